From an optimization exercise on the open Yosys and OpenROAD flow, aimed at small area and a short achievable clock period; shortcuts taken in it are not production practice. At most, simulation tests tie the RTL to the original design; equivalence was not proved. Runs are listed by start time; runs that overlapped did not see each other's results, and the first one shown may already differ from the original design. Some runs may be left out. An edit can pass the tests and still lose a function that they never use. Only the layout flow was run in runs 3 to 12, 18 and 25 to 28; the RTL was not checked for function there. Power figures rest on the tool's default switching activity, not on a simulated workload.

### flow/run.sh
#!/bin/bash
# synth_recipe.tcl (not shown) runs the flow's synth.tcl, then flattens the netlist and writes it again
# the make line also repeats each setting of config.mk as NAME=value (left out here)
make -C /OpenROAD-flow-scripts/flow DESIGN_CONFIG=/design/flow/config.mk WORK_HOME=/design/flow/orfs CLKGATE_MAP_FILE= SYNTH_SCRIPT=/design/flow/synth_recipe.tcl finish
### flow/constraint.sdc
create_clock -name core_clock -period 12.0 [get_ports {clk}]
set_input_delay 2.4000 -clock core_clock [delete_from_list [all_inputs] [get_ports {clk}]]
set_output_delay 2.4000 -clock core_clock [all_outputs]
set_load 0.01 [all_outputs]
### flow/config.mk
export PLATFORM = sky130hd
export DESIGN_NAME = max_pool_3x3
export DESIGN_NICKNAME = max_pool_3x3
export VERILOG_FILES = /design/flow/design.v
export SDC_FILE = /design/flow/constraint.sdc
export NUM_CORES = 4
export LEC_CHECK = 0
export CAP_MARGIN = 20
export CORE_MARGIN = 2
export CORE_UTILIZATION = 40
export SLEW_MARGIN = 20
### flow/design.v
module max_c(input [31:0] i1, 
            input [31:0] i2,
            output [31:0] max); 
    assign max = (i1 > i2) ? i1 : i2;
endmodule
module max_relu( input [31:0] i1, 
            input [31:0] i2,
            output [31:0] max); 
    assign max = (~i1[31]) ? 
                        ((~i2[31]) ? 
                                ((i1[30:0] > i2[30:0]) ? 
                                        i1 
                                        : i2) 
                                : i1) 
                        : ((~i2[31]) ? 
                                i2 
                                : 0);
endmodule
module max_pool_3x3 (
    input [31:0] v1,
    input [31:0] v2,
    input [31:0] v3,
    input [31:0] v4,
    input [31:0] v5,
    input [31:0] v6,
    input [31:0] v7,
    input [31:0] v8,
    input [31:0] v9,
    input en, 
    input clk,
    output reg [31:0]selected );  
    wire [31:0] max12;
    wire [31:0] max34;
    wire [31:0] max56;
    wire [31:0] max78;
    wire [31:0] max14;
    wire [31:0] max58;
    wire [31:0] max18;
    wire [31:0] max19;
    max_relu m12 (v1, v2, max12);
    max_relu m34 (v3, v4, max34);
    max_relu m56 (v5, v6, max56);
    max_relu m78 (v7, v8, max78);
    max_c m14 (max12, max34, max14);
    max_c m58 (max56, max78, max58);
    max_c m18 (max14, max58, max18);
    max_relu m19(max18, v9, max19);
    always @ (posedge clk)
    begin
        if (en) begin
            selected <= max19;
        end
    end
endmodule
==> results of run 1 <==
-- repair_timing --
item | in CTS | in global routing
setup buffers | 0 | 2
resized for setup | 0 | 34
hold endpoints to repair | 0 | 0
endpoints found under the setup margin | 0 | 31
-- through the flow --
stage,TNS [ns],hold slack (ns)
final,0,2.85
after global routing,-0.00207,2.87
after CTS,0,2.85
after detailed placement,-0.0307,3.13
after global placement,0,3.12
after floorplan,0,2.51
-- cells in the final DEF, fill, tap and decap left out, drive strengths merged, types with 7 or more instances in the layout --
cell | Yosys | routed
a211oi | 13 | 13
a21o | 50 | 50
a21oi | 73 | 73
a22o | 33 | 33
a22oi | 91 | 91
buf | 11 | 40
clkbuf | 36 | 7
clkdlybuf4s50 | 0 | 320
edfxtp | 31 | 31
ha | 247 | 247
inv | 231 | 231
mux2i | 62 | 62
nand2 | 91 | 91
nand2b | 8 | 8
nand3 | 23 | 23
nand4 | 43 | 43
nor2 | 33 | 33
nor2b | 14 | 14
nor3 | 17 | 17
o211ai | 7 | 7
o21a | 12 | 12
o21ai | 127 | 127
-- final cells by class --
cell class	instances	area, µm²	share of cell area
Sequential cell	31	931	0.0662
Tap cell	324	405	0.0288
Clock inverter	1	5.00	0.000356
Timing Repair Buffer	360	3610	0.257
Clock buffer	7	133	0.00943
Antenna cell	1	2.50	0.000178
Inverter	231	867	0.0617
Multi-Input combinational cell	1008	8110	0.577
-- worst max-delay path: cells and delay by family --
kind	cells	cell delay (ns)
AOI/OAI and AO/OA	23	4.23
adders and majority gates	4	1.21
buffers and inverters	6	1.30
muxes	1	0.37
and+or+nand+nor	9	1.96
-- power groups by stage --
stage,Clock [µW],Sequential [µW],Combinational [µW]
floorplan,0,226,701
global placement,0,216,1180
detailed placement,0,212,1200
CTS,126,213,1210
global route,132,216,1370
finish,124,213,1230
-- routing by layer --
layer | up-vias | global-route usage | wire, µm
met2 | 337 | 0.443 | 17000
met1 | 5004 | 0.362 | 16700
met3 | 30 | 0.0326 | 1860
li1 | 5475 | - | -
met5 | - | 0 | 0
met4 | 0 | 0.0475 | 569
-- how the worst min path moves through the flow --
stage	depth (start not counted)	endpoint	start
floorplan	0	selected[0]	en
global placement	2	selected[2]	v9[2]
detailed placement	2	selected[2]	v9[2]
CTS	2	selected[2]	v9[2]
global route	2	selected[2]	v9[2]
finish	2	selected[2]	v9[2]
-- cell families after synthesis --
logic type | share of synthesized area
compound gates | 0.289
fa+ha+maj | 0.311
buf+inv | 0.108
flops | 0.0938
mux | 0.0637
other cells | 0.000378
simple gates | 0.134
==> notes.md, run 1 <==
Vias 10800; slowest cell on the critical path or4_1; CP arrival about 12 ns; Final Max Slew Viols 0; top achievable clock speed 86.9 MHz; status no timing/DRC/antenna violations; I/O pin cnt between 300 and 400; Worst EP required about 12 ns; CTS tree yes; final cell count without fillers slightly below 2000; worst-path maximum fanout 31; fill cell count 2315; Die Area ~26000 µm²; Top FF cell, synth edfxtp_1; DRT iter0 DRCs about 740; first-pass GRT wire length roughly 55 mm; leading area contributor after synthesis ha_1; Vias/cell about 5.5; crit path time final 11.50 ns; Tcrit/Tclk final 0.959; Worst Setup SP v4[12]; Post-synth EDFFs 31; input/output buffers 320; HP Class in2reg; Clk pwr share 0.079; total gr overflow 0; Die Ht about 160 µm; peak supply drop ~97 µV; total power between 1500 and 2000 µW; Worst Setup Start Kind input pin; Longest Clk Path Bufs 2; clk slew on worst S/H paths roughly 0.050 ns; max reg flops 31; Synth cell types 63; first drt pass iteration count 5; PwrDens between 100 and 150 nW/µm²; Routed WL around 36 mm; critical path class in2reg; final setup vio count 0; Post-synth ARST share 0; DRC Markers 0; Placed Area between 10000 and 15000 µm²; Routed Antenna Nets 0; synth cell count leaders ha_1, inv_1, o21ai_0; final instance area approximately 14000 µm²; Post-Place Cells between 1500 and 2000; Core ar. about 24000 µm²; syn avg cell area around 7.5 µm²; synth warn 1; Initial Util 0.408; layout cells sized above 1 0.0513; clock sinks 31; Area Growth Syn to Fin 41.7%; combinational power share 0.785; final worst slack about 0.5 ns; hpwl dp 31.1 mm; Worst Max-Slew Pin Slew 0.538 ns; initial antenna violation count 1; number of H-tree levels 2; Row Count 57; GR Util All Layers 0.263; worst setup path end selected[30]; max_slew headroom 0.638; largest net degree at the start of global routing 33; maximum capacitance violations 0; sw frac 0.461; Yosys top cell area share 0.311; delay of the slowest critical-path stage roughly 0.5 ns; Layout Utilization 0.578; CP endpoint kind register; Routed WL per cell about 18 µm; FF+latch count, synth 31; CTS Buf Count 5; Final Hold Viols 0; Post-Syn Area approximately 10000 µm²; vias in the first global route between 10000 and 15000; internal power about 840 µW; Biggest register selected; Setup WS pre-CTS -0.0122 ns; Die X between 150 and 200 µm; sequential share of the synthesized area 0.0938; ranking of synthesized cells by area ha_1, edfxtp_1, inv_1; share of power burned in registers 0.136; gpl congestion approximately 0.96; CTS root buf clkbuf_16; largest registers selected: 31 flops; Sw Pwr 724 µW; most frequent cell after synthesis ha_1; # hold bufs at CTS 0; Static Leak ~0.0070 µW; Cells after Synth 1317; fin nets 2174
==> inputs of run 2 (changes only) <==
==> flow/flow/run.sh (new file) <==
#!/bin/bash
# Standard ORFS layout, with the smallest buffer cell on every port.
set -euo pipefail
export BUFFER_PORTS_ARGS="-buffer_cell sky130_fd_sc_hd__buf_1"
bash standard.sh > standard_flow.log 2>&1
==> flow/standard.sh (new file) <==
#!/bin/bash
# synth_recipe.tcl (not shown) runs the flow's synth.tcl, then flattens the netlist and writes it again
# the make line also repeats each setting of config.mk as NAME=value (left out here)
make -C /OpenROAD-flow-scripts/flow DESIGN_CONFIG=/design/flow/config.mk WORK_HOME=/design/flow/orfs CLKGATE_MAP_FILE= SYNTH_SCRIPT=/design/flow/synth_recipe.tcl "${@:-finish}"
removed: flow/run.sh
==> run 2 against run 1 <==
Area after synthesis stayed put; core utilization is 8.8 points lower; still clean on timing, DRC and antenna; sequential share of layout area is 1.2 points higher; clock power hardly changed; critical endpoint is now selected[13]; first-iteration DRC count is 3.2% lower; critical path type unchanged; cell count is 0.10% higher.
==> notes.md, run 2 <==
status no timing/DRC/antenna violations (unchanged); ranking of synthesized cells by area ha_1, edfxtp_1, inv_1 (unchanged); commonest cells after routing, fill and taps aside buf_1, ha_1, inv_1 (was clkdlybuf4s50_1, ha_1, inv_1); first-pass GRT wire length 51.9 mm (was 54.5 mm); input/output buffers 320 (unchanged); min-delay src v9[2] (unchanged); CTS root buf clkbuf_16 (unchanged); Die Ht 161 µm (unchanged); initial antenna violation count 2 (was 1); fin nets 2175 (was 2174); Top FF cell, synth edfxtp_1 (unchanged); DRC Markers 0 (unchanged); Vias/cell 5.51 (was 5.53); slowest cell on the critical path mux2i_1 (was or4_1); maximum capacitance violations 0 (unchanged); final setup vio count 0 (unchanged); Area Growth Syn to Fin 20.2% (was 41.7%); FF+latch count, synth 31 (unchanged); gpl congestion 0.923 (was 0.962); I/O pin cnt 322 (unchanged); Routed Antenna Nets 0 (unchanged); # hold bufs at CTS 0 (unchanged); most frequent cell after synthesis ha_1 (unchanged); critical path class in2reg (unchanged); Biggest register selected (unchanged); layout cells sized above 1 0.0445 (was 0.0513); Tcrit/Tclk final 0.946 (was 0.959); Worst Setup SP v6[8] (was v4[12]); Cells after Synth 1317 (unchanged); Post-synth ARST share 0 (unchanged); clock sinks 31 (unchanged); max_slew headroom 0.413 (was 0.638); PwrDens 121 nW/µm² (was 112 nW/µm²); Die Area 26100 µm² (unchanged); vias in the first global route 10100 (was 10500); Final Max Slew Viols 0 (unchanged); CP arrival 11.36 ns (was 11.51 ns); Vias 10800 (about the same); syn avg cell area 7.53 µm² (unchanged); largest net degree at the start of global routing 41 (was 33); Post-Syn Area 9920 µm² (unchanged); Worst Max-Slew Pin Slew 0.880 ns (was 0.538 ns); leading area contributor after synthesis ha_1 (unchanged); worst-path maximum fanout 19 (was 31); CP bufs+invs 5 (was 6); largest registers selected: 31 flops (unchanged); max reg flops 31 (unchanged); hpwl dp 29.3 mm (was 31.1 mm); HP Class in2reg (unchanged); Worst EP required 12.01 ns (about the same); most common cell after layout, fill and taps aside buf_1 (was clkdlybuf4s50_1); most used cell along the critical path o21ai_0; peak supply drop 85.2 µV (was 96.5 µV); Longest Clk Path Bufs 2 (unchanged); setup TNS 0 ns (unchanged); Yosys top cell area share 0.311 (unchanged); Core ar. 24300 µm² (unchanged); CTS Buf Count 5 (unchanged); Static Leak 0.00608 µW (was 0.00697 µW); total gr overflow 0 (unchanged); Routed WL 33.7 mm (was 36.1 mm); critical path's top delay family compound AO/OA/AOI/OAI gates (unchanged); synth warn 1 (unchanged); clk slew on worst S/H paths 0.06 ns (was 0.05 ns); fill cell count 2499 (was 2315); delay of the slowest critical-path stage 0.40 ns (was 0.49 ns); top achievable clock speed 88.1 MHz (was 86.9 MHz); Synth cell types 63 (unchanged); Row Count 57 (unchanged); GR Util All Layers 0.247 (was 0.263); CP endpoint kind register (unchanged); number of H-tree levels 2 (unchanged); register area 931 µm² (unchanged); Worst Setup Start Kind input pin (unchanged); sequential share of the synthesized area 0.0938 (unchanged); Routed WL per cell 17.1 µm (was 18.4 µm); CTS tree yes (unchanged); synth cell count leaders ha_1, inv_1, o21ai_0 (unchanged); crit path time final 11.35 ns (was 11.50 ns); Die X 161 µm (unchanged); Fin Hold WS 2.46 ns (was 2.85 ns); area of the multi-input gates 8030 µm² (was 8110 µm²); Final Hold Viols 0 (unchanged); DRT iter0 DRCs 720 (was 744); RSZ-0062 raised after global routing false; Post-synth EDFFs 31 (unchanged); Initial Util 0.408 (unchanged); first drt pass iteration count 5 (unchanged)
## run 2: cell counts after synthesis
Identical to the previous run, type by type.
## run 2: kinds of logic after synthesis
kind of cell,after synthesis,synth area share
AO/OA/AOI/OAI,439,0.289
buffers and inverters,278,0.108
AND/OR/NAND/NOR,258,0.134
adder cells (fa/ha/maj),247,0.311
multiplexers,63,0.0637
flip-flops,31,0.0938
other,1,0.000378
## run 2: repair_timing
action,CTS,global route
endpoints found under the hold margin,0,0
resized for setup,0,13
setup endpoints to repair,0,31
setup buffers,0,6
## run 2: routing by layer
metal	part of all wire	track usage	wire (µm)	up-vias
met5	0	0	0	-
met4	0.018	0.0491	619	0
met3	0.063	0.0293	2120	41
met2	0.46	0.412	15500	384
met1	0.46	0.344	15500	4906
li1	-	-	-	5487
## run 2: path summary, 6_finish.rpt
path,end,slack [ns],cells after the start
worst max-delay path,selected[13],0.65,44
worst min-delay path,selected[2],2.46,2
## run 2: layout make-up
cell class	count	area share
multi-input cells	1008	0.673
well taps	324	0.0340
flip-flops and latches	31	0.0780
clock inverters	2	0.000629
diodes	2	0.000420
inverters	231	0.0727
repair buffers	361	0.131
clock buffers	6	0.0108
## run 2: per-stage QoR
stage | cell area (µm²) | util | power (µW) | instances | setup WS [ns]
4_1_cts | 11800 | 0.486 | 1420 | 1957 | 0.432
6_report | 11900 | 0.491 | 1440 | 1965 | 0.648
5_1_grt | 11900 | 0.491 | 1580 | 1965 | 0.0172
3_3_place_gp | 11700 | 0.481 | 1280 | 1949 | 0.401
2_1_floorplan | 9920 | - | 928 | 1317 | 1.07
3_5_place_dp | 11700 | 0.481 | 1290 | 1949 | 0.177
## run 2: report_power, final
| part | switching, µW | total (µW) | internal (µW) | leakage [µW] |
|---|---|---|---|---|
| logic | 655 | 1110 | 455 | 0.00572 |
| registers | 14.9 | 203 | 188 | 0.000301 |
| clock network | 50.8 | 126 | 75.6 | 0.0000659 |
==> inputs of run 3 (changes only) <==
==> flow/design.v (replaced) <==
module max_c #(parameter W = 32) (
    input  [W-1:0] a,
    input  [W-1:0] b,
    output         gt);
    localparam L = $clog2(W);
    wire [2*W-2:0] g;
    wire [2*W-2:0] p;
    assign g[W-1:0] = a & ~b;
    assign p[W-1:0] = a | ~b;
    genvar l, i;
    generate
        for (l = 0; l < L; l = l + 1) begin : lvl
            localparam N   = W >> l;               
            localparam IN  = 2*W - 2*N;            
            localparam OUT = 2*W - N;              
            for (i = 0; i < N/2; i = i + 1) begin : node
                assign g[OUT+i] = g[IN+2*i+1] | (p[IN+2*i+1] & g[IN+2*i]);
                assign p[OUT+i] = p[IN+2*i+1] & p[IN+2*i];
            end
        end
    endgenerate
    assign gt = g[2*W-2];
endmodule
module max_relu (
    input  [31:0] a,
    input  [31:0] b,
    input  [31:0] c,
    output        sa,
    output        sb,
    output        sc);
    wire ab, ac, bc;
    max_c #(32) cab ({~a[31], a[30:0]}, {~b[31], b[30:0]}, ab);
    max_c #(32) cac ({~a[31], a[30:0]}, {~c[31], c[30:0]}, ac);
    max_c #(32) cbc ({~b[31], b[30:0]}, {~c[31], c[30:0]}, bc);
    assign sa = ab & ac;
    assign sb = ~ab & bc;
    assign sc = ~ac & ~bc;
endmodule
module max_pool_3x3 (
    input [31:0] v1,
    input [31:0] v2,
    input [31:0] v3,
    input [31:0] v4,
    input [31:0] v5,
    input [31:0] v6,
    input [31:0] v7,
    input [31:0] v8,
    input [31:0] v9,
    input en,
    input clk,
    output [31:0] selected);
    wire s1, s2, s3, s4, s5, s6, s7, s8, s9;
    max_relu g0 (v1, v2, v3, s1, s2, s3);
    max_relu g1 (v4, v5, v6, s4, s5, s6);
    max_relu g2 (v7, v8, v9, s7, s8, s9);
    wire [31:0] m0 = ({32{s1}} & v1) | ({32{s2}} & v2) | ({32{s3}} & v3);
    wire [31:0] m1 = ({32{s4}} & v4) | ({32{s5}} & v5) | ({32{s6}} & v6);
    wire [31:0] m2 = ({32{s7}} & v7) | ({32{s8}} & v8) | ({32{s9}} & v9);
    wire t0, t1, t2;
    max_relu gf (m0, m1, m2, t0, t1, t2);
    wire u0 = t0 & ~m0[31];
    wire u1 = t1 & ~m1[31];
    wire u2 = t2 & ~m2[31];
    wire [30:0] mx = ({31{u0}} & m0[30:0]) | ({31{u1}} & m1[30:0]) | ({31{u2}} & m2[30:0]);
    reg [30:0] q;
    always @(posedge clk)
        if (en) q <= mx;
    assign selected = {1'b0, q};
endmodule
==> run 3 against run 2 <==
Cell count increased by 0.15%; hold slack better by 0.20 ns; sequential share of layout area is 0.66 points higher; maximum frequency increased by 34%; clock power about the same; largest power group unchanged; global-route usage grew 6.9 points; area after synthesis is 5.4% lower; first-iteration DRC count grew to 3.0 times the previous value; die area down 5.3%; core utilization shrank 1.8 points; critical path type unchanged; via count grew 21%; wire length grew 25%.
==> notes.md, run 3 <==
peak supply drop 66.5 µV (was 85.2 µV); Setup WS pre-CTS 3.32 ns (was 0.177 ns); vias in the first global route 11400 (was 10100); max_slew headroom 0.171 (was 0.413); Static Leak 0.00406 µW (was 0.00608 µW); I/O pin cnt 322 (unchanged); most common cell after layout, fill and taps aside buf_1 (unchanged); Worst EP required 12.11 ns (was 12.01 ns); Core ar. 23300 µm² (was 24300 µm²); first drt pass iteration count 8 (was 5); initial antenna violation count 0 (was 2); leading area contributor after synthesis a222oi_1 (was ha_1); clk slew on worst S/H paths 0.05 ns (was 0.06 ns); fill cell count 2523 (was 2499); Clk pwr share 0.106 (was 0.088); total power 1150 µW (was 1440 µW); Cells after Synth 1343 (was 1317); gpl congestion 0.993 (was 0.923); status no timing/DRC/antenna violations (unchanged); DRC Markers 0 (unchanged); crit path time final 8.48 ns (was 11.35 ns); max reg flops 31 (unchanged); hpwl dp 34.6 mm (was 29.3 mm); Die Area 24700 µm² (was 26100 µm²); Biggest register q (was selected); Final Hold Viols 0 (unchanged); syn avg cell area 6.99 µm² (was 7.53 µm²); input/output buffers 320 (unchanged); Worst Setup Start Kind input pin (unchanged); combinational power share 0.735 (was 0.771); Die X 157 µm (was 161 µm); fin nets 1938 (was 2175); FF+latch count, synth 31 (unchanged); CP endpoint kind register (unchanged); HP Class in2reg (unchanged); Die Ht 157 µm (was 161 µm); Post-synth ARST share 0 (unchanged); DRT iter0 DRCs 2171 (was 720); share of power burned in registers 0.159 (was 0.141); Fin Hold WS 2.66 ns (was 2.46 ns); total gr overflow 0 (unchanged); Routed WL 42.1 mm (was 33.7 mm); synth cell count leaders inv_1, a222oi_1, nand2_1 (was ha_1, inv_1, o21ai_0); Vias/cell 6.64 (was 5.51); post-CTS setup buffer count 0 (unchanged); CTS tree yes (unchanged); sw frac 0.530 (was 0.501); PwrDens 105 nW/µm² (was 121 nW/µm²); Worst Max-Slew Pin Slew 1.24 ns (was 0.880 ns); Sw Pwr 611 µW (was 721 µW); CTS root buf clkbuf_16 (unchanged); CP arrival 8.58 ns (was 11.36 ns); first-pass GRT wire length 62.7 mm (was 51.9 mm); final worst slack 3.52 ns (was 0.648 ns); ant diodes 0 (was 2); clock sinks 31 (unchanged); synth warn 1 (unchanged); Routed WL per cell 21.4 µm (was 17.1 µm); Routed Antenna Nets 0 (unchanged); Final Max Slew Viols 0 (unchanged); Row Count 56 (was 57); Layout Utilization 0.473 (was 0.491); Vias 13100 (was 10800); final setup vio count 0 (unchanged); sequential share of the synthesized area 0.0992 (was 0.0938); commonest cells after routing, fill and taps aside buf_1, inv_1, a222oi_1 (was buf_1, ha_1, inv_1); worst-path maximum fanout 31 (was 19); largest net degree at the start of global routing 43 (was 41); GR Util All Layers 0.316 (was 0.247); Tcrit/Tclk final 0.706 (was 0.946); maximum capacitance violations 0 (unchanged); ranking of synthesized cells by area a222oi_1, edfxtp_1, inv_1 (was ha_1, edfxtp_1, inv_1); largest registers q: 31 flops (was selected: 31 flops); internal power 541 µW (was 719 µW); most frequent cell after synthesis inv_1 (was ha_1); setup TNS 0 ns (unchanged); Area Growth Syn to Fin 17.2% (was 20.2%); Post-Syn Area 9390 µm² (was 9920 µm²); Longest Clk Path Bufs 2 (unchanged); Synth cell types 77 (was 63); # hold bufs at CTS 0 (unchanged); critical path class in2reg (unchanged); Initial Util 0.404 (was 0.408); number of H-tree levels 2 (unchanged); RSZ-0062 raised after global routing false (unchanged); top achievable clock speed 118 MHz (was 88.1 MHz); layout cells sized above 1 0.0315 (was 0.0445); CTS Buf Count 5 (unchanged); Post-synth EDFFs 31 (unchanged); Top FF cell, synth edfxtp_1 (unchanged); Yosys top cell area share 0.104 (was 0.311); CTS resizes 0 (unchanged)
## run 3: path summary, 6_finish.rpt
check,from,endpoint,slack (ns),cells past startpoint
worst max-delay path,v2[26],q[7],3.52,18
worst min-delay path,v5[25],q[25],2.66,3
## run 3: area by class of cell
| type | instances | area [µm²] | area share |
|---|---|---|---|
| flip-flops and latches | 31 | 931 | 0.0846 |
| clock inverters | 2 | 7.51 | 0.000682 |
| inverters | 217 | 815 | 0.0740 |
| clock buffers | 6 | 129 | 0.0117 |
| repair buffers | 342 | 1360 | 0.123 |
| multi-input cells | 1051 | 7360 | 0.669 |
| well taps | 319 | 399 | 0.0363 |
## run 3: power by group through the flow
stage	registers, µW	logic (µW)	clock network, µW
global route	186	909	127
CTS	184	822	122
finish	183	846	123
global placement	185	813	0
detailed placement	186	818	0
floorplan	197	533	0
## run 3: logic make-up (layout without fill, tap and decap cells)
| logic type | count (synthesis) | in the layout | synth area share |
|---|---|---|---|
| other cells | 1 | 1 | 0.000399 |
| compound gates | 573 | 573 | 0.483 |
| buf+inv | 261 | 567 | 0.118 |
| fa+ha+maj | 71 | 71 | 0.0761 |
| flops | 31 | 31 | 0.0992 |
| simple gates | 406 | 406 | 0.224 |
## run 3: critical path: stages
cell,delay [ns]
buf_1,0.18
inv_1,0.10
a222oi_1,0.49
nor4b_1,0.53
nand3_1,0.19
a311oi_1,0.37
or3_1,0.45
nor2_1,0.18
buf_4,0.27
a222oi_1,0.92
nor2b_1,0.12
maj3_1,0.39
o221a_2,0.24
a2111o_1,0.32
a21oi_1,0.24
nand2_1,0.08
or3_2,0.77
o221ai_1,0.32
## run 3: layer usage
layer | vias to the layer above | global-route usage | share of wire
met5 | - | 0 | 0
met4 | 0 | 0.0740 | 0.021
met3 | 59 | 0.0465 | 0.11
met2 | 869 | 0.518 | 0.45
met1 | 6132 | 0.437 | 0.42
li1 | 6017 | - | -
## run 3: stage by stage
stage	instances	instance area, µm²
4_1_cts	1967	11000
5_1_grt	1968	11000
2_1_floorplan	1343	9390
6_report	1968	11000
3_5_place_dp	1959	10900
3_3_place_gp	1955	10800
==> inputs of run 4 (changes only) <==
--- a/flow/config.mk
+++ b/flow/config.mk
@@ -9,3 +9,4 @@
 export CORE_MARGIN = 2
 export CORE_UTILIZATION = 40
+export SETUP_SLACK_MARGIN = 5
 export SLEW_MARGIN = 20
==> run 4 against run 3 <==
Sequential share of layout area fell by 1.3 points; critical path depth grew 2; sequential power hardly changed; count of clock-buffer cells in the layout stayed put; largest power group unchanged; power increased by 26%; wire length increased by 12%; synthesized cell count unchanged; area after synthesis unchanged; die area stayed put; non-clock buffer count grew 140; via count rose by 8.7%; maximum frequency grew 19%.
==> notes.md, run 4 <==
status no timing/DRC/antenna violations (unchanged); first drt pass iteration count 13 (was 8); min-delay src v5[25] (unchanged); CTS tree yes (unchanged); final worst slack 4.90 ns (was 3.52 ns); most frequent cell after synthesis inv_1 (unchanged); crit path time final 7.10 ns (was 8.48 ns); setup TNS 0 ns (unchanged); worst-path maximum fanout 6 (was 31); Vias/cell 6.72 (was 6.64); gpl congestion 0.993 (unchanged); Worst EP required 12.11 ns (about the same); CTS root buf clkbuf_16 (unchanged); synth cell count leaders inv_1, a222oi_1, nand2_1 (unchanged); Cells after Synth 1343 (unchanged); ranking of synthesized cells by area a222oi_1, edfxtp_1, inv_1 (unchanged); Die Area 24700 µm² (unchanged); clock sinks 31 (unchanged); Final Max Slew Viols 0 (unchanged); fill cell count 2323 (was 2523); share of power burned in registers 0.126 (was 0.159); combinational power share 0.789 (was 0.735); Biggest register q (unchanged); CTS Buf Count 5 (unchanged); largest registers q: 31 flops (unchanged); max_slew headroom 0.386 (was 0.171); vias in the first global route 11800 (was 11400); internal power 720 µW (was 541 µW); Setup WS pre-CTS 3.32 ns (unchanged); RSZ-0062 raised after global routing false (unchanged); commonest cells after routing, fill and taps aside buf_1, inv_1, buf_4 (was buf_1, inv_1, a222oi_1); Worst Max-Slew Pin Slew 0.921 ns (was 1.24 ns); GR Util All Layers 0.327 (was 0.316); top achievable clock speed 141 MHz (was 118 MHz); synth warn 1 (unchanged); final setup vio count 0 (unchanged); Routed WL per cell 22.2 µm (was 21.4 µm); fin nets 2085 (was 1938); HP Class in2reg (unchanged); Worst Setup Start Kind input pin (unchanged); Final Hold Viols 0 (unchanged); number of H-tree levels 2 (unchanged); # hold bufs at CTS 0 (unchanged); largest net degree at the start of global routing 32 (was 43); most common cell after layout, fill and taps aside buf_1 (unchanged); layout cells sized above 1 0.185 (was 0.0315); Longest Clk Path Bufs 2 (unchanged); Static Leak 0.00507 µW (was 0.00406 µW); Post-synth ARST share 0 (unchanged); Post-Syn Area 9390 µm² (unchanged); Die X 157 µm (unchanged); sequential share of the synthesized area 0.0992 (unchanged); Worst Setup SP v3[20] (was v2[26]); clk slew on worst S/H paths 0.06 ns (was 0.05 ns); DRT iter0 DRCs 2300 (was 2171); leading area contributor after synthesis a222oi_1 (unchanged); critical path class in2reg (unchanged); I/O pin cnt 322 (unchanged); input/output buffers 320 (unchanged); FF+latch count, synth 31 (unchanged); first-pass GRT wire length 64.8 mm (was 62.7 mm); max reg flops 31 (unchanged); Core ar. 23300 µm² (unchanged); hpwl dp 34.6 mm (unchanged); ant diodes 0 (unchanged); maximum capacitance violations 0 (unchanged); CP endpoint kind register (unchanged); Sw Pwr 736 µW (was 611 µW); syn avg cell area 6.99 µm² (unchanged); Post-synth EDFFs 31 (unchanged); CP arrival 7.22 ns (was 8.58 ns); Area Growth Syn to Fin 38.1% (was 17.2%); initial antenna violation count 0 (unchanged); Fin Hold WS 2.68 ns (was 2.66 ns); Initial Util 0.404 (unchanged); Routed WL 46.9 mm (was 42.1 mm); DRC Markers 0 (unchanged); total gr overflow 0 (unchanged); Clk pwr share 0.085 (was 0.106); Yosys top cell area share 0.104 (unchanged); PwrDens 112 nW/µm² (was 105 nW/µm²); sw frac 0.505 (was 0.530); peak supply drop 79.8 µV (was 66.5 µV); Synth cell types 77 (unchanged); Routed Antenna Nets 0 (unchanged); Die Ht 157 µm (unchanged); Row Count 56 (unchanged); Vias 14200 (was 13100); Tcrit/Tclk final 0.592 (was 0.706); Top FF cell, synth edfxtp_1 (unchanged)
[run 4: cell counts after synthesis]
Identical to the previous run, type by type.
[run 4: cell families (layout without fill, tap and decap cells)]
kind of cell    after synthesis  after routing  share of synthesized area
flops                        31             31                     0.0992
buf+inv                     261            707                      0.118
compound gates              573            573                      0.483
simple gates                406            413                      0.224
other cells                   1              1                   0.000399
fa+ha+maj                    71             71                     0.0761
[run 4: worst paths after layout]
path  endpoint  slack (ns)  cells after the start
max       q[1]        4.90                     20
min      q[25]        2.68                      3
[run 4: timing repair]
action,CTS,global route
buffers inserted,58,75
gates resized for setup,59,146
endpoints found under the setup margin,31,31
pin swaps,37,100
gates cloned,3,12
[run 4: critical path, stage by stage]
cell	delay (ns)
buf_1	0.30
o22ai_1	0.15
a221o_1	0.39
a21oi_1	0.25
o21ai_2	0.16
or3_4	0.45
nor2_4	0.23
buf_12	0.15
a222oi_1	0.09
buf_4	0.17
buf_6	0.12
a222oi_1	0.44
o2111ai_1	0.21
or3_4	0.44
a2111oi_4	0.29
a211oi_2	0.13
a211oi_2	0.33
buf_6	0.19
or2b_1	0.23
o221ai_1	0.08
[run 4: per-stage QoR]
step | instance area, µm² | util | power, µW | cells
floorplan | 9390 | - | 730 | 1343
global placement | 10800 | 0.466 | 998 | 1955
detailed placement | 10900 | 0.467 | 1000 | 1959
CTS | 11700 | 0.503 | 1230 | 2028
global route | 13000 | 0.557 | 1510 | 2115
finish | 13000 | 0.557 | 1460 | 2115
[run 4: power by group through the flow]
stage | registers [µW] | logic (µW) | clock network [µW]
after floorplan | 197 | 533 | 0
after global placement | 185 | 813 | 0
after detailed placement | 186 | 818 | 0
after CTS | 184 | 926 | 122
after global routing | 185 | 1200 | 127
final | 183 | 1150 | 124
[run 4: metal layers]
metal  global-route usage  share of wire  up-vias
met4               0.0879          0.034        0
met3               0.0504           0.12      134
met1                0.444           0.39     6663
met2                0.540           0.45     1085
li1                     -              -     6332
met5                    0              0        -
[run 4: area by class of cell]
cell class | count | area (µm²) | area share
clock buffer | 6 | 129 | 0.00994
clock inverter | 2 | 7.51 | 0.000579
inverter | 217 | 815 | 0.0628
multi-input combinational | 1058 | 8010 | 0.617
sequential | 31 | 931 | 0.0718
tap | 319 | 399 | 0.0308
timing repair buffer | 482 | 2680 | 0.207
==> inputs of run 5 (changes only) <==
--- a/flow/config.mk
+++ b/flow/config.mk
@@ -9,4 +9,4 @@
 export CORE_MARGIN = 2
 export CORE_UTILIZATION = 40
-export SETUP_SLACK_MARGIN = 5
+export SETUP_SLACK_MARGIN = 3
 export SLEW_MARGIN = 20
==> run 5 against run 4 <==
Still clean on timing, DRC and antenna; wire length fell by 10%; via count fell by 8.0%; cell count fell by 7.0%; setup slack got worse by 1.4 ns; die area did not move; sequential share of layout area rose by 1.3 points; synthesized cell count did not move; hold slack got worse by 0.016 ns; global-route usage fell by 1.1 points.
==> notes.md, run 5 <==
gpl congestion 0.993 (unchanged); CP bufs+invs 3 (was 5); largest net degree at the start of global routing 43 (was 32); Top FF cell, synth edfxtp_1 (unchanged); uppermost layer routed met4 (unchanged); maximum capacitance violations 0 (unchanged); slowest cell on the critical path a222oi_1 (was or3_4); Final Hold Viols 0 (unchanged); Worst path depth 18 (was 20); total gr overflow 0 (unchanged); most common cell after layout, fill and taps aside buf_1 (unchanged); commonest cells after routing, fill and taps aside buf_1, inv_1, a222oi_1 (was buf_1, inv_1, buf_4); leading area contributor after synthesis a222oi_1 (unchanged); ranking of synthesized cells by area a222oi_1, edfxtp_1, inv_1 (unchanged); Worst Setup SP v2[26] (was v3[20]); CTS root buf clkbuf_16 (unchanged); Post-synth EDFFs 31 (unchanged); WL met2 18.8 mm (was 21.2 mm); Worst EP required 12.11 ns (about the same); synth warn 1 (unchanged); Biggest register q (unchanged); Vias/cell 6.64 (was 6.72); met3 WL 4.53 mm (was 5.81 mm); Final Max Slew Viols 0 (unchanged); setup TNS 0 ns (unchanged); delay of the slowest critical-path stage 0.92 ns (was 0.45 ns); Routed WL 42.1 mm (was 46.9 mm); Worst Setup Start Kind input pin (unchanged); hpwl dp 34.6 mm (unchanged); critical path class in2reg (unchanged); Cells after Synth 1343 (unchanged); total power 1150 µW (was 1460 µW); initial antenna violation count 0 (unchanged); most used cell along the critical path a222oi_1; hold path depth 3 (unchanged); FF+latch count, synth 31 (unchanged); worst-path maximum fanout 31 (was 6); Yosys top cell area share 0.104 (unchanged); number of H-tree levels 2 (unchanged); Die Area 24700 µm² (unchanged); post-CTS setup buffer count 0 (was 58); Tcrit/Tclk final 0.706 (was 0.592); synth cell count leaders inv_1, a222oi_1, nand2_1 (unchanged); max reg flops 31 (unchanged); critical path's top delay family compound AO/OA/AOI/OAI gates (unchanged); Post-Place Cells 1959 (unchanged); Setup WS pre-CTS 3.32 ns (unchanged); # hold bufs at CTS 0 (unchanged); ant diodes 0 (unchanged); status no timing/DRC/antenna violations (unchanged); input/output buffers 320 (unchanged); CP endpoint kind register (unchanged); first-pass GRT wire length 62.7 mm (was 64.8 mm); min-delay src v5[25] (unchanged); PwrDens 105 nW/µm² (was 112 nW/µm²); CTS tree yes (unchanged); Core ar. 23300 µm² (unchanged); Die X 157 µm (unchanged); syn avg cell area 6.99 µm² (unchanged); DRT iter0 DRCs 2171 (was 2300); RSZ-0062 raised after global routing false (unchanged); fin nets 1938 (was 2085); Post-synth ARST share 0 (unchanged); max_slew headroom 0.171 (was 0.386); CP arrival 8.58 ns (was 7.22 ns); clk slew on worst S/H paths 0.05 ns (was 0.06 ns); Worst Max-Slew Pin Slew 1.24 ns (was 0.921 ns); DRC Markers 0 (unchanged); Routed WL per cell 21.4 µm (was 22.2 µm); Area Growth Syn to Fin 17.2% (was 38.1%); most frequent cell after synthesis inv_1 (unchanged); Longest Clk Path Bufs 2 (unchanged); Vias 13100 (was 14200); first drt pass iteration count 8 (was 13); fill cell count 2523 (was 2323); top achievable clock speed 118 MHz (was 141 MHz); final setup vio count 0 (unchanged); crit path time final 8.48 ns (was 7.10 ns); final cell count without fillers 1968 (was 2115); Hold Path End q[25] (unchanged); I/O pin cnt 322 (unchanged); vias in the first global route 11400 (was 11800); GR Util All Layers 0.316 (was 0.327); CTS resizes 0 (was 59); layout cells sized above 1 0.0315 (was 0.185); Post-Route M1 WL 17.9 mm (was 18.3 mm); Routed Antenna Nets 0 (unchanged); CTS Buf Count 5 (unchanged); HP Class in2reg (unchanged); largest registers q: 31 flops (unchanged); worst-path cell chain buf_1 > inv_1 > a222oi_1 > nor4b_1 > nand3_1 > a311oi_1 > or3_1 > nor2_1 > buf_4 > a222oi_1 > nor2b_1 > maj3_1 > o221a_2 > a2111o_1 > a21oi_1 > nand2_1 > or3_2 > o221ai_1 (was buf_1 > o22ai_1 > a221o_1 > a21oi_1 > o21ai_2 > or3_4 > nor2_4 > buf_12 > a222oi_1 > buf_4 > buf_6 > a222oi_1 > o2111ai_1 > or3_4 > a2111oi_4 > a211oi_2 > a211oi_2 > buf_6 > or2b_1 > o221ai_1); Layout Utilization 0.473 (was 0.557); sequential share of the synthesized area 0.0992 (unchanged); final worst slack 3.52 ns (was 4.90 ns); Initial Util 0.404 (unchanged); Die Ht 157 µm (unchanged); Row Count 56 (unchanged); clock sinks 31 (unchanged); Synth cell types 77 (unchanged); Post-Syn Area 9390 µm² (unchanged); Static Leak 0.00406 µW (was 0.00507 µW); peak supply drop 66.5 µV (was 79.8 µV)
[run 5: cell counts after synthesis]
Identical to the previous run, type by type.
[run 5: cells by family after synthesis]
family | synth area share
DFF | 0.0992
buffers and inverters | 0.118
other | 0.000399
AOI/OAI and AO/OA | 0.483
and+or+nand+nor | 0.224
adders and majority gates | 0.0761
[run 5: per-layer routing]
layer,up-vias,global-route usage
li1,6017,-
met1,6132,0.437
met5,-,0
met4,0,0.0740
met2,869,0.518
met3,59,0.0465
[run 5: how the worst max path moves through the flow]
stage,end
2_1_floorplan,q[18]
6_report,q[7]
4_1_cts,q[7]
3_3_place_gp,q[22]
5_1_grt,q[22]
3_5_place_dp,q[7]
[run 5: area by class of cell]
type	count	area, µm²	share of cell area
inverters	217	815	0.0740
multi-input cells	1051	7360	0.669
clock buffers	6	129	0.0117
repair buffers	342	1360	0.123
well taps	319	399	0.0363
flip-flops and latches	31	931	0.0846
clock inverters	2	7.51	0.000682
[run 5: power breakdown]
| part | leakage, µW | internal, µW | switching (µW) | total [µW] |
|---|---|---|---|---|
| logic | 0.00369 | 297 | 549 | 846 |
| clock network | 0.0000659 | 75.4 | 47.2 | 123 |
| registers | 0.000297 | 169 | 13.9 | 183 |
| total | 0.00406 | 541 | 611 | 1150 |
[run 5: through the flow]
stage / hold WS, ns / area (µm²)
after floorplan: 2.51 / 9390
final: 2.66 / 11000
after CTS: 2.67 / 11000
after global routing: 2.69 / 11000
after global placement: 2.86 / 10800
after detailed placement: 2.86 / 10900
==> inputs of run 6 (changes only) <==
==> flow/flow/run.sh (replaced) <==
#!/bin/bash
# The standard layout, with two changes: ABC maps the logic with flow/map.abc
# (delay-targeted mapping) and every port gets the smallest buffer cell.
set -euo pipefail
here=$(pwd)
export BUFFER_PORTS_ARGS="-buffer_cell sky130_fd_sc_hd__buf_1"
export FLOW_ABC_SCRIPT=$here/flow/map.abc
sed "s|SYNTH_SCRIPT=[^ ]*|SYNTH_SCRIPT=$here/flow/synth.tcl|" standard.sh > flow_standard.sh
bash flow_standard.sh > standard_flow.log 2>&1
==> flow/flow/map.abc (new file) <==
strash
dch
map -D 2500
buffer
upsize -D 2500
dnsize -D 2500
==> flow/flow/synth.tcl (new file) <==
# The standard synthesis script, with ABC's mapping script replaced by flow/map.abc
proc synth {args} { yosys synth -nofsm -noshare {*}$args }
proc abc {args} {
  set i [lsearch -exact $args -script]
  if { $i >= 0 } { lset args [expr {$i + 1}] $::env(FLOW_ABC_SCRIPT) }
  yosys abc {*}$args
}
source $::env(SCRIPTS_DIR)/synth.tcl
# left out here: clear keep_hierarchy, flatten, clean up, hide names made inside functions, write 1_2_yosys.v
--- a/flow/config.mk
+++ b/flow/config.mk
@@ -9,4 +9,3 @@
 export CORE_MARGIN = 2
 export CORE_UTILIZATION = 40
-export SETUP_SLACK_MARGIN = 3
 export SLEW_MARGIN = 20
==> run 6 against run 5 <==
Sequential cell count did not move; wire length rose by 3.6%; still clean; critical path type unchanged; highest routed layer unchanged; hold slack gained 0.086 ns; sequential share of layout area increased by 0.054 points; first-iteration DRC count decreased by 20%; non-clock buffer count fell by 12; critical path depth rose by 3; synthesized cell count grew 23%; cell count up 15%; global-route usage rose by 2.2 points; count of clock-buffer cells in the layout decreased by 1.
==> notes.md, run 6 <==
status no timing/DRC/antenna violations (unchanged); Worst EP required 12.11 ns (about the same); Longest Clk Path Bufs 2 (unchanged); synth cell count leaders inv_1, nand2_1, nor2_1 (was inv_1, a222oi_1, nand2_1); largest registers q: 31 flops (unchanged); Core ar. 22800 µm² (was 23300 µm²); Die Area 24500 µm² (was 24700 µm²); commonest cells after routing, fill and taps aside buf_1, inv_1, nand2_1 (was buf_1, inv_1, a222oi_1); CTS resizes 0 (unchanged); crit path time final 8.08 ns (was 8.48 ns); Die Ht 157 µm (about the same); post-CTS setup buffer count 0 (unchanged); fill cell count 2509 (was 2523); Vias/cell 6.23 (was 6.64); layout cells sized above 1 0.0319 (was 0.0315); Synth cell types 62 (was 77); Initial Util 0.409 (was 0.404); DRT iter0 DRCs 1743 (was 2171); vias in the first global route 12400 (was 11400); slowest cell on the critical path a21o_1 (was a222oi_1); peak supply drop 66.8 µV (was 66.5 µV); setup TNS 0 ns (unchanged); CP endpoint kind register (unchanged); gpl congestion 1.01 (was 0.993); first drt pass iteration count 8 (unchanged); RSZ-0062 raised after global routing false (unchanged); Post-Syn Area 9310 µm² (was 9390 µm²); # hold bufs at CTS 0 (unchanged); GR Util All Layers 0.338 (was 0.316); Hold Path End q[11] (was q[25]); CTS Buf Count 5 (unchanged); Top FF cell, synth edfxtp_1 (unchanged); leading area contributor after synthesis inv_1 (was a222oi_1); Static Leak 0.00474 µW (was 0.00406 µW); max reg flops 31 (unchanged); total gr overflow 0 (unchanged); worst-path cell chain buf_1 > inv_1 > o221ai_1 > o221ai_1 > a221oi_1 > o2111ai_1 > a21oi_1 > nand2_1 > inv_1 > a22oi_1 > o21ai_0 > inv_1 > nand2_1 > o21ai_0 > a21oi_1 > nand2_1 > nor4_1 > and3_1 > a21o_1 > nand4_1 > o211ai_1 (was buf_1 > inv_1 > a222oi_1 > nor4b_1 > nand3_1 > a311oi_1 > or3_1 > nor2_1 > buf_4 > a222oi_1 > nor2b_1 > maj3_1 > o221a_2 > a2111o_1 > a21oi_1 > nand2_1 > or3_2 > o221ai_1); Final Max Slew Viols 0 (unchanged); first-pass GRT wire length 66.2 mm (was 62.7 mm); CP arrival 8.18 ns (was 8.58 ns); min-delay src v3[11] (was v5[25]); Area Growth Syn to Fin 17.4% (was 17.2%); Row Count 55 (was 56); worst-path maximum fanout 33 (was 31); Routed WL per cell 19.3 µm (was 21.4 µm); Setup WS pre-CTS 3.84 ns (was 3.32 ns); sequential share of the synthesized area 0.100 (was 0.0992); most frequent cell after synthesis inv_1 (unchanged); final worst slack 3.92 ns (was 3.52 ns); ranking of synthesized cells by area inv_1, edfxtp_1, nand2_1 (was a222oi_1, edfxtp_1, inv_1); Post-synth EDFFs 31 (unchanged); clk slew on worst S/H paths 0.05 ns (about the same); largest net degree at the start of global routing 34 (was 43); PwrDens 120 nW/µm² (was 105 nW/µm²); Final Hold Viols 0 (unchanged); Routed Antenna Nets 0 (unchanged); hold path depth 5 (was 3); HP Class in2reg (unchanged); DRC Markers 0 (unchanged); Yosys top cell area share 0.119 (was 0.104); input/output buffers 320 (unchanged); total power 1310 µW (was 1150 µW); Worst Max-Slew Pin Slew 1.22 ns (was 1.24 ns); hpwl dp 36.4 mm (was 34.6 mm); most common cell after layout, fill and taps aside buf_1 (unchanged); maximum capacitance violations 0 (unchanged); syn avg cell area 5.64 µm² (was 6.99 µm²); I/O pin cnt 322 (unchanged); number of H-tree levels 2 (unchanged); Tcrit/Tclk final 0.673 (was 0.706); CTS root buf clkbuf_16 (unchanged); delay of the slowest critical-path stage 0.84 ns (was 0.92 ns); Die X 157 µm (about the same); Biggest register q (unchanged); CTS tree yes (unchanged); synth warn 1 (unchanged); FF+latch count, synth 31 (unchanged); initial antenna violation count 0 (unchanged); Post-synth ARST share 0 (unchanged); Routed WL 43.6 mm (was 42.1 mm); clock sinks 31 (unchanged); Cells after Synth 1652 (was 1343); critical path class in2reg (unchanged); Worst Setup Start Kind input pin (unchanged); final setup vio count 0 (unchanged); Vias 14100 (was 13100); max_slew headroom 0.189 (was 0.171); top achievable clock speed 124 MHz (was 118 MHz); fin nets 2233 (was 1938)
==> run 6: cell types whose count changed in the layout (fill, tap and decap cells not counted), moves of 74 or more <==
cell | previous run | this run
nand2_1 | 90 | 231
a21oi_1 | 50 | 130
nor2_1 | 65 | 189
nand4_1 | 4 | 82
nand2b_1 | 74 | 0
inv_1 | 216 | 295
a222oi_1 | 98 | 0
==> run 6: final cells by class <==
cell class,instances,area (µm²),area share
clock buffer,5,125,0.0114
antenna,1,2.50,0.000229
inverter,314,1180,0.108
timing repair buffer,330,1280,0.118
clock inverter,3,38.8,0.00355
tap,313,392,0.0358
sequential,31,931,0.0852
multi-input combinational,1261,6980,0.638
==> run 6: per-layer routing <==
metal / track usage / wire, µm / vias to the layer above
li1: - / - / 6625
met1: 0.463 / 18000 / 6379
met2: 0.538 / 19100 / 986
met3: 0.0568 / 5140 / 78
met4: 0.111 / 1310 / 0
met5: 0 / 0 / -
==> run 6: how the worst max path moves through the flow <==
stage / slack, ns / end / startpoint / cells after the start
2_1_floorplan: 6.40 / q[24] / v5[18] / 19
3_3_place_gp: 4.05 / q[27] / v5[16] / 21
3_5_place_dp: 3.84 / q[24] / v5[17] / 21
4_1_cts: 4.12 / q[24] / v5[17] / 21
5_1_grt: 3.35 / q[11] / v5[16] / 21
6_report: 3.92 / q[24] / v5[17] / 21
==> run 6: critical path, delay by kind of cell <==
family | cells | cell delay [ns]
buffers and inverters | 4 | 1.51
AO/OA/AOI/OAI | 11 | 2.67
AND/OR/NAND/NOR | 6 | 1.57
==> run 6: stage by stage <==
step,util,std cells,hold WS (ns),area [µm²]
after floorplan,-,1652,2.51,9310
after global placement,0.472,2248,2.87,10700
after detailed placement,0.472,2248,2.85,10700
after CTS,0.479,2256,2.73,10900
after global routing,0.480,2257,2.81,10900
final,0.480,2258,2.75,10900
==> run 6: kinds of logic after synthesis <==
kind of cell    Yosys count  share of synthesized area
other cells               1                   0.000403
simple gates            645                      0.307
compound gates          615                      0.441
flops                    31                      0.100
buf+inv                 360                      0.152
==> run 6: power breakdown <==
part | switching (µW) | total [µW] | internal [µW]
logic | 685 | 978 | 293
clock network | 47.1 | 144 | 96.7
registers | 15.3 | 188 | 173
==> inputs of run 7 (changes only) <==
--- a/flow/config.mk
+++ b/flow/config.mk
@@ -9,3 +9,4 @@
 export CORE_MARGIN = 2
 export CORE_UTILIZATION = 40
+export GPL_TIMING_DRIVEN = 0
 export SLEW_MARGIN = 20
==> run 7 against run 6 <==
Still clean on timing, DRC and antenna; area after synthesis is the same; cell area grew 1.3%; global-route usage increased by 0.46 points; combinational power about the same; setup slack gained 0.80 ns; hold slack lost 0.043 ns; die area unchanged; power up 1.2%; clock power decreased by 12%; first-iteration DRC count increased by 0.17%; cell count up 1.8%; sequential share of layout area decreased by 0.11 points; critical path type unchanged; highest routed layer unchanged.
==> notes.md, run 7 <==
status no timing/DRC/antenna violations (unchanged); CTS tree yes (unchanged); register area 931 µm² (unchanged); Area Growth Syn to Fin 18.9% (was 17.4%); Vias/cell 6.08 (was 6.23); Yosys top cell area share 0.119 (unchanged); # hold bufs at CTS 0 (unchanged); initial antenna violation count 3 (was 0); Vias 14000 (was 14100); CTS Buf Count 5 (unchanged); leading area contributor after synthesis inv_1 (unchanged); I/O pin cnt 322 (unchanged); HP Class in2reg (unchanged); clock sinks 31 (unchanged); Setup WS pre-CTS 4.65 ns (was 3.84 ns); Placed Area 10900 µm² (was 10700 µm²); DRT iter0 DRCs 1746 (was 1743); most frequent cell after synthesis inv_1 (unchanged); Die Area 24500 µm² (unchanged); Post-synth EDFFs 31 (unchanged); area of the multi-input gates 6970 µm² (was 6980 µm²); Cells after Synth 1652 (unchanged); syn avg cell area 5.64 µm² (unchanged); gpl congestion 0.991 (was 1.01); clk slew on worst S/H paths 0.06 ns (was 0.05 ns); final instance area 11100 µm² (was 10900 µm²); final worst slack 4.72 ns (was 3.92 ns); Die X 157 µm (unchanged); Top FF cell, synth edfxtp_1 (unchanged); final setup vio count 0 (unchanged); delay of the slowest critical-path stage 0.88 ns (was 0.84 ns); Final Hold Viols 0 (unchanged); critical path's top delay family compound AO/OA/AOI/OAI gates (unchanged); CP bufs+invs 5 (was 4); Routed Antenna Nets 0 (unchanged); layout cells sized above 1 0.0449 (was 0.0319); Final Max Slew Viols 0 (unchanged); synth cell count leaders inv_1, nand2_1, nor2_1 (unchanged); critical path class in2reg (unchanged); Biggest register q (unchanged); synth warn 1 (unchanged); input/output buffers 320 (unchanged); Die Ht 157 µm (unchanged); worst-path cell chain buf_1 > inv_1 > a21oi_1 > nand2_1 > o311ai_1 > nand3_1 > o2111ai_1 > a21oi_1 > nand2_2 > buf_2 > nor2_1 > nor3_1 > inv_1 > a221oi_1 > nand2_1 > o31ai_1 > a31oi_2 > nand3_4 > buf_6 > o211ai_1 (was buf_1 > inv_1 > o221ai_1 > o221ai_1 > a221oi_1 > o2111ai_1 > a21oi_1 > nand2_1 > inv_1 > a22oi_1 > o21ai_0 > inv_1 > nand2_1 > o21ai_0 > a21oi_1 > nand2_1 > nor4_1 > and3_1 > a21o_1 > nand4_1 > o211ai_1); Row Count 55 (unchanged); most common cell after layout, fill and taps aside buf_1 (unchanged); largest family of logic cells by synthesized area compound AO/OA/AOI/OAI gates (unchanged); Longest Clk Path Bufs 2 (unchanged); max_slew headroom 0.130 (was 0.189); Routed WL 44.4 mm (was 43.6 mm); Post-Syn Area 9310 µm² (unchanged); simple-gate share of the synthesized area 0.307 (unchanged); crit path time final 7.28 ns (was 8.08 ns); number of H-tree levels 2 (unchanged); Synth Area in Compound Gates 0.441 (unchanged); post-synthesis xor/xnor area fraction 0 (unchanged); post-synthesis mux area share 0 (unchanged); largest net degree at the start of global routing 32 (was 34); Tcrit/Tclk final 0.607 (was 0.673); PwrDens 120 nW/µm² (about the same); largest registers q: 31 flops (unchanged); RSZ-0062 raised after global routing false (unchanged); ranking of synthesized cells by area inv_1, edfxtp_1, nand2_1 (unchanged); CP endpoint kind register (unchanged); total power 1320 µW (was 1310 µW); Worst Setup Start Kind input pin (unchanged); hpwl dp 38.2 mm (was 36.4 mm); first-pass GRT wire length 66.1 mm (was 66.2 mm); sequential share of the synthesized area 0.100 (unchanged); maximum capacitance violations 0 (unchanged); slowest cell on the critical path nor3_1 (was a21o_1); peak supply drop 78.2 µV (was 66.8 µV); CTS resizes 0 (unchanged); post-CTS setup buffer count 0 (unchanged); fin nets 2271 (was 2233); setup TNS 0 ns (unchanged); Layout Utilization 0.486 (was 0.480); CTS root buf clkbuf_16 (unchanged); CP arrival 7.26 ns (was 8.18 ns); Static Leak 0.00483 µW (was 0.00474 µW); vias in the first global route 12400 (about the same); GR Util All Layers 0.342 (was 0.338); Routed WL per cell 19.3 µm (about the same); Post-Synth Adder-Cell Area 0 (unchanged); top achievable clock speed 137 MHz (was 124 MHz); FF+latch count, synth 31 (unchanged); Worst EP required 11.98 ns (was 12.11 ns); DRC Markers 0 (unchanged); commonest cells after routing, fill and taps aside buf_1, inv_1, nand2_1 (unchanged); worst-path maximum fanout 10 (was 33); fill cell count 2567 (was 2509); Synth cell types 62 (unchanged); total gr overflow 0 (unchanged); first drt pass iteration count 6 (was 8); max reg flops 31 (unchanged); Post-synth ARST share 0 (unchanged); Worst Max-Slew Pin Slew 1.31 ns (was 1.22 ns); Core ar. 22800 µm² (unchanged); Initial Util 0.409 (unchanged)
## run 7: cell counts after synthesis
No cell type changed its count.
## run 7: routing by layer
layer	up-vias	part of all wire	track usage
li1	6713	-	-
met1	6298	0.41	0.448
met2	874	0.44	0.554
met3	90	0.11	0.0645
met4	0	0.036	0.138
met5	-	0	0
## run 7: cell type report
type,count,share of cell area
antenna,3,0.000678
buffer,46,0.0212
clock buffer,5,0.0113
clock inverter,3,0.00215
inverter,314,0.106
multi-input combinational,1261,0.629
sequential,31,0.0840
tap,313,0.0354
timing repair buffer,322,0.110
## run 7: power by group
part,internal (µW),switching [µW]
combinational,312,700
clock,77.4,49.7
sequential,172,13.1
total,562,763
## run 7: final timing paths
path	startpoint	end	slack, ns	cells past startpoint
worst max-delay path	v7[6]	q[22]	4.72	20
worst min-delay path	en	q[28]	2.70	1
## run 7: logic make-up (layout without fill, tap and decap cells)
family                 Yosys count  in the layout
other                            1              4
buffers and inverters          360            690
flip-flops                      31             31
AO/OA/AOI/OAI                  615            615
AND/OR/NAND/NOR                645            645
## run 7: metrics by stage
stage / hold slack (ns) / std cells
floorplan: 2.51 / 1652
global placement: 2.84 / 2285
detailed placement: 2.85 / 2286
CTS: 2.72 / 2294
global route: 2.74 / 2296
finish: 2.70 / 2298
==> inputs of run 8 (changes only) <==
--- a/flow/config.mk
+++ b/flow/config.mk
@@ -9,4 +9,4 @@
 export CORE_MARGIN = 2
 export CORE_UTILIZATION = 40
-export GPL_TIMING_DRIVEN = 0
+export SETUP_SLACK_MARGIN = 5
 export SLEW_MARGIN = 20
==> run 8 against run 7 <==
Hold slack improved by 0.0012 ns; sequential share of layout area is 0.14 points lower; count of clock-buffer cells in the layout did not move; cell count fell by 1.1%; still clean on timing, DRC and antenna.
==> notes.md, run 8 <==
HP Class in2reg (unchanged); most used cell along the critical path o211ai_1; Area Growth Syn to Fin 20.9% (was 18.9%); worst setup path end q[24] (was q[22]); max reg flops 31 (unchanged); total gr overflow 0 (unchanged); Routed Antenna Nets 0 (unchanged); CP endpoint kind register (unchanged); max_slew headroom 0.361 (was 0.130); Top FF cell, synth edfxtp_1 (unchanged); # hold bufs at CTS 0 (unchanged); syn avg cell area 5.64 µm² (unchanged); first drt pass iteration count 7 (was 6); leading area contributor after synthesis inv_1 (unchanged); initial antenna violation count 0 (was 3); synth warn 1 (unchanged); sequential share of the synthesized area 0.100 (unchanged); I/O pin cnt 322 (unchanged); delay of the slowest critical-path stage 0.40 ns (was 0.88 ns); number of H-tree levels 2 (unchanged); Biggest register q (unchanged); Initial Util 0.409 (unchanged); Post-synth ARST share 0 (unchanged); PwrDens 124 nW/µm² (was 120 nW/µm²); Post-synth EDFFs 31 (unchanged); Die Area 24500 µm² (unchanged); hpwl dp 36.4 mm (was 38.2 mm); Core ar. 22800 µm² (unchanged); DRT iter0 DRCs 1918 (was 1746); peak supply drop 59.6 µV (was 78.2 µV); critical path's top delay family compound AO/OA/AOI/OAI gates (unchanged); largest registers q: 31 flops (unchanged); status no timing/DRC/antenna violations (unchanged); top achievable clock speed 148 MHz (was 137 MHz); most frequent cell after synthesis inv_1 (unchanged); Worst Setup SP v9[1] (was v7[6]); Worst Max-Slew Pin Slew 0.958 ns (was 1.31 ns); synth cell count leaders inv_1, nand2_1, nor2_1 (unchanged); fill cell count 2485 (was 2567); min-delay src v7[22] (was en); gpl congestion 1.01 (was 0.991); Routed WL per cell 19.6 µm (was 19.3 µm); Yosys top cell area share 0.119 (unchanged); fin nets 2248 (was 2271); most common cell after layout, fill and taps aside buf_1 (unchanged); Worst path depth 23 (was 20); clk slew on worst S/H paths 0.05 ns (was 0.06 ns); met3 WL 5.28 mm (was 4.92 mm); Post-Route M1 WL 18.3 mm (was 18.2 mm); commonest cells after routing, fill and taps aside buf_1, inv_1, nand2_1 (unchanged); RSZ-0062 raised after global routing true (was false); Fin Hold WS 2.70 ns (about the same); Synth cell types 62 (unchanged); Vias/cell 6.33 (was 6.08); vias in the first global route 12500 (was 12400); DRC Markers 0 (unchanged); Cells after Synth 1652 (unchanged); hold path depth 3 (was 1); Longest Clk Path Bufs 2 (unchanged); Die Ht 157 µm (unchanged); Row Count 55 (unchanged); Tcrit/Tclk final 0.563 (was 0.607); final setup vio count 0 (unchanged); slowest cell on the critical path a41oi_4 (was nor3_1); Static Leak 0.00484 µW (was 0.00483 µW); layout cells sized above 1 0.0495 (was 0.0449); worst-path cell chain buf_1 > inv_1 > o211ai_1 > o21ai_0 > a21oi_1 > o311ai_2 > a31oi_1 > nor2_1 > nor2_2 > nand3_4 > inv_6 > nand2_1 > nand3_1 > inv_1 > o21ai_0 > o21ai_0 > o211ai_1 > nor2_1 > nand3_1 > o211ai_1 > a41oi_4 > nand3_4 > o211ai_1 (was buf_1 > inv_1 > a21oi_1 > nand2_1 > o311ai_1 > nand3_1 > o2111ai_1 > a21oi_1 > nand2_2 > buf_2 > nor2_1 > nor3_1 > inv_1 > a221oi_1 > nand2_1 > o31ai_1 > a31oi_2 > nand3_4 > buf_6 > o211ai_1); first-pass GRT wire length 66.6 mm (was 66.1 mm); CP arrival 6.86 ns (was 7.26 ns); Final Max Slew Viols 0 (unchanged); WL met2 19.5 mm (was 19.7 mm); CTS Buf Count 5 (unchanged); ranking of synthesized cells by area inv_1, edfxtp_1, nand2_1 (unchanged); largest net degree at the start of global routing 33 (was 32); CTS tree yes (unchanged); crit path time final 6.75 ns (was 7.28 ns); uppermost layer routed met4 (unchanged); maximum capacitance violations 0 (unchanged); Vias 14400 (was 14000); input/output buffers 320 (unchanged); FF+latch count, synth 31 (unchanged); CP bufs+invs 4 (was 5); Die X 157 µm (unchanged); Routed WL 44.6 mm (was 44.4 mm); clock sinks 31 (unchanged); Worst Setup Start Kind input pin (unchanged); setup TNS 0 ns (unchanged); worst-path maximum fanout 19 (was 10); final worst slack 5.25 ns (was 4.72 ns); CTS root buf clkbuf_16 (unchanged); critical path class in2reg (unchanged); Post-Syn Area 9310 µm² (unchanged); GR Util All Layers 0.340 (was 0.342); Worst EP required 12.11 ns (was 11.98 ns); Final Hold Viols 0 (unchanged); Setup WS pre-CTS 3.84 ns (was 4.65 ns)
-- run 8: cell types whose count changed in the layout (fill, tap and decap cells not counted), moves of 3 or more --
cell / delta
a221oi_1: -4
buf_4: +15
a21oi_1: -3
buf_2: -31
clkbuf_1: -10
nand2_4: +3
-- run 8: routing by layer --
layer,global-route usage,vias up
met4,0.117,0
met2,0.539,1045
met1,0.466,6551
met5,0,-
met3,0.0559,108
li1,-,6673
-- run 8: final cells by class --
type	count	area [µm²]	area share
flip-flops and latches	31	931	0.0827
clock inverters	3	38.8	0.00345
repair inverters	1	5.00	0.000445
inverters	314	1190	0.106
well taps	313	392	0.0348
diodes	1	2.50	0.000222
repair buffers	342	1380	0.122
multi-input cells	1263	7200	0.639
clock buffers	5	125	0.0111
-- run 8: cell families (layout without fill, tap and decap cells) --
kind of cell,Yosys count,in the layout,synth area share
buffers and inverters,360,665,0.152
AND/OR/NAND/NOR,645,645,0.307
AO/OA/AOI/OAI,615,617,0.441
flip-flops,31,31,0.100
other,1,2,0.000403
-- run 8: metrics by stage --
step / utilization / cell area, µm² / cells / power (µW)
2_1_floorplan: - / 9310 / 1652 / 830
5_1_grt: 0.494 / 11300 / 2272 / 1480
6_report: 0.494 / 11300 / 2273 / 1400
4_1_cts: 0.483 / 11000 / 2258 / 1290
3_5_place_dp: 0.472 / 10700 / 2248 / 1130
3_3_place_gp: 0.472 / 10700 / 2248 / 1120
-- run 8: tightest hold or removal path: cells and delay by family --
kind	cells	cell delay [ns]
compound gates	2	0.32
buf+inv	1	0.15
-- run 8: worst min-delay path by stage --
| stage | end | slack (ns) |
|---|---|---|
| floorplan | q[0] | 2.51 |
| detailed placement | selected[7] | 2.85 |
| finish | q[22] | 2.70 |
| CTS | q[30] | 2.70 |
| global route | q[22] | 2.75 |
| global placement | selected[7] | 2.87 |
-- run 8: power breakdown --
group | leakage, µW | switching (µW) | internal (µW)
logic | 0.00446 | 732 | 332
clock network | 0.0000812 | 47.4 | 96.7
registers | 0.000297 | 15.4 | 173
-- run 8: timing repair --
| item | CTS | global route |
|---|---|---|
| gates resized for setup | 16 | 26 |
| hold endpoints to repair | 0 | 0 |
| cloned | 1 | 2 |
| pin swaps | 0 | 3 |
| endpoints found under the setup margin | 31 | 31 |
| buffers inserted | 1 | 12 |
==> inputs of run 9 (changes only) <==
--- a/flow/flow/run.sh
+++ b/flow/flow/run.sh
@@ -5,4 +5,5 @@
 here=$(pwd)
 export BUFFER_PORTS_ARGS="-buffer_cell sky130_fd_sc_hd__buf_1"
+export SETUP_SLACK_MARGIN=6.5
 export FLOW_ABC_SCRIPT=$here/flow/map.abc
 sed "s|SYNTH_SCRIPT=[^ ]*|SYNTH_SCRIPT=$here/flow/synth.tcl|" standard.sh > flow_standard.sh
--- a/flow/config.mk
+++ b/flow/config.mk
@@ -9,4 +9,3 @@
 export CORE_MARGIN = 2
 export CORE_UTILIZATION = 40
-export SETUP_SLACK_MARGIN = 5
 export SLEW_MARGIN = 20
==> run 9 against run 8 <==
Still clean; cell count rose by 6.3%; clock power is 4% higher; setup slack improved by 0.59 ns; die area unchanged; wire length grew 14%; first-iteration DRC count rose by 9.9%; count of clock-buffer cells in the layout did not move; maximum frequency increased by 9.5%; sequential share of layout area fell by 1.7 points.
==> notes.md, run 9 <==
Cells after Synth 1652 (unchanged); CTS Buf Count 5 (unchanged); slowest cell on the critical path a211oi_2 (was a41oi_4); RSZ-0062 raised after global routing true (unchanged); Core ar. 22800 µm² (unchanged); Post-Place Cells 2247 (was 2248); sequential share of the synthesized area 0.100 (unchanged); combinational power share 0.819 (was 0.762); M2 GR Usage 0.630 (was 0.539); Setup WS pre-CTS 3.70 ns (was 3.84 ns); hpwl dp 36.1 mm (was 36.4 mm); crit path time final 6.17 ns (was 6.75 ns); Longest Clk Path Bufs 2 (unchanged); Hold Path End q[30] (was q[22]); CP endpoint kind register (unchanged); most used cell along the critical path buf_4 (was o211ai_1); Die Ht 157 µm (unchanged); clk slew on worst S/H paths 0.06 ns (was 0.05 ns); commonest cells after routing, fill and taps aside buf_1, inv_1, nand2_1 (unchanged); fill cell count 2229 (was 2485); Fin Hold WS 2.68 ns (was 2.70 ns); top achievable clock speed 162 MHz (was 148 MHz); I/O pin cnt 322 (unchanged); Die X 157 µm (unchanged); min-delay src v7[30] (was v7[22]); max_slew headroom 0.432 (was 0.361); Post-synth EDFFs 31 (unchanged); CP arrival 6.18 ns (was 6.86 ns); Row Count 55 (unchanged); Routed WL 50.8 mm (was 44.6 mm); share of power burned in registers 0.100 (was 0.135); Worst Max-Slew Pin Slew 0.851 ns (was 0.958 ns); synth cell count leaders inv_1, nand2_1, nor2_1 (unchanged); delay of the slowest critical-path stage 0.32 ns (was 0.40 ns); Routed WL per cell 21.0 µm (was 19.6 µm); initial antenna violation count 0 (unchanged); Synth cell types 62 (unchanged); ant diodes 0 (was 1); final cell count without fillers 2416 (was 2273); hold path depth 3 (unchanged); worst-path cell chain buf_2 > a22oi_2 > o211ai_1 > a211oi_2 > o21ai_2 > a211oi_2 > buf_4 > o21ai_4 > buf_4 > buf_4 > buf_4 > o221ai_4 > nor2_1 > a21oi_1 > a31oi_1 > o211ai_1 > nand2_2 > o2111ai_4 > a21oi_4 > buf_12 > buf_16 > nand4_1 > nand3_1 (was buf_1 > inv_1 > o211ai_1 > o21ai_0 > a21oi_1 > o311ai_2 > a31oi_1 > nor2_1 > nor2_2 > nand3_4 > inv_6 > nand2_1 > nand3_1 > inv_1 > o21ai_0 > o21ai_0 > o211ai_1 > nor2_1 > nand3_1 > o211ai_1 > a41oi_4 > nand3_4 > o211ai_1); internal power 856 µW (was 601 µW); CTS tree yes (unchanged); GR Util All Layers 0.387 (was 0.340); vias in the first global route 14000 (was 12500); number of H-tree levels 2 (unchanged); Routed Antenna Nets 0 (unchanged); clock sinks 31 (unchanged); Vias/cell 6.39 (was 6.33); Final Max Slew Viols 0 (unchanged); max reg flops 31 (unchanged); status no timing/DRC/antenna violations (unchanged); GRT busiest layer met2 (unchanged); largest registers q: 31 flops (unchanged); total gr overflow 0 (unchanged); CTS root buf clkbuf_16 (unchanged); Yosys top cell area share 0.119 (unchanged); Area Growth Syn to Fin 52.1% (was 20.9%); Final Hold Viols 0 (unchanged); total power 1870 µW (was 1400 µW); FF+latch count, synth 31 (unchanged); Worst Setup Start Kind input pin (unchanged); DRC Markers 0 (unchanged); first drt pass iteration count 19 (was 7); largest net degree at the start of global routing 32 (was 33); Initial Util 0.409 (unchanged); leading area contributor after synthesis inv_1 (unchanged); most common cell after layout, fill and taps aside buf_1 (unchanged); most frequent cell after synthesis inv_1 (unchanged); Post-Syn Area 9310 µm² (unchanged); Static Leak 0.00604 µW (was 0.00484 µW); Sw Pwr 1010 µW (was 794 µW); final setup vio count 0 (unchanged); sw frac 0.542 (was 0.569); ranking of synthesized cells by area inv_1, edfxtp_1, nand2_1 (unchanged); syn avg cell area 5.64 µm² (unchanged); final worst slack 5.83 ns (was 5.25 ns); Post-synth ARST share 0 (unchanged); Worst EP required 12.02 ns (was 12.11 ns); input/output buffers 320 (unchanged); setup TNS 0 ns (unchanged); Tcrit/Tclk final 0.514 (was 0.563); worst-path maximum fanout 15 (was 19); fin nets 2392 (was 2248); layout cells sized above 1 0.252 (was 0.0495); Worst Setup SP v3[15] (was v9[1]); Clk pwr share 0.080 (was 0.103); gpl congestion 0.988 (was 1.01); HP Class in2reg (unchanged); Vias 15400 (was 14400); maximum capacitance violations 0 (unchanged); peak supply drop 95.8 µV (was 59.6 µV); PwrDens 132 nW/µm² (was 124 nW/µm²); synth warn 1 (unchanged); DRT iter0 DRCs 2108 (was 1918); first-pass GRT wire length 74.7 mm (was 66.6 mm); critical path class in2reg (unchanged); Biggest register q (unchanged); Top FF cell, synth edfxtp_1 (unchanged); met3 Track Usage GR 0.0731 (was 0.0559); M1 GR Usage 0.488 (was 0.466); Die Area 24500 µm² (unchanged)
-- run 9: cell counts after synthesis --
No cell type changed its count.
-- run 9: routing by layer --
| metal | share of wire | up-vias |
|---|---|---|
| met1 | 0.38 | 6980 |
| met4 | 0.063 | 0 |
| met5 | 0 | - |
| li1 | - | 6999 |
| met3 | 0.12 | 245 |
| met2 | 0.44 | 1215 |
-- run 9: per-stage QoR --
step	util	cell area [µm²]
floorplan	-	9390
global placement	0.475	10800
detailed placement	0.475	10800
CTS	0.587	13400
global route	0.622	14200
finish	0.622	14200
-- run 9: power groups by stage --
stage | Clock (µW) | Sequential, µW | Combinational, µW
6_report | 150 | 187 | 1530
5_1_grt | 152 | 190 | 1600
4_1_cts | 148 | 188 | 1330
3_5_place_dp | 0 | 191 | 951
3_3_place_gp | 0 | 190 | 944
2_1_floorplan | 0 | 202 | 635
-- run 9: timing repair --
action / 4_1_cts / 5_1_grt
pin swaps: 84 / 91
hold endpoints to repair: 0 / 0
gates cloned: 20 / 1
buffers inserted: 98 / 42
gates resized for setup: 330 / 134
hold buffers: 0 / 0
setup endpoints to repair: 31 / 31
-- run 9: worst max-delay path by stage --
stage | slack, ns | to | cells after the start
2_1_floorplan | 6.47 | q[24] | 21
3_3_place_gp | 4.00 | q[26] | 20
3_5_place_dp | 3.70 | q[1] | 21
4_1_cts | 5.99 | q[26] | 20
5_1_grt | 5.69 | q[20] | 27
6_report | 5.83 | q[0] | 23
-- run 9: cell families after synthesis --
family,count (synthesis),share of synthesized area
buf+inv,360,0.152
compound gates,615,0.441
other cells,1,0.000403
simple gates,645,0.307
flops,31,0.100
-- run 9: area by class of cell --
class,instances,area (µm²),share of cell area
Timing Repair Buffer,472,2750,0.194
Clock inverter,3,43.8,0.00309
Timing Repair inverter,2,13.8,0.000971
Inverter,314,1250,0.0886
Multi-Input combinational cell,1276,8660,0.611
Tap cell,313,392,0.0276
Clock buffer,5,125,0.00883
Sequential cell,31,931,0.0657
-- run 9: worst max-delay path, delay by kind of cell --
kind	cells	cell delay [ns]
simple gates	4	0.45
compound gates	12	2.21
buf+inv	7	1.08
==> inputs of run 10 (changes only) <==
--- a/flow/flow/run.sh
+++ b/flow/flow/run.sh
@@ -5,5 +5,4 @@
 here=$(pwd)
 export BUFFER_PORTS_ARGS="-buffer_cell sky130_fd_sc_hd__buf_1"
-export SETUP_SLACK_MARGIN=6.5
 export FLOW_ABC_SCRIPT=$here/flow/map.abc
 sed "s|SYNTH_SCRIPT=[^ ]*|SYNTH_SCRIPT=$here/flow/synth.tcl|" standard.sh > flow_standard.sh
--- a/flow/config.mk
+++ b/flow/config.mk
@@ -9,3 +9,5 @@
 export CORE_MARGIN = 2
 export CORE_UTILIZATION = 40
+export GPL_TIMING_DRIVEN = 0
+export SETUP_SLACK_MARGIN = 5
 export SLEW_MARGIN = 20
==> run 10 against run 9 <==
Hold slack better by 0.028 ns; clock power is 15% lower; count of clock-buffer cells in the layout stayed put; combinational power is 33% lower; cell area is 21% lower; wire length is 12% lower; critical endpoint is now q[22]; largest power group unchanged.
==> notes.md, run 10 <==
max reg flops 31 (unchanged); DRC Markers 0 (unchanged); leading area contributor after synthesis inv_1 (unchanged); vias in the first global route 12400 (was 14000); sequential share of the synthesized area 0.100 (unchanged); Top FF cell, synth edfxtp_1 (unchanged); Vias 14100 (was 15400); Tcrit/Tclk final 0.569 (was 0.514); Die Area 24500 µm² (unchanged); layout cells sized above 1 0.0575 (was 0.252); fin nets 2273 (was 2392); Worst Max-Slew Pin Slew 0.885 ns (was 0.851 ns); Area Growth Syn to Fin 20.9% (was 52.1%); most frequent cell after synthesis inv_1 (unchanged); worst-path cell chain buf_1 > inv_1 > a21oi_1 > nand2_1 > o311ai_1 > nand3_1 > o2111ai_1 > a21oi_1 > nand2_2 > buf_2 > o221ai_1 > a21boi_0 > o211a_1 > nand2_1 > o31ai_1 > a31o_2 > buf_2 > nand4_1 > o211ai_1 (was buf_2 > a22oi_2 > o211ai_1 > a211oi_2 > o21ai_2 > a211oi_2 > buf_4 > o21ai_4 > buf_4 > buf_4 > buf_4 > o221ai_4 > nor2_1 > a21oi_1 > a31oi_1 > o211ai_1 > nand2_2 > o2111ai_4 > a21oi_4 > buf_12 > buf_16 > nand4_1 > nand3_1); maximum capacitance violations 0 (unchanged); CTS Buf Count 5 (unchanged); min-delay src en (was v7[30]); Die Ht 157 µm (unchanged); fill cell count 2556 (was 2229); Worst EP required 12.08 ns (was 12.02 ns); most common cell after layout, fill and taps aside buf_1 (unchanged); Core ar. 22800 µm² (unchanged); clock sinks 31 (unchanged); Post-Syn Area 9310 µm² (unchanged); total gr overflow 0 (unchanged); critical path's top delay family compound AO/OA/AOI/OAI gates (unchanged); total power 1340 µW (was 1870 µW); Cells after Synth 1652 (unchanged); RSZ-0062 raised after global routing false (was true); CTS root buf clkbuf_16 (unchanged); hold path depth 1 (was 3); Routed WL per cell 19.4 µm (was 21.0 µm); final setup vio count 0 (unchanged); Post-synth ARST share 0 (unchanged); top achievable clock speed 146 MHz (was 162 MHz); crit path time final 6.83 ns (was 6.17 ns); Initial Util 0.409 (unchanged); Worst Setup Start Kind input pin (unchanged); initial antenna violation count 3 (was 0); ranking of synthesized cells by area inv_1, edfxtp_1, nand2_1 (unchanged); Longest Clk Path Bufs 2 (unchanged); HP Class in2reg (unchanged); Die X 157 µm (unchanged); gpl congestion 0.991 (was 0.988); GR Util All Layers 0.343 (was 0.387); slowest cell on the critical path o311ai_1 (was a211oi_2); critical path class in2reg (unchanged); CP endpoint kind register (unchanged); DRT iter0 DRCs 1785 (was 2108); Worst Setup SP v7[6] (was v3[15]); Static Leak 0.00490 µW (was 0.00604 µW); largest registers q: 31 flops (unchanged); commonest cells after routing, fill and taps aside buf_1, inv_1, nand2_1 (unchanged); Hold Path End q[28] (was q[30]); clk slew on worst S/H paths 0.06 ns (about the same); Final Max Slew Viols 0 (unchanged); synth warn 1 (unchanged); setup TNS 0 ns (unchanged); Synth cell types 62 (unchanged); first-pass GRT wire length 66.2 mm (was 74.7 mm); Vias/cell 6.11 (was 6.39); CP bufs+invs 4 (was 7); Yosys top cell area share 0.119 (unchanged); Post-synth EDFFs 31 (unchanged); FF+latch count, synth 31 (unchanged); syn avg cell area 5.64 µm² (unchanged); PwrDens 119 nW/µm² (was 132 nW/µm²); synth cell count leaders inv_1, nand2_1, nor2_1 (unchanged); input/output buffers 320 (unchanged); number of H-tree levels 2 (unchanged); CP arrival 6.91 ns (was 6.18 ns); delay of the slowest critical-path stage 0.48 ns (was 0.32 ns); Routed Antenna Nets 0 (unchanged); Biggest register q (unchanged); I/O pin cnt 322 (unchanged); max_slew headroom 0.410 (was 0.432); peak supply drop 78.3 µV (was 95.8 µV); Row Count 55 (unchanged); first drt pass iteration count 6 (was 19); Routed WL 44.6 mm (was 50.8 mm); status no timing/DRC/antenna violations (unchanged); CTS tree yes (unchanged); largest net degree at the start of global routing 32 (unchanged); worst-path maximum fanout 10 (was 15); hpwl dp 38.2 mm (was 36.1 mm); Final Hold Viols 0 (unchanged)
[run 10: cell count changes in the layout (fill, tap and decap cells not counted), moves of 18 or more]
| cell | previous run | this run |
|---|---|---|
| o21ai_0 | 57 | 80 |
| nor2_1 | 170 | 189 |
| buf_4 | 136 | 8 |
| buf_1 | 263 | 319 |
| a22oi_1 | 71 | 89 |
| a21oi_2 | 32 | 2 |
| a21oi_1 | 96 | 130 |
| inv_2 | 39 | 17 |
| inv_1 | 259 | 295 |
| a22oi_2 | 19 | 1 |
[run 10: final cells by class]
cell class / instances / area, µm² / share of cell area
clock buffer: 5 / 125 / 0.0111
multi-input combinational: 1261 / 7120 / 0.633
tap: 313 / 392 / 0.0348
inverter: 314 / 1180 / 0.105
antenna: 4 / 10.0 / 0.000889
sequential: 31 / 931 / 0.0827
clock inverter: 3 / 23.8 / 0.00211
buffer: 46 / 243 / 0.0216
timing repair buffer: 324 / 1230 / 0.109
[run 10: repair_timing]
item / 4_1_cts / 5_1_grt
pin swaps: 0 / 4
resized for setup: 2 / 35
setup buffers: 0 / 2
hold buffers: 0 / 0
endpoints found under the setup margin: 13 / 31
[run 10: kinds of logic (layout without fill, tap and decap cells)]
group,Yosys count,in the layout,synth area share
simple gates,645,645,0.307
compound gates,615,615,0.441
buf+inv,360,692,0.152
flops,31,31,0.100
other cells,1,5,0.000403
[run 10: per-stage QoR]
stage	utilization	hold slack, ns	setup slack (ns)	std cells	cell area (µm²)
6_report	0.494	2.70	5.17	2301	11300
5_1_grt	0.494	2.74	5.00	2298	11300
3_3_place_gp	0.479	2.84	4.68	2285	10900
3_5_place_dp	0.479	2.85	4.65	2286	10900
2_1_floorplan	-	2.51	6.40	1652	9310
4_1_cts	0.486	2.71	5.00	2294	11100
[run 10: how the worst max path moves through the flow]
stage | to | slack, ns | depth (start not counted)
2_1_floorplan | q[24] | 6.40 | 19
3_3_place_gp | q[22] | 4.68 | 20
3_5_place_dp | q[22] | 4.65 | 20
4_1_cts | q[22] | 5.00 | 22
5_1_grt | q[22] | 5.00 | 22
6_report | q[22] | 5.17 | 19
[run 10: metal layers]
metal / track usage / part of all wire
met3: 0.0654 / 0.11
met1: 0.448 / 0.41
met4: 0.129 / 0.036
met5: 0 / 0
met2: 0.558 / 0.44
[run 10: where the power goes]
| group | total [µW] | switching (µW) | internal (µW) |
|---|---|---|---|
| clock network | 127 | 49.8 | 77.4 |
| logic | 1030 | 710 | 323 |
| registers | 185 | 12.8 | 172 |
| total | 1340 | 772 | 572 |
==> inputs of run 11 (changes only) <==
--- a/flow/design.v
+++ b/flow/design.v
@@ -29,11 +29,14 @@
     output        sb,
     output        sc);
-    wire ab, ac, bc;
-    max_c #(32) cab ({~a[31], a[30:0]}, {~b[31], b[30:0]}, ab);
-    max_c #(32) cac ({~a[31], a[30:0]}, {~c[31], c[30:0]}, ac);
-    max_c #(32) cbc ({~b[31], b[30:0]}, {~c[31], c[30:0]}, bc);
+    wire lab, lac, lbc;
+    max_c #(32) cab ({1'b0, a[30:0]}, {1'b0, b[30:0]}, lab);
+    max_c #(32) cac ({1'b0, a[30:0]}, {1'b0, c[30:0]}, lac);
+    max_c #(32) cbc ({1'b0, b[30:0]}, {1'b0, c[30:0]}, lbc);
+    wire ab = ~a[31] & (b[31] | lab);
+    wire ac = ~a[31] & (c[31] | lac);
+    wire bc = ~b[31] & (c[31] | lbc);
     assign sa = ab & ac;
-    assign sb = ~ab & bc;
-    assign sc = ~ac & ~bc;
+    assign sb = ~ab & bc & ~b[31];
+    assign sc = ~ac & ~bc & ~c[31];
 endmodule
 module max_pool_3x3 (
@@ -54,16 +57,14 @@
     max_relu g1 (v4, v5, v6, s4, s5, s6);
     max_relu g2 (v7, v8, v9, s7, s8, s9);
-    wire [31:0] m0 = ({32{s1}} & v1) | ({32{s2}} & v2) | ({32{s3}} & v3);
-    wire [31:0] m1 = ({32{s4}} & v4) | ({32{s5}} & v5) | ({32{s6}} & v6);
-    wire [31:0] m2 = ({32{s7}} & v7) | ({32{s8}} & v8) | ({32{s9}} & v9);
+    wire [30:0] m0 = ({31{s1}} & v1[30:0]) | ({31{s2}} & v2[30:0]) | ({31{s3}} & v3[30:0]);
+    wire [30:0] m1 = ({31{s4}} & v4[30:0]) | ({31{s5}} & v5[30:0]) | ({31{s6}} & v6[30:0]);
+    wire [30:0] m2 = ({31{s7}} & v7[30:0]) | ({31{s8}} & v8[30:0]) | ({31{s9}} & v9[30:0]);
     wire t0, t1, t2;
-    max_relu gf (m0, m1, m2, t0, t1, t2);
-    wire u0 = t0 & ~m0[31];
-    wire u1 = t1 & ~m1[31];
-    wire u2 = t2 & ~m2[31];
-    wire [30:0] mx = ({31{u0}} & m0[30:0]) | ({31{u1}} & m1[30:0]) | ({31{u2}} & m2[30:0]);
+    max_relu gf ({1'b0, m0}, {1'b0, m1}, {1'b0, m2}, t0, t1, t2);
     reg [30:0] q;
+    wire [30:0] d = ({31{t0 & en}} & m0) | ({31{t1 & en}} & m1) | ({31{t2 & en}} & m2)
+                  | ({31{~en}} & q);
     always @(posedge clk)
-        if (en) q <= mx;
+        q <= d;
     assign selected = {1'b0, q};
 endmodule
--- a/flow/config.mk
+++ b/flow/config.mk
@@ -9,5 +9,4 @@
 export CORE_MARGIN = 2
 export CORE_UTILIZATION = 40
-export GPL_TIMING_DRIVEN = 0
 export SETUP_SLACK_MARGIN = 5
 export SLEW_MARGIN = 20
==> run 11 against run 10 <==
Cell count is 1.4% lower; core utilization is 0.81 points lower; via count is 2.2% lower; non-clock buffer count is 29 lower; first-iteration DRC count is 4.4% lower; critical path depth is 3 higher; clock power is 4% higher; sequential share of layout area is 2.7 points lower; critical path type unchanged; sequential power is 9.7% lower; count of clock-buffer cells in the layout is 1 higher.
==> notes.md, run 11 <==
status no timing/DRC/antenna violations (unchanged); synth cell count leaders inv_1, nand2_1, nor2_1 (unchanged); FF+latch count, synth 31 (unchanged); Synth cell types 70 (was 62); Worst-Skew Late Latency approximately 0.28 ns; total gr overflow 0 (unchanged); largest net degree at the start of global routing 94 (was 32); final setup vio count 0 (unchanged); Die Area 24600 µm² (was 24500 µm²); syn avg cell area 5.64 µm² (about the same); worst-path maximum fanout 25 (was 10); crit path time final 6.69 ns (was 6.83 ns); Row Count 55 (unchanged); worst-path cell chain buf_1 > nor2_1 > a21oi_1 > o211ai_1 > nor3_1 > o21ai_0 > o2111ai_1 > a31oi_1 > nor2_1 > o21ai_2 > a21oi_4 > inv_4 > o21ai_2 > inv_1 > o221ai_2 > o21ai_1 > a21oi_1 > o2111a_1 > o21a_2 > buf_4 > nand4_1 > nand4_1 (was buf_1 > inv_1 > a21oi_1 > nand2_1 > o311ai_1 > nand3_1 > o2111ai_1 > a21oi_1 > nand2_2 > buf_2 > o221ai_1 > a21boi_0 > o211a_1 > nand2_1 > o31ai_1 > a31o_2 > buf_2 > nand4_1 > o211ai_1); Initial Util 0.410 (was 0.409); Post-synth EDFFs 0 (was 31); DRC Markers 0 (unchanged); CTS root buf clkbuf_16 (unchanged); Die Ht 157 µm (about the same); Tcrit/Tclk final 0.558 (was 0.569); leading area contributor after synthesis inv_1 (unchanged); critical path class in2reg (unchanged); critical path's top delay family compound AO/OA/AOI/OAI gates (unchanged); Final Hold Viols 0 (unchanged); Yosys top cell area share 0.117 (was 0.119); Die X 157 µm (about the same); first-pass GRT wire length 62.9 mm (was 66.2 mm); Final Max Slew Viols 0 (unchanged); input/output buffers 320 (unchanged); number of H-tree levels 2 (unchanged); most common cell after layout, fill and taps aside buf_1 (unchanged); I/O pin cnt 322 (unchanged); clk_skew 0 ns; Placed Area 10700 µm² (was 10900 µm²); Routed WL 41.9 mm (was 44.6 mm); RSZ-0062 raised after global routing false (unchanged); slowest cell on the critical path a21oi_4 (was o311ai_1); Longest Clk Path Bufs 2 (unchanged); sequential share of the synthesized area 0.0664 (was 0.100); CP arrival 6.90 ns (was 6.91 ns); gpl congestion 1.02 (was 0.991); initial antenna violation count 0 (was 3); ant diodes 0 (was 4); CP endpoint kind register (unchanged); Worst EP required 12.21 ns (was 12.08 ns); Post-synth ARST share 0 (unchanged); commonest cells after routing, fill and taps aside buf_1, inv_1, nand2_1 (unchanged); max_slew headroom 0.317 (was 0.410); most frequent cell after synthesis inv_1 (unchanged); Routed Antenna Nets 0 (unchanged); first drt pass iteration count 8 (was 6); final cell count without fillers 2269 (was 2301); GR Util All Layers 0.314 (was 0.343); top achievable clock speed 149 MHz (was 146 MHz); DRT iter0 DRCs 1707 (was 1785); max reg flops 31 (unchanged); clk slew on worst S/H paths 0.06 ns (about the same); maximum capacitance violations 0 (unchanged); delay of the slowest critical-path stage 0.34 ns (was 0.48 ns); final instance area 11100 µm² (was 11300 µm²); Biggest register q (unchanged); Core ar. 22800 µm² (unchanged); ranking of synthesized cells by area inv_1, nand4_1, nand2_1 (was inv_1, edfxtp_1, nand2_1); Area Growth Syn to Fin 18.5% (was 20.9%); Static Leak 0.00464 µW (was 0.00490 µW); layout cells sized above 1 0.0598 (was 0.0575); Worst Max-Slew Pin Slew 1.01 ns (was 0.885 ns); Worst Setup Start Kind input pin (unchanged); PwrDens 97.4 nW/µm² (was 119 nW/µm²); largest registers q: 31 flops (unchanged); Post-Place Cells 2245 (was 2286); Cells after Synth 1658 (was 1652); CTS Buf Count 5 (unchanged); synth warn 1 (unchanged); vias in the first global route 12100 (was 12400); HP Class reg2reg (was in2reg); CTS tree yes (unchanged); Routed WL per cell 18.5 µm (was 19.4 µm); Top FF cell, synth dfxtp_1 (was edfxtp_1); Vias/cell 6.06 (was 6.11); hpwl dp 33.2 mm (was 38.2 mm); Vias 13800 (was 14100); peak supply drop 79.1 µV (was 78.3 µV); clock sinks 31 (unchanged); Post-Syn Area 9350 µm² (was 9310 µm²); # hold bufs at CTS 0 (unchanged); setup TNS 0 ns (unchanged); total power 1080 µW (was 1340 µW); Layout Utilization 0.486 (was 0.494); fin nets 2246 (was 2273); CP bufs+invs 4 (unchanged)
-- run 11: changes by cell type in the layout (fill, tap and decap cells not counted), sizes merged, moves of 18 or more --
cell    change
a21oi      +20
o21ai      +18
nand4      +55
o22ai      -32
edfxtp     -31
dfxtp      +31
nand3      -19
-- run 11: worst paths after layout --
path / start / to / slack [ns] / depth (start not counted)
worst min-delay path: q[6] / q[6] / 0.49 / 2
worst max register to register: q[20] / q[20] / 11.34 / 2
worst min register to register: q[6] / q[6] / 0.49 / 2
worst max-delay path: v5[15] / q[22] / 5.31 / 22
-- run 11: power breakdown --
group	total (µW)	internal [µW]	switching [µW]	leakage (µW)
Sequential	167	143	24.0	0.000256
Combinational	779	242	537	0.00431
Clock	132	81.1	51.2	0.0000727
-- run 11: final cells by class --
class                           instances  area, µm²
Sequential cell                        31        621
Multi-Input combinational cell       1266       7370
Fill cell                            2503      11700
Timing Repair Buffer                  341       1380
Clock buffer                            6        139
Clock inverter                          1       5.00
Inverter                              311       1170
Tap cell                              313        392
-- run 11: kinds of logic after synthesis --
| kind of cell | after synthesis | share of synthesized area |
|---|---|---|
| other | 1 | 0.000401 |
| and+or+nand+nor | 647 | 0.317 |
| AOI/OAI and AO/OA | 613 | 0.452 |
| DFF | 31 | 0.0664 |
| buffers and inverters | 366 | 0.165 |
-- run 11: worst register-to-register path, stage by stage (launching register included) --
cell and delay (ns):
dfxtp_1 0.44, nand2_1 0.08, nand4_1 0.08
-- run 11: layer usage --
layer / GRT usage / vias up / part of all wire
met2: 0.507 / 853 / 0.44
met4: 0.133 / 0 / 0.047
met5: 0 / - / 0
met1: 0.418 / 6135 / 0.41
met3: 0.0419 / 100 / 0.10
li1: - / 6673 / -
-- run 11: metrics by stage --
step,hold WS (ns),setup slack (ns)
after floorplan,0.517,6.66
after global placement,0.468,4.57
after detailed placement,0.470,4.57
after CTS,0.483,5.01
after global routing,0.495,5.02
final,0.486,5.31
-- run 11: repair_timing --
action | CTS | global route
setup endpoints to repair | 31 | 31
resized for setup | 2 | 19
gates cloned | 0 | 5
pin swaps | 0 | 5
buffers inserted | 0 | 11
==> inputs of run 12 (changes only) <==
--- a/flow/config.mk
+++ b/flow/config.mk
@@ -8,5 +8,5 @@
 export CAP_MARGIN = 20
 export CORE_MARGIN = 2
-export CORE_UTILIZATION = 40
+export CORE_UTILIZATION = 60
 export SETUP_SLACK_MARGIN = 5
 export SLEW_MARGIN = 20
==> run 12 against run 11 <==
Global-route usage up 10 points; clock power down 4%; maximum frequency fell by 2.1%; largest power group unchanged; still clean; core utilization up 22 points; die area decreased by 33%; combinational power is 7.4% lower; hold slack got worse by 0.0070 ns; cell count shrank 6.1%; register-to-register slack lost 0.02 ns; via count grew 2.2%; sequential cell count unchanged; setup slack worse by 0.14 ns.
==> notes.md, run 12 <==
layout cells sized above 1 0.0494 (was 0.0598); max_slew headroom 0.240 (was 0.317); DRC Markers 0 (unchanged); most frequent cell after synthesis inv_1 (unchanged); synth warn 1 (unchanged); share of power burned in registers 0.165 (was 0.155); Post-synth ARST share 0 (unchanged); Placed Area 10500 µm² (was 10700 µm²); synth cell count leaders inv_1, nand2_1, nor2_1 (unchanged); worst-path maximum fanout 31 (was 25); PwrDens 94.7 nW/µm² (was 97.4 nW/µm²); initial antenna violation count 0 (unchanged); Post-synth EDFFs 0 (unchanged); fin nets 2231 (was 2246); Cells after Synth 1658 (unchanged); peak supply drop 79.6 µV (was 79.1 µV); Routed Antenna Nets 0 (unchanged); Final Hold Viols 0 (unchanged); sequential share of the synthesized area 0.0664 (unchanged); final worst slack 5.17 ns (was 5.31 ns); FF+latch count, synth 31 (unchanged); commonest cells after routing, fill and taps aside buf_1, inv_1, nand2_1 (unchanged); Worst Max-Slew Pin Slew 1.14 ns (was 1.01 ns); vias in the first global route 12200 (was 12100); hpwl dp 29.1 mm (was 33.2 mm); Vias 14100 (was 13800); Yosys top cell area share 0.117 (unchanged); RSZ-0062 raised after global routing false (unchanged); largest net degree at the start of global routing 95 (was 94); fill cell count 1490 (was 2503); Final Max Slew Viols 0 (unchanged); first-pass GRT wire length 57.0 mm (was 62.9 mm); CTS Buf Count 5 (unchanged); ant diodes 0 (unchanged); Layout Utilization 0.705 (was 0.486); clock sinks 31 (unchanged); largest registers q: 31 flops (unchanged); # hold bufs at CTS 0 (unchanged); syn avg cell area 5.64 µm² (unchanged); Area Growth Syn to Fin 14.6% (was 18.5%); internal power 442 µW (was 466 µW); Core ar. 15200 µm² (was 22800 µm²); critical path class in2reg (unchanged); input/output buffers 320 (unchanged); number of H-tree levels 2 (unchanged); total gr overflow 0 (unchanged); top achievable clock speed 146 MHz (was 149 MHz); Worst-Skew Late Latency 0.28 ns (about the same); I/O pin cnt 322 (unchanged); ranking of synthesized cells by area inv_1, nand4_1, nand2_1 (unchanged); sw frac 0.565 (was 0.568); Post-Syn Area 9350 µm² (unchanged); first drt pass iteration count 9 (was 8); Row Count 45 (was 55); HP Class reg2reg (unchanged); Die Ht 129 µm (was 157 µm); Initial Util 0.615 (was 0.410); Setup WS pre-CTS 4.65 ns (was 4.57 ns); CP arrival 7.05 ns (was 6.90 ns); final cell count without fillers 2130 (was 2269); Biggest register q (unchanged); Routed WL per cell 17.3 µm (was 18.5 µm); CTS tree yes (unchanged); Tcrit/Tclk final 0.570 (was 0.558); Routed WL 36.9 mm (was 41.9 mm); combinational power share 0.710 (was 0.722); DRT iter0 DRCs 1572 (was 1707); Synth cell types 70 (unchanged); setup TNS 0 ns (unchanged); final instance area 10700 µm² (was 11100 µm²); Clk pwr share 0.125 (was 0.123); most common cell after layout, fill and taps aside buf_1 (unchanged); Top FF cell, synth dfxtp_1 (unchanged); Worst EP required 12.21 ns (about the same); max reg flops 31 (unchanged); gpl congestion 1.04 (was 1.02); CP endpoint kind register (unchanged); clk slew on worst S/H paths 0.06 ns (about the same); leading area contributor after synthesis inv_1 (unchanged); Post-Place Cells 2120 (was 2245); GR Util All Layers 0.414 (was 0.314); Die X 129 µm (was 157 µm); Vias/cell 6.60 (was 6.06); Die Area 16600 µm² (was 24600 µm²); maximum capacitance violations 0 (unchanged); crit path time final 6.83 ns (was 6.69 ns); final setup vio count 0 (unchanged); Worst Setup Start Kind input pin (unchanged); clk_skew 0 ns (unchanged); status no timing/DRC/antenna violations (unchanged); Longest Clk Path Bufs 2 (unchanged); Static Leak 0.00455 µW (was 0.00464 µW); Sw Pwr 573 µW (was 612 µW); CTS root buf clkbuf_16 (unchanged)
[run 12: cell types whose count changed in the layout (fill, tap and decap cells not counted), moves of 2 or more]
cell / previous run / this run
a21o_4: 4 / 2
a21oi_4: 6 / 3
o21ai_0: 80 / 78
o21bai_1: 2 / 4
clkbuf_1: 0 / 2
o21bai_2: 2 / 0
o21ai_1: 33 / 37
o21ai_2: 11 / 9
buf_4: 19 / 11
[run 12: final timing paths]
check,startpoint,endpoint,slack [ns],cells after the start
worst min-delay path,q[25],q[25],0.48,2
worst min register to register,q[25],q[25],0.48,2
worst max register to register,q[16],q[16],11.32,2
worst max-delay path,v9[3],q[1],5.17,20
[run 12: what timing repair did]
item,CTS,global route
endpoints found under the setup margin,11,31
resized for setup,3,13
pin swaps,0,1
buffers inserted,0,2
hold endpoints to repair,0,0
[run 12: power groups by stage]
stage          Sequential [µW]  Clock [µW]  Combinational [µW]
2_1_floorplan              182           0                 441
3_5_place_dp               167           0                 669
4_1_cts                    165         124                 673
5_1_grt                    171         130                 771
6_report                   168         127                 721
3_3_place_gp               165           0                 660
[run 12: cells by family (layout without fill, tap and decap cells)]
| kind of cell | after synthesis | after routing | synth area share |
|---|---|---|---|
| other | 1 | 1 | 0.000401 |
| AO/OA/AOI/OAI | 613 | 613 | 0.452 |
| buffers and inverters | 366 | 650 | 0.165 |
| AND/OR/NAND/NOR | 647 | 647 | 0.317 |
| flip-flops | 31 | 31 | 0.0664 |
[run 12: final cells by class]
type                            count  area, µm²  area share
Inverter                          311       1170       0.109
Clock inverter                      1       5.00    0.000467
Timing Repair Buffer              331       1280       0.120
Sequential cell                    31        621      0.0579
Clock buffer                        7        133      0.0124
Tap cell                          188        235      0.0219
Multi-Input combinational cell   1261       7270       0.678
[run 12: through the flow]
stage / power, µW / hold slack (ns)
CTS: 963 / 0.482
floorplan: 623 / 0.517
finish: 1010 / 0.479
detailed placement: 835 / 0.469
global placement: 825 / 0.464
global route: 1070 / 0.508
[run 12: critical path: stages]
cell and delay, ns:
buf_1 0.07, inv_1 0.10, nor2_1 0.14, a21oi_1 0.06, a221oi_1 0.33, o2111ai_1 0.17, a31oi_1 0.38, nor3_2 0.12
o211ai_4 0.58, inv_2 0.32, a221oi_2 0.56, inv_1 0.11, nor3_1 0.24, a21oi_1 0.06, o21ai_0 0.10, a21oi_1 0.08
o21bai_1 0.40, a21o_4 0.43, o2111ai_1 0.21, nand4_1 0.16
[run 12: layer usage]
layer	vias to the layer above	part of all wire	track usage
met3	157	0.12	0.0649
li1	6637	-	-
met5	-	0	0
met1	6244	0.38	0.522
met2	1028	0.44	0.674
met4	0	0.058	0.234
==> inputs of run 13 (changes only) <==
--- a/flow/design.v
+++ b/flow/design.v
@@ -1,7 +1,6 @@
-module max_c #(parameter W = 32) (
+module max_c #(parameter L = 5, parameter W = 1 << L) (
     input  [W-1:0] a,
     input  [W-1:0] b,
     output         gt);
-    localparam L = $clog2(W);
     wire [2*W-2:0] g;
     wire [2*W-2:0] p;
@@ -30,7 +29,7 @@
     output        sc);
     wire lab, lac, lbc;
-    max_c #(32) cab ({1'b0, a[30:0]}, {1'b0, b[30:0]}, lab);
-    max_c #(32) cac ({1'b0, a[30:0]}, {1'b0, c[30:0]}, lac);
-    max_c #(32) cbc ({1'b0, b[30:0]}, {1'b0, c[30:0]}, lbc);
+    max_c #(5) cab ({1'b0, a[30:0]}, {1'b0, b[30:0]}, lab);
+    max_c #(5) cac ({1'b0, a[30:0]}, {1'b0, c[30:0]}, lac);
+    max_c #(5) cbc ({1'b0, b[30:0]}, {1'b0, c[30:0]}, lbc);
     wire ab = ~a[31] & (b[31] | lab);
     wire ac = ~a[31] & (c[31] | lac);
--- a/flow/config.mk
+++ b/flow/config.mk
@@ -8,5 +8,5 @@
 export CAP_MARGIN = 20
 export CORE_MARGIN = 2
-export CORE_UTILIZATION = 60
+export CORE_UTILIZATION = 40
 export SETUP_SLACK_MARGIN = 5
 export SLEW_MARGIN = 20
==> run 13 against run 12 <==
Still clean; clock skew is the same; non-clock buffer count grew 10; maximum frequency grew 2.1%; cell area grew 3.4%; power grew 6.3%; area after synthesis is the same; first-iteration DRC count grew 8.6%; global-route usage shrank 10 points; register-to-register slack gained 0.02 ns; clock power grew 4%; synthesized cell count is the same; critical endpoint is now q[22]; largest cell class unchanged; largest power group unchanged; highest routed layer unchanged.
==> notes.md, run 13 <==
total gr overflow 0 (unchanged); CP endpoint kind register (unchanged); most common cell after layout, fill and taps aside buf_1 (unchanged); Post-synth EDFFs 0 (unchanged); first-pass GRT wire length 62.9 mm (was 57.0 mm); peak supply drop 79.1 µV (was 79.6 µV); Sw Pwr 612 µW (was 573 µW); leading area contributor after synthesis inv_1 (unchanged); clk_skew 0 ns (unchanged); sequential share of the synthesized area 0.0664 (unchanged); most frequent cell after synthesis inv_1 (unchanged); Row Count 55 (was 45); Tcrit/Tclk final 0.558 (was 0.570); Routed Antenna Nets 0 (unchanged); syn avg cell area 5.64 µm² (unchanged); slowest cell on the critical path a21oi_4 (was o211ai_4); Yosys top cell area share 0.117 (unchanged); Die Ht 157 µm (was 129 µm); Synth cell types 70 (unchanged); Die X 157 µm (was 129 µm); setup TNS 0 ns (unchanged); Worst Max-Slew Pin Slew 1.01 ns (was 1.14 ns); area of the multi-input gates 7370 µm² (was 7270 µm²); number of H-tree levels 2 (unchanged); ant diodes 0 (unchanged); total power 1080 µW (was 1010 µW); fin nets 2246 (was 2231); layout cells sized above 1 0.0598 (was 0.0494); Routed WL per cell 18.5 µm (was 17.3 µm); critical path class in2reg (unchanged); GR Util All Layers 0.314 (was 0.414); CTS Buf Count 5 (unchanged); Routed WL 41.9 mm (was 36.9 mm); delay of the slowest critical-path stage 0.34 ns (was 0.58 ns); max reg flops 31 (unchanged); CP arrival 6.90 ns (was 7.05 ns); max_slew headroom 0.317 (was 0.240); hpwl dp 33.2 mm (was 29.1 mm); PwrDens 97.4 nW/µm² (was 94.7 nW/µm²); sw frac 0.568 (was 0.565); status no timing/DRC/antenna violations (unchanged); internal power 466 µW (was 442 µW); Die Area 24600 µm² (was 16600 µm²); Worst EP required 12.21 ns (about the same); Post-Syn Area 9350 µm² (unchanged); Cells after Synth 1658 (unchanged); Vias 13800 (was 14100); Worst Setup Start Kind input pin (unchanged); vias in the first global route 12100 (was 12200); share of power burned in registers 0.155 (was 0.165); Area Growth Syn to Fin 18.5% (was 14.6%); Clk pwr share 0.123 (was 0.125); I/O pin cnt 322 (unchanged); clk slew on worst S/H paths 0.06 ns (about the same); CTS root buf clkbuf_16 (unchanged); first drt pass iteration count 8 (was 9); Vias/cell 6.06 (was 6.60); Post-synth ARST share 0 (unchanged); crit path time final 6.69 ns (was 6.83 ns); RSZ-0062 raised after global routing false (unchanged); Longest Clk Path Bufs 2 (unchanged); combinational power share 0.722 (was 0.710); fill cell count 2503 (was 1490); final worst slack 5.31 ns (was 5.17 ns); synth cell count leaders inv_1, nand2_1, nor2_1 (unchanged); maximum capacitance violations 0 (unchanged); ranking of synthesized cells by area inv_1, nand4_1, nand2_1 (unchanged); Core ar. 22800 µm² (was 15200 µm²); largest registers q: 31 flops (unchanged); Top FF cell, synth dfxtp_1 (unchanged); FF+latch count, synth 31 (unchanged); Setup WS pre-CTS 4.57 ns (was 4.65 ns); clock sinks 31 (unchanged); worst-path cell chain buf_1 > nor2_1 > a21oi_1 > o211ai_1 > nor3_1 > o21ai_0 > o2111ai_1 > a31oi_1 > nor2_1 > o21ai_2 > a21oi_4 > inv_4 > o21ai_2 > inv_1 > o221ai_2 > o21ai_1 > a21oi_1 > o2111a_1 > o21a_2 > buf_4 > nand4_1 > nand4_1 (was buf_1 > inv_1 > nor2_1 > a21oi_1 > a221oi_1 > o2111ai_1 > a31oi_1 > nor3_2 > o211ai_4 > inv_2 > a221oi_2 > inv_1 > nor3_1 > a21oi_1 > o21ai_0 > a21oi_1 > o21bai_1 > a21o_4 > o2111ai_1 > nand4_1); Initial Util 0.410 (was 0.615); final setup vio count 0 (unchanged); commonest cells after routing, fill and taps aside buf_1, inv_1, nand2_1 (unchanged); # hold bufs at CTS 0 (unchanged); Static Leak 0.00464 µW (was 0.00455 µW); Post-Place Cells 2245 (was 2120); HP Class reg2reg (unchanged); Final Max Slew Viols 0 (unchanged); synth warn 1 (unchanged); CTS tree yes (unchanged); initial antenna violation count 0 (unchanged); register area 621 µm² (unchanged); DRT iter0 DRCs 1707 (was 1572); gpl congestion 1.02 (was 1.04); DRC Markers 0 (unchanged); final cell count without fillers 2269 (was 2130); input/output buffers 320 (unchanged); largest net degree at the start of global routing 94 (was 95); top achievable clock speed 149 MHz (was 146 MHz); Biggest register q (unchanged); Final Hold Viols 0 (unchanged); worst-path maximum fanout 25 (was 31); Worst-Skew Late Latency 0.28 ns (about the same)
## run 13: cell counts after synthesis
Identical to the previous run, type by type.
## run 13: stage by stage
stage / utilization / hold slack (ns) / instance area (µm²)
2_1_floorplan: - / 0.517 / 9350
3_3_place_gp: 0.468 / 0.468 / 10700
3_5_place_dp: 0.468 / 0.470 / 10700
4_1_cts: 0.475 / 0.483 / 10800
5_1_grt: 0.486 / 0.495 / 11100
6_report: 0.486 / 0.486 / 11100
## run 13: worst max-delay path: cells and delay by family
| kind | cells | cell delay, ns |
|---|---|---|
| simple gates | 5 | 0.80 |
| compound gates | 13 | 2.77 |
| buf+inv | 4 | 0.91 |
## run 13: logic make-up (layout without fill, tap and decap cells)
| group | count (synthesis) | after routing | synth area share |
|---|---|---|---|
| and+or+nand+nor | 647 | 647 | 0.317 |
| AOI/OAI and AO/OA | 613 | 618 | 0.452 |
| buffers and inverters | 366 | 659 | 0.165 |
| DFF | 31 | 31 | 0.0664 |
| other | 1 | 1 | 0.000401 |
## run 13: power by group through the flow
stage / Combinational (µW) / Clock, µW / Sequential (µW)
after floorplan: 441 / 0 / 182
after global placement: 686 / 0 / 168
after global routing: 836 / 137 / 172
final: 779 / 132 / 167
after CTS: 690 / 132 / 167
after detailed placement: 687 / 0 / 168
## run 13: cell type report
cell class / count / share of cell area
multi-input cells: 1266 / 0.665
repair buffers: 341 / 0.125
inverters: 311 / 0.106
flip-flops and latches: 31 / 0.0560
well taps: 313 / 0.0354
clock buffers: 6 / 0.0125
clock inverters: 1 / 0.000452
## run 13: path summary, 6_finish.rpt
check,from,to,slack [ns],cells after the start
worst min-delay path,q[6],q[6],0.49,2
worst max register to register,q[20],q[20],11.34,2
worst min register to register,q[6],q[6],0.49,2
worst max-delay path,v5[15],q[22],5.31,22
## run 13: routing by layer
metal	routed length, µm	global-route usage	up-vias
li1	-	-	6673
met1	17300	0.418	6135
met2	18300	0.507	853
met3	4320	0.0419	100
met4	1950	0.133	0
met5	0	0	-
## run 13: repair_timing
action                     in CTS  in global routing
cloned                          0                  5
buffers inserted                0                 11
setup endpoints to repair      31                 31
resized for setup               2                 19
pin swaps                       0                  5
==> inputs of run 14 (changes only) <==
--- a/flow/config.mk
+++ b/flow/config.mk
@@ -9,4 +9,4 @@
 export CORE_MARGIN = 2
 export CORE_UTILIZATION = 40
-export SETUP_SLACK_MARGIN = 5
+export SETUP_SLACK_MARGIN = 4
 export SLEW_MARGIN = 20
==> run 14 against run 13 <==
Still clean on timing, DRC and antenna; combinational power decreased by 9.1%; first-iteration DRC count decreased by 3.7%; cell area decreased by 2.3%; count of clock-buffer cells in the layout unchanged; maximum frequency decreased by 9.4%; critical path type unchanged; highest routed layer unchanged.
==> notes.md, run 14 <==
Worst Setup SP v9[0] (was v5[15]); largest family of logic cells by synthesized area compound AO/OA/AOI/OAI gates (unchanged); leading area contributor after synthesis inv_1 (unchanged); Post-Route M1 WL 17.2 mm (was 17.3 mm); # hold bufs at CTS 0 (unchanged); number of H-tree levels 2 (unchanged); Yosys top cell area share 0.117 (unchanged); clock sinks 31 (unchanged); final setup vio count 0 (unchanged); post-synthesis mux area share 0 (unchanged); hold path depth 2 (unchanged); post-CTS setup buffer count 0 (unchanged); Top FF cell, synth dfxtp_1 (unchanged); WL met2 17.8 mm (was 18.3 mm); Post-Place Cells 2245 (unchanged); sequential share of the synthesized area 0.0664 (unchanged); uppermost layer routed met4 (unchanged); layout cells sized above 1 0.0469 (was 0.0598); ranking of synthesized cells by area inv_1, nand4_1, nand2_1 (unchanged); Routed WL 40.6 mm (was 41.9 mm); R2R cell count 2 (unchanged); CTS Buf Count 5 (unchanged); commonest cells after routing, fill and taps aside buf_1, inv_1, nand2_1 (unchanged); peak supply drop 103 µV (was 79.1 µV); Static Leak 0.00455 µW (was 0.00464 µW); R2R Path Start q[20] (unchanged); min-delay src q[0] (was q[6]); CP arrival 7.60 ns (was 6.90 ns); Cells after Synth 1658 (unchanged); Worst EP required 12.21 ns (about the same); Synth cell types 70 (unchanged); FF+latch count, synth 31 (unchanged); gpl congestion 1.02 (unchanged); CP endpoint kind register (unchanged); total gr overflow 0 (unchanged); Worst-Skew Late Latency 0.28 ns (about the same); maximum capacitance violations 0 (unchanged); Fin Hold WS 0.482 ns (was 0.486 ns); synth cell count leaders inv_1, nand2_1, nor2_1 (unchanged); vias in the first global route 12100 (about the same); Vias 13600 (was 13800); input/output buffers 320 (unchanged); DRT iter0 DRCs 1644 (was 1707); largest registers q: 31 flops (unchanged); Post-synth ARST share 0 (unchanged); Vias/cell 6.02 (was 6.06); CTS tree yes (unchanged); clk slew on worst S/H paths 0.05 ns (was 0.06 ns); HP Class reg2reg (unchanged); setup TNS 0 ns (unchanged); most frequent cell after synthesis inv_1 (unchanged); clk_skew 0 ns (unchanged); ant diodes 0 (unchanged); met3 WL 3.87 mm (was 4.32 mm); register area 621 µm² (unchanged); Die Area 24600 µm² (unchanged); Core ar. 22800 µm² (unchanged); synth warn 1 (unchanged); Die Ht 157 µm (unchanged); simple-gate share of the synthesized area 0.317 (unchanged); Synth Area in Compound Gates 0.452 (unchanged); DRC Markers 0 (unchanged); max reg flops 31 (unchanged); post-synthesis xor/xnor area fraction 0 (unchanged); Biggest register q (unchanged); syn avg cell area 5.64 µm² (unchanged); CTS resizes 0 (was 2); final cell count without fillers 2253 (was 2269); Routed WL per cell 18.0 µm (was 18.5 µm); Initial Util 0.410 (unchanged); Area Growth Syn to Fin 15.7% (was 18.5%); Post-Synth Adder-Cell Area 0 (unchanged); Tcrit/Tclk final 0.616 (was 0.558); fin nets 2230 (was 2246); top achievable clock speed 135 MHz (was 149 MHz); PwrDens 93.0 nW/µm² (was 97.4 nW/µm²); largest net degree at the start of global routing 94 (unchanged); Worst Max-Slew Pin Slew 1.20 ns (was 1.01 ns); Worst Setup Start Kind input pin (unchanged); Final Max Slew Viols 0 (unchanged); crit path time final 7.39 ns (was 6.69 ns); most common cell after layout, fill and taps aside buf_1 (unchanged); Post-synth EDFFs 0 (unchanged); Die X 157 µm (unchanged); Routed Antenna Nets 0 (unchanged); initial antenna violation count 0 (unchanged); Final Hold Viols 0 (unchanged); worst-path maximum fanout 31 (was 25); CTS root buf clkbuf_16 (unchanged); first drt pass iteration count 6 (was 8); critical path class in2reg (unchanged); I/O pin cnt 322 (unchanged); Row Count 55 (unchanged); Post-Syn Area 9350 µm² (unchanged); hpwl dp 33.2 mm (unchanged); status no timing/DRC/antenna violations (unchanged); total power 1010 µW (was 1080 µW); Longest Clk Path Bufs 2 (unchanged); first-pass GRT wire length 62.9 mm (about the same); fill cell count 2529 (was 2503); max_slew headroom 0.202 (was 0.317); GR Util All Layers 0.314 (about the same); RSZ-0062 raised after global routing false (unchanged); area of the multi-input gates 7210 µm² (was 7370 µm²)
-- run 14: cell counts after synthesis --
Identical to the previous run, type by type.
-- run 14: worst paths after layout --
kind,endpoint,slack (ns)
worst max-delay path,q[22],4.61
worst min-delay path,q[0],0.48
worst max register to register,q[20],11.33
worst min register to register,q[0],0.48
-- run 14: logic make-up after synthesis --
group / count (synthesis)
DFF: 31
and+or+nand+nor: 647
buffers and inverters: 366
AOI/OAI and AO/OA: 613
other: 1
-- run 14: power by group --
group          switching [µW]  internal (µW)
clock network            50.7           81.1
registers                24.2            143
logic                     495            213
total                     569            437
-- run 14: layer usage --
metal	GRT usage	vias up
met5	0	-
met1	0.418	6052
li1	-	6623
met3	0.0419	93
met4	0.133	0
met2	0.507	797
-- run 14: per-stage QoR --
stage          instance area (µm²)  utilization  setup WS, ns
6_report                     10800        0.475          4.61
2_1_floorplan                 9350            -          6.66
4_1_cts                      10800        0.474          4.83
5_1_grt                      10800        0.475          4.20
3_3_place_gp                 10700        0.468          4.57
3_5_place_dp                 10700        0.468          4.57
-- run 14: critical path: stages --
cell	delay, ns
buf_1	0.07
inv_1	0.15
nand2_1	0.07
o21ai_0	0.24
a221oi_1	0.13
o2111ai_1	0.24
a31oi_1	0.20
nor3_2	0.27
o21ai_1	0.09
nand3b_1	0.34
buf_4	0.33
inv_2	0.19
a22oi_1	0.17
o21ai_1	0.22
a22oi_1	0.29
o21a_1	0.17
o21ai_0	0.08
nor2_1	0.25
nand3_1	0.14
a21oi_2	0.20
a21o_1	0.95
nand4_1	0.22
nand4_1	0.18
-- run 14: final cells by class --
type,count,area share
Sequential cell,31,0.0574
Tap cell,313,0.0362
Clock inverter,1,0.000463
Clock buffer,6,0.0128
Inverter,311,0.108
Timing Repair Buffer,330,0.119
Multi-Input combinational cell,1261,0.666
==> inputs of run 15 (changes only) <==
--- a/flow/flow/run.sh
+++ b/flow/flow/run.sh
@@ -5,4 +5,5 @@
 here=$(pwd)
 export BUFFER_PORTS_ARGS="-buffer_cell sky130_fd_sc_hd__buf_1"
+export SETUP_SLACK_MARGIN=6
 export FLOW_ABC_SCRIPT=$here/flow/map.abc
 sed "s|SYNTH_SCRIPT=[^ ]*|SYNTH_SCRIPT=$here/flow/synth.tcl|" standard.sh > flow_standard.sh
--- a/flow/config.mk
+++ b/flow/config.mk
@@ -9,4 +9,3 @@
 export CORE_MARGIN = 2
 export CORE_UTILIZATION = 40
-export SETUP_SLACK_MARGIN = 4
 export SLEW_MARGIN = 20
==> run 15 against run 14 <==
Combinational power is 51% higher; first-iteration DRC count rose by 32%; hold slack got worse by 0.0052 ns; maximum frequency grew 21%; core utilization grew 12 points; setup slack improved by 1.3 ns; count of clock-buffer cells in the layout stayed put; cell count is 5.7% higher; area after synthesis stayed put; global-route usage rose by 2.5 points; critical endpoint is now q[19]; largest power group unchanged.
==> notes.md, run 15 <==
status no timing/DRC/antenna violations (unchanged); initial antenna violation count 0 (unchanged); sw frac 0.544 (was 0.566); Die X 157 µm (unchanged); simple-gate share of the synthesized area 0.317 (unchanged); largest family of logic cells by synthesized area compound AO/OA/AOI/OAI gates (unchanged); gpl congestion 1.02 (unchanged); post-synthesis xor/xnor area fraction 0 (unchanged); Final Hold Viols 0 (unchanged); Cells after Synth 1658 (unchanged); Synth cell types 70 (unchanged); RSZ-0062 raised after global routing true (was false); max_slew headroom 0.367 (was 0.202); critical path class in2reg (unchanged); most frequent cell after synthesis inv_1 (unchanged); top achievable clock speed 163 MHz (was 135 MHz); Post-synth ARST share 0 (unchanged); Routed WL per cell 20.7 µm (was 18.0 µm); Yosys top cell area share 0.117 (unchanged); Final Max Slew Viols 0 (unchanged); Core ar. 22800 µm² (unchanged); total power 1380 µW (was 1010 µW); GR Util All Layers 0.339 (was 0.314); ranking of synthesized cells by area inv_1, nand4_1, nand2_1 (unchanged); total gr overflow 0 (unchanged); CP arrival 6.28 ns (was 7.60 ns); Routed WL 49.3 mm (was 40.6 mm); Area Growth Syn to Fin 45.1% (was 15.7%); crit path time final 6.12 ns (was 7.39 ns); worst-path maximum fanout 8 (was 31); synth warn 1 (unchanged); Worst Max-Slew Pin Slew 0.949 ns (was 1.20 ns); DRT iter0 DRCs 2172 (was 1644); combinational power share 0.780 (was 0.703); Clk pwr share 0.098 (was 0.131); Post-Synth Adder-Cell Area 0 (unchanged); Static Leak 0.00565 µW (was 0.00455 µW); Post-Syn Area 9350 µm² (unchanged); internal power 628 µW (was 437 µW); sequential share of the synthesized area 0.0664 (unchanged); final instance area 13600 µm² (was 10800 µm²); Biggest register q (unchanged); Worst-Skew Late Latency 0.29 ns (was 0.28 ns); clk_skew 0 ns (unchanged); clk slew on worst S/H paths 0.06 ns (was 0.05 ns); Routed Antenna Nets 0 (unchanged); Vias 15300 (was 13600); Worst EP required 12.17 ns (was 12.21 ns); input/output buffers 320 (unchanged); CTS Buf Count 5 (unchanged); post-synthesis mux area share 0 (unchanged); DRC Markers 0 (unchanged); syn avg cell area 5.64 µm² (unchanged); R2R Setup Slk 11.36 ns (was 11.33 ns); Post-synth EDFFs 0 (unchanged); fin nets 2359 (was 2230); CTS tree yes (unchanged); CTS root buf clkbuf_16 (unchanged); commonest cells after routing, fill and taps aside buf_1, inv_1, nand2_1 (unchanged); vias in the first global route 12800 (was 12100); Sw Pwr 749 µW (was 569 µW); layout cells sized above 1 0.233 (was 0.0469); setup TNS 0 ns (unchanged); hpwl dp 33.2 mm (unchanged); first drt pass iteration count 10 (was 6); Placed Area 10700 µm² (unchanged); Top FF cell, synth dfxtp_1 (unchanged); Die Area 24600 µm² (unchanged); peak supply drop 89.4 µV (was 103 µV); Worst Setup Start Kind input pin (unchanged); final setup vio count 0 (unchanged); synth cell count leaders inv_1, nand2_1, nor2_1 (unchanged); Longest Clk Path Bufs 2 (unchanged); PwrDens 101 nW/µm² (was 93.0 nW/µm²); Fin Hold WS 0.477 ns (was 0.482 ns); Row Count 55 (unchanged); I/O pin cnt 322 (unchanged); first-pass GRT wire length 67.3 mm (was 62.9 mm); Synth Area in Compound Gates 0.452 (unchanged); number of H-tree levels 2 (unchanged); largest registers q: 31 flops (unchanged); Initial Util 0.410 (unchanged); max reg flops 31 (unchanged); FF+latch count, synth 31 (unchanged); largest net degree at the start of global routing 94 (unchanged); share of power burned in registers 0.122 (was 0.166); maximum capacitance violations 0 (unchanged); HP Class reg2reg (unchanged); most common cell after layout, fill and taps aside buf_1 (unchanged); leading area contributor after synthesis inv_1 (unchanged); Layout Utilization 0.596 (was 0.475); Tcrit/Tclk final 0.510 (was 0.616); CP endpoint kind register (unchanged); clock sinks 31 (unchanged); ant diodes 0 (unchanged); Die Ht 157 µm (unchanged); Vias/cell 6.41 (was 6.02)
## run 15: cell counts after synthesis
Identical to the previous run, type by type.
## run 15: area by class of cell
class,instances,area (µm²)
clock buffers,6,139
well taps,313,392
clock inverters,1,5.00
repair inverters,2,15.0
repair buffers,448,2620
multi-input cells,1270,8580
inverters,311,1190
fillers,2203,9210
flip-flops and latches,31,621
## run 15: per-stage QoR
step	worst slack, ns	cells
2_1_floorplan	6.66	1658
3_3_place_gp	4.57	2245
3_5_place_dp	4.57	2245
4_1_cts	6.00	2301
5_1_grt	5.77	2382
6_report	5.88	2382
## run 15: repair_timing
item | CTS | global route
endpoints found under the setup margin | 31 | 31
buffers inserted | 41 | 70
hold buffers | 0 | 0
resized for setup | 90 | 343
gates cloned | 8 | 10
endpoints found under the hold margin | 0 | 0
pin swaps | 26 | 120
## run 15: cells by family after synthesis
family          count (synthesis)
other cells                     1
flops                          31
simple gates                  647
compound gates                613
buf+inv                       366
## run 15: power by group through the flow
stage | Sequential (µW) | Clock [µW] | Combinational (µW)
after floorplan | 182 | 0 | 441
after global routing | 172 | 137 | 1120
final | 168 | 136 | 1070
after CTS | 167 | 132 | 815
after global placement | 168 | 0 | 686
after detailed placement | 168 | 0 | 687
## run 15: worst paths after layout
kind / to / depth (start not counted) / start
setup / recovery: q[19] / 22 / v9[2]
hold / removal: q[6] / 2 / q[6]
setup reg to reg: q[20] / 2 / q[20]
hold reg to reg: q[6] / 2 / q[6]
## run 15: routing by layer
layer	routed length [µm]	GRT usage	part of all wire	vias up
li1	-	-	-	6915
met1	18600	0.445	0.38	6895
met2	21700	0.556	0.44	1192
met3	5820	0.0441	0.12	271
met4	3180	0.143	0.064	0
met5	0	0	0	-
## run 15: worst max-delay path, cell delays in order
cell	delay (ns)
buf_1	0.26
a21oi_1	0.13
a221oi_2	0.28
o2111ai_2	0.19
a31oi_4	0.30
nor3_4	0.07
buf_6	0.12
o211ai_4	0.29
buf_4	0.19
inv_4	0.08
a22oi_1	0.14
o21a_1	0.40
a22oi_2	0.17
nor3_2	0.28
o21bai_1	0.13
nand3b_1	0.09
o21bai_4	0.14
buf_4	0.19
a21oi_4	0.08
buf_4	0.16
nand4_1	0.07
nand4_1	0.11
==> inputs of run 16 (changes only) <==
--- a/flow/flow/run.sh
+++ b/flow/flow/run.sh
@@ -5,5 +5,5 @@
 here=$(pwd)
 export BUFFER_PORTS_ARGS="-buffer_cell sky130_fd_sc_hd__buf_1"
-export SETUP_SLACK_MARGIN=6
+export SETUP_SLACK_MARGIN=5.5
 export FLOW_ABC_SCRIPT=$here/flow/map.abc
 sed "s|SYNTH_SCRIPT=[^ ]*|SYNTH_SCRIPT=$here/flow/synth.tcl|" standard.sh > flow_standard.sh
--- a/flow/config.mk
+++ b/flow/config.mk
@@ -9,3 +9,4 @@
 export CORE_MARGIN = 2
 export CORE_UTILIZATION = 40
+export CTS_BUF_LIST = sky130_fd_sc_hd__clkbuf_4
 export SLEW_MARGIN = 20
==> run 16 against run 15 <==
Sequential share of layout area increased by 0.90 points; maximum frequency decreased by 3.1%; critical path depth decreased by 2; cell area decreased by 16%; wire length decreased by 13%; setup slack got worse by 0.20 ns; clock power decreased by 52%; cell count decreased by 3.9%.
==> notes.md, run 16 <==
PwrDens 93.8 nW/µm² (was 101 nW/µm²); Worst Setup Start Kind input pin (unchanged); CTS root buf clkbuf_4 (was clkbuf_16); Initial Util 0.410 (unchanged); Worst EP required 12.23 ns (was 12.17 ns); RSZ-0062 raised after global routing false (was true); max reg flops 31 (unchanged); first-pass GRT wire length 64.3 mm (was 67.3 mm); largest net degree at the start of global routing 94 (unchanged); DRT iter0 DRCs 1682 (was 2172); fin nets 2266 (was 2359); most common cell after layout, fill and taps aside buf_1 (unchanged); Routed WL 42.7 mm (was 49.3 mm); delay of the slowest critical-path stage 0.90 ns (was 0.40 ns); Setup WS pre-CTS 4.57 ns (unchanged); worst-path cell chain buf_1 > inv_1 > o21ai_0 > a221oi_1 > o2111ai_1 > a41oi_1 > o2111ai_1 > nand2_1 > a21oi_2 > buf_4 > inv_2 > o21ai_0 > a22oi_1 > o221ai_1 > nand2_1 > o2111a_1 > o21a_4 > buf_6 > nand4_1 > nand4_1 (was buf_1 > a21oi_1 > a221oi_2 > o2111ai_2 > a31oi_4 > nor3_4 > buf_6 > o211ai_4 > buf_4 > inv_4 > a22oi_1 > o21a_1 > a22oi_2 > nor3_2 > o21bai_1 > nand3b_1 > o21bai_4 > buf_4 > a21oi_4 > buf_4 > nand4_1 > nand4_1); Worst Max-Slew Pin Slew 1.11 ns (was 0.949 ns); worst-path maximum fanout 21 (was 8); most frequent cell after synthesis inv_1 (unchanged); critical path class in2reg (unchanged); FF+latch count, synth 31 (unchanged); clock sinks 31 (unchanged); Die Area 24600 µm² (unchanged); Cells after Synth 1658 (unchanged); I/O pin cnt 322 (unchanged); Synth cell types 70 (unchanged); maximum capacitance violations 0 (unchanged); input/output buffers 320 (unchanged); clk slew on worst S/H paths 0.12 ns (was 0.06 ns); Post-synth EDFFs 0 (unchanged); HP Class reg2reg (unchanged); vias in the first global route 12300 (was 12800); Top FF cell, synth dfxtp_1 (unchanged); Die X 157 µm (unchanged); ranking of synthesized cells by area inv_1, nand4_1, nand2_1 (unchanged); synth warn 1 (unchanged); fill cell count 2489 (was 2203); syn avg cell area 5.64 µm² (unchanged); first drt pass iteration count 6 (was 10); CTS tree yes (unchanged); total gr overflow 0 (unchanged); Vias/cell 6.08 (was 6.41); Post-Syn Area 9350 µm² (unchanged); Row Count 55 (unchanged); status no timing/DRC/antenna violations (unchanged); largest registers q: 31 flops (unchanged); Tcrit/Tclk final 0.526 (was 0.510); Static Leak 0.00474 µW (was 0.00565 µW); final setup vio count 0 (unchanged); number of H-tree levels 2 (unchanged); commonest cells after routing, fill and taps aside buf_1, inv_1, nand2_1 (unchanged); setup TNS 0 ns (unchanged); initial antenna violation count 1 (was 0); clk_skew 0 ns (unchanged); Die Ht 157 µm (unchanged); Placed Area 10700 µm² (unchanged); Final Hold Viols 0 (unchanged); CP arrival 6.55 ns (was 6.28 ns); CTS Buf Count 5 (unchanged); Core ar. 22800 µm² (unchanged); crit path time final 6.31 ns (was 6.12 ns); Yosys top cell area share 0.117 (unchanged); max_slew headroom 0.253 (was 0.367); Area Growth Syn to Fin 21.2% (was 45.1%); Post-synth ARST share 0 (unchanged); top achievable clock speed 158 MHz (was 163 MHz); leading area contributor after synthesis inv_1 (unchanged); Routed Antenna Nets 0 (unchanged); Routed WL per cell 18.7 µm (was 20.7 µm); CP endpoint kind register (unchanged); gpl congestion 1.02 (unchanged); Longest Clk Path Bufs 2 (unchanged); Biggest register q (unchanged); Worst-Skew Late Latency 0.34 ns (was 0.29 ns); Final Max Slew Viols 0 (unchanged); layout cells sized above 1 0.0739 (was 0.233); final worst slack 5.69 ns (was 5.88 ns); Vias 13900 (was 15300); final instance area 11300 µm² (was 13600 µm²); synth cell count leaders inv_1, nand2_1, nor2_1 (unchanged); DRC Markers 0 (unchanged); GR Util All Layers 0.322 (was 0.339); peak supply drop 70.5 µV (was 89.4 µV); # hold bufs at CTS 0 (unchanged); sequential share of the synthesized area 0.0664 (unchanged); hpwl dp 33.2 mm (unchanged); slowest cell on the critical path o21ai_0 (was o21a_1)
## run 16: kinds of logic after synthesis
kind of cell,Yosys count,synth area share
compound gates,613,0.452
buf+inv,366,0.165
flops,31,0.0664
other cells,1,0.000401
simple gates,647,0.317
## run 16: area by class of cell
class	instances	area (µm²)	share of cell area
diodes	1	2.50	0.000221
clock buffers	5	37.5	0.00331
clock inverters	2	8.76	0.000773
inverters	311	1170	0.103
multi-input cells	1268	7540	0.665
flip-flops and latches	31	621	0.0548
well taps	313	392	0.0346
repair buffers	359	1560	0.138
## run 16: metal layers
metal,share of wire,wire length (µm),GRT usage,vias to the layer above
li1,-,-,-,6718
met1,0.41,17700,0.430,6240
met2,0.44,18900,0.527,837
met3,0.098,4170,0.0396,119
met4,0.045,1920,0.126,0
met5,0,0,0,-
## run 16: worst paths after layout
path,cells after the start,endpoint,startpoint,slack (ns)
setup / recovery,20,q[22],v2[1],5.69
setup reg to reg,2,q[20],q[20],11.35
hold reg to reg,2,q[6],q[6],0.50
hold / removal,2,q[6],q[6],0.50
## run 16: what timing repair did
action                     CTS  global route
gates resized for setup     20            38
setup endpoints to repair   31            31
hold endpoints to repair     0             0
setup buffers               11            18
cloned                       4             3
pin swaps                    5             9
## run 16: stage by stage
stage | total power (µW) | utilization | hold WS (ns) | instances
after detailed placement | 855 | 0.468 | 0.470 | 2245
after global routing | 1130 | 0.498 | 0.512 | 2290
final | 1060 | 0.498 | 0.498 | 2290
after global placement | 854 | 0.468 | 0.468 | 2245
after CTS | 985 | 0.480 | 0.496 | 2267
after floorplan | 623 | - | 0.517 | 1658
## run 16: power breakdown
group	leakage, µW	switching (µW)	total (µW)	internal (µW)
Clock	0.0000285	44.8	65.6	20.8
Sequential	0.000256	23.8	166	143
Combinational	0.00445	555	832	277
Total	0.00474	624	1060	440
## run 16: critical path, delay by kind of cell
family,cells,cell delay [ns]
simple gates,4,0.43
compound gates,11,2.82
buf+inv,5,0.89
==> inputs of run 17 (changes only) <==
--- a/flow/config.mk
+++ b/flow/config.mk
@@ -9,4 +9,3 @@
 export CORE_MARGIN = 2
 export CORE_UTILIZATION = 40
-export CTS_BUF_LIST = sky130_fd_sc_hd__clkbuf_4
 export SLEW_MARGIN = 20
==> run 17 against run 16 <==
Still clean; setup slack better by 0.047 ns; via count up 0.25%; area after synthesis unchanged; clock skew unchanged; core utilization up 0.69 points; critical endpoint is now q[30].
==> notes.md, run 17 <==
status no timing/DRC/antenna violations (unchanged); # hold bufs at CTS 0 (unchanged); Setup WS pre-CTS 4.57 ns (unchanged); hpwl dp 33.2 mm (unchanged); Routed Antenna Nets 0 (unchanged); CTS tree yes (unchanged); final worst slack 5.73 ns (was 5.69 ns); largest registers q: 31 flops (unchanged); leading area contributor after synthesis inv_1 (unchanged); total gr overflow 0 (unchanged); CTS root buf clkbuf_16 (was clkbuf_4); synth cell count leaders inv_1, nand2_1, nor2_1 (unchanged); first-pass GRT wire length 64.6 mm (was 64.3 mm); number of H-tree levels 2 (unchanged); initial antenna violation count 0 (was 1); Top FF cell, synth dfxtp_1 (unchanged); Die Area 24600 µm² (unchanged); clk_skew 0 ns (unchanged); commonest cells after routing, fill and taps aside buf_1, inv_1, nand2_1 (unchanged); largest net degree at the start of global routing 94 (unchanged); ant diodes 0 (was 1); CTS Buf Count 5 (unchanged); Post-Syn Area 9350 µm² (unchanged); Worst Max-Slew Pin Slew 0.901 ns (was 1.11 ns); fin nets 2270 (was 2266); DRT iter0 DRCs 1681 (was 1682); vias in the first global route 12300 (about the same); top achievable clock speed 160 MHz (was 158 MHz); peak supply drop 60.3 µV (was 70.5 µV); final setup vio count 0 (unchanged); syn avg cell area 5.64 µm² (unchanged); Routed WL per cell 18.4 µm (was 18.7 µm); CP endpoint kind register (unchanged); gpl congestion 1.02 (unchanged); PwrDens 98.0 nW/µm² (was 93.8 nW/µm²); I/O pin cnt 322 (unchanged); synth warn 1 (unchanged); Vias 13900 (about the same); Core ar. 22800 µm² (unchanged); Vias/cell 6.08 (about the same); crit path time final 6.27 ns (was 6.31 ns); final instance area 11500 µm² (was 11300 µm²); max reg flops 31 (unchanged); Yosys top cell area share 0.117 (unchanged); critical path class in2reg (unchanged); most common cell after layout, fill and taps aside buf_1 (unchanged); maximum capacitance violations 0 (unchanged); RSZ-0062 raised after global routing true (was false); Placed Area 10700 µm² (unchanged); fill cell count 2452 (was 2489); HP Class reg2reg (unchanged); Final Max Slew Viols 0 (unchanged); setup TNS 0 ns (unchanged); Tcrit/Tclk final 0.522 (was 0.526); Worst-Skew Late Latency 0.28 ns (was 0.34 ns); Static Leak 0.00481 µW (was 0.00474 µW); total power 1130 µW (was 1060 µW); Post-synth ARST share 0 (unchanged); max_slew headroom 0.400 (was 0.253); ranking of synthesized cells by area inv_1, nand4_1, nand2_1 (unchanged); Cells after Synth 1658 (unchanged); most frequent cell after synthesis inv_1 (unchanged); Routed WL 42.3 mm (was 42.7 mm); sequential share of the synthesized area 0.0664 (unchanged); register area 621 µm² (unchanged); area of the multi-input gates 7560 µm² (was 7540 µm²); Worst EP required 12.21 ns (was 12.23 ns); Final Hold Viols 0 (unchanged); FF+latch count, synth 31 (unchanged); Die X 157 µm (unchanged); clock sinks 31 (unchanged); layout cells sized above 1 0.0783 (was 0.0739); clk slew on worst S/H paths 0.06 ns (was 0.12 ns); Fin Hold WS 0.481 ns (was 0.498 ns); Die Ht 157 µm (unchanged); GR Util All Layers 0.323 (was 0.322); worst-path maximum fanout 16 (was 21); first drt pass iteration count 7 (was 6); CP arrival 6.48 ns (was 6.55 ns); input/output buffers 320 (unchanged); Area Growth Syn to Fin 22.9% (was 21.2%); Longest Clk Path Bufs 2 (unchanged); Row Count 55 (unchanged); Synth cell types 70 (unchanged); Biggest register q (unchanged); Initial Util 0.410 (unchanged); Post-synth EDFFs 0 (unchanged); Worst Setup Start Kind input pin (unchanged); DRC Markers 0 (unchanged)
run 17: cell counts after synthesis:
No cell type changed its count.
run 17: power by group:
| part | switching (µW) | internal, µW | leakage [µW] |
|---|---|---|---|
| Combinational | 548 | 278 | 0.00448 |
| Clock | 52.2 | 81.2 | 0.0000727 |
| Sequential | 23.9 | 143 | 0.000256 |
run 17: per-layer routing:
layer / global-route usage / vias to the layer above / wire [µm]
met5: 0 / - / 0
met4: 0.143 / 0 / 1850
met3: 0.0402 / 105 / 4290
met2: 0.521 / 849 / 18800
met1: 0.432 / 6260 / 17400
li1: - / 6735 / -
run 17: area by class of cell:
| class | instances | area share |
|---|---|---|
| timing repair buffer | 364 | 0.140 |
| sequential | 31 | 0.0540 |
| tap | 313 | 0.0341 |
| clock inverter | 1 | 0.000435 |
| multi-input combinational | 1267 | 0.658 |
| clock buffer | 6 | 0.0121 |
| inverter | 311 | 0.102 |
run 17: cell families (layout without fill, tap and decap cells):
family                 after synthesis  count (layout)  synth area share
buffers and inverters              366             682             0.165
flip-flops                          31              31            0.0664
AND/OR/NAND/NOR                    647             648             0.317
AO/OA/AOI/OAI                      613             618             0.452
other                                1               1          0.000401
run 17: final timing paths:
check         from     to  slack (ns)  cells past startpoint
min           q[6]   q[6]        0.48                      2
min reg2reg   q[6]   q[6]        0.48                      2
max reg2reg  q[20]  q[20]       11.35                      2
max          v9[1]  q[30]        5.73                     19
run 17: critical path, stage by stage:
cell and delay [ns]:
buf_1 0.10, inv_1 0.09, nor2_1 0.09, o21ai_0 0.11, a221oi_1 0.31, o2111ai_1 0.17
a31oi_1 0.33, nor3_2 0.10, buf_4 0.15, o211ai_4 0.28, inv_2 0.24, a22oi_1 0.24
o21a_1 0.31, o21ai_1 0.14, a2111o_1 0.41, o21bai_2 0.40, a21o_4 0.33, nand4_1 0.13
nand4_1 0.13
run 17: per-stage QoR:
stage,util,std cells
floorplan,-,1658
global placement,0.468,2245
detailed placement,0.468,2245
CTS,0.485,2270
global route,0.505,2293
finish,0.505,2293
run 17: repair_timing:
item                                    4_1_cts  5_1_grt
gates resized for setup                      20       54
endpoints found under the setup margin       31       31
buffers inserted                             14       20
cloned                                        4        2
pin swaps                                     4       11
hold endpoints to repair                      0        0
==> inputs of run 18 (changes only) <==
--- a/flow/design.v
+++ b/flow/design.v
@@ -29,7 +29,7 @@
     output        sc);
     wire lab, lac, lbc;
-    max_c #(5) cab ({1'b0, a[30:0]}, {1'b0, b[30:0]}, lab);
-    max_c #(5) cac ({1'b0, a[30:0]}, {1'b0, c[30:0]}, lac);
-    max_c #(5) cbc ({1'b0, b[30:0]}, {1'b0, c[30:0]}, lbc);
+    max_c cab ({1'b0, a[30:0]}, {1'b0, b[30:0]}, lab);
+    max_c cac ({1'b0, a[30:0]}, {1'b0, c[30:0]}, lac);
+    max_c cbc ({1'b0, b[30:0]}, {1'b0, c[30:0]}, lbc);
     wire ab = ~a[31] & (b[31] | lab);
     wire ac = ~a[31] & (c[31] | lac);
==> flow/flow/run.sh (replaced) <==
#!/bin/bash
# The standard layout, with these changes: synthesis keeps the comparator
# module apart so that ABC maps it on its own for speed (flow/cmp.abc) and the
# rest with flow/map.abc, before flattening as the standard synthesis does;
# every port gets the smallest buffer cell; timing repair aims 5.5 ns beyond
# the clock period.
set -euo pipefail
here=$(pwd)
export BUFFER_PORTS_ARGS="-buffer_cell sky130_fd_sc_hd__buf_1"
export SETUP_SLACK_MARGIN=5.5
export SYNTH_KEEP_MODULES=max_c
export FLOW_ABC_SCRIPT=$here/flow/map.abc
export FLOW_ABC_CMP=$here/flow/cmp.abc
sed "s|SYNTH_SCRIPT=[^ ]*|SYNTH_SCRIPT=$here/flow/synth.tcl|" standard.sh > flow_standard.sh
bash flow_standard.sh > standard_flow.log 2>&1
==> flow/flow/cmp.abc (new file) <==
strash
dch
map -D 700
buffer
upsize -D 700
dnsize -D 700
==> flow/flow/synth.tcl (replaced) <==
# The standard synthesis script, except that ABC maps the comparator
# module (kept apart until after mapping) with flow/cmp.abc and the rest of
# the design with flow/map.abc.
proc synth {args} { yosys synth -nofsm -noshare {*}$args }
proc abc {args} {
  set i [lsearch -exact $args -script]
  set a_cmp $args
  lset a_cmp [expr {$i + 1}] $::env(FLOW_ABC_CMP)
  set a_main $args
  lset a_main [expr {$i + 1}] $::env(FLOW_ABC_SCRIPT)
  yosys abc {*}$a_cmp max_c
  yosys abc {*}$a_main $::env(DESIGN_NAME)
}
source $::env(SCRIPTS_DIR)/synth.tcl
# left out here: clear keep_hierarchy, flatten, clean up, hide names made inside functions, write 1_2_yosys.v
==> run 18 against run 17 <==
Still clean; count of clock-buffer cells in the layout is 2 higher; core utilization is 0.61 points lower; die area is 5.9% higher; register-to-register slack worse by 0.10 ns; critical path depth is 6 higher; sequential share of layout area is 0.28 points lower; hold slack better by 0.014 ns; sequential power hardly changed; power is 13% lower; global-route usage is 2.6 points lower; synthesized cell count is 17% higher; area after synthesis is 6.1% higher; critical path type unchanged; highest routed layer unchanged.
==> notes.md, run 18 <==
status no timing/DRC/antenna violations (unchanged); synth cell count leaders nand2_1, inv_1, a22oi_1 (was inv_1, nand2_1, nor2_1); most used cell along the critical path nand2_1 (was nand4_1); max_slew headroom 0.540 (was 0.400); Tcrit/Tclk final 0.512 (was 0.522); CTS Buf Count 5 (unchanged); Hold Path End q[18] (was q[6]); vias in the first global route 12900 (was 12300); largest net degree at the start of global routing 33 (was 94); Routed Antenna Nets 0 (unchanged); top achievable clock speed 163 MHz (was 160 MHz); total gr overflow 0 (unchanged); DRT iter0 DRCs 1449 (was 1681); RSZ-0062 raised after global routing false (was true); first drt pass iteration count 7 (unchanged); Post-Synth Adder-Cell Area 0 (unchanged); Post-synth EDFFs 0 (unchanged); sequential share of the synthesized area 0.0626 (was 0.0664); synth warn 1 (unchanged); Post-Syn Area 9920 µm² (was 9350 µm²); Die Area 26100 µm² (was 24600 µm²); peak supply drop 60.4 µV (was 60.3 µV); DRC Markers 0 (unchanged); R2R cell count 2 (unchanged); Die X 161 µm (was 157 µm); Synth Area in Compound Gates 0.374 (was 0.452); max reg flops 31 (unchanged); Final Hold Viols 0 (unchanged); CP endpoint kind register (unchanged); Core ar. 24300 µm² (was 22800 µm²); Top FF cell, synth dfxtp_1 (unchanged); Biggest register q (unchanged); largest registers q: 31 flops (unchanged); Static Leak 0.00603 µW (was 0.00481 µW); Post-synth ARST share 0 (unchanged); most frequent cell after synthesis nand2_1 (was inv_1); Worst R2R End q[20] (unchanged); number of H-tree levels 2 (unchanged); Vias/cell 5.54 (was 6.08); Routed WL per cell 16.0 µm (was 18.4 µm); first-pass GRT wire length 64.0 mm (was 64.6 mm); post-synthesis xor/xnor area fraction 0 (unchanged); Worst-Skew Late Latency 0.28 ns (about the same); Worst Max-Slew Pin Slew 0.687 ns (was 0.901 ns); hpwl dp 34.3 mm (was 33.2 mm); setup TNS 0 ns (unchanged); Synth cell types 24 (was 70); GR Util All Layers 0.297 (was 0.323); Worst Setup Start Kind input pin (unchanged); clock sinks 31 (unchanged); post-synthesis mux area share 0 (unchanged); worst-path maximum fanout 31 (was 16); Longest Clk Path Bufs 2 (unchanged); Initial Util 0.408 (was 0.410); fin nets 2595 (was 2270); R2R Setup Slk 11.25 ns (was 11.35 ns); HP Class reg2reg (unchanged); Area Growth Syn to Fin 22.2% (was 22.9%); Worst EP required 12.16 ns (was 12.21 ns); delay of the slowest critical-path stage 0.40 ns (was 0.41 ns); gpl congestion 0.983 (was 1.02); maximum capacitance violations 0 (unchanged); layout cells sized above 1 0.0364 (was 0.0783); clk slew on worst S/H paths 0.05 ns (was 0.06 ns); final setup vio count 0 (unchanged); slowest cell on the critical path buf_4 (was a2111o_1); largest family of logic cells by synthesized area simple AND/OR/NAND/NOR gates (was compound AO/OA/AOI/OAI gates); crit path time final 6.14 ns (was 6.27 ns); commonest cells after routing, fill and taps aside nand2_1, inv_1, buf_1 (was buf_1, inv_1, nand2_1); clk_skew 0 ns (unchanged); initial antenna violation count 1 (was 0); ranking of synthesized cells by area nand2_1, inv_1, a22oi_1 (was inv_1, nand4_1, nand2_1); hold path depth 2 (unchanged); Final Max Slew Viols 0 (unchanged); input/output buffers 320 (unchanged); Worst Setup SP v9[6] (was v9[1]); most common cell after layout, fill and taps aside nand2_1 (was buf_1); Row Count 57 (was 55); Cells after Synth 1937 (was 1658); R2R Path Start q[20] (unchanged); total power 985 µW (was 1130 µW); I/O pin cnt 322 (unchanged); simple-gate share of the synthesized area 0.386 (was 0.317); PwrDens 81.2 nW/µm² (was 98.0 nW/µm²); Routed WL 42.2 mm (was 42.3 mm); critical path class in2reg (unchanged); CTS tree yes (unchanged); leading area contributor after synthesis nand2_1 (was inv_1); Vias 14600 (was 13900); CTS root buf clkbuf_16 (unchanged); # hold bufs at CTS 0 (unchanged); min-delay src q[18] (was q[6]); CP arrival 6.31 ns (was 6.48 ns); syn avg cell area 5.12 µm² (was 5.64 µm²); Fin Hold WS 0.495 ns (was 0.481 ns); fill cell count 2738 (was 2452); Yosys top cell area share 0.188 (was 0.117); FF+latch count, synth 31 (unchanged); Die Ht 161 µm (was 157 µm)
-- run 18: cell count changes in the layout (fill, tap and decap cells not counted), moves of 24 or more --
| cell | delta |
|---|---|
| nand2_1 | +276 |
| inv_1 | +130 |
| a22oi_1 | +99 |
| nand4_1 | -77 |
| nand3_1 | +57 |
| conb_1 | +48 |
| a21oi_1 | -45 |
| nor2_1 | -41 |
| o22ai_1 | +37 |
| nand2b_1 | +36 |
| nor3_1 | -34 |
| a22oi_2 | +25 |
| o21ai_1 | -25 |
| nor2b_1 | +24 |
-- run 18: worst max path at each step --
stage / to / slack, ns
after floorplan: q[11] / 6.58
after global placement: q[7] / 4.93
after detailed placement: q[9] / 4.98
after CTS: q[15] / 5.50
after global routing: q[20] / 5.50
final: q[15] / 5.86
-- run 18: Yosys stat by module, one instance, submodules excluded --
module        cells inside  cell area [µm²]  flops+latches
max_pool_3x3           509             3070             31
max_c                  119              571              0
-- run 18: through the flow --
step | setup slack, ns | util | area (µm²) | instances
2_1_floorplan | 6.58 | - | 10100 | 1985
3_3_place_gp | 4.93 | 0.478 | 11600 | 2594
3_5_place_dp | 4.98 | 0.478 | 11600 | 2594
4_1_cts | 5.50 | 0.485 | 11800 | 2602
5_1_grt | 5.50 | 0.498 | 12100 | 2630
6_report | 5.86 | 0.498 | 12100 | 2631
-- run 18: metal layers --
layer	track usage	wire [µm]	up-vias
met5	0	0	-
li1	-	-	7261
met2	0.532	20600	625
met4	0.0718	894	0
met1	0.374	17300	6608
met3	0.0431	3350	70
-- run 18: logic make-up (layout without fill, tap and decap cells) --
group,after synthesis,in the layout
flip-flops,31,31
other,1,50
AND/OR/NAND/NOR,889,890
AO/OA/AOI/OAI,548,548
buffers and inverters,468,788
-- run 18: report_power, final --
part / internal [µW] / switching, µW / total (µW)
Sequential: 139 / 26.8 / 166
Combinational: 237 / 446 / 683
Clock: 88.3 / 47.7 / 136
-- run 18: cell type report --
| class | instances | area (µm²) | share of cell area |
|---|---|---|---|
| Timing Repair inverter | 5 | 37.5 | 0.00310 |
| Timing Repair Buffer | 350 | 1510 | 0.124 |
| Clock buffer | 8 | 156 | 0.0129 |
| Sequential cell | 31 | 621 | 0.0512 |
| Multi-Input combinational cell | 1487 | 7780 | 0.642 |
| Antenna cell | 1 | 2.50 | 0.000206 |
| Inverter | 425 | 1610 | 0.133 |
| Tap cell | 324 | 405 | 0.0334 |
-- run 18: timing repair --
action / in CTS / in global routing
setup endpoints to repair: 31 / 31
pin swaps: 0 / 11
cloned: 0 / 6
gates resized for setup: 3 / 16
buffers inserted: 0 / 21
-- run 18: critical path: cells and delay by family --
kind / cells / cell delay, ns
buffers and inverters: 7 / 1.18
and+or+nand+nor: 7 / 0.75
AOI/OAI and AO/OA: 11 / 1.95
==> inputs of run 19 (changes only) <==
--- a/flow/design.v
+++ b/flow/design.v
@@ -29,7 +29,7 @@
     output        sc);
     wire lab, lac, lbc;
-    max_c cab ({1'b0, a[30:0]}, {1'b0, b[30:0]}, lab);
-    max_c cac ({1'b0, a[30:0]}, {1'b0, c[30:0]}, lac);
-    max_c cbc ({1'b0, b[30:0]}, {1'b0, c[30:0]}, lbc);
+    max_c #(5) cab ({1'b0, a[30:0]}, {1'b0, b[30:0]}, lab);
+    max_c #(5) cac ({1'b0, a[30:0]}, {1'b0, c[30:0]}, lac);
+    max_c #(5) cbc ({1'b0, b[30:0]}, {1'b0, c[30:0]}, lbc);
     wire ab = ~a[31] & (b[31] | lab);
     wire ac = ~a[31] & (c[31] | lac);
==> flow/flow/run.sh (replaced) <==
#!/bin/bash
# The standard layout, with two changes: ABC maps the logic with flow/map.abc
# (delay-targeted mapping) and every port gets the smallest buffer cell.
set -euo pipefail
here=$(pwd)
export BUFFER_PORTS_ARGS="-buffer_cell sky130_fd_sc_hd__buf_1"
export SETUP_SLACK_MARGIN=5.5
export FLOW_ABC_SCRIPT=$here/flow/map.abc
sed "s|SYNTH_SCRIPT=[^ ]*|SYNTH_SCRIPT=$here/flow/synth.tcl|" standard.sh > flow_standard.sh
bash flow_standard.sh > standard_flow.log 2>&1
==> flow/flow/synth.tcl (replaced) <==
# The standard synthesis script, with ABC's mapping script replaced by flow/map.abc
proc synth {args} { yosys synth -nofsm -noshare {*}$args }
proc abc {args} {
  set i [lsearch -exact $args -script]
  if { $i >= 0 } { lset args [expr {$i + 1}] $::env(FLOW_ABC_SCRIPT) }
  yosys abc {*}$args
}
source $::env(SCRIPTS_DIR)/synth.tcl
# left out here: clear keep_hierarchy, flatten, clean up, hide names made inside functions, write 1_2_yosys.v
--- a/flow/config.mk
+++ b/flow/config.mk
@@ -9,3 +9,4 @@
 export CORE_MARGIN = 2
 export CORE_UTILIZATION = 40
+export CTS_BUF_LIST = sky130_fd_sc_hd__clkbuf_8
 export SLEW_MARGIN = 20
removed: flow/flow/cmp.abc
==> run 19 against run 18 <==
Via count decreased by 3.2%; wire length increased by 2.5%; sequential share of layout area rose by 0.25 points; critical path depth down 5; core utilization increased by 0.85 points; setup slack lost 0.17 ns; largest power group unchanged.
==> notes.md, run 19 <==
Initial Util 0.410 (was 0.408); setup TNS 0 ns (unchanged); fin nets 2276 (was 2595); Yosys top cell area share 0.117 (was 0.188); RSZ-0062 raised after global routing false (unchanged); worst-path maximum fanout 16 (was 31); Worst R2R End q[20] (unchanged); Area Growth Syn to Fin 23.5% (was 22.2%); max reg flops 31 (unchanged); synth cell count leaders inv_1, nand2_1, nor2_1 (was nand2_1, inv_1, a22oi_1); clock sinks 31 (unchanged); DRT iter0 DRCs 1773 (was 1449); CP bufs+invs 5 (was 7); ranking of synthesized cells by area inv_1, nand4_1, nand2_1 (was nand2_1, inv_1, a22oi_1); Tcrit/Tclk final 0.526 (was 0.512); CTS Buf Count 5 (unchanged); Row Count 55 (was 57); Synth cell types 70 (was 24); CP arrival 6.54 ns (was 6.31 ns); layout cells sized above 1 0.0826 (was 0.0364); Vias/cell 6.13 (was 5.54); Layout Utilization 0.507 (was 0.498); first-pass GRT wire length 64.4 mm (was 64.0 mm); register area 621 µm² (unchanged); Vias 14100 (was 14600); number of H-tree levels 2 (unchanged); I/O pin cnt 322 (unchanged); Worst EP required 12.23 ns (was 12.16 ns); total gr overflow 0 (unchanged); Cells after Synth 1658 (was 1937); Die Area 24600 µm² (was 26100 µm²); Routed WL per cell 18.8 µm (was 16.0 µm); final cell count without fillers 2299 (was 2631); Biggest register q (unchanged); ant diodes 0 (was 1); crit path time final 6.31 ns (was 6.14 ns); HP Class reg2reg (unchanged); CTS root buf clkbuf_8 (was clkbuf_16); Worst Max-Slew Pin Slew 0.895 ns (was 0.687 ns); CP endpoint kind register (unchanged); maximum capacitance violations 0 (unchanged); Static Leak 0.00483 µW (was 0.00603 µW); FF+latch count, synth 31 (unchanged); Hold Path End q[6] (was q[18]); CTS tree yes (unchanged); Top FF cell, synth dfxtp_1 (unchanged); clk slew on worst S/H paths 0.08 ns (was 0.05 ns); critical path's top delay family compound AO/OA/AOI/OAI gates (unchanged); Die X 157 µm (was 161 µm); largest net degree at the start of global routing 94 (was 33); total power 1110 µW (was 985 µW); final setup vio count 0 (unchanged); area of the multi-input gates 7620 µm² (was 7780 µm²); Worst path depth 20 (was 25); top achievable clock speed 158 MHz (was 163 MHz); R2R Path Start q[20] (unchanged); commonest cells after routing, fill and taps aside buf_1, inv_1, nand2_1 (was nand2_1, inv_1, buf_1); Core ar. 22800 µm² (was 24300 µm²); most frequent cell after synthesis inv_1 (was nand2_1); hold path depth 2 (unchanged); fill cell count 2449 (was 2738); peak supply drop 71.3 µV (was 60.4 µV); Post-Syn Area 9350 µm² (was 9920 µm²); clk_skew 0 ns (unchanged); gpl congestion 1.02 (was 0.983); status no timing/DRC/antenna violations (unchanged); R2R cell count 2 (unchanged); Fin Hold WS 0.485 ns (was 0.495 ns); largest registers q: 31 flops (unchanged); worst-path cell chain buf_1 > inv_1 > nor2_1 > a21oi_1 > a221oi_1 > o2111ai_1 > a31oi_1 > nor3_2 > buf_4 > o211ai_4 > inv_2 > a221oi_2 > o21ai_1 > nor3_2 > o2111ai_2 > o2111ai_4 > buf_4 > a21o_2 > nand4_1 > nand4_1; Final Hold Viols 0 (unchanged); leading area contributor after synthesis inv_1 (was nand2_1); syn avg cell area 5.64 µm² (was 5.12 µm²); critical path class in2reg (unchanged); hpwl dp 33.2 mm (was 34.3 mm); first drt pass iteration count 6 (was 7); most common cell after layout, fill and taps aside buf_1 (was nand2_1); input/output buffers 320 (unchanged); Final Max Slew Viols 0 (unchanged); Longest Clk Path Bufs 2 (unchanged); Worst-Skew Late Latency 0.29 ns (was 0.28 ns); GR Util All Layers 0.322 (was 0.297); Post-synth ARST share 0 (unchanged); Die Ht 157 µm (was 161 µm); synth warn 1 (unchanged); initial antenna violation count 0 (was 1); delay of the slowest critical-path stage 0.48 ns (was 0.40 ns); Post-Place Cells 2245 (was 2594); Routed Antenna Nets 0 (unchanged); slowest cell on the critical path a221oi_2 (was buf_4); Worst Setup Start Kind input pin (unchanged); Routed WL 43.2 mm (was 42.2 mm); sequential share of the synthesized area 0.0664 (was 0.0626); DRC Markers 0 (unchanged); R2R Setup Slk 11.36 ns (was 11.25 ns); # hold bufs at CTS 0 (unchanged); vias in the first global route 12300 (was 12900); Post-synth EDFFs 0 (unchanged); max_slew headroom 0.403 (was 0.540); min-delay src q[6] (was q[18]); PwrDens 96.3 nW/µm² (was 81.2 nW/µm²)
[run 19: cell families (layout without fill, tap and decap cells)]
group | Yosys count | after routing | share of synthesized area
flops | 31 | 31 | 0.0664
buf+inv | 366 | 686 | 0.165
simple gates | 647 | 648 | 0.317
other cells | 1 | 1 | 0.000401
compound gates | 613 | 620 | 0.452
[run 19: worst register-to-register path, cell delays in order, from the launching register on]
cell,delay (ns)
dfxtp_1,0.36
nand2_1,0.09
nand4_1,0.08
[run 19: report_power, final]
part / leakage [µW] / internal, µW / switching [µW] / total (µW)
sequential: 0.000256 / 143 / 23.7 / 167
combinational: 0.00453 / 288 / 566 / 854
clock: 0.0000470 / 45.1 / 46.8 / 91.9
total: 0.00483 / 476 / 636 / 1110
[run 19: layout make-up]
type	instances	share of cell area
multi-input combinational	1269	0.660
clock inverter	1	0.000433
timing repair buffer	368	0.143
sequential	31	0.0537
tap	313	0.0339
clock buffer	6	0.00715
inverter	311	0.102
[run 19: metrics by stage]
step / setup WS, ns / cell area (µm²)
final: 5.69 / 11500
after global placement: 4.57 / 10700
after floorplan: 6.66 / 9350
after global routing: 5.41 / 11500
after CTS: 5.53 / 11000
after detailed placement: 4.57 / 10700
[run 19: worst max path at each step]
stage	start	to	slack [ns]
finish	v9[3]	q[30]	5.69
global route	v7[1]	q[16]	5.41
CTS	v1[1]	q[3]	5.53
detailed placement	v9[15]	q[1]	4.57
global placement	v9[0]	q[1]	4.57
floorplan	v9[15]	q[21]	6.66
[run 19: what timing repair did]
| item | CTS | global route |
|---|---|---|
| setup endpoints to repair | 31 | 31 |
| buffers inserted | 13 | 25 |
| cloned | 4 | 4 |
| pin swaps | 5 | 12 |
| gates resized for setup | 20 | 60 |
[run 19: layer usage]
metal	share of wire	global-route usage	vias up
met5	0	0	-
li1	-	-	6741
met4	0.045	0.134	0
met3	0.10	0.0430	114
met1	0.41	0.428	6317
met2	0.44	0.524	923
==> inputs of run 20 (changes only) <==
--- a/flow/config.mk
+++ b/flow/config.mk
@@ -9,4 +9,4 @@
 export CORE_MARGIN = 2
 export CORE_UTILIZATION = 40
-export CTS_BUF_LIST = sky130_fd_sc_hd__clkbuf_8
+export PLACE_DENSITY = 0.75
 export SLEW_MARGIN = 20
==> run 20 against run 19 <==
Power is 2.8% higher; critical path type unchanged; largest cell class unchanged; highest routed layer unchanged; maximum frequency is 0.17% lower; wire length is 0.24% higher; critical endpoint is now q[12]; still clean.
==> notes.md, run 20 <==
Routed Antenna Nets 0 (unchanged); internal power 512 µW (was 476 µW); layout cells sized above 1 0.0765 (was 0.0826); largest registers q: 31 flops (unchanged); clk_skew 0 ns (unchanged); largest net degree at the start of global routing 95 (was 94); Area Growth Syn to Fin 22.3% (was 23.5%); R2R Path Start q[12] (was q[20]); maximum capacitance violations 0 (unchanged); area of the multi-input gates 7530 µm² (was 7620 µm²); Sw Pwr 631 µW (was 636 µW); Static Leak 0.00477 µW (was 0.00483 µW); fill cell count 2442 (was 2449); initial antenna violation count 1 (was 0); vias in the first global route 13000 (was 12300); Hold Path End q[28] (was q[6]); Die X 157 µm (unchanged); Clk pwr share 0.139 (was 0.083); leading area contributor after synthesis inv_1 (unchanged); clock sinks 31 (unchanged); DRC Markers 0 (unchanged); Die Ht 157 µm (unchanged); FF+latch count, synth 31 (unchanged); Row Count 55 (unchanged); most common cell after layout, fill and taps aside buf_1 (unchanged); Synth cell types 70 (unchanged); clk slew on worst S/H paths 0.05 ns (was 0.08 ns); HP Class reg2reg (unchanged); Routed WL 43.3 mm (was 43.2 mm); Die Area 24600 µm² (unchanged); R2R cell count 2 (unchanged); fin nets 2262 (was 2276); critical path class in2reg (unchanged); I/O pin cnt 322 (unchanged); final instance area 11400 µm² (was 11500 µm²); setup TNS 0 ns (unchanged); first-pass GRT wire length 64.8 mm (was 64.4 mm); Post-synth ARST share 0 (unchanged); Vias/cell 6.28 (was 6.13); hold path depth 2 (unchanged); Worst Setup Start Kind input pin (unchanged); gpl congestion 0.986 (was 1.02); peak supply drop 79.3 µV (was 71.3 µV); R2R Setup Slk 11.24 ns (was 11.36 ns); Post-Place Cells 2245 (unchanged); max_slew headroom 0.250 (was 0.403); worst-path maximum fanout 31 (was 16); register area 621 µm² (unchanged); Worst-Skew Late Latency 0.29 ns (about the same); RSZ-0062 raised after global routing true (was false); number of H-tree levels 2 (unchanged); Routed WL per cell 18.9 µm (was 18.8 µm); Top FF cell, synth dfxtp_1 (unchanged); Biggest register q (unchanged); CP endpoint kind register (unchanged); combinational power share 0.714 (was 0.768); status no timing/DRC/antenna violations (unchanged); commonest cells after routing, fill and taps aside buf_1, inv_1, nand2_1 (unchanged); most frequent cell after synthesis inv_1 (unchanged); Tcrit/Tclk final 0.527 (was 0.526); synth cell count leaders inv_1, nand2_1, nor2_1 (unchanged); PwrDens 100 nW/µm² (was 96.3 nW/µm²); Vias 14400 (was 14100); synth warn 1 (unchanged); max reg flops 31 (unchanged); sequential share of the synthesized area 0.0664 (unchanged); ranking of synthesized cells by area inv_1, nand4_1, nand2_1 (unchanged); Longest Clk Path Bufs 2 (unchanged); first drt pass iteration count 6 (unchanged); Cells after Synth 1658 (unchanged); final setup vio count 0 (unchanged); total gr overflow 0 (unchanged); Post-synth EDFFs 0 (unchanged); total power 1140 µW (was 1110 µW); CP arrival 6.45 ns (was 6.54 ns); GR Util All Layers 0.324 (was 0.322); Initial Util 0.410 (unchanged); Worst Max-Slew Pin Slew 1.12 ns (was 0.895 ns); syn avg cell area 5.64 µm² (unchanged); input/output buffers 320 (unchanged); CTS root buf clkbuf_16 (was clkbuf_8); Placed Area 10700 µm² (about the same); final cell count without fillers 2287 (was 2299); Core ar. 22800 µm² (unchanged); min-delay src q[28] (was q[6]); crit path time final 6.32 ns (was 6.31 ns); share of power burned in registers 0.147 (was 0.150); sw frac 0.552 (was 0.572); Worst EP required 12.13 ns (was 12.23 ns); Post-Syn Area 9350 µm² (unchanged); hpwl dp 33.1 mm (was 33.2 mm); Final Max Slew Viols 0 (unchanged); Yosys top cell area share 0.117 (unchanged); top achievable clock speed 158 MHz (about the same); Final Hold Viols 0 (unchanged); CTS tree yes (unchanged); DRT iter0 DRCs 1764 (was 1773); CTS Buf Count 5 (unchanged); Worst R2R End q[12] (was q[20])
-- run 20: cell counts after synthesis --
No cell type changed its count.
-- run 20: kinds of logic (layout without fill, tap and decap cells) --
logic type	count (synthesis)	count (layout)	synth area share
AO/OA/AOI/OAI	613	617	0.452
other	1	2	0.000401
buffers and inverters	366	676	0.165
flip-flops	31	31	0.0664
AND/OR/NAND/NOR	647	648	0.317
-- run 20: metal layers --
metal  routed length [µm]  share of wire  track usage  vias to the layer above
li1                     -              -            -                     6711
met1                16700           0.39        0.402                     6528
met2                20000           0.46        0.551                      944
met3                 4180          0.097       0.0366                      185
met4                 2350          0.054        0.171                        0
met5                    0              0            0                        -
-- run 20: worst max path at each step --
stage           start    end  slack, ns  cells past startpoint
6_report       v4[25]  q[12]       5.68                     25
5_1_grt         v3[1]   q[1]       5.43                     23
4_1_cts        v1[15]   q[1]       5.51                     23
3_5_place_dp    v8[7]   q[1]       4.54                     23
3_3_place_gp    v9[0]   q[1]       4.61                     23
2_1_floorplan  v9[15]  q[21]       6.66                     22
-- run 20: final cells by class --
class / instances / area share
Timing Repair Buffer: 357 / 0.134
Sequential cell: 31 / 0.0543
Clock buffer: 6 / 0.0121
Tap cell: 313 / 0.0343
Antenna cell: 1 / 0.000219
Clock inverter: 2 / 0.00306
Multi-Input combinational cell: 1266 / 0.659
Inverter: 311 / 0.103
-- run 20: repair_timing --
item	4_1_cts	5_1_grt
resized for setup	16	47
hold buffers	0	0
buffers inserted	10	18
pin swaps	5	11
gates cloned	3	2
hold endpoints to repair	0	0
endpoints found under the setup margin	31	31
-- run 20: stage by stage --
step | setup slack [ns] | utilization | hold slack [ns]
floorplan | 6.66 | - | 0.517
global placement | 4.61 | 0.468 | 0.464
detailed placement | 4.54 | 0.468 | 0.469
CTS | 5.51 | 0.485 | 0.482
global route | 5.43 | 0.502 | 0.511
finish | 5.68 | 0.502 | 0.477
-- run 20: critical path: stages --
cell and delay (ns):
buf_1 0.18, inv_1 0.12, a22oi_1 0.21, o21ai_0 0.17, nor2_1 0.17, nand2_1 0.10
a31oi_1 0.18, a211oi_1 0.07, o311ai_1 0.08, nand2_1 0.18, nor2_2 0.20, buf_12 0.22
a21oi_1 0.14, o21ai_4 0.11, inv_1 0.14, a22oi_2 0.16, o21ai_1 0.13, nor3_2 0.32
o2111ai_2 0.22, o2111ai_2 0.27, buf_4 0.17, a21oi_4 0.04, buf_4 0.20, nand4_1 0.11
nand4_1 0.14
-- run 20: power by group through the flow --
stage | registers [µW] | clock network (µW) | logic, µW
2_1_floorplan | 182 | 0 | 441
3_3_place_gp | 170 | 0 | 678
3_5_place_dp | 169 | 0 | 685
4_1_cts | 168 | 156 | 745
5_1_grt | 173 | 161 | 869
6_report | 168 | 159 | 816
==> inputs of run 21 (changes only) <==
==> flow/flow/map.abc (replaced) <==
strash
dch
map -D 2500
--- a/flow/config.mk
+++ b/flow/config.mk
@@ -9,4 +9,3 @@
 export CORE_MARGIN = 2
 export CORE_UTILIZATION = 40
-export PLACE_DENSITY = 0.75
 export SLEW_MARGIN = 20
==> run 21 against run 20 <==
Synthesized cell count down 3.3%; still clean; core utilization is 5.6 points higher; sequential share of layout area fell by 0.19 points.
==> notes.md, run 21 <==
Die X 152 µm (was 157 µm); input/output buffers 320 (unchanged); crit path time final 6.49 ns (was 6.32 ns); HP Class reg2reg (unchanged); CTS tree yes (unchanged); Core ar. 21200 µm² (was 22800 µm²); CP arrival 6.65 ns (was 6.45 ns); first-pass GRT wire length 62.8 mm (was 64.8 mm); max_slew headroom 0.263 (was 0.250); WL met2 20.3 mm (was 20.0 mm); Row Count 53 (was 55); Routed WL 43.3 mm (about the same); Post-synth ARST share 0 (unchanged); vias in the first global route 12600 (was 13000); Static Leak 0.00387 µW (was 0.00477 µW); peak supply drop 74.4 µV (was 79.3 µV); most frequent cell after synthesis clkinv_1 (was inv_1); top achievable clock speed 154 MHz (was 158 MHz); clk slew on worst S/H paths 0.06 ns (was 0.05 ns); fin nets 2293 (was 2262); Routed WL per cell 19.0 µm (was 18.9 µm); Die Area 23000 µm² (was 24600 µm²); slowest cell on the critical path a221oi_1 (was nor3_2); syn avg cell area 5.43 µm² (was 5.64 µm²); sequential share of the synthesized area 0.0713 (was 0.0664); Tcrit/Tclk final 0.541 (was 0.527); Vias/cell 6.33 (was 6.28); critical path class in2reg (unchanged); Worst Max-Slew Pin Slew 1.10 ns (was 1.12 ns); largest net degree at the start of global routing 95 (unchanged); Cells after Synth 1604 (was 1658); first drt pass iteration count 6 (unchanged); Longest Clk Path Bufs 2 (unchanged); RSZ-0062 raised after global routing false (was true); final worst slack 5.51 ns (was 5.68 ns); Setup WS pre-CTS 3.99 ns (was 4.54 ns); commonest cells after routing, fill and taps aside buf_1, clkinv_1, nand2_1 (was buf_1, inv_1, nand2_1); CTS root buf clkbuf_16 (unchanged); largest registers q: 31 flops (unchanged); synth warn 1 (unchanged); DRC Markers 0 (unchanged); Routed Antenna Nets 0 (unchanged); total gr overflow 0 (unchanged); Post-Route M1 WL 16.4 mm (was 16.7 mm); Synth cell types 41 (was 70); Post-Syn Area 8700 µm² (was 9350 µm²); Yosys top cell area share 0.134 (was 0.117); Post-synth EDFFs 0 (unchanged); synth cell count leaders clkinv_1, nand2_1, nor2_1 (was inv_1, nand2_1, nor2_1); max reg flops 31 (unchanged); number of H-tree levels 2 (unchanged); worst-path maximum fanout 8 (was 31); CTS Buf Count 5 (unchanged); layout cells sized above 1 0.0944 (was 0.0765); setup TNS 0 ns (unchanged); Vias 14400 (about the same); clk_skew 0 ns (unchanged); ant diodes 0 (was 1); I/O pin cnt 322 (unchanged); critical path's top delay family compound AO/OA/AOI/OAI gates (unchanged); PwrDens 103 nW/µm² (was 100 nW/µm²); DRT iter0 DRCs 1526 (was 1764); Initial Util 0.410 (about the same); Die Ht 152 µm (was 157 µm); CP endpoint kind register (unchanged); CP bufs+invs 6 (unchanged); Biggest register q (unchanged); final setup vio count 0 (unchanged); Top FF cell, synth dfxtp_1 (unchanged); status no timing/DRC/antenna violations (unchanged); delay of the slowest critical-path stage 0.34 ns (was 0.32 ns); Worst-Skew Late Latency 0.28 ns (was 0.29 ns); ranking of synthesized cells by area clkinv_1, nand4_1, nand2_1 (was inv_1, nand4_1, nand2_1); maximum capacitance violations 0 (unchanged); Final Hold Viols 0 (unchanged); initial antenna violation count 0 (was 1); Final Max Slew Viols 0 (unchanged); Worst EP required 12.16 ns (was 12.13 ns); clock sinks 31 (unchanged); hpwl dp 32.0 mm (was 33.1 mm); gpl congestion 0.941 (was 0.986); FF+latch count, synth 31 (unchanged); GR Util All Layers 0.342 (was 0.324); Area Growth Syn to Fin 36.0% (was 22.3%); Worst Setup Start Kind input pin (unchanged); uppermost layer routed met4 (unchanged); most common cell after layout, fill and taps aside buf_1 (unchanged); met3 WL 4.70 mm (was 4.18 mm); leading area contributor after synthesis clkinv_1 (was inv_1)
[run 21: cell count changes in the layout (fill, tap and decap cells not counted), moves of 11 or more]
cell	before	now
o21ai_1	36	21
inv_2	17	6
buf_4	30	45
inv_1	291	0
clkinv_1	1	301
[run 21: worst paths after layout]
kind              slack (ns)  cells after the start     to  start
setup / recovery        5.51                     25   q[4]  v6[1]
hold / removal          0.48                      2  q[11]  q[11]
setup reg to reg       11.33                      2  q[30]  q[30]
hold reg to reg         0.48                      2  q[11]  q[11]
[run 21: cell families (layout without fill, tap and decap cells)]
logic type             after synthesis  after routing  share of synthesized area
buffers and inverters              312            700                      0.135
AOI/OAI and AO/OA                  613            622                      0.457
other                                1              1                   0.000431
DFF                                 31             31                     0.0713
and+or+nand+nor                    647            649                      0.337
[run 21: through the flow]
step	instance area [µm²]	hold slack (ns)	util	instances	total power (µW)
3_5_place_dp	10400	0.470	0.489	2208	836
6_report	11800	0.478	0.558	2278	1220
5_1_grt	11800	0.503	0.558	2278	1270
3_3_place_gp	10400	0.464	0.489	2208	834
2_1_floorplan	8740	0.517	-	1604	570
4_1_cts	11000	0.484	0.521	2240	1080
[run 21: worst register-to-register path, delay by kind of cell, from the launching register on]
family,cells,cell delay [ns]
flops,1,0.40
simple gates,2,0.20
[run 21: routing by layer]
metal  vias to the layer above  track usage
met1                      6567        0.419
met2                       854        0.581
li1                       6837            -
met3                       164       0.0662
met5                         -            0
met4                         0        0.156
[run 21: layout make-up]
type / instances / area [µm²]
fill: 2285 / 9380
sequential: 31 / 621
clock buffer: 6 / 139
multi-input combinational: 1272 / 7720
clock inverter: 1 / 5.00
timing repair buffer: 381 / 1820
tap: 275 / 344
timing repair inverter: 1 / 6.26
inverter: 311 / 1190
[run 21: power by group]
| part | total, µW | switching, µW | internal, µW |
|---|---|---|---|
| Combinational | 916 | 592 | 324 |
| Sequential | 170 | 26.9 | 143 |
| Clock | 133 | 51.9 | 81.1 |
[run 21: what timing repair did]
item / CTS / global route
resized for setup: 88 / 100
gates cloned: 7 / 5
setup buffers: 18 / 33
hold buffers: 0 / 0
pin swaps: 10 / 16
endpoints found under the setup margin: 31 / 31
==> inputs of run 22 (changes only) <==
--- a/flow/flow/run.sh
+++ b/flow/flow/run.sh
@@ -7,4 +7,4 @@
 export SETUP_SLACK_MARGIN=5.5
 export FLOW_ABC_SCRIPT=$here/flow/map.abc
-sed "s|SYNTH_SCRIPT=[^ ]*|SYNTH_SCRIPT=$here/flow/synth.tcl|" standard.sh > flow_standard.sh
+sed -e "s|SYNTH_SCRIPT=[^ ]*|SYNTH_SCRIPT=$here/flow/synth.tcl|" -e "s|CLKGATE_MAP_FILE= |CLKGATE_MAP_FILE= ABC_LOAD_IN_FF=12 |" standard.sh > flow_standard.sh
 bash flow_standard.sh > standard_flow.log 2>&1
==> flow/flow/map.abc (replaced) <==
strash
dch
map -D 2500
buffer
upsize -D 2500
dnsize -D 2500
==> run 22 against run 21 <==
Critical endpoint is now q[18]; setup slack improved by 0.15 ns; clock power decreased by 5%; hold slack improved by 0.0057 ns; largest power group unchanged; critical path depth decreased by 1; power decreased by 5.0%; still clean on timing, DRC and antenna; global-route usage decreased by 2.9 points; die area increased by 9.7%.
==> notes.md, run 22 <==
Hold Path End q[30] (was q[11]); R2R Setup Slk 11.31 ns (was 11.33 ns); Top FF cell, synth dfxtp_1 (unchanged); DRT iter0 DRCs 1759 (was 1526); min-delay src q[30] (was q[11]); Die Ht 159 µm (was 152 µm); area of the multi-input gates 7870 µm² (was 7720 µm²); Routed Antenna Nets 0 (unchanged); first drt pass iteration count 6 (unchanged); final setup vio count 0 (unchanged); syn avg cell area 5.77 µm² (was 5.43 µm²); Worst R2R End q[12] (was q[30]); CP arrival 6.55 ns (was 6.65 ns); most common cell after layout, fill and taps aside buf_1 (unchanged); largest registers q: 31 flops (unchanged); register area 621 µm² (unchanged); Final Max Slew Viols 0 (unchanged); Fin Hold WS 0.484 ns (was 0.478 ns); peak supply drop 59.7 µV (was 74.4 µV); FF+latch count, synth 31 (unchanged); Final Hold Viols 0 (unchanged); Post-synth ARST share 0 (unchanged); Longest Clk Path Bufs 2 (unchanged); Routed WL per cell 18.9 µm (was 19.0 µm); Worst EP required 12.22 ns (was 12.16 ns); ant diodes 0 (unchanged); layout cells sized above 1 0.0967 (was 0.0944); hold path depth 2 (unchanged); Vias 14200 (was 14400); gpl congestion 0.981 (was 0.941); worst-path maximum fanout 21 (was 8); I/O pin cnt 322 (unchanged); input/output buffers 320 (unchanged); HP Class reg2reg (unchanged); top achievable clock speed 158 MHz (was 154 MHz); CTS tree yes (unchanged); setup TNS 0 ns (unchanged); Die Area 25200 µm² (was 23000 µm²); GR Util All Layers 0.313 (was 0.342); total gr overflow 0 (unchanged); CP endpoint kind register (unchanged); CTS root buf clkbuf_16 (unchanged); Row Count 56 (was 53); Yosys top cell area share 0.114 (was 0.134); clock sinks 31 (unchanged); Cells after Synth 1658 (was 1604); Core ar. 23500 µm² (was 21200 µm²); max reg flops 31 (unchanged); RSZ-0062 raised after global routing false (unchanged); Static Leak 0.00486 µW (was 0.00387 µW); sequential share of the synthesized area 0.0648 (was 0.0713); most frequent cell after synthesis inv_1 (was clkinv_1); synth warn 1 (unchanged); crit path time final 6.34 ns (was 6.49 ns); ranking of synthesized cells by area inv_1, nand2_1, a21oi_1 (was clkinv_1, nand4_1, nand2_1); clk slew on worst S/H paths 0.05 ns (was 0.06 ns); Post-synth EDFFs 0 (unchanged); R2R cell count 2 (unchanged); Worst Setup Start Kind input pin (unchanged); commonest cells after routing, fill and taps aside buf_1, inv_1, nand2_1 (was buf_1, clkinv_1, nand2_1); Routed WL 43.5 mm (was 43.3 mm); Post-Syn Area 9570 µm² (was 8700 µm²); Vias/cell 6.17 (was 6.33); Worst Max-Slew Pin Slew 1.09 ns (was 1.10 ns); PwrDens 98.9 nW/µm² (was 103 nW/µm²); maximum capacitance violations 0 (unchanged); first-pass GRT wire length 65.0 mm (was 62.8 mm); max_slew headroom 0.266 (was 0.263); fill cell count 2546 (was 2285); Worst-Skew Late Latency 0.28 ns (about the same); Area Growth Syn to Fin 22.4% (was 36.0%); largest net degree at the start of global routing 94 (was 95); Biggest register q (unchanged); Tcrit/Tclk final 0.528 (was 0.541); DRC Markers 0 (unchanged); clk_skew 0 ns (unchanged); CTS Buf Count 5 (unchanged); leading area contributor after synthesis inv_1 (was clkinv_1); Initial Util 0.408 (was 0.410); critical path class in2reg (unchanged); Synth cell types 73 (was 41); vias in the first global route 12500 (was 12600); fin nets 2265 (was 2293); Die X 159 µm (was 152 µm); number of H-tree levels 2 (unchanged); hpwl dp 33.2 mm (was 32.0 mm); synth cell count leaders inv_1, nand2_1, nor2_1 (was clkinv_1, nand2_1, nor2_1); initial antenna violation count 0 (unchanged); R2R Path Start q[12] (was q[30]); status no timing/DRC/antenna violations (unchanged)
## run 22: layer usage
metal,track usage,routed length (µm),part of all wire
met5,0,0,0
met1,0.406,17500,0.40
met2,0.518,20000,0.46
met4,0.126,1810,0.042
met3,0.0486,4240,0.098
## run 22: cell type report
cell class              instances  area share
inverters                     311       0.100
multi-input cells            1271       0.672
clock buffers                   7      0.0113
repair buffers                355       0.129
flip-flops and latches         31      0.0530
well taps                     319      0.0341
clock inverters                 1    0.000427
## run 22: logic make-up (layout without fill, tap and decap cells)
| family | Yosys count | in the layout | share of synthesized area |
|---|---|---|---|
| buffers and inverters | 366 | 674 | 0.164 |
| and+or+nand+nor | 647 | 651 | 0.328 |
| other | 1 | 1 | 0.000392 |
| DFF | 31 | 31 | 0.0648 |
| AOI/OAI and AO/OA | 613 | 619 | 0.443 |
## run 22: power by group
| part | switching [µW] | internal, µW | total, µW |
|---|---|---|---|
| sequential | 26.8 | 143 | 170 |
| clock | 49.9 | 76.8 | 127 |
| combinational | 570 | 292 | 862 |
## run 22: what timing repair did
action,in CTS,in global routing
cloned,5,5
setup buffers,15,15
hold buffers,0,0
resized for setup,28,50
endpoints found under the setup margin,31,31
pin swaps,8,10
## run 22: worst max-delay path: stages
cell and delay (ns):
buf_1 0.20, nor2_1 0.10, a21oi_2 0.14, nand2_1 0.11, a211oi_2 0.19, nand2_1 0.08, o2111ai_1 0.08, a31oi_1 0.11
o311ai_1 0.34, nand2_2 0.21, nand3_4 0.22, buf_4 0.18, nor2_1 0.04, a21oi_1 0.10, and2_1 0.31, inv_1 0.13
a22oi_1 0.24, o211ai_1 0.16, o221ai_1 0.35, a21oi_4 0.10, o21ai_4 0.22, buf_6 0.24, nand4_1 0.14, nand4_2 0.14
## run 22: worst max path at each step
| stage | start | to | slack [ns] | depth (start not counted) |
|---|---|---|---|---|
| floorplan | v6[15] | q[18] | 6.62 | 21 |
| global placement | v9[18] | q[29] | 4.53 | 19 |
| detailed placement | v7[15] | q[6] | 4.46 | 22 |
| CTS | v4[15] | q[6] | 5.51 | 22 |
| global route | v4[15] | q[29] | 5.45 | 24 |
| finish | v4[15] | q[18] | 5.66 | 24 |
## run 22: through the flow
step | worst slack (ns) | total power [µW] | utilization | cells | area [µm²]
after floorplan | 6.62 | 663 | - | 1658 | 9570
after global placement | 4.53 | 871 | 0.461 | 2247 | 10800
after detailed placement | 4.46 | 875 | 0.461 | 2247 | 10800
after CTS | 5.51 | 1050 | 0.479 | 2275 | 11300
after global routing | 5.45 | 1220 | 0.499 | 2295 | 11700
final | 5.66 | 1160 | 0.499 | 2295 | 11700
==> inputs of run 23 (changes only) <==
==> flow/flow/run.sh (replaced) <==
#!/bin/bash
# The standard layout, with two changes: ABC maps the logic with flow/map.abc
# (delay-targeted mapping) and every port gets the smallest buffer cell.
set -euo pipefail
here=$(pwd)
export BUFFER_PORTS_ARGS="-buffer_cell sky130_fd_sc_hd__buf_1"
export SETUP_SLACK_MARGIN=5.75
export FLOW_ABC_SCRIPT=$here/flow/map.abc
sed "s|SYNTH_SCRIPT=[^ ]*|SYNTH_SCRIPT=$here/flow/synth.tcl|" standard.sh > flow_standard.sh
bash flow_standard.sh > standard_flow.log 2>&1
==> run 23 against run 22 <==
Cell count grew 1.5%; non-clock buffer count grew 41; largest power group unchanged; critical path type unchanged; synthesized cell count is the same; cell area grew 5.1%; combinational power grew 6.5%; area after synthesis shrank 2.3%; global-route usage grew 1.5 points; critical endpoint is now q[11]; via count grew 2.4%; wire length grew 4.5%; count of clock-buffer cells in the layout shrank 1; setup slack gained 0.22 ns.
==> notes.md, run 23 <==
peak supply drop 74.4 µV (was 59.7 µV); Post-Place Cells 2245 (was 2247); Worst Setup Start Kind input pin (unchanged); Cells after Synth 1658 (unchanged); Static Leak 0.00512 µW (was 0.00486 µW); Routed WL 45.4 mm (was 43.5 mm); most frequent cell after synthesis inv_1 (unchanged); Clk pwr share 0.109 (about the same); R2R Setup Slk 11.36 ns (was 11.31 ns); largest registers q: 31 flops (unchanged); Final Max Slew Viols 0 (unchanged); clk slew on worst S/H paths 0.06 ns (was 0.05 ns); Routed WL per cell 19.5 µm (was 18.9 µm); Vias 14500 (was 14200); Vias/cell 6.22 (was 6.17); Biggest register q (unchanged); max reg flops 31 (unchanged); most common cell after layout, fill and taps aside buf_1 (unchanged); Worst Max-Slew Pin Slew 0.924 ns (was 1.09 ns); final cell count without fillers 2330 (was 2295); top achievable clock speed 164 MHz (was 158 MHz); Core ar. 22800 µm² (was 23500 µm²); first-pass GRT wire length 65.4 mm (was 65.0 mm); Post-synth ARST share 0 (unchanged); Post-Syn Area 9350 µm² (was 9570 µm²); Sw Pwr 675 µW (was 647 µW); synth warn 1 (unchanged); # hold bufs at CTS 0 (unchanged); Die X 157 µm (was 159 µm); total power 1220 µW (was 1160 µW); worst-path maximum fanout 7 (was 21); Setup WS pre-CTS 4.57 ns (was 4.46 ns); largest net degree at the start of global routing 94 (unchanged); ranking of synthesized cells by area inv_1, nand4_1, nand2_1 (was inv_1, nand2_1, a21oi_1); GR Util All Layers 0.328 (was 0.313); internal power 543 µW (was 511 µW); status no timing/DRC/antenna violations (unchanged); CP endpoint kind register (unchanged); number of H-tree levels 2 (unchanged); Row Count 55 (was 56); syn avg cell area 5.64 µm² (was 5.77 µm²); sequential share of the synthesized area 0.0664 (was 0.0648); fin nets 2307 (was 2265); vias in the first global route 12500 (about the same); layout cells sized above 1 0.129 (was 0.0967); leading area contributor after synthesis inv_1 (unchanged); CTS tree yes (unchanged); Layout Utilization 0.541 (was 0.499); Synth cell types 70 (was 73); Worst EP required 12.22 ns (about the same); max_slew headroom 0.384 (was 0.266); sw frac 0.554 (was 0.558); Initial Util 0.410 (was 0.408); initial antenna violation count 0 (unchanged); Worst-Skew Late Latency 0.28 ns (about the same); CTS root buf clkbuf_16 (unchanged); Routed Antenna Nets 0 (unchanged); clk_skew 0 ns (unchanged); maximum capacitance violations 0 (unchanged); first drt pass iteration count 8 (was 6); PwrDens 98.9 nW/µm² (about the same); Yosys top cell area share 0.117 (was 0.114); gpl congestion 1.02 (was 0.981); DRC Markers 0 (unchanged); synth cell count leaders inv_1, nand2_1, nor2_1 (unchanged); FF+latch count, synth 31 (unchanged); setup TNS 0 ns (unchanged); clock sinks 31 (unchanged); Die Area 24600 µm² (was 25200 µm²); commonest cells after routing, fill and taps aside buf_1, inv_1, nand2_1 (unchanged); I/O pin cnt 322 (unchanged); share of power burned in registers 0.137 (was 0.147); ant diodes 0 (unchanged); Final Hold Viols 0 (unchanged); total gr overflow 0 (unchanged); RSZ-0062 raised after global routing true (was false); Die Ht 157 µm (was 159 µm); Top FF cell, synth dfxtp_1 (unchanged); Area Growth Syn to Fin 31.7% (was 22.4%); CP arrival 6.33 ns (was 6.55 ns); hpwl dp 33.2 mm (about the same); HP Class reg2reg (unchanged); critical path class in2reg (unchanged); final worst slack 5.89 ns (was 5.66 ns); Longest Clk Path Bufs 2 (unchanged); crit path time final 6.11 ns (was 6.34 ns); CTS Buf Count 5 (unchanged); Tcrit/Tclk final 0.510 (was 0.528); DRT iter0 DRCs 1715 (was 1759); combinational power share 0.754 (was 0.744); Post-synth EDFFs 0 (unchanged); final setup vio count 0 (unchanged); input/output buffers 320 (unchanged)
==> run 23: worst max-delay path, cell delays in order <==
cell and delay [ns]:
buf_1 0.15, inv_1 0.16, o22ai_1 0.09, o21ai_0 0.11
o21ai_1 0.15, nand2_1 0.08, o21ai_1 0.07, o311ai_1 0.24
nand4_1 0.18, o21ai_4 0.31, a21oi_4 0.06, buf_12 0.15
buf_6 0.15, a221oi_4 0.25, buf_4 0.21, nand2_1 0.09
nand3_1 0.18, a2bb2oi_1 0.17, o221a_2 0.23, o2111ai_4 0.12
buf_12 0.17, a21oi_4 0.16, buf_4 0.19, nand4_1 0.10
nand4_1 0.14
==> run 23: what timing repair did <==
item	4_1_cts	5_1_grt
setup endpoints to repair	31	31
buffers inserted	18	45
gates cloned	6	8
resized for setup	35	148
pin swaps	8	38
==> run 23: final timing paths <==
kind / from / end / cells past startpoint
max reg2reg: q[20] / q[20] / 2
min reg2reg: q[6] / q[6] / 2
max: v5[19] / q[11] / 25
min: q[6] / q[6] / 2
==> run 23: layer usage <==
layer	track usage	vias up	part of all wire
li1	-	6806	-
met3	0.0413	157	0.11
met2	0.530	984	0.45
met4	0.149	0	0.047
met5	0	-	0
met1	0.436	6545	0.39
==> run 23: cell families after synthesis <==
family	count (synthesis)	share of synthesized area
other cells	1	0.000401
compound gates	613	0.452
simple gates	647	0.317
buf+inv	366	0.165
flops	31	0.0664
==> run 23: power groups by stage <==
stage	clock, µW	combinational (µW)	sequential, µW
3_3_place_gp	0	686	168
2_1_floorplan	0	441	182
6_report	133	918	167
5_1_grt	137	972	171
3_5_place_dp	0	687	168
4_1_cts	132	771	167
==> run 23: cell type report <==
class,instances,area [µm²]
Fill cell,2360,10500
Multi-Input combinational cell,1270,7970
Timing Repair Buffer,396,1990
Inverter,311,1190
Sequential cell,31,621
Tap cell,313,392
Clock buffer,6,139
Timing Repair inverter,2,17.5
Clock inverter,1,5.00
==> run 23: stage by stage <==
step	instance area, µm²	hold WS [ns]
2_1_floorplan	9350	0.517
3_3_place_gp	10700	0.468
3_5_place_dp	10700	0.470
4_1_cts	11200	0.483
5_1_grt	12300	0.495
6_report	12300	0.483
==> inputs of run 24 (changes only) <==
--- a/flow/flow/run.sh
+++ b/flow/flow/run.sh
@@ -5,5 +5,5 @@
 here=$(pwd)
 export BUFFER_PORTS_ARGS="-buffer_cell sky130_fd_sc_hd__buf_1"
-export SETUP_SLACK_MARGIN=5.75
+export SETUP_SLACK_MARGIN=5.25
 export FLOW_ABC_SCRIPT=$here/flow/map.abc
 sed "s|SYNTH_SCRIPT=[^ ]*|SYNTH_SCRIPT=$here/flow/synth.tcl|" standard.sh > flow_standard.sh
==> run 24 against run 23 <==
Highest routed layer unchanged; cell area fell by 8.5%; core utilization decreased by 4.6 points; still clean on timing, DRC and antenna; cell count is 2.0% lower; die area did not move.
==> notes.md, run 24 <==
final instance area 11300 µm² (was 12300 µm²); Row Count 55 (unchanged); Worst Max-Slew Pin Slew 1.12 ns (was 0.924 ns); Die X 157 µm (unchanged); Die Ht 157 µm (unchanged); R2R Setup Slk 11.37 ns (was 11.36 ns); total power 1110 µW (was 1220 µW); first-pass GRT wire length 63.9 mm (was 65.4 mm); layout cells sized above 1 0.0690 (was 0.129); CTS Buf Count 5 (unchanged); vias in the first global route 12300 (was 12500); Area Growth Syn to Fin 20.6% (was 31.7%); Hold Path End q[0] (was q[6]); Yosys top cell area share 0.117 (unchanged); sequential share of the synthesized area 0.0664 (unchanged); Post-Syn Area 9350 µm² (unchanged); leading area contributor after synthesis inv_1 (unchanged); HP Class reg2reg (unchanged); number of H-tree levels 2 (unchanged); crit path time final 6.44 ns (was 6.11 ns); most frequent cell after synthesis inv_1 (unchanged); Post-synth EDFFs 0 (unchanged); Biggest register q (unchanged); delay of the slowest critical-path stage 0.91 ns (was 0.31 ns); Cells after Synth 1658 (unchanged); Post-Place Cells 2245 (unchanged); Tcrit/Tclk final 0.537 (was 0.510); worst-path cell chain buf_1 > inv_1 > nand2_1 > o21ai_0 > a211oi_1 > nand4_1 > o2111ai_1 > nand2_1 > a21oi_2 > buf_4 > inv_2 > o21ai_0 > a22oi_1 > o221ai_1 > nand2_1 > o2111a_1 > o21a_4 > buf_6 > nand4_1 > nand4_1; Routed Antenna Nets 0 (unchanged); R2R cell count 2 (unchanged); DRT iter0 DRCs 1806 (was 1715); RSZ-0062 raised after global routing false (was true); input/output buffers 320 (unchanged); Worst R2R End q[20] (unchanged); CP endpoint kind register (unchanged); PwrDens 98.8 nW/µm² (was 98.9 nW/µm²); Core ar. 22800 µm² (unchanged); Static Leak 0.00473 µW (was 0.00512 µW); FF+latch count, synth 31 (unchanged); Worst EP required 12.15 ns (was 12.22 ns); maximum capacitance violations 0 (unchanged); clock sinks 31 (unchanged); Routed WL 42.4 mm (was 45.4 mm); setup TNS 0 ns (unchanged); synth cell count leaders inv_1, nand2_1, nor2_1 (unchanged); syn avg cell area 5.64 µm² (unchanged); final setup vio count 0 (unchanged); CTS tree yes (unchanged); slowest cell on the critical path o21ai_0 (was o21ai_4); R2R Path Start q[20] (unchanged); synth warn 1 (unchanged); top achievable clock speed 155 MHz (was 164 MHz); hold path depth 2 (unchanged); ranking of synthesized cells by area inv_1, nand4_1, nand2_1 (unchanged); Top FF cell, synth dfxtp_1 (unchanged); CTS root buf clkbuf_16 (unchanged); most common cell after layout, fill and taps aside buf_1 (unchanged); critical path class in2reg (unchanged); min-delay src q[0] (was q[6]); Longest Clk Path Bufs 2 (unchanged); Vias/cell 6.09 (was 6.22); status no timing/DRC/antenna violations (unchanged); Post-synth ARST share 0 (unchanged); hpwl dp 33.2 mm (unchanged); I/O pin cnt 322 (unchanged); Vias 13900 (was 14500); commonest cells after routing, fill and taps aside buf_1, inv_1, nand2_1 (unchanged); GR Util All Layers 0.319 (was 0.328); Routed WL per cell 18.6 µm (was 19.5 µm); critical path's top delay family compound AO/OA/AOI/OAI gates (unchanged); worst-path maximum fanout 21 (was 7); clk_skew 0 ns (unchanged); first drt pass iteration count 8 (unchanged); Worst-Skew Late Latency 0.28 ns (about the same); max_slew headroom 0.246 (was 0.384); final cell count without fillers 2283 (was 2330); CP bufs+invs 5 (was 7); largest registers q: 31 flops (unchanged); Synth cell types 70 (unchanged); initial antenna violation count 0 (unchanged); fin nets 2260 (was 2307); Initial Util 0.410 (unchanged); Final Max Slew Viols 0 (unchanged); clk slew on worst S/H paths 0.06 ns (about the same); CP arrival 6.59 ns (was 6.33 ns); Worst Setup Start Kind input pin (unchanged); total gr overflow 0 (unchanged); largest net degree at the start of global routing 94 (unchanged); Placed Area 10700 µm² (unchanged); max reg flops 31 (unchanged); gpl congestion 1.02 (unchanged); ant diodes 0 (unchanged); peak supply drop 58.1 µV (was 74.4 µV); DRC Markers 0 (unchanged); Die Area 24600 µm² (unchanged); Final Hold Viols 0 (unchanged)
==> run 24: cell counts after synthesis <==
No cell type changed its count.
==> run 24: kinds of logic after synthesis <==
group	after synthesis	share of synthesized area
AOI/OAI and AO/OA	613	0.452
buffers and inverters	366	0.165
other	1	0.000401
DFF	31	0.0664
and+or+nand+nor	647	0.317
==> run 24: power breakdown <==
part / internal, µW / switching, µW
clock: 81.1 / 51.2
sequential: 143 / 23.7
combinational: 267 / 548
total: 491 / 623
==> run 24: worst max path at each step <==
stage	from	to	slack, ns	cells after the start
6_report	v2[27]	q[30]	5.56	20
3_3_place_gp	v9[0]	q[1]	4.57	23
4_1_cts	v9[15]	q[19]	5.24	24
3_5_place_dp	v9[15]	q[1]	4.57	25
5_1_grt	v4[25]	q[30]	5.23	25
2_1_floorplan	v9[15]	q[21]	6.66	22
==> run 24: final cells by class <==
| type | instances | area (µm²) |
|---|---|---|
| multi-input cells | 1268 | 7440 |
| clock inverters | 1 | 5.00 |
| flip-flops and latches | 31 | 621 |
| well taps | 313 | 392 |
| fillers | 2474 | 11500 |
| repair buffers | 353 | 1510 |
| inverters | 311 | 1170 |
| clock buffers | 6 | 139 |
==> run 24: routing by layer <==
metal / GRT usage / part of all wire / vias up / routed length (µm)
li1: - / - / 6703 / -
met1: 0.430 / 0.41 / 6225 / 17500
met2: 0.517 / 0.44 / 863 / 18700
met3: 0.0363 / 0.10 / 112 / 4310
met4: 0.131 / 0.046 / 0 / 1950
met5: 0 / 0 / - / 0
==> run 24: what timing repair did <==
action,4_1_cts,5_1_grt
gates resized for setup,14,26
buffers inserted,5,18
cloned,2,5
pin swaps,1,10
hold buffers,0,0
setup endpoints to repair,31,31
==> run 24: tightest hold or removal path, delay by kind of cell, from the launching register on <==
family	cells	cell delay, ns
and+or+nand+nor	2	0.14
DFF	1	0.32
==> run 24: per-stage QoR <==
step                      hold slack, ns  setup WS (ns)  utilization
after floorplan                    0.517           6.66            -
after global placement             0.468           4.57        0.468
after detailed placement           0.470           4.57        0.468
after CTS                          0.483           5.24        0.480
after global routing               0.495           5.23        0.495
final                              0.486           5.56        0.495
==> inputs of run 25 (changes only) <==
--- a/flow/design.v
+++ b/flow/design.v
@@ -29,7 +29,7 @@
     output        sc);
     wire lab, lac, lbc;
-    max_c #(5) cab ({1'b0, a[30:0]}, {1'b0, b[30:0]}, lab);
-    max_c #(5) cac ({1'b0, a[30:0]}, {1'b0, c[30:0]}, lac);
-    max_c #(5) cbc ({1'b0, b[30:0]}, {1'b0, c[30:0]}, lbc);
+    max_c cab ({1'b0, a[30:0]}, {1'b0, b[30:0]}, lab);
+    max_c cac ({1'b0, a[30:0]}, {1'b0, c[30:0]}, lac);
+    max_c cbc ({1'b0, b[30:0]}, {1'b0, c[30:0]}, lbc);
     wire ab = ~a[31] & (b[31] | lab);
     wire ac = ~a[31] & (c[31] | lac);
==> flow/flow/run.sh (replaced) <==
#!/bin/bash
# The standard layout, with these changes: synthesis keeps the comparator
# module apart so that ABC maps it on its own for speed (flow/cmp.abc) and the
# rest with flow/map.abc, before flattening as the standard synthesis does;
# every port gets the smallest buffer cell; timing repair aims 5.5 ns beyond
# the clock period.
set -euo pipefail
here=$(pwd)
export BUFFER_PORTS_ARGS="-buffer_cell sky130_fd_sc_hd__buf_1"
export SETUP_SLACK_MARGIN=5
export SYNTH_KEEP_MODULES=max_c
export FLOW_ABC_SCRIPT=$here/flow/map.abc
export FLOW_ABC_CMP=$here/flow/cmp.abc
sed "s|SYNTH_SCRIPT=[^ ]*|SYNTH_SCRIPT=$here/flow/synth.tcl|" standard.sh > flow_standard.sh
bash flow_standard.sh > standard_flow.log 2>&1
==> flow/flow/cmp.abc (new file) <==
strash
dch
map -D 700
buffer
upsize -D 700
dnsize -D 700
==> flow/flow/synth.tcl (replaced) <==
# The standard synthesis script, except that ABC maps the comparator
# module (kept apart until after mapping) with flow/cmp.abc and the rest of
# the design with flow/map.abc.
proc synth {args} { yosys synth -nofsm -noshare {*}$args }
proc abc {args} {
  set i [lsearch -exact $args -script]
  set a_cmp $args
  lset a_cmp [expr {$i + 1}] $::env(FLOW_ABC_CMP)
  set a_main $args
  lset a_main [expr {$i + 1}] $::env(FLOW_ABC_SCRIPT)
  yosys abc {*}$a_cmp max_c
  yosys abc {*}$a_main $::env(DESIGN_NAME)
}
source $::env(SCRIPTS_DIR)/synth.tcl
# left out here: clear keep_hierarchy, flatten, clean up, hide names made inside functions, write 1_2_yosys.v
==> run 25 against run 24 <==
Sequential power barely moved; cell area rose by 5.0%; wire length is 2.9% lower; power down 15%; critical endpoint is now q[20]; critical path depth increased by 4; highest routed layer unchanged; maximum frequency is 2.2% lower.
==> notes.md, run 25 <==
status no timing/DRC/antenna violations (unchanged); most frequent cell after synthesis nand2_1 (was inv_1); max_slew headroom 0.414 (was 0.246); DRT iter0 DRCs 1367 (was 1806); worst-path maximum fanout 31 (was 21); Sw Pwr 506 µW (was 623 µW); Worst-Skew Late Latency 0.28 ns (about the same); max reg flops 31 (unchanged); synth cell count leaders nand2_1, inv_1, a22oi_1 (was inv_1, nand2_1, nor2_1); gpl congestion 0.983 (was 1.02); layout cells sized above 1 0.0237 (was 0.0690); FF+latch count, synth 31 (unchanged); Vias/cell 5.51 (was 6.09); Die Ht 161 µm (was 157 µm); delay of the slowest critical-path stage 0.74 ns (was 0.91 ns); PwrDens 80.3 nW/µm² (was 98.8 nW/µm²); slowest cell on the critical path o211ai_1 (was o21ai_0); Die Area 26100 µm² (was 24600 µm²); worst-path cell chain buf_1 > inv_1 > nand2_1 > o221ai_1 > o21ai_0 > a21oi_1 > o21bai_1 > nand2_1 > nand2_1 > nor2_1 > nor2_1 > o21ai_2 > buf_4 > o211ai_1 > a22oi_2 > nand4_1 > nand4_1 > o21bai_1 > nand2_1 > nand2_1 > nor3_2 > buf_4 > a22oi_1 > nand2_1 (was buf_1 > inv_1 > nand2_1 > o21ai_0 > a211oi_1 > nand4_1 > o2111ai_1 > nand2_1 > a21oi_2 > buf_4 > inv_2 > o21ai_0 > a22oi_1 > o221ai_1 > nand2_1 > o2111a_1 > o21a_4 > buf_6 > nand4_1 > nand4_1); GR Util All Layers 0.297 (was 0.319); Final Max Slew Viols 0 (unchanged); setup TNS 0 ns (unchanged); Top FF cell, synth dfxtp_1 (unchanged); Worst Max-Slew Pin Slew 0.876 ns (was 1.12 ns); Setup WS pre-CTS 4.98 ns (was 4.57 ns); sequential share of the synthesized area 0.0626 (was 0.0664); CP arrival 6.81 ns (was 6.59 ns); sw frac 0.533 (was 0.559); CP endpoint kind register (unchanged); Routed WL per cell 15.8 µm (was 18.6 µm); Vias 14400 (was 13900); top achievable clock speed 152 MHz (was 155 MHz); share of power burned in registers 0.174 (was 0.150); CTS tree yes (unchanged); Post-synth ARST share 0 (unchanged); Post-Syn Area 9920 µm² (was 9350 µm²); Static Leak 0.00590 µW (was 0.00473 µW); clk_skew 0 ns (unchanged); Worst EP required 12.23 ns (was 12.15 ns); commonest cells after routing, fill and taps aside nand2_1, inv_1, buf_1 (was buf_1, inv_1, nand2_1); Synth cell types 24 (was 70); GRT busiest layer met2 (unchanged); first-pass GRT wire length 64.0 mm (was 63.9 mm); DRC Markers 0 (unchanged); Cells after Synth 1937 (was 1658); CTS Buf Count 5 (unchanged); Area Growth Syn to Fin 19.4% (was 20.6%); Final Hold Viols 0 (unchanged); internal power 444 µW (was 491 µW); syn avg cell area 5.12 µm² (was 5.64 µm²); input/output buffers 320 (unchanged); Row Count 57 (was 55); CTS root buf clkbuf_16 (unchanged); most common cell after layout, fill and taps aside nand2_1 (was buf_1); most used cell along the critical path nand2_1; number of H-tree levels 2 (unchanged); total gr overflow 0 (unchanged); leading area contributor after synthesis nand2_1 (was inv_1); largest registers q: 31 flops (unchanged); fin nets 2569 (was 2260); hpwl dp 34.3 mm (was 33.2 mm); final worst slack 5.42 ns (was 5.56 ns); first drt pass iteration count 5 (was 8); crit path time final 6.58 ns (was 6.44 ns); Routed Antenna Nets 0 (unchanged); Longest Clk Path Bufs 2 (unchanged); Worst Setup Start Kind input pin (unchanged); critical path's top delay family compound AO/OA/AOI/OAI gates (unchanged); Die X 161 µm (was 157 µm); met3 Track Usage GR 0.0431 (was 0.0363); vias in the first global route 12900 (was 12300); Clk pwr share 0.142 (was 0.119); clock sinks 31 (unchanged); critical path class in2reg (unchanged); Tcrit/Tclk final 0.549 (was 0.537); maximum capacitance violations 0 (unchanged); largest net degree at the start of global routing 33 (was 94); M1 GR Usage 0.374 (was 0.430); initial antenna violation count 1 (was 0); Yosys top cell area share 0.188 (was 0.117); HP Class reg2reg (unchanged); clk slew on worst S/H paths 0.05 ns (was 0.06 ns); combinational power share 0.683 (was 0.732); CP bufs+invs 4 (was 5); peak supply drop 59.4 µV (was 58.1 µV); synth warn 1 (unchanged); Routed WL 41.2 mm (was 42.4 mm); RSZ-0062 raised after global routing true (was false); I/O pin cnt 322 (unchanged); Core ar. 24300 µm² (was 22800 µm²); ranking of synthesized cells by area nand2_1, inv_1, a22oi_1 (was inv_1, nand4_1, nand2_1); Post-synth EDFFs 0 (unchanged); M2 GR Usage 0.532 (was 0.517); final setup vio count 0 (unchanged); Biggest register q (unchanged); Initial Util 0.408 (was 0.410)
## run 25: cell count changes after synthesis, moves of 37 or more
cell      change
nand2_1     +276
inv_1       +133
a22oi_1     +101
nand4_1      -77
nand3_1      +56
a21oi_1      -47
clkbuf_1     +37
o22ai_1      +37
## run 25: worst paths after layout
kind | startpoint | end | slack, ns | depth (start not counted)
min | q[18] | q[18] | 0.49 | 2
max reg2reg | q[20] | q[20] | 11.25 | 2
min reg2reg | q[18] | q[18] | 0.49 | 2
max | v7[7] | q[20] | 5.42 | 24
## run 25: kinds of logic (layout without fill, tap and decap cells)
| kind of cell | count (synthesis) | in the layout | share of synthesized area |
|---|---|---|---|
| flops | 31 | 31 | 0.0626 |
| other cells | 1 | 50 | 0.000378 |
| buf+inv | 468 | 762 | 0.177 |
| simple gates | 889 | 890 | 0.386 |
| compound gates | 548 | 548 | 0.374 |
## run 25: per-stage QoR
step                instances  utilization  instance area (µm²)  total power [µW]  hold slack [ns]
global route             2604        0.487                11800              1030            0.522
finish                   2605        0.487                11800               950            0.489
global placement         2594        0.478                11600               790            0.467
floorplan                1985            -                10100               564            0.529
CTS                      2602        0.485                11800               938            0.492
detailed placement       2594        0.478                11600               800            0.479
## run 25: modules after synthesis, one instance, submodules excluded
module | cell area (µm²) | copies in the design | cells
max_c | 571 | 12 | 119
max_pool_3x3 | 3070 | 1 | 509
## run 25: metal layers
layer  vias up  routed length, µm
met5         -                  0
met4         0                915
met3        68               3050
met2       550              20200
met1      6539              17100
li1       7205                  -
## run 25: area by class of cell
cell class | instances | area, µm²
timing repair buffer | 329 | 1290
tap | 324 | 405
inverter | 425 | 1610
antenna | 1 | 2.50
clock buffer | 8 | 156
sequential | 31 | 621
fill | 2755 | 12500
multi-input combinational | 1487 | 7760
## run 25: worst reg2reg max path, cell delays in order (launching register included)
cell     delay, ns
dfxtp_1       0.35
a22oi_1       0.21
nand2_1       0.07
## run 25: power by group through the flow
stage	sequential, µW	combinational, µW	clock, µW
2_1_floorplan	175	389	0
3_3_place_gp	167	623	0
3_5_place_dp	166	634	0
4_1_cts	164	637	137
5_1_grt	169	721	141
6_report	166	650	135
## run 25: repair_timing
| item | CTS | global route |
|---|---|---|
| setup buffers | 0 | 0 |
| hold buffers | 0 | 0 |
| resized for setup | 0 | 4 |
| setup endpoints to repair | 0 | 31 |
==> inputs of run 26 (changes only) <==
--- a/flow/design.v
+++ b/flow/design.v
@@ -1,10 +1,12 @@
-module max_c #(parameter L = 5, parameter W = 1 << L) (
-    input  [W-1:0] a,
-    input  [W-1:0] b,
-    output         gt);
+module max_c (
+    input  [30:0] a,
+    input  [30:0] nb,
+    output        gt);
+    localparam L = 5;
+    localparam W = 1 << L;
     wire [2*W-2:0] g;
     wire [2*W-2:0] p;
-    assign g[W-1:0] = a & ~b;
-    assign p[W-1:0] = a | ~b;
+    assign g[W-1:0] = {1'b0, a & nb};
+    assign p[W-1:0] = {1'b1, a | nb};
     genvar l, i;
     generate
@@ -28,8 +30,10 @@
     output        sb,
     output        sc);
+    wire [30:0] nb = ~b[30:0];
+    wire [30:0] nc = ~c[30:0];
     wire lab, lac, lbc;
-    max_c cab ({1'b0, a[30:0]}, {1'b0, b[30:0]}, lab);
-    max_c cac ({1'b0, a[30:0]}, {1'b0, c[30:0]}, lac);
-    max_c cbc ({1'b0, b[30:0]}, {1'b0, c[30:0]}, lbc);
+    max_c cab (a[30:0], nb, lab);
+    max_c cac (a[30:0], nc, lac);
+    max_c cbc (b[30:0], nc, lbc);
     wire ab = ~a[31] & (b[31] | lab);
     wire ac = ~a[31] & (c[31] | lac);
--- a/flow/flow/run.sh
+++ b/flow/flow/run.sh
@@ -8,5 +8,5 @@
 here=$(pwd)
 export BUFFER_PORTS_ARGS="-buffer_cell sky130_fd_sc_hd__buf_1"
-export SETUP_SLACK_MARGIN=5
+export SETUP_SLACK_MARGIN=5.5
 export SYNTH_KEEP_MODULES=max_c
 export FLOW_ABC_SCRIPT=$here/flow/map.abc
==> run 26 against run 25 <==
Maximum frequency increased by 7.1%; cell count decreased by 0.19%; core utilization decreased by 0.16 points; synthesized cell count increased by 1.8%; power increased by 1.7%; first-iteration DRC count decreased by 1.2%; combinational power increased by 3.2%; cell area decreased by 0.91%; sequential share of layout area about the same; critical endpoint is now q[17]; critical path depth decreased by 1; non-clock buffer count increased by 5.
==> notes.md, run 26 <==
setup TNS 0 ns (unchanged); most common cell after layout, fill and taps aside nand2_1 (unchanged); worst-path maximum fanout 20 (was 31); crit path time final 6.15 ns (was 6.58 ns); DRC Markers 0 (unchanged); maximum capacitance violations 0 (unchanged); Worst-Skew Late Latency 0.28 ns (about the same); Row Count 57 (unchanged); Vias/cell 5.41 (was 5.51); total gr overflow 0 (unchanged); fin nets 2563 (was 2569); Worst EP required 12.21 ns (was 12.23 ns); final setup vio count 0 (unchanged); hold path depth 2 (unchanged); R2R cell count 2 (unchanged); number of H-tree levels 2 (unchanged); most frequent cell after synthesis nand2_1 (unchanged); Fin Hold WS 0.485 ns (was 0.489 ns); Worst Setup Start Kind input pin (unchanged); initial antenna violation count 1 (unchanged); Routed WL 37.0 mm (was 41.2 mm); Die Ht 160 µm (was 161 µm); Top FF cell, synth dfxtp_1 (unchanged); RSZ-0062 raised after global routing false (was true); R2R Path Start q[8] (was q[20]); Post-synth EDFFs 0 (unchanged); CP arrival 6.36 ns (was 6.81 ns); layout cells sized above 1 0.0330 (was 0.0237); Final Max Slew Viols 0 (unchanged); Worst Max-Slew Pin Slew 1.02 ns (was 0.876 ns); Routed Antenna Nets 0 (unchanged); DRT iter0 DRCs 1350 (was 1367); CP endpoint kind register (unchanged); Worst R2R End q[8] (was q[20]); commonest cells after routing, fill and taps aside nand2_1, inv_1, buf_1 (unchanged); max_slew headroom 0.316 (was 0.414); R2R Setup Slk 11.27 ns (was 11.25 ns); critical path's top delay family compound AO/OA/AOI/OAI gates (unchanged); critical path class in2reg (unchanged); total power 967 µW (was 950 µW); Tcrit/Tclk final 0.512 (was 0.549); vias in the first global route 12300 (was 12900); Die X 160 µm (was 161 µm); slowest cell on the critical path o221ai_2 (was o211ai_1); # hold bufs at CTS 0 (unchanged); top achievable clock speed 163 MHz (was 152 MHz); first-pass GRT wire length 58.9 mm (was 64.0 mm); Post-Place Cells 2587 (was 2594); Synth cell types 24 (unchanged); Yosys top cell area share 0.164 (was 0.188); CTS tree yes (unchanged); Post-synth ARST share 0 (unchanged); delay of the slowest critical-path stage 0.31 ns (was 0.74 ns); input/output buffers 320 (unchanged); clk_skew 0 ns (unchanged); largest registers q: 31 flops (unchanged); Post-Syn Area 9780 µm² (was 9920 µm²); HP Class reg2reg (unchanged); first drt pass iteration count 5 (unchanged); Area Growth Syn to Fin 20.0% (was 19.4%); min-delay src q[10] (was q[18]); CTS root buf clkbuf_16 (unchanged); clock sinks 31 (unchanged); most used cell along the critical path nand2_1 (unchanged); GR Util All Layers 0.272 (was 0.297); Static Leak 0.00578 µW (was 0.00590 µW); Core ar. 24200 µm² (was 24300 µm²); gpl congestion 0.965 (was 0.983); Initial Util 0.404 (was 0.408); I/O pin cnt 322 (unchanged); PwrDens 82.4 nW/µm² (was 80.3 nW/µm²); CP bufs+invs 3 (was 4); syn avg cell area 4.96 µm² (was 5.12 µm²); hpwl dp 30.8 mm (was 34.3 mm); Cells after Synth 1972 (was 1937); Biggest register q (unchanged); ranking of synthesized cells by area nand2_1, inv_1, nor2_1 (was nand2_1, inv_1, a22oi_1); Die Area 25700 µm² (was 26100 µm²); status no timing/DRC/antenna violations (unchanged); sequential share of the synthesized area 0.0635 (was 0.0626); Final Hold Viols 0 (unchanged); max reg flops 31 (unchanged); worst-path cell chain buf_1 > o21ai_0 > nand2_1 > o221ai_1 > o21ai_1 > a21oi_1 > o21ai_1 > nor2_1 > nor2_2 > o21ai_4 > buf_8 > o221ai_2 > o21ai_0 > nand2_1 > o221ai_1 > o21ai_0 > a21oi_1 > o21ai_1 > nand2_1 > nor2_4 > buf_4 > a22oi_1 > nand2_1 (was buf_1 > inv_1 > nand2_1 > o221ai_1 > o21ai_0 > a21oi_1 > o21bai_1 > nand2_1 > nand2_1 > nor2_1 > nor2_1 > o21ai_2 > buf_4 > o211ai_1 > a22oi_2 > nand4_1 > nand4_1 > o21bai_1 > nand2_1 > nand2_1 > nor3_2 > buf_4 > a22oi_1 > nand2_1); synth cell count leaders nand2_1, inv_1, nor2_1 (was nand2_1, inv_1, a22oi_1); synth warn 1 (unchanged); final cell count without fillers 2600 (was 2605); largest net degree at the start of global routing 34 (was 33); Longest Clk Path Bufs 2 (unchanged); final instance area 11700 µm² (was 11800 µm²); FF+latch count, synth 31 (unchanged); Placed Area 11300 µm² (was 11600 µm²); Vias 14100 (was 14400); peak supply drop 45.8 µV (was 59.4 µV); leading area contributor after synthesis nand2_1 (unchanged); Routed WL per cell 14.2 µm (was 15.8 µm); Hold Path End q[10] (was q[18]); clk slew on worst S/H paths 0.05 ns (about the same); CTS Buf Count 5 (unchanged)
-- run 26: changes by cell type in the layout (fill, tap and decap cells not counted), sizes merged, moves of 36 or more --
cell	before	now
o22ai	96	48
nand3	116	0
a21oi	97	220
nand2b	36	0
nor2	140	303
a22oi	208	86
nand4	60	12
o21ai	65	204
inv	421	375
conb	49	1
nand2	498	428
-- run 26: metal layers --
metal,track usage,vias up,routed length (µm)
li1,-,7226,-
met1,0.375,6230,17000
met2,0.446,539,16300
met3,0.0284,61,2710
met4,0.0913,0,1080
met5,0,-,0
-- run 26: worst max-delay path by stage --
stage / start / to / cells after the start
2_1_floorplan: v9[7] / q[11] / 23
3_3_place_gp: v3[7] / q[11] / 22
3_5_place_dp: v3[7] / q[1] / 22
4_1_cts: v9[7] / q[8] / 24
5_1_grt: v5[29] / q[1] / 26
6_report: v1[7] / q[17] / 23
-- run 26: layout make-up --
type,count,area (µm²)
fill,2717,12400
multi-input combinational,1525,7810
inverter,376,1410
timing repair buffer,334,1340
sequential,31,621
tap,324,405
clock buffer,6,129
clock inverter,2,12.5
antenna,2,5.00
-- run 26: tightest hold or removal path, cell delays in order, from the launching register on --
cell,delay [ns]
dfxtp_1,0.32
a22oi_1,0.08
nand2_1,0.06
-- run 26: cells by family (layout without fill, tap and decap cells) --
family,after synthesis,in the layout,synth area share
compound gates,724,724,0.448
buf+inv,416,718,0.160
flops,31,31,0.0635
other cells,1,3,0.000384
simple gates,800,800,0.328
-- run 26: Yosys stat by module, one instance, submodules excluded --
| module | flops+latches | cell area [µm²] | cells | times used |
|---|---|---|---|---|
| max_pool_3x3 | 31 | 4060 | 784 | 1 |
| max_c | 0 | 477 | 99 | 12 |
-- run 26: what timing repair did --
action,in CTS,in global routing
buffers inserted,1,2
gates resized for setup,14,37
pin swaps,1,1
setup endpoints to repair,31,31
-- run 26: metrics by stage --
stage,utilization,setup WS [ns]
6_report,0.485,5.85
5_1_grt,0.485,5.50
4_1_cts,0.478,5.59
3_5_place_dp,0.469,4.82
3_3_place_gp,0.469,4.92
2_1_floorplan,-,6.40
-- run 26: power breakdown --
part,switching (µW),leakage (µW),internal (µW)
sequential,25.9,0.000257,146
clock,47.3,0.0000669,76.4
combinational,435,0.00546,236
total,508,0.00578,459
==> inputs of run 27 (changes only) <==
--- a/flow/flow/run.sh
+++ b/flow/flow/run.sh
@@ -8,5 +8,5 @@
 here=$(pwd)
 export BUFFER_PORTS_ARGS="-buffer_cell sky130_fd_sc_hd__buf_1"
-export SETUP_SLACK_MARGIN=5.5
+export SETUP_SLACK_MARGIN=6
 export SYNTH_KEEP_MODULES=max_c
 export FLOW_ABC_SCRIPT=$here/flow/map.abc
==> run 27 against run 26 <==
Register-to-register slack hardly changed; clock skew stayed put; global-route usage is 0.19 points higher; via count is 2.0% higher; count of clock-buffer cells in the layout stayed put; combinational power is 13% higher; area after synthesis stayed put; critical path type unchanged; critical endpoint is now q[6].
==> notes.md, run 27 <==
Post-synth EDFFs 0 (unchanged); input/output buffers 320 (unchanged); sequential share of the synthesized area 0.0635 (unchanged); RSZ-0062 raised after global routing true (was false); Routed WL 39.5 mm (was 37.0 mm); Die X 160 µm (unchanged); delay of the slowest critical-path stage 0.26 ns (was 0.31 ns); Post-Syn Area 9780 µm² (unchanged); Worst-Skew Late Latency 0.28 ns (about the same); Synth cell types 24 (unchanged); Post-synth ARST share 0 (unchanged); Post-Place Cells 2587 (unchanged); combinational power share 0.719 (was 0.694); internal power 506 µW (was 459 µW); Final Max Slew Viols 0 (unchanged); HP Class reg2reg (unchanged); Worst Max-Slew Pin Slew 1.06 ns (was 1.02 ns); ranking of synthesized cells by area nand2_1, inv_1, nor2_1 (unchanged); Top FF cell, synth dfxtp_1 (unchanged); max_slew headroom 0.288 (was 0.316); GRT busiest layer met2 (unchanged); DRT iter0 DRCs 1362 (was 1350); critical path class in2reg (unchanged); Biggest register q (unchanged); synth cell count leaders nand2_1, inv_1, nor2_1 (unchanged); Clk pwr share 0.117 (was 0.128); most used cell along the critical path o21ai_1 (was nand2_1); CP endpoint kind register (unchanged); most frequent cell after synthesis nand2_1 (unchanged); CTS tree yes (unchanged); largest net degree at the start of global routing 34 (unchanged); CP arrival 5.93 ns (was 6.36 ns); sw frac 0.520 (was 0.525); Vias 14300 (was 14100); most common cell after layout, fill and taps aside nand2_1 (unchanged); slowest cell on the critical path o221ai_4 (was o221ai_2); clk slew on worst S/H paths 0.05 ns (about the same); M1 GR Usage 0.376 (was 0.375); Worst EP required 12.16 ns (was 12.21 ns); Initial Util 0.404 (unchanged); syn avg cell area 4.96 µm² (unchanged); vias in the first global route 12300 (about the same); Die Area 25700 µm² (unchanged); Core ar. 24200 µm² (unchanged); gpl congestion 0.965 (unchanged); M2 GR Usage 0.448 (was 0.446); Yosys top cell area share 0.164 (unchanged); Sw Pwr 547 µW (was 508 µW); Routed Antenna Nets 0 (unchanged); I/O pin cnt 322 (unchanged); worst-path cell chain buf_1 > inv_1 > o21ai_1 > nand2_1 > o221ai_1 > o21ai_1 > a21oi_2 > o21ai_1 > nor2_1 > nor2_2 > o21ai_4 > buf_6 > o221ai_4 > nor2_1 > nor3_2 > o21ai_1 > nor2_1 > nand4_1 > o21ai_2 > nor3_2 > buf_4 > buf_12 > a22oi_1 > nand2_1 (was buf_1 > o21ai_0 > nand2_1 > o221ai_1 > o21ai_1 > a21oi_1 > o21ai_1 > nor2_1 > nor2_2 > o21ai_4 > buf_8 > o221ai_2 > o21ai_0 > nand2_1 > o221ai_1 > o21ai_0 > a21oi_1 > o21ai_1 > nand2_1 > nor2_4 > buf_4 > a22oi_1 > nand2_1); total gr overflow 0 (unchanged); commonest cells after routing, fill and taps aside nand2_1, inv_1, nor2_1, buf_1, a21oi_1 (was nand2_1, inv_1, buf_1); Longest Clk Path Bufs 2 (unchanged); Die Ht 160 µm (unchanged); DRC Markers 0 (unchanged); synth warn 1 (unchanged); initial antenna violation count 1 (unchanged); status no timing/DRC/antenna violations (unchanged); largest registers q: 31 flops (unchanged); peak supply drop 47.7 µV (was 45.8 µV); GR Util All Layers 0.274 (was 0.272); number of H-tree levels 2 (unchanged); layout cells sized above 1 0.100 (was 0.0330); hpwl dp 30.8 mm (unchanged); Worst Setup Start Kind input pin (unchanged); CTS root buf clkbuf_16 (unchanged); top achievable clock speed 173 MHz (was 163 MHz); final instance area 12700 µm² (was 11700 µm²); fin nets 2588 (was 2563); Vias/cell 5.46 (was 5.41); PwrDens 83.0 nW/µm² (was 82.4 nW/µm²); Placed Area 11300 µm² (unchanged); FF+latch count, synth 31 (unchanged); maximum capacitance violations 0 (unchanged); Final Hold Viols 0 (unchanged); CTS Buf Count 5 (unchanged); worst-path maximum fanout 16 (was 20); Area Growth Syn to Fin 29.8% (was 20.0%); max reg flops 31 (unchanged); Static Leak 0.00612 µW (was 0.00578 µW); clk_skew 0 ns (unchanged); crit path time final 5.77 ns (was 6.15 ns); setup TNS 0 ns (unchanged); final cell count without fillers 2625 (was 2600); clock sinks 31 (unchanged); first-pass GRT wire length 59.2 mm (was 58.9 mm); Tcrit/Tclk final 0.481 (was 0.512); Cells after Synth 1972 (unchanged); Row Count 57 (unchanged); share of power burned in registers 0.164 (was 0.178); first drt pass iteration count 7 (was 5); final setup vio count 0 (unchanged); Routed WL per cell 15.0 µm (was 14.2 µm); leading area contributor after synthesis nand2_1 (unchanged); met3 Track Usage GR 0.0269 (was 0.0284); # hold bufs at CTS 0 (unchanged)
run 27: kinds of logic (layout without fill, tap and decap cells):
group | count (synthesis) | in the layout | share of synthesized area
AND/OR/NAND/NOR | 800 | 801 | 0.328
buffers and inverters | 416 | 742 | 0.160
flip-flops | 31 | 31 | 0.0635
AO/OA/AOI/OAI | 724 | 724 | 0.448
other | 1 | 3 | 0.000384
run 27: power groups by stage:
stage	clock, µW	combinational, µW	sequential, µW
after detailed placement	0	642	175
after floorplan	0	404	188
final	123	757	173
after global routing	129	836	177
after CTS	126	666	173
after global placement	0	630	173
run 27: layer usage:
metal	wire, µm	part of all wire
met1	17300	0.44
met2	18100	0.46
met3	2850	0.072
met4	1180	0.030
met5	0	0
run 27: repair_timing:
| action | CTS | global route |
|---|---|---|
| resized for setup | 50 | 214 |
| pin swaps | 5 | 40 |
| setup endpoints to repair | 31 | 31 |
| gates cloned | 1 | 7 |
| setup buffers | 4 | 16 |
run 27: final timing paths:
check,from,end,slack [ns],depth (start not counted)
max,v2[7],q[6],6.23,24
min,q[10],q[10],0.49,2
max reg2reg,q[8],q[8],11.27,2
min reg2reg,q[10],q[10],0.49,2
run 27: final cells by class:
class / instances / area [µm²]
Antenna cell: 2 / 5.00
Clock buffer: 6 / 129
Clock inverter: 2 / 12.5
Fill cell: 2622 / 11500
Inverter: 376 / 1410
Multi-Input combinational cell: 1526 / 8350
Sequential cell: 31 / 621
Tap cell: 324 / 405
Timing Repair Buffer: 358 / 1750
run 27: metrics by stage:
stage | hold WS [ns] | setup slack, ns | power [µW] | utilization
after floorplan | 0.532 | 6.40 | 592 | -
after global placement | 0.475 | 4.92 | 803 | 0.469
after detailed placement | 0.478 | 4.82 | 817 | 0.469
after CTS | 0.492 | 6.00 | 965 | 0.485
after global routing | 0.500 | 5.95 | 1140 | 0.525
final | 0.486 | 6.23 | 1050 | 0.525
run 27: per-module statistics from Yosys, one instance, submodules excluded:
module | cell area (µm²) | cells
max_c | 477 | 99
max_pool_3x3 | 4060 | 784
run 27: critical path: cells and delay by family:
kind | cells | cell delay, ns
AO/OA/AOI/OAI | 10 | 1.55
buffers and inverters | 5 | 0.77
AND/OR/NAND/NOR | 9 | 1.19
==> inputs of run 28 (changes only) <==
--- a/flow/flow/run.sh
+++ b/flow/flow/run.sh
@@ -8,5 +8,5 @@
 here=$(pwd)
 export BUFFER_PORTS_ARGS="-buffer_cell sky130_fd_sc_hd__buf_1"
-export SETUP_SLACK_MARGIN=6
+export SETUP_SLACK_MARGIN=5.5
 export SYNTH_KEEP_MODULES=max_c
 export FLOW_ABC_SCRIPT=$here/flow/map.abc
==> flow/flow/cmp.abc (replaced) <==
strash
dch
map -D 900
buffer
upsize -D 900
dnsize -D 900
==> run 28 against run 27 <==
Largest cell class unchanged; largest power group unchanged; still clean; critical endpoint is now q[13]; sequential share of layout area grew 0.28 points; clock power barely moved; hold slack better by 0.0010 ns; global-route usage rose by 1.0 points; register-to-register slack about the same; via count down 4.4%; critical path depth increased by 3; non-clock buffer count up 6.
==> notes.md, run 28 <==
status no timing/DRC/antenna violations (unchanged); fill cell count 2660 (was 2622); clock sinks 31 (unchanged); Post-synth EDFFs 0 (unchanged); Post-Syn Area 9450 µm² (was 9780 µm²); worst-path maximum fanout 15 (was 16); number of H-tree levels 2 (unchanged); Worst Max-Slew Pin Slew 0.703 ns (was 1.06 ns); max_slew headroom 0.531 (was 0.288); largest registers q: 31 flops (unchanged); I/O pin cnt 322 (unchanged); Worst path depth 27 (was 24); critical path's top delay family compound AO/OA/AOI/OAI gates (unchanged); Static Leak 0.00607 µW (was 0.00612 µW); CP endpoint kind register (unchanged); Longest Clk Path Bufs 2 (unchanged); peak supply drop 67.7 µV (was 47.7 µV); synth cell count leaders inv_1, nor2_1, nand2_1 (was nand2_1, inv_1, nor2_1); Routed Antenna Nets 0 (unchanged); Post-synth ARST share 0 (unchanged); synth warn 1 (unchanged); Routed WL 38.6 mm (was 39.5 mm); HP Class reg2reg (unchanged); Worst Setup Start Kind input pin (unchanged); max reg flops 31 (unchanged); worst setup path end q[13] (was q[6]); first-pass GRT wire length 58.2 mm (was 59.2 mm); # hold bufs at CTS 0 (unchanged); RSZ-0062 raised after global routing false (was true); CTS Buf Count 5 (unchanged); DRC Markers 0 (unchanged); vias in the first global route 12300 (about the same); CP arrival 6.57 ns (was 5.93 ns); clk_skew 0 ns (unchanged); ant diodes 0 (was 2); Top FF cell, synth dfxtp_1 (unchanged); Row Count 56 (was 57); Worst R2R End q[23] (was q[8]); setup TNS 0 ns (unchanged); final setup vio count 0 (unchanged); Tcrit/Tclk final 0.529 (was 0.481); syn avg cell area 5.00 µm² (was 4.96 µm²); delay of the slowest critical-path stage 0.32 ns (was 0.26 ns); CTS tree yes (unchanged); crit path time final 6.35 ns (was 5.77 ns); Die Ht 158 µm (was 160 µm); clk slew on worst S/H paths 0.05 ns (about the same); Die X 158 µm (was 160 µm); critical path class in2reg (unchanged); R2R cell count 2 (unchanged); leading area contributor after synthesis inv_1 (was nand2_1); sequential share of the synthesized area 0.0657 (was 0.0635); R2R Path Start q[23] (was q[8]); CTS root buf clkbuf_16 (unchanged); slowest cell on the critical path or2_2 (was o221ai_4); min-delay src q[19] (was q[10]); most frequent cell after synthesis inv_1 (was nand2_1); maximum capacitance violations 0 (unchanged); Vias 13700 (was 14300); Cells after Synth 1888 (was 1972); Biggest register q (unchanged); CP bufs+invs 6 (was 5); most common cell after layout, fill and taps aside inv_1 (was nand2_1); Synth cell types 23 (was 24); layout cells sized above 1 0.0576 (was 0.100); Worst-Skew Late Latency 0.28 ns (about the same); Vias/cell 5.39 (was 5.46); Worst EP required 12.22 ns (was 12.16 ns); Routed WL per cell 15.2 µm (was 15.0 µm); largest net degree at the start of global routing 34 (unchanged); Worst Setup SP v9[7] (was v2[7]); total gr overflow 0 (unchanged); top achievable clock speed 158 MHz (was 173 MHz); PwrDens 84.5 nW/µm² (was 83.0 nW/µm²); fin nets 2511 (was 2588); FF+latch count, synth 31 (unchanged); hpwl dp 31.1 mm (was 30.8 mm); R2R Setup Slk 11.28 ns (was 11.27 ns); Layout Utilization 0.514 (was 0.525); first drt pass iteration count 5 (was 7); Area Growth Syn to Fin 27.0% (was 29.8%); Core ar. 23300 µm² (was 24200 µm²); commonest cells after routing, fill and taps aside inv_1, buf_1, nor2_1 (was nand2_1, inv_1, nor2_1, buf_1, a21oi_1); Die Area 24900 µm² (was 25700 µm²); ranking of synthesized cells by area inv_1, nor2_1, o21ai_0 (was nand2_1, inv_1, nor2_1); input/output buffers 320 (unchanged); GR Util All Layers 0.284 (was 0.274); Final Max Slew Viols 0 (unchanged); DRT iter0 DRCs 1005 (was 1362); initial antenna violation count 1 (unchanged); Final Hold Viols 0 (unchanged); Yosys top cell area share 0.183 (was 0.164); gpl congestion 0.927 (was 0.965); Initial Util 0.405 (was 0.404)
[run 28: logic make-up after synthesis]
kind of cell	synth area share
buffers and inverters	0.199
flip-flops	0.0657
AO/OA/AOI/OAI	0.431
AND/OR/NAND/NOR	0.304
other	0.000397
[run 28: final cells by class]
| cell class | count | area, µm² | area share |
|---|---|---|---|
| Clock buffer | 7 | 133 | 0.0111 |
| Clock inverter | 1 | 5.00 | 0.000417 |
| Inverter | 460 | 1730 | 0.144 |
| Multi-Input combinational cell | 1359 | 7310 | 0.609 |
| Sequential cell | 31 | 621 | 0.0517 |
| Tap cell | 319 | 399 | 0.0333 |
| Timing Repair Buffer | 364 | 1810 | 0.151 |
[run 28: worst min-delay path by stage]
stage / endpoint / slack, ns / depth (start not counted)
after global placement: q[10] / 0.48 / 2
after CTS: q[16] / 0.49 / 2
after floorplan: q[11] / 0.53 / 2
after global routing: q[3] / 0.53 / 2
after detailed placement: q[19] / 0.48 / 2
final: q[19] / 0.49 / 2
[run 28: timing repair]
| action | 4_1_cts | 5_1_grt |
|---|---|---|
| cloned | 0 | 14 |
| endpoints found under the setup margin | 31 | 31 |
| resized for setup | 22 | 94 |
| buffers inserted | 3 | 17 |
| pin swaps | 4 | 24 |
[run 28: layer usage]
metal  part of all wire  global-route usage  vias up
met4              0.031              0.0987        2
met3              0.069              0.0424       85
met5            0.00039                   0        -
met2               0.47               0.504      514
li1                   -                   -     6947
met1               0.43               0.349     6157
[run 28: worst reg2reg max path, delay by kind of cell, from the launching register on]
family          cells  cell delay (ns)
flops               1             0.35
compound gates      1             0.20
simple gates        1             0.07
[run 28: where the power goes]
group          internal, µW  switching, µW
sequential              146           31.5
combinational           270            443
clock                  76.6           46.2
[run 28: modules after synthesis, one instance, submodules excluded]
| module | flip-flops and latches | area (µm²) | times used | cells inside |
|---|---|---|---|---|
| max_c | 0 | 449 | 12 | 92 |
| max_pool_3x3 | 31 | 4060 | 1 | 784 |
[run 28: through the flow]
step | cell area (µm²) | hold slack (ns) | power, µW | setup slack (ns) | std cells
after floorplan | 9450 | 0.532 | 574 | 6.11 | 1888
after global placement | 11000 | 0.475 | 788 | 4.55 | 2498
after detailed placement | 11000 | 0.478 | 798 | 4.50 | 2498
after CTS | 11300 | 0.491 | 931 | 5.50 | 2509
after global routing | 12000 | 0.526 | 1100 | 5.46 | 2541
final | 12000 | 0.487 | 1010 | 5.65 | 2541

==> port drivers added, routing unchanged <==
How much do the figures lean on ideal ports? The routed layouts below were timed once more, with nothing changed but the port constraints.
Step 1 sets driving cells, clkbuf_16 on the clock port and buf_2 on the other inputs (assumed; they add their load-dependent delay and slew).
Step 2 moves the port delays by t, midway between the first and last clock arrival at a register: inputs arrive t later, outputs are due t later. That takes back most of the time a late clock gives input paths.
a / b / c = ideal ports / drivers / drivers and shift; a / b = the first two.
run	shift t [ns]	setup WS [ns]	hold WS [ns]	worst setup path after step 2	cell pins on the clock port's net
run 1	0.316	0.497 / 0.501 / 0.185	2.851 / 2.854 / 3.169	input to register	1
run 2	0.326	0.648 / 0.649 / 0.323	2.461 / 2.476 / 2.802	input to register	1
run 3	0.322	3.522 / 3.539 / 3.217	2.661 / 2.644 / 2.864	input to register	1
run 4	0.324	4.897 / 4.912 / 4.588	2.677 / 2.660 / 2.863	input to register	1
run 5	0.322	3.522 / 3.539 / 3.217	2.661 / 2.644 / 2.864	input to register	1
run 6	0.318	3.922 / 3.935 / 3.617	2.747 / 2.733 / 2.868	input to register	1
run 7	0.320	4.718 / 4.724 / 4.404	2.704 / 2.684 / 2.861	input to register	1
run 8	0.318	5.246 / 5.212 / 4.894	2.705 / 2.697 / 2.867	input to register	1
run 9	0.327	5.833 / 5.844 / 5.517	2.676 / 2.665 / 2.871	input to register	1
run 10	0.320	5.170 / 5.179 / 4.859	2.704 / 2.685 / 2.861	input to register	1
run 11	0.322	5.308 / 5.318 / 4.997	0.486 / 0.486 / 0.486	input to register	1
run 12	0.323	5.165 / 5.168 / 4.845	0.479 / 0.479 / 0.479	input to register	1
run 13	0.322	5.308 / 5.318 / 4.997	0.486 / 0.486 / 0.486	input to register	1
run 14	0.320	4.612 / 4.633 / 4.313	0.482 / 0.482 / 0.482	input to register	1
run 15	0.336	5.883 / 5.904 / 5.569	0.477 / 0.477 / 0.477	input to register	1
run 16	0.381	5.686 / 5.696 / 5.315	0.498 / 0.498 / 0.498	input to register	1
run 17	0.324	5.733 / 5.715 / 5.391	0.481 / 0.481 / 0.481	input to register	1
run 18	0.318	5.859 / 5.873 / 5.555	0.495 / 0.495 / 0.495	input to register	1
run 19	0.330	5.690 / 5.675 / 5.345	0.485 / 0.485 / 0.485	input to register	1
run 20	0.324	5.679 / 5.695 / 5.371	0.477 / 0.477 / 0.477	input to register	1
run 21	0.315	5.507 / 5.510 / 5.195	0.478 / 0.478 / 0.478	input to register	1
run 22	0.323	5.661 / 5.678 / 5.355	0.484 / 0.484 / 0.484	input to register	1
run 23	0.324	5.886 / 5.902 / 5.578	0.483 / 0.483 / 0.483	input to register	1
run 24	0.321	5.561 / 5.576 / 5.256	0.486 / 0.486 / 0.486	input to register	1
run 25	0.317	5.416 / 5.426 / 5.110	0.489 / 0.489 / 0.489	input to register	1
run 26	0.315	5.852 / 5.868 / 5.553	0.485 / 0.485 / 0.485	input to register	1
run 27	0.314	6.229 / 6.244 / 5.930	0.486 / 0.486 / 0.486	input to register	1
run 28	0.315	5.653 / 5.646 / 5.331	0.487 / 0.487 / 0.487	input to register	1
After both steps every run listed still meets setup and hold. For run 16, which loses most, drivers alone change the setup slack by +0.010 ns; drivers and shift together by -0.371 ns.
